What follows belongs to an exercise in optimizing a design on an open flow for small area and a short achievable clock period; a production flow would make more cautious choices. The RTL was checked by simulation tests, not by an equivalence proof against the original design. Runs are listed by start time; runs that overlapped did not see each other's results, and the first one shown may already differ from the original design. The series may have gaps, and a smaller design here may also do less where the tests do not look. Power figures rest on the tool's default switching activity, not on a simulated workload.

<file path="flow/config.mk">
export PLATFORM = sky130hd
export DESIGN_NAME = ALU_Top
export DESIGN_NICKNAME = ALU_Top
export VERILOG_FILES = /design/flow/design.v
export SDC_FILE = /design/flow/constraint.sdc
export NUM_CORES = 4
export LEC_CHECK = 0
export CAP_MARGIN = 20
export CORE_MARGIN = 2
export CORE_UTILIZATION = 40
export SLEW_MARGIN = 20
</file>
<file path="flow/constraint.sdc">
create_clock -name core_clock -period 85.0 [get_ports {clk}]
set_input_delay 17.0000 -clock core_clock [delete_from_list [all_inputs] [get_ports {clk}]]
set_output_delay 17.0000 -clock core_clock [all_outputs]
set_load 0.01 [all_outputs]
</file>
<file path="flow/design.v">
module decod 
(
	input wire[1:0] ALU_FUN,
	output reg [3:0] Enables	
);
	always @(*)
	begin
		case (ALU_FUN)
			2'b00: Enables = 4'b1000;
			2'b01: Enables = 4'b0100;
			2'b10: Enables = 4'b0010;
			2'b11: Enables = 4'b0001;	
		endcase
	end
endmodule
module ARITH_UNIT #(parameter width = 16)
(
	input wire signed [width-1:0] A,B,
	input wire clk,reset_n,arith_en,
	output reg signed [2*width-1:0] arith_out,
	output reg arith_flag,carry_out,
	input wire [1:0] ALU_FUN
);
	always @(posedge clk, negedge reset_n)
	begin
		if (~reset_n)
		begin
			arith_out <= 0;
			arith_flag <= 0;
			carry_out <= 0;
		end
		else if (arith_en)
		begin
			case (ALU_FUN)
				2'b00: 
				begin
					{carry_out,arith_out} <= A + B;
					arith_flag <= 1'b1;
				end
				2'b01:
				begin
					{carry_out,arith_out} <= A - B;
					arith_flag <= 1'b1;
				end
				2'b10:
				begin
					{carry_out,arith_out} <= A * B;
					arith_flag <= 1'b1;
				end
				2'b11:
				begin
					{carry_out,arith_out} <= (B == 0) ? 0 : A / B;   
					arith_flag <= 1'b1;
				end
			endcase
		end
		else
		begin
			arith_out <= 0;
			arith_flag <= 0;
			carry_out <= 0;
		end
	end
endmodule
module LOGIC_UNIT #(parameter width = 16)
(
	input wire [width-1:0] A,B,
	input wire clk,reset_n,logic_en,
	output reg [width-1:0] logic_out,
	output reg logic_flag,
	input wire [1:0] ALU_FUN
);
	always @(posedge clk, negedge reset_n)
	begin
		if (~reset_n)
		begin
			logic_out <= 0;
			logic_flag <= 0;
		end
		else if (logic_en)
		begin
			case (ALU_FUN)
				2'b00: 
				begin
					logic_out <= A & B;
					logic_flag <= 1'b1;
				end
				2'b01:
				begin
					logic_out <= A | B;
					logic_flag <= 1'b1;
				end
				2'b10:
				begin
					logic_out <= ~(A & B);
					logic_flag <= 1'b1;
				end
				2'b11:
				begin
					logic_out <= ~(A | B);
					logic_flag <= 1'b1;
				end
			endcase
		end
		else
		begin
			logic_out <= 0;
			logic_flag <= 0;
		end
	end
endmodule
module CMP_UNIT #(parameter width = 16)
(
	input wire [width-1:0] A,B,
	input wire clk,reset_n,cmp_en,
	output reg [1:0] cmp_out,
	output reg cmp_flag,
	input wire [1:0] ALU_FUN
);
	always @(posedge clk, negedge reset_n)
	begin
		if (~reset_n)
		begin
			cmp_out <= 0;
			cmp_flag <= 0;
		end
		else if (cmp_en)
		begin
			case (ALU_FUN)
				2'b01: 
				begin
					cmp_out <= (A == B) ? 2'b01 : 2'b00;
					cmp_flag <= 1'b1;
				end
				2'b10:
				begin
					cmp_out <= (A > B) ? 2'b10 : 2'b00;
					cmp_flag <= 1'b1;
				end
				2'b11:
				begin
					cmp_out <= (A < B) ? 2'b11 : 2'b00;
					cmp_flag <= 1'b1;
				end
				default:
				begin
					cmp_out <= 0;
					cmp_flag <= 0;
				end
			endcase
		end
		else
		begin
			cmp_out <= 0;
			cmp_flag <= 0;
		end
	end
endmodule
module SFIT_UNIT #(parameter width = 16)
(
	input wire [width-1:0] A,B,
	input wire clk,reset_n,shift_en,
	output reg [width-1:0] shift_out,
	output reg shift_flag,
	input wire [1:0] ALU_FUN
);
	always @(posedge clk, negedge reset_n)
	begin
		if (~reset_n)
		begin
			shift_out <= 0;
			shift_flag <= 0;
		end
		else if (shift_en)
		begin
			case (ALU_FUN)
				2'b00: 
				begin
					shift_out <= A >> 1;
					shift_flag <= 1'b1;
				end
				2'b01:
				begin
					shift_out <= A << 1;
					shift_flag <= 1'b1;
				end
				2'b10:
				begin
					shift_out <= B >> 1;
					shift_flag <= 1'b1;
				end
				2'b11:
				begin
					shift_out <= B << 1;
					shift_flag <= 1'b1;
				end
			endcase
		end
		else
		begin
			shift_out <= 0;
			shift_flag <= 0;
		end
	end
endmodule
module ALU_Top #(parameter width = 16)
(
	input wire [width-1:0] A,B,
	input wire [3:0] ALU_FUN,
	input wire clk,reset_n,
	output  [2*width-1:0] Arith_OUT,
	output  [width-1:0] Logic_OUT,SHIFT_OUT,
	output [1:0] CMP_OUT,
	output Carry_OUT,Arith_Flag,CMP_Flag,Logic_Flag,SHIFT_Flag
);
	wire [3:0] Enables;
	decod B0 
	(
	.ALU_FUN(ALU_FUN[3:2]),
	.Enables(Enables)
	);
	ARITH_UNIT #(.width(width)) B1
	(
	.A(A),
	.B(B),
	.clk(clk),
	.reset_n(reset_n),
	.arith_en(Enables[3]),
	.arith_out(Arith_OUT),
	.arith_flag(Arith_Flag),
	.carry_out(Carry_OUT),
	.ALU_FUN(ALU_FUN[1:0])
	);
	LOGIC_UNIT #(.width(width)) B2
	(
	.A(A),
	.B(B),
	.clk(clk),
	.reset_n(reset_n),
	.logic_en(Enables[2]),
	.logic_out(Logic_OUT),
	.logic_flag(Logic_Flag),
	.ALU_FUN(ALU_FUN[1:0])
	);
	CMP_UNIT #(.width(width)) B3
	(
	.A(A),
	.B(B),
	.clk(clk),
	.reset_n(reset_n),
	.cmp_en(Enables[1]),
	.cmp_out(CMP_OUT),
	.cmp_flag(CMP_Flag),
	.ALU_FUN(ALU_FUN[1:0])
	);
	SFIT_UNIT #(.width(width)) B4
	(
	.A(A),
	.B(B),
	.clk(clk),
	.reset_n(reset_n),
	.shift_en(Enables[0]),
	.shift_out(SHIFT_OUT),
	.shift_flag(SHIFT_Flag),
	.ALU_FUN(ALU_FUN[1:0])
	);
endmodule
</file>
<file path="flow/run.sh">
#!/bin/bash
# synth_recipe.tcl (not shown) runs the flow's synth.tcl, then flattens the netlist and writes it again
# the make line also repeats each setting of config.mk as NAME=value (left out here)
make -C /OpenROAD-flow-scripts/flow DESIGN_CONFIG=/design/flow/config.mk WORK_HOME=/design/flow/orfs CLKGATE_MAP_FILE= SYNTH_SCRIPT=/design/flow/synth_recipe.tcl finish
</file>
==> impl_metrics.py, run 1 <==
metrics = {
    "run_status": {
        "status": "no timing/DRC/antenna violations",
    },
    "detailed_routing": {
        "routedWlPerCell_um": 21.7,
        "viasPerCell": 5.85,
        "drc_errors": 0,
        "drt-total-wl_um": 182000,
        "first_pass_iters": 6,
        "routed-via-count": 49100,
        "drtIter0Drc": 4421,
        "ant_nets": 0,
    },
    "clock_tree": {
        "cts_hold_buf": 0,
        "cts.clk_slew.worst_paths_ps": 70,
        "cts_tree": "built",
        "cts_sinks": 71,
        "clk_path_buf_depth": 2,
        "cts-buffers-inserted": 9,
        "htreeDepth": 3,
        "cts_root_buf": "clkbuf_16",
    },
    "yosys": {
        "syn_area_sq_um": 44700,
        "yosysSeqAreaShare_pct": 3.97,
        "synth_edf_count": 0,
        "ys_seq_elements": 71,
        "synth.avg_cell_area_sq_um": 7.44,
        "ys.warnings.count": 5,
        "synth_cell_types": 106,
        "synth-async-reset-ratio_pct": 100,
        "synth_ff_type": "dfrtp_1",
        "syn-instance-count": 6013,
    },
    "layout": {
        "register_area_sq_um": 1780,
        "layout_commonest_cell": "buf_4",
        "areaGrowthSynthToFinish_pct": 26.1,
        "multi_input_area_sq_um": 43300,
        "drive_gt1_share_pct": 19.7,
        "fillers": 11000,
        "nets": 7895,
        "n_antenna_cell": 0,
        "final_cell_mix": "buf_4 (767), ha_1 (674), nand2_1 (603)",
    },
    "grt": {
        "antenna_found_initial": 3,
        "grt_pass1_wl_um": 274000,
        "grt_use_total_pct": 30.4,
        "overflow": 0,
        "grt_pass1_vias": 46800,
        "grt_max_degree": 72,
    },
    "floorplanning": {
        "rows": 122,
        "die_height_um": 338,
        "coreArea_sq_um": 111000,
        "chipWidth_um": 338,
        "initial_core_util_pct": 40.4,
        "io_pins": 109,
        "dieArea_sq_um": 115000,
    },
    "worst_setup_path": {
        "path_buf_inv": 43,
        "cp-startpoint": "B[1]",
        "crit_path_start_kind": "input port",
        "crit_family": "compound AO/OA/AOI/OAI gates",
        "cp.depth": 320,
        "cp.required_ps": 85260,
        "cp.arrival_ps": 82700,
        "critPathMostFrequentCell": "ha_1",
        "crit_type": "in -> reg",
        "worst_path_max_delay_cell": "or4_4",
        "critPathMaxFanout": 21,
        "setup.worst_path.end_class": "register",
        "slowest_delay_ps": 520,
    },
    "sta": {
        "finalHoldViolations": 0,
        "period_minus_slack_ps": 82440,
        "finalMaxSlewViolations": 0,
        "slew_headroom_pct": 25.8,
        "setup_viol": 0,
        "finalCritPeriodShare_pct": 97.0,
        "worst_pin_slew_ps": 1100,
        "fin_ws_ps": 2560,
        "timing.fmax_ghz": 0.0121,
    },
    "placement": {
        "preCtsSetupSlack_ps": -2830,
        "gp_congestion": 0.994,
        "dp_hpwl_um": 146000,
        "port_buffers": 108,
    },
    "flow_run": {
        "max_cap_violations": 0,
    },
    "min_path": {
        "hp-class": "in -> async",
    },
}
-- logic make-up after synthesis --
logic type / synth area share (%)
and+or+nand+nor: 20.7
AOI/OAI and AO/OA: 25.7
adders and majority gates: 31.3
buffers and inverters: 5.83
xor gates and xnor gates: 9.01
muxes: 3.49
DFF: 3.97
other: 0.0168
-- layout make-up --
cell class,instances,area share (%)
Clock buffer,11,0.448
Clock inverter,5,0.0998
Inverter,472,3.14
Multi-Input combinational cell,5431,76.7
Sequential cell,71,3.15
Tap cell,1488,3.30
Timing Repair Buffer,913,13.2
-- cell usage after synthesis, types with 18 or more instances --
cell / n / share of area [%]
a22oi_1: 19 / 0.32
nor4_1: 31 / 0.43
mux2i_1: 33 / 0.74
nand3_1: 112 / 1.3
buf_1: 39 / 0.33
ha_1: 695 / 19
dfrtp_1: 71 / 4.0
nor3_1: 156 / 1.7
nand2_1: 612 / 5.1
o21bai_1: 55 / 0.92
nand4_1: 62 / 0.87
o22ai_1: 18 / 0.25
xor2_1: 145 / 2.8
and3_1: 42 / 0.59
o21a_1: 151 / 2.5
or2_2: 44 / 0.62
and2_1: 43 / 0.60
a21o_1: 197 / 3.3
or3_1: 77 / 1.1
a31o_2: 18 / 0.35
mux2_2: 77 / 1.9
xnor2_1: 315 / 6.2
nor2b_1: 91 / 1.3
nand2b_1: 40 / 0.56
a221oi_1: 43 / 0.84
a31oi_1: 65 / 0.91
o211ai_1: 49 / 0.82
nor2_1: 621 / 5.2
inv_1: 459 / 3.9
a211oi_1: 67 / 1.1
o21ai_0: 267 / 3.0
clkbuf_1: 148 / 1.2
a21oi_1: 441 / 4.9
fa_1: 264 / 12
o31a_1: 18 / 0.35
buf_2: 19 / 0.21
o31ai_1: 57 / 0.96
a211o_1: 20 / 0.39
a21boi_0: 24 / 0.40
-- routing by layer --
layer	vias to the layer above	part of all wire, %	global-route usage [%]
li1	23200	-	-
met1	23500	44	42.0
met2	2079	43	47.8
met3	370	8.4	5.06
met4	6	3.9	10.0
met5	-	0.020	0
-- worst paths after layout --
kind / end / slack [ps]
min in group core_clock: B2.logic_out[4] / 17330
max in group asynchronous: B4.shift_out[11] / 67740
min: B1.arith_out[24] / 16580
max: B1.carry_out / 2560
-- flip-flops by register name, summed over array words and instances (netlist names) --
signal	flops
B3.cmp_flag	1
B3.cmp_out	2
B2.logic_flag	1
B1.arith_flag	1
B4.shift_out	16
B1.carry_out	1
B2.logic_out	16
B1.arith_out	32
B4.shift_flag	1
-- repair_timing --
action,4_1_cts,5_1_grt
resized for setup,62,353
buffers inserted,4,86
cloned,1,4
setup endpoints to repair,33,33
pin swaps,4,132
-- through the flow --
step                      instances  hold WS (ps)  util, %  area (sq um)  TNS, ps
after CTS                      8301         16820     48.7         54000        0
after global routing           8391         16650     50.9         56400    -9460
after floorplan                6181         16700        -         45700        0
final                          8391         16580     50.9         56400        0
after detailed placement       8280         17250     48.1         53300   -75250
after global placement         8280         17220     48.1         53300   -46500
Power of run 1 is not shown: default switching activity piles up to over one toggle a cycle in this logic, so the estimate is an artifact.
==> run 2: changes to the inputs <==
==> flow/design.v (replaced) <==
module decod
(
	input wire [1:0] ALU_FUN,
	output wire [3:0] Enables
);
	assign Enables[3] = ~ALU_FUN[1] & ~ALU_FUN[0];
	assign Enables[2] = ~ALU_FUN[1] &  ALU_FUN[0];
	assign Enables[1] =  ALU_FUN[1] & ~ALU_FUN[0];
	assign Enables[0] =  ALU_FUN[1] &  ALU_FUN[0];
endmodule
module ARITH_UNIT (
	input wire [15:0] A, B,
	input wire clk, reset_n, arith_en,
	input wire [3:0] ALU_FUN,
	output wire a_ge_b, a_eq_b,
	output reg [31:0] arith_out,
	output reg arith_flag, carry_out
);
  wire pp1 = A[0] & B[0];
  wire pp2 = A[0] & B[1];
  wire pp3 = A[0] & B[2];
  wire pp4 = A[0] & B[3];
  wire pp5 = A[0] & B[4];
  wire pp6 = A[0] & B[5];
  wire pp7 = A[0] & B[6];
  wire pp8 = A[0] & B[7];
  wire pp9 = A[0] & B[8];
  wire pp10 = A[0] & B[9];
  wire pp11 = A[0] & B[10];
  wire pp12 = A[0] & B[11];
  wire pp13 = A[0] & B[12];
  wire pp14 = A[0] & B[13];
  wire pp15 = A[0] & B[14];
  wire pp16 = ~(A[0] & B[15]);
  wire pp17 = A[1] & B[0];
  wire pp18 = A[1] & B[1];
  wire pp19 = A[1] & B[2];
  wire pp20 = A[1] & B[3];
  wire pp21 = A[1] & B[4];
  wire pp22 = A[1] & B[5];
  wire pp23 = A[1] & B[6];
  wire pp24 = A[1] & B[7];
  wire pp25 = A[1] & B[8];
  wire pp26 = A[1] & B[9];
  wire pp27 = A[1] & B[10];
  wire pp28 = A[1] & B[11];
  wire pp29 = A[1] & B[12];
  wire pp30 = A[1] & B[13];
  wire pp31 = A[1] & B[14];
  wire pp32 = ~(A[1] & B[15]);
  wire pp33 = A[2] & B[0];
  wire pp34 = A[2] & B[1];
  wire pp35 = A[2] & B[2];
  wire pp36 = A[2] & B[3];
  wire pp37 = A[2] & B[4];
  wire pp38 = A[2] & B[5];
  wire pp39 = A[2] & B[6];
  wire pp40 = A[2] & B[7];
  wire pp41 = A[2] & B[8];
  wire pp42 = A[2] & B[9];
  wire pp43 = A[2] & B[10];
  wire pp44 = A[2] & B[11];
  wire pp45 = A[2] & B[12];
  wire pp46 = A[2] & B[13];
  wire pp47 = A[2] & B[14];
  wire pp48 = ~(A[2] & B[15]);
  wire pp49 = A[3] & B[0];
  wire pp50 = A[3] & B[1];
  wire pp51 = A[3] & B[2];
  wire pp52 = A[3] & B[3];
  wire pp53 = A[3] & B[4];
  wire pp54 = A[3] & B[5];
  wire pp55 = A[3] & B[6];
  wire pp56 = A[3] & B[7];
  wire pp57 = A[3] & B[8];
  wire pp58 = A[3] & B[9];
  wire pp59 = A[3] & B[10];
  wire pp60 = A[3] & B[11];
  wire pp61 = A[3] & B[12];
  wire pp62 = A[3] & B[13];
  wire pp63 = A[3] & B[14];
  wire pp64 = ~(A[3] & B[15]);
  wire pp65 = A[4] & B[0];
  wire pp66 = A[4] & B[1];
  wire pp67 = A[4] & B[2];
  wire pp68 = A[4] & B[3];
  wire pp69 = A[4] & B[4];
  wire pp70 = A[4] & B[5];
  wire pp71 = A[4] & B[6];
  wire pp72 = A[4] & B[7];
  wire pp73 = A[4] & B[8];
  wire pp74 = A[4] & B[9];
  wire pp75 = A[4] & B[10];
  wire pp76 = A[4] & B[11];
  wire pp77 = A[4] & B[12];
  wire pp78 = A[4] & B[13];
  wire pp79 = A[4] & B[14];
  wire pp80 = ~(A[4] & B[15]);
  wire pp81 = A[5] & B[0];
  wire pp82 = A[5] & B[1];
  wire pp83 = A[5] & B[2];
  wire pp84 = A[5] & B[3];
  wire pp85 = A[5] & B[4];
  wire pp86 = A[5] & B[5];
  wire pp87 = A[5] & B[6];
  wire pp88 = A[5] & B[7];
  wire pp89 = A[5] & B[8];
  wire pp90 = A[5] & B[9];
  wire pp91 = A[5] & B[10];
  wire pp92 = A[5] & B[11];
  wire pp93 = A[5] & B[12];
  wire pp94 = A[5] & B[13];
  wire pp95 = A[5] & B[14];
  wire pp96 = ~(A[5] & B[15]);
  wire pp97 = A[6] & B[0];
  wire pp98 = A[6] & B[1];
  wire pp99 = A[6] & B[2];
  wire pp100 = A[6] & B[3];
  wire pp101 = A[6] & B[4];
  wire pp102 = A[6] & B[5];
  wire pp103 = A[6] & B[6];
  wire pp104 = A[6] & B[7];
  wire pp105 = A[6] & B[8];
  wire pp106 = A[6] & B[9];
  wire pp107 = A[6] & B[10];
  wire pp108 = A[6] & B[11];
  wire pp109 = A[6] & B[12];
  wire pp110 = A[6] & B[13];
  wire pp111 = A[6] & B[14];
  wire pp112 = ~(A[6] & B[15]);
  wire pp113 = A[7] & B[0];
  wire pp114 = A[7] & B[1];
  wire pp115 = A[7] & B[2];
  wire pp116 = A[7] & B[3];
  wire pp117 = A[7] & B[4];
  wire pp118 = A[7] & B[5];
  wire pp119 = A[7] & B[6];
  wire pp120 = A[7] & B[7];
  wire pp121 = A[7] & B[8];
  wire pp122 = A[7] & B[9];
  wire pp123 = A[7] & B[10];
  wire pp124 = A[7] & B[11];
  wire pp125 = A[7] & B[12];
  wire pp126 = A[7] & B[13];
  wire pp127 = A[7] & B[14];
  wire pp128 = ~(A[7] & B[15]);
  wire pp129 = A[8] & B[0];
  wire pp130 = A[8] & B[1];
  wire pp131 = A[8] & B[2];
  wire pp132 = A[8] & B[3];
  wire pp133 = A[8] & B[4];
  wire pp134 = A[8] & B[5];
  wire pp135 = A[8] & B[6];
  wire pp136 = A[8] & B[7];
  wire pp137 = A[8] & B[8];
  wire pp138 = A[8] & B[9];
  wire pp139 = A[8] & B[10];
  wire pp140 = A[8] & B[11];
  wire pp141 = A[8] & B[12];
  wire pp142 = A[8] & B[13];
  wire pp143 = A[8] & B[14];
  wire pp144 = ~(A[8] & B[15]);
  wire pp145 = A[9] & B[0];
  wire pp146 = A[9] & B[1];
  wire pp147 = A[9] & B[2];
  wire pp148 = A[9] & B[3];
  wire pp149 = A[9] & B[4];
  wire pp150 = A[9] & B[5];
  wire pp151 = A[9] & B[6];
  wire pp152 = A[9] & B[7];
  wire pp153 = A[9] & B[8];
  wire pp154 = A[9] & B[9];
  wire pp155 = A[9] & B[10];
  wire pp156 = A[9] & B[11];
  wire pp157 = A[9] & B[12];
  wire pp158 = A[9] & B[13];
  wire pp159 = A[9] & B[14];
  wire pp160 = ~(A[9] & B[15]);
  wire pp161 = A[10] & B[0];
  wire pp162 = A[10] & B[1];
  wire pp163 = A[10] & B[2];
  wire pp164 = A[10] & B[3];
  wire pp165 = A[10] & B[4];
  wire pp166 = A[10] & B[5];
  wire pp167 = A[10] & B[6];
  wire pp168 = A[10] & B[7];
  wire pp169 = A[10] & B[8];
  wire pp170 = A[10] & B[9];
  wire pp171 = A[10] & B[10];
  wire pp172 = A[10] & B[11];
  wire pp173 = A[10] & B[12];
  wire pp174 = A[10] & B[13];
  wire pp175 = A[10] & B[14];
  wire pp176 = ~(A[10] & B[15]);
  wire pp177 = A[11] & B[0];
  wire pp178 = A[11] & B[1];
  wire pp179 = A[11] & B[2];
  wire pp180 = A[11] & B[3];
  wire pp181 = A[11] & B[4];
  wire pp182 = A[11] & B[5];
  wire pp183 = A[11] & B[6];
  wire pp184 = A[11] & B[7];
  wire pp185 = A[11] & B[8];
  wire pp186 = A[11] & B[9];
  wire pp187 = A[11] & B[10];
  wire pp188 = A[11] & B[11];
  wire pp189 = A[11] & B[12];
  wire pp190 = A[11] & B[13];
  wire pp191 = A[11] & B[14];
  wire pp192 = ~(A[11] & B[15]);
  wire pp193 = A[12] & B[0];
  wire pp194 = A[12] & B[1];
  wire pp195 = A[12] & B[2];
  wire pp196 = A[12] & B[3];
  wire pp197 = A[12] & B[4];
  wire pp198 = A[12] & B[5];
  wire pp199 = A[12] & B[6];
  wire pp200 = A[12] & B[7];
  wire pp201 = A[12] & B[8];
  wire pp202 = A[12] & B[9];
  wire pp203 = A[12] & B[10];
  wire pp204 = A[12] & B[11];
  wire pp205 = A[12] & B[12];
  wire pp206 = A[12] & B[13];
  wire pp207 = A[12] & B[14];
  wire pp208 = ~(A[12] & B[15]);
  wire pp209 = A[13] & B[0];
  wire pp210 = A[13] & B[1];
  wire pp211 = A[13] & B[2];
  wire pp212 = A[13] & B[3];
  wire pp213 = A[13] & B[4];
  wire pp214 = A[13] & B[5];
  wire pp215 = A[13] & B[6];
  wire pp216 = A[13] & B[7];
  wire pp217 = A[13] & B[8];
  wire pp218 = A[13] & B[9];
  wire pp219 = A[13] & B[10];
  wire pp220 = A[13] & B[11];
  wire pp221 = A[13] & B[12];
  wire pp222 = A[13] & B[13];
  wire pp223 = A[13] & B[14];
  wire pp224 = ~(A[13] & B[15]);
  wire pp225 = A[14] & B[0];
  wire pp226 = A[14] & B[1];
  wire pp227 = A[14] & B[2];
  wire pp228 = A[14] & B[3];
  wire pp229 = A[14] & B[4];
  wire pp230 = A[14] & B[5];
  wire pp231 = A[14] & B[6];
  wire pp232 = A[14] & B[7];
  wire pp233 = A[14] & B[8];
  wire pp234 = A[14] & B[9];
  wire pp235 = A[14] & B[10];
  wire pp236 = A[14] & B[11];
  wire pp237 = A[14] & B[12];
  wire pp238 = A[14] & B[13];
  wire pp239 = A[14] & B[14];
  wire pp240 = ~(A[14] & B[15]);
  wire pp241 = ~(A[15] & B[0]);
  wire pp242 = ~(A[15] & B[1]);
  wire pp243 = ~(A[15] & B[2]);
  wire pp244 = ~(A[15] & B[3]);
  wire pp245 = ~(A[15] & B[4]);
  wire pp246 = ~(A[15] & B[5]);
  wire pp247 = ~(A[15] & B[6]);
  wire pp248 = ~(A[15] & B[7]);
  wire pp249 = ~(A[15] & B[8]);
  wire pp250 = ~(A[15] & B[9]);
  wire pp251 = ~(A[15] & B[10]);
  wire pp252 = ~(A[15] & B[11]);
  wire pp253 = ~(A[15] & B[12]);
  wire pp254 = ~(A[15] & B[13]);
  wire pp255 = ~(A[15] & B[14]);
  wire pp256 = A[15] & B[15];
  wire s257 = pp14 ^ pp29;
  wire c258 = pp14 & pp29;
  wire s259 = pp15 ^ pp30 ^ pp45;
  wire c260 = (pp15 & pp30) | (pp15 & pp45) | (pp30 & pp45);
  wire s261 = pp60 ^ pp75;
  wire c262 = pp60 & pp75;
  wire s263 = pp16 ^ pp31 ^ pp46;
  wire c264 = (pp16 & pp31) | (pp16 & pp46) | (pp31 & pp46);
  wire s265 = pp61 ^ pp76 ^ pp91;
  wire c266 = (pp61 & pp76) | (pp61 & pp91) | (pp76 & pp91);
  wire s267 = pp106 ^ pp121;
  wire c268 = pp106 & pp121;
  wire s269 = pp32 ^ pp47 ^ pp62;
  wire c270 = (pp32 & pp47) | (pp32 & pp62) | (pp47 & pp62);
  wire s271 = pp77 ^ pp92 ^ pp107;
  wire c272 = (pp77 & pp92) | (pp77 & pp107) | (pp92 & pp107);
  wire s273 = pp122 ^ pp137 ^ pp152;
  wire c274 = (pp122 & pp137) | (pp122 & pp152) | (pp137 & pp152);
  wire s275 = pp48 ^ pp63 ^ pp78;
  wire c276 = (pp48 & pp63) | (pp48 & pp78) | (pp63 & pp78);
  wire s277 = pp93 ^ pp108 ^ pp123;
  wire c278 = (pp93 & pp108) | (pp93 & pp123) | (pp108 & pp123);
  wire s279 = pp64 ^ pp79 ^ pp94;
  wire c280 = (pp64 & pp79) | (pp64 & pp94) | (pp79 & pp94);
  wire s281 = pp10 ^ pp25;
  wire c282 = pp10 & pp25;
  wire s283 = pp11 ^ pp26 ^ pp41;
  wire c284 = (pp11 & pp26) | (pp11 & pp41) | (pp26 & pp41);
  wire s285 = pp56 ^ pp71;
  wire c286 = pp56 & pp71;
  wire s287 = pp12 ^ pp27 ^ pp42;
  wire c288 = (pp12 & pp27) | (pp12 & pp42) | (pp27 & pp42);
  wire s289 = pp57 ^ pp72 ^ pp87;
  wire c290 = (pp57 & pp72) | (pp57 & pp87) | (pp72 & pp87);
  wire s291 = pp102 ^ pp117;
  wire c292 = pp102 & pp117;
  wire s293 = pp13 ^ pp28 ^ pp43;
  wire c294 = (pp13 & pp28) | (pp13 & pp43) | (pp28 & pp43);
  wire s295 = pp58 ^ pp73 ^ pp88;
  wire c296 = (pp58 & pp73) | (pp58 & pp88) | (pp73 & pp88);
  wire s297 = pp103 ^ pp118 ^ pp133;
  wire c298 = (pp103 & pp118) | (pp103 & pp133) | (pp118 & pp133);
  wire s299 = pp148 ^ pp163;
  wire c300 = pp148 & pp163;
  wire s301 = s257 ^ pp44 ^ pp59;
  wire c302 = (s257 & pp44) | (s257 & pp59) | (pp44 & pp59);
  wire s303 = pp74 ^ pp89 ^ pp104;
  wire c304 = (pp74 & pp89) | (pp74 & pp104) | (pp89 & pp104);
  wire s305 = pp119 ^ pp134 ^ pp149;
  wire c306 = (pp119 & pp134) | (pp119 & pp149) | (pp134 & pp149);
  wire s307 = pp164 ^ pp179 ^ pp194;
  wire c308 = (pp164 & pp179) | (pp164 & pp194) | (pp179 & pp194);
  wire s309 = c258 ^ s259 ^ s261;
  wire c310 = (c258 & s259) | (c258 & s261) | (s259 & s261);
  wire s311 = pp90 ^ pp105 ^ pp120;
  wire c312 = (pp90 & pp105) | (pp90 & pp120) | (pp105 & pp120);
  wire s313 = pp135 ^ pp150 ^ pp165;
  wire c314 = (pp135 & pp150) | (pp135 & pp165) | (pp150 & pp165);
  wire s315 = pp180 ^ pp195 ^ pp210;
  wire c316 = (pp180 & pp195) | (pp180 & pp210) | (pp195 & pp210);
  wire s317 = c260 ^ c262 ^ s263;
  wire c318 = (c260 & c262) | (c260 & s263) | (c262 & s263);
  wire s319 = s265 ^ s267 ^ pp136;
  wire c320 = (s265 & s267) | (s265 & pp136) | (s267 & pp136);
  wire s321 = pp151 ^ pp166 ^ pp181;
  wire c322 = (pp151 & pp166) | (pp151 & pp181) | (pp166 & pp181);
  wire s323 = pp196 ^ pp211 ^ pp226;
  wire c324 = (pp196 & pp211) | (pp196 & pp226) | (pp211 & pp226);
  wire s325 = c264 ^ c266 ^ c268;
  wire c326 = (c264 & c266) | (c264 & c268) | (c266 & c268);
  wire s327 = s269 ^ s271 ^ s273;
  wire c328 = (s269 & s271) | (s269 & s273) | (s271 & s273);
  wire s329 = pp167 ^ pp182 ^ pp197;
  wire c330 = (pp167 & pp182) | (pp167 & pp197) | (pp182 & pp197);
  wire s331 = pp212 ^ pp227 ^ pp242;
  wire c332 = (pp212 & pp227) | (pp212 & pp242) | (pp227 & pp242);
  wire s333 = c270 ^ c272 ^ c274;
  wire c334 = (c270 & c272) | (c270 & c274) | (c272 & c274);
  wire s335 = s275 ^ s277 ^ pp138;
  wire c336 = (s275 & s277) | (s275 & pp138) | (s277 & pp138);
  wire s337 = pp153 ^ pp168 ^ pp183;
  wire c338 = (pp153 & pp168) | (pp153 & pp183) | (pp168 & pp183);
  wire s339 = pp198 ^ pp213 ^ pp228;
  wire c340 = (pp198 & pp213) | (pp198 & pp228) | (pp213 & pp228);
  wire s341 = c276 ^ c278 ^ s279;
  wire c342 = (c276 & c278) | (c276 & s279) | (c278 & s279);
  wire s343 = pp109 ^ pp124 ^ pp139;
  wire c344 = (pp109 & pp124) | (pp109 & pp139) | (pp124 & pp139);
  wire s345 = pp154 ^ pp169 ^ pp184;
  wire c346 = (pp154 & pp169) | (pp154 & pp184) | (pp169 & pp184);
  wire s347 = pp199 ^ pp214 ^ pp229;
  wire c348 = (pp199 & pp214) | (pp199 & pp229) | (pp214 & pp229);
  wire s349 = c280 ^ pp80 ^ pp95;
  wire c350 = (c280 & pp80) | (c280 & pp95) | (pp80 & pp95);
  wire s351 = pp110 ^ pp125 ^ pp140;
  wire c352 = (pp110 & pp125) | (pp110 & pp140) | (pp125 & pp140);
  wire s353 = pp155 ^ pp170 ^ pp185;
  wire c354 = (pp155 & pp170) | (pp155 & pp185) | (pp170 & pp185);
  wire s355 = pp200 ^ pp215 ^ pp230;
  wire c356 = (pp200 & pp215) | (pp200 & pp230) | (pp215 & pp230);
  wire s357 = pp96 ^ pp111 ^ pp126;
  wire c358 = (pp96 & pp111) | (pp96 & pp126) | (pp111 & pp126);
  wire s359 = pp141 ^ pp156 ^ pp171;
  wire c360 = (pp141 & pp156) | (pp141 & pp171) | (pp156 & pp171);
  wire s361 = pp186 ^ pp201 ^ pp216;
  wire c362 = (pp186 & pp201) | (pp186 & pp216) | (pp201 & pp216);
  wire s363 = pp112 ^ pp127 ^ pp142;
  wire c364 = (pp112 & pp127) | (pp112 & pp142) | (pp127 & pp142);
  wire s365 = pp157 ^ pp172 ^ pp187;
  wire c366 = (pp157 & pp172) | (pp157 & pp187) | (pp172 & pp187);
  wire s367 = pp128 ^ pp143 ^ pp158;
  wire c368 = (pp128 & pp143) | (pp128 & pp158) | (pp143 & pp158);
  wire s369 = pp7 ^ pp22;
  wire c370 = pp7 & pp22;
  wire s371 = pp8 ^ pp23 ^ pp38;
  wire c372 = (pp8 & pp23) | (pp8 & pp38) | (pp23 & pp38);
  wire s373 = pp53 ^ pp68;
  wire c374 = pp53 & pp68;
  wire s375 = pp9 ^ pp24 ^ pp39;
  wire c376 = (pp9 & pp24) | (pp9 & pp39) | (pp24 & pp39);
  wire s377 = pp54 ^ pp69 ^ pp84;
  wire c378 = (pp54 & pp69) | (pp54 & pp84) | (pp69 & pp84);
  wire s379 = pp99 ^ pp114;
  wire c380 = pp99 & pp114;
  wire s381 = s281 ^ pp40 ^ pp55;
  wire c382 = (s281 & pp40) | (s281 & pp55) | (pp40 & pp55);
  wire s383 = pp70 ^ pp85 ^ pp100;
  wire c384 = (pp70 & pp85) | (pp70 & pp100) | (pp85 & pp100);
  wire s385 = pp115 ^ pp130 ^ pp145;
  wire c386 = (pp115 & pp130) | (pp115 & pp145) | (pp130 & pp145);
  wire s387 = c282 ^ s283 ^ s285;
  wire c388 = (c282 & s283) | (c282 & s285) | (s283 & s285);
  wire s389 = pp86 ^ pp101 ^ pp116;
  wire c390 = (pp86 & pp101) | (pp86 & pp116) | (pp101 & pp116);
  wire s391 = pp131 ^ pp146 ^ pp161;
  wire c392 = (pp131 & pp146) | (pp131 & pp161) | (pp146 & pp161);
  wire s393 = c284 ^ c286 ^ s287;
  wire c394 = (c284 & c286) | (c284 & s287) | (c286 & s287);
  wire s395 = s289 ^ s291 ^ pp132;
  wire c396 = (s289 & s291) | (s289 & pp132) | (s291 & pp132);
  wire s397 = pp147 ^ pp162 ^ pp177;
  wire c398 = (pp147 & pp162) | (pp147 & pp177) | (pp162 & pp177);
  wire s399 = c288 ^ c290 ^ c292;
  wire c400 = (c288 & c290) | (c288 & c292) | (c290 & c292);
  wire s401 = s293 ^ s295 ^ s297;
  wire c402 = (s293 & s295) | (s293 & s297) | (s295 & s297);
  wire s403 = s299 ^ pp178 ^ pp193;
  wire c404 = (s299 & pp178) | (s299 & pp193) | (pp178 & pp193);
  wire s405 = c294 ^ c296 ^ c298;
  wire c406 = (c294 & c296) | (c294 & c298) | (c296 & c298);
  wire s407 = c300 ^ s301 ^ s303;
  wire c408 = (c300 & s301) | (c300 & s303) | (s301 & s303);
  wire s409 = s305 ^ s307 ^ pp209;
  wire c410 = (s305 & s307) | (s305 & pp209) | (s307 & pp209);
  wire s411 = c302 ^ c304 ^ c306;
  wire c412 = (c302 & c304) | (c302 & c306) | (c304 & c306);
  wire s413 = c308 ^ s309 ^ s311;
  wire c414 = (c308 & s309) | (c308 & s311) | (s309 & s311);
  wire s415 = s313 ^ s315 ^ pp225;
  wire c416 = (s313 & s315) | (s313 & pp225) | (s315 & pp225);
  wire s417 = c310 ^ c312 ^ c314;
  wire c418 = (c310 & c312) | (c310 & c314) | (c312 & c314);
  wire s419 = c316 ^ s317 ^ s319;
  wire c420 = (c316 & s317) | (c316 & s319) | (s317 & s319);
  wire s421 = s321 ^ s323 ^ pp241;
  wire c422 = (s321 & s323) | (s321 & pp241) | (s323 & pp241);
  wire s423 = c318 ^ c320 ^ c322;
  wire c424 = (c318 & c320) | (c318 & c322) | (c320 & c322);
  wire s425 = c324 ^ s325 ^ s327;
  wire c426 = (c324 & s325) | (c324 & s327) | (s325 & s327);
  wire s427 = s329 ^ s331 ^ 1'b1;
  wire c428 = (s329 & s331) | (s329 & 1'b1) | (s331 & 1'b1);
  wire s429 = c326 ^ c328 ^ c330;
  wire c430 = (c326 & c328) | (c326 & c330) | (c328 & c330);
  wire s431 = c332 ^ s333 ^ s335;
  wire c432 = (c332 & s333) | (c332 & s335) | (s333 & s335);
  wire s433 = s337 ^ s339 ^ pp243;
  wire c434 = (s337 & s339) | (s337 & pp243) | (s339 & pp243);
  wire s435 = c334 ^ c336 ^ c338;
  wire c436 = (c334 & c336) | (c334 & c338) | (c336 & c338);
  wire s437 = c340 ^ s341 ^ s343;
  wire c438 = (c340 & s341) | (c340 & s343) | (s341 & s343);
  wire s439 = s345 ^ s347 ^ pp244;
  wire c440 = (s345 & s347) | (s345 & pp244) | (s347 & pp244);
  wire s441 = c342 ^ c344 ^ c346;
  wire c442 = (c342 & c344) | (c342 & c346) | (c344 & c346);
  wire s443 = c348 ^ s349 ^ s351;
  wire c444 = (c348 & s349) | (c348 & s351) | (s349 & s351);
  wire s445 = s353 ^ s355 ^ pp245;
  wire c446 = (s353 & s355) | (s353 & pp245) | (s355 & pp245);
  wire s447 = c350 ^ c352 ^ c354;
  wire c448 = (c350 & c352) | (c350 & c354) | (c352 & c354);
  wire s449 = c356 ^ s357 ^ s359;
  wire c450 = (c356 & s357) | (c356 & s359) | (s357 & s359);
  wire s451 = s361 ^ pp231 ^ pp246;
  wire c452 = (s361 & pp231) | (s361 & pp246) | (pp231 & pp246);
  wire s453 = c358 ^ c360 ^ c362;
  wire c454 = (c358 & c360) | (c358 & c362) | (c360 & c362);
  wire s455 = s363 ^ s365 ^ pp202;
  wire c456 = (s363 & s365) | (s363 & pp202) | (s365 & pp202);
  wire s457 = pp217 ^ pp232 ^ pp247;
  wire c458 = (pp217 & pp232) | (pp217 & pp247) | (pp232 & pp247);
  wire s459 = c364 ^ c366 ^ s367;
  wire c460 = (c364 & c366) | (c364 & s367) | (c366 & s367);
  wire s461 = pp173 ^ pp188 ^ pp203;
  wire c462 = (pp173 & pp188) | (pp173 & pp203) | (pp188 & pp203);
  wire s463 = pp218 ^ pp233 ^ pp248;
  wire c464 = (pp218 & pp233) | (pp218 & pp248) | (pp233 & pp248);
  wire s465 = c368 ^ pp144 ^ pp159;
  wire c466 = (c368 & pp144) | (c368 & pp159) | (pp144 & pp159);
  wire s467 = pp174 ^ pp189 ^ pp204;
  wire c468 = (pp174 & pp189) | (pp174 & pp204) | (pp189 & pp204);
  wire s469 = pp219 ^ pp234 ^ pp249;
  wire c470 = (pp219 & pp234) | (pp219 & pp249) | (pp234 & pp249);
  wire s471 = pp160 ^ pp175 ^ pp190;
  wire c472 = (pp160 & pp175) | (pp160 & pp190) | (pp175 & pp190);
  wire s473 = pp205 ^ pp220 ^ pp235;
  wire c474 = (pp205 & pp220) | (pp205 & pp235) | (pp220 & pp235);
  wire s475 = pp176 ^ pp191 ^ pp206;
  wire c476 = (pp176 & pp191) | (pp176 & pp206) | (pp191 & pp206);
  wire s477 = pp5 ^ pp20;
  wire c478 = pp5 & pp20;
  wire s479 = pp6 ^ pp21 ^ pp36;
  wire c480 = (pp6 & pp21) | (pp6 & pp36) | (pp21 & pp36);
  wire s481 = pp51 ^ pp66;
  wire c482 = pp51 & pp66;
  wire s483 = s369 ^ pp37 ^ pp52;
  wire c484 = (s369 & pp37) | (s369 & pp52) | (pp37 & pp52);
  wire s485 = pp67 ^ pp82 ^ pp97;
  wire c486 = (pp67 & pp82) | (pp67 & pp97) | (pp82 & pp97);
  wire s487 = c370 ^ s371 ^ s373;
  wire c488 = (c370 & s371) | (c370 & s373) | (s371 & s373);
  wire s489 = pp83 ^ pp98 ^ pp113;
  wire c490 = (pp83 & pp98) | (pp83 & pp113) | (pp98 & pp113);
  wire s491 = c372 ^ c374 ^ s375;
  wire c492 = (c372 & c374) | (c372 & s375) | (c374 & s375);
  wire s493 = s377 ^ s379 ^ pp129;
  wire c494 = (s377 & s379) | (s377 & pp129) | (s379 & pp129);
  wire s495 = c376 ^ c378 ^ c380;
  wire c496 = (c376 & c378) | (c376 & c380) | (c378 & c380);
  wire s497 = s381 ^ s383 ^ s385;
  wire c498 = (s381 & s383) | (s381 & s385) | (s383 & s385);
  wire s499 = c382 ^ c384 ^ c386;
  wire c500 = (c382 & c384) | (c382 & c386) | (c384 & c386);
  wire s501 = s387 ^ s389 ^ s391;
  wire c502 = (s387 & s389) | (s387 & s391) | (s389 & s391);
  wire s503 = c388 ^ c390 ^ c392;
  wire c504 = (c388 & c390) | (c388 & c392) | (c390 & c392);
  wire s505 = s393 ^ s395 ^ s397;
  wire c506 = (s393 & s395) | (s393 & s397) | (s395 & s397);
  wire s507 = c394 ^ c396 ^ c398;
  wire c508 = (c394 & c396) | (c394 & c398) | (c396 & c398);
  wire s509 = s399 ^ s401 ^ s403;
  wire c510 = (s399 & s401) | (s399 & s403) | (s401 & s403);
  wire s511 = c400 ^ c402 ^ c404;
  wire c512 = (c400 & c402) | (c400 & c404) | (c402 & c404);
  wire s513 = s405 ^ s407 ^ s409;
  wire c514 = (s405 & s407) | (s405 & s409) | (s407 & s409);
  wire s515 = c406 ^ c408 ^ c410;
  wire c516 = (c406 & c408) | (c406 & c410) | (c408 & c410);
  wire s517 = s411 ^ s413 ^ s415;
  wire c518 = (s411 & s413) | (s411 & s415) | (s413 & s415);
  wire s519 = c412 ^ c414 ^ c416;
  wire c520 = (c412 & c414) | (c412 & c416) | (c414 & c416);
  wire s521 = s417 ^ s419 ^ s421;
  wire c522 = (s417 & s419) | (s417 & s421) | (s419 & s421);
  wire s523 = c418 ^ c420 ^ c422;
  wire c524 = (c418 & c420) | (c418 & c422) | (c420 & c422);
  wire s525 = s423 ^ s425 ^ s427;
  wire c526 = (s423 & s425) | (s423 & s427) | (s425 & s427);
  wire s527 = c424 ^ c426 ^ c428;
  wire c528 = (c424 & c426) | (c424 & c428) | (c426 & c428);
  wire s529 = s429 ^ s431 ^ s433;
  wire c530 = (s429 & s431) | (s429 & s433) | (s431 & s433);
  wire s531 = c430 ^ c432 ^ c434;
  wire c532 = (c430 & c432) | (c430 & c434) | (c432 & c434);
  wire s533 = s435 ^ s437 ^ s439;
  wire c534 = (s435 & s437) | (s435 & s439) | (s437 & s439);
  wire s535 = c436 ^ c438 ^ c440;
  wire c536 = (c436 & c438) | (c436 & c440) | (c438 & c440);
  wire s537 = s441 ^ s443 ^ s445;
  wire c538 = (s441 & s443) | (s441 & s445) | (s443 & s445);
  wire s539 = c442 ^ c444 ^ c446;
  wire c540 = (c442 & c444) | (c442 & c446) | (c444 & c446);
  wire s541 = s447 ^ s449 ^ s451;
  wire c542 = (s447 & s449) | (s447 & s451) | (s449 & s451);
  wire s543 = c448 ^ c450 ^ c452;
  wire c544 = (c448 & c450) | (c448 & c452) | (c450 & c452);
  wire s545 = s453 ^ s455 ^ s457;
  wire c546 = (s453 & s455) | (s453 & s457) | (s455 & s457);
  wire s547 = c454 ^ c456 ^ c458;
  wire c548 = (c454 & c456) | (c454 & c458) | (c456 & c458);
  wire s549 = s459 ^ s461 ^ s463;
  wire c550 = (s459 & s461) | (s459 & s463) | (s461 & s463);
  wire s551 = c460 ^ c462 ^ c464;
  wire c552 = (c460 & c462) | (c460 & c464) | (c462 & c464);
  wire s553 = s465 ^ s467 ^ s469;
  wire c554 = (s465 & s467) | (s465 & s469) | (s467 & s469);
  wire s555 = c466 ^ c468 ^ c470;
  wire c556 = (c466 & c468) | (c466 & c470) | (c468 & c470);
  wire s557 = s471 ^ s473 ^ pp250;
  wire c558 = (s471 & s473) | (s471 & pp250) | (s473 & pp250);
  wire s559 = c472 ^ c474 ^ s475;
  wire c560 = (c472 & c474) | (c472 & s475) | (c474 & s475);
  wire s561 = pp221 ^ pp236 ^ pp251;
  wire c562 = (pp221 & pp236) | (pp221 & pp251) | (pp236 & pp251);
  wire s563 = c476 ^ pp192 ^ pp207;
  wire c564 = (c476 & pp192) | (c476 & pp207) | (pp192 & pp207);
  wire s565 = pp222 ^ pp237 ^ pp252;
  wire c566 = (pp222 & pp237) | (pp222 & pp252) | (pp237 & pp252);
  wire s567 = pp208 ^ pp223 ^ pp238;
  wire c568 = (pp208 & pp223) | (pp208 & pp238) | (pp223 & pp238);
  wire s569 = pp4 ^ pp19;
  wire c570 = pp4 & pp19;
  wire s571 = s477 ^ pp35 ^ pp50;
  wire c572 = (s477 & pp35) | (s477 & pp50) | (pp35 & pp50);
  wire s573 = c478 ^ s479 ^ s481;
  wire c574 = (c478 & s479) | (c478 & s481) | (s479 & s481);
  wire s575 = c480 ^ c482 ^ s483;
  wire c576 = (c480 & c482) | (c480 & s483) | (c482 & s483);
  wire s577 = c484 ^ c486 ^ s487;
  wire c578 = (c484 & c486) | (c484 & s487) | (c486 & s487);
  wire s579 = c488 ^ c490 ^ s491;
  wire c580 = (c488 & c490) | (c488 & s491) | (c490 & s491);
  wire s581 = c492 ^ c494 ^ s495;
  wire c582 = (c492 & c494) | (c492 & s495) | (c494 & s495);
  wire s583 = c496 ^ c498 ^ s499;
  wire c584 = (c496 & c498) | (c496 & s499) | (c498 & s499);
  wire s585 = c500 ^ c502 ^ s503;
  wire c586 = (c500 & c502) | (c500 & s503) | (c502 & s503);
  wire s587 = c504 ^ c506 ^ s507;
  wire c588 = (c504 & c506) | (c504 & s507) | (c506 & s507);
  wire s589 = c508 ^ c510 ^ s511;
  wire c590 = (c508 & c510) | (c508 & s511) | (c510 & s511);
  wire s591 = c512 ^ c514 ^ s515;
  wire c592 = (c512 & c514) | (c512 & s515) | (c514 & s515);
  wire s593 = c516 ^ c518 ^ s519;
  wire c594 = (c516 & c518) | (c516 & s519) | (c518 & s519);
  wire s595 = c520 ^ c522 ^ s523;
  wire c596 = (c520 & c522) | (c520 & s523) | (c522 & s523);
  wire s597 = c524 ^ c526 ^ s527;
  wire c598 = (c524 & c526) | (c524 & s527) | (c526 & s527);
  wire s599 = c528 ^ c530 ^ s531;
  wire c600 = (c528 & c530) | (c528 & s531) | (c530 & s531);
  wire s601 = c532 ^ c534 ^ s535;
  wire c602 = (c532 & c534) | (c532 & s535) | (c534 & s535);
  wire s603 = c536 ^ c538 ^ s539;
  wire c604 = (c536 & c538) | (c536 & s539) | (c538 & s539);
  wire s605 = c540 ^ c542 ^ s543;
  wire c606 = (c540 & c542) | (c540 & s543) | (c542 & s543);
  wire s607 = c544 ^ c546 ^ s547;
  wire c608 = (c544 & c546) | (c544 & s547) | (c546 & s547);
  wire s609 = c548 ^ c550 ^ s551;
  wire c610 = (c548 & c550) | (c548 & s551) | (c550 & s551);
  wire s611 = c552 ^ c554 ^ s555;
  wire c612 = (c552 & c554) | (c552 & s555) | (c554 & s555);
  wire s613 = c556 ^ c558 ^ s559;
  wire c614 = (c556 & c558) | (c556 & s559) | (c558 & s559);
  wire s615 = c560 ^ c562 ^ s563;
  wire c616 = (c560 & c562) | (c560 & s563) | (c562 & s563);
  wire s617 = c564 ^ c566 ^ s567;
  wire c618 = (c564 & c566) | (c564 & s567) | (c566 & s567);
  wire s619 = c568 ^ pp224 ^ pp239;
  wire c620 = (c568 & pp224) | (c568 & pp239) | (pp224 & pp239);
  wire s621 = pp3 ^ pp18;
  wire c622 = pp3 & pp18;
  wire s623 = s569 ^ pp34 ^ pp49;
  wire c624 = (s569 & pp34) | (s569 & pp49) | (pp34 & pp49);
  wire s625 = c570 ^ s571 ^ pp65;
  wire c626 = (c570 & s571) | (c570 & pp65) | (s571 & pp65);
  wire s627 = c572 ^ s573 ^ pp81;
  wire c628 = (c572 & s573) | (c572 & pp81) | (s573 & pp81);
  wire s629 = c574 ^ s575 ^ s485;
  wire c630 = (c574 & s575) | (c574 & s485) | (s575 & s485);
  wire s631 = c576 ^ s577 ^ s489;
  wire c632 = (c576 & s577) | (c576 & s489) | (s577 & s489);
  wire s633 = c578 ^ s579 ^ s493;
  wire c634 = (c578 & s579) | (c578 & s493) | (s579 & s493);
  wire s635 = c580 ^ s581 ^ s497;
  wire c636 = (c580 & s581) | (c580 & s497) | (s581 & s497);
  wire s637 = c582 ^ s583 ^ s501;
  wire c638 = (c582 & s583) | (c582 & s501) | (s583 & s501);
  wire s639 = c584 ^ s585 ^ s505;
  wire c640 = (c584 & s585) | (c584 & s505) | (s585 & s505);
  wire s641 = c586 ^ s587 ^ s509;
  wire c642 = (c586 & s587) | (c586 & s509) | (s587 & s509);
  wire s643 = c588 ^ s589 ^ s513;
  wire c644 = (c588 & s589) | (c588 & s513) | (s589 & s513);
  wire s645 = c590 ^ s591 ^ s517;
  wire c646 = (c590 & s591) | (c590 & s517) | (s591 & s517);
  wire s647 = c592 ^ s593 ^ s521;
  wire c648 = (c592 & s593) | (c592 & s521) | (s593 & s521);
  wire s649 = c594 ^ s595 ^ s525;
  wire c650 = (c594 & s595) | (c594 & s525) | (s595 & s525);
  wire s651 = c596 ^ s597 ^ s529;
  wire c652 = (c596 & s597) | (c596 & s529) | (s597 & s529);
  wire s653 = c598 ^ s599 ^ s533;
  wire c654 = (c598 & s599) | (c598 & s533) | (s599 & s533);
  wire s655 = c600 ^ s601 ^ s537;
  wire c656 = (c600 & s601) | (c600 & s537) | (s601 & s537);
  wire s657 = c602 ^ s603 ^ s541;
  wire c658 = (c602 & s603) | (c602 & s541) | (s603 & s541);
  wire s659 = c604 ^ s605 ^ s545;
  wire c660 = (c604 & s605) | (c604 & s545) | (s605 & s545);
  wire s661 = c606 ^ s607 ^ s549;
  wire c662 = (c606 & s607) | (c606 & s549) | (s607 & s549);
  wire s663 = c608 ^ s609 ^ s553;
  wire c664 = (c608 & s609) | (c608 & s553) | (s609 & s553);
  wire s665 = c610 ^ s611 ^ s557;
  wire c666 = (c610 & s611) | (c610 & s557) | (s611 & s557);
  wire s667 = c612 ^ s613 ^ s561;
  wire c668 = (c612 & s613) | (c612 & s561) | (s613 & s561);
  wire s669 = c614 ^ s615 ^ s565;
  wire c670 = (c614 & s615) | (c614 & s565) | (s615 & s565);
  wire s671 = c616 ^ s617 ^ pp253;
  wire c672 = (c616 & s617) | (c616 & pp253) | (s617 & pp253);
  wire s673 = c618 ^ s619 ^ pp254;
  wire c674 = (c618 & s619) | (c618 & pp254) | (s619 & pp254);
  wire s675 = c620 ^ pp240 ^ pp255;
  wire c676 = (c620 & pp240) | (c620 & pp255) | (pp240 & pp255);
  wire s677 = pp2 ^ pp17;
  wire c678 = pp2 & pp17;
  wire s679 = s621 ^ pp33 ^ c678;
  wire c680 = (s621 & pp33) | (s621 & c678) | (pp33 & c678);
  wire s681 = c622 ^ s623 ^ c680;
  wire c682 = (c622 & s623) | (c622 & c680) | (s623 & c680);
  wire s683 = c624 ^ s625 ^ c682;
  wire c684 = (c624 & s625) | (c624 & c682) | (s625 & c682);
  wire s685 = c626 ^ s627 ^ c684;
  wire c686 = (c626 & s627) | (c626 & c684) | (s627 & c684);
  wire s687 = c628 ^ s629 ^ c686;
  wire c688 = (c628 & s629) | (c628 & c686) | (s629 & c686);
  wire s689 = c630 ^ s631 ^ c688;
  wire c690 = (c630 & s631) | (c630 & c688) | (s631 & c688);
  wire s691 = c632 ^ s633 ^ c690;
  wire c692 = (c632 & s633) | (c632 & c690) | (s633 & c690);
  wire s693 = c634 ^ s635 ^ c692;
  wire c694 = (c634 & s635) | (c634 & c692) | (s635 & c692);
  wire s695 = c636 ^ s637 ^ c694;
  wire c696 = (c636 & s637) | (c636 & c694) | (s637 & c694);
  wire s697 = c638 ^ s639 ^ c696;
  wire c698 = (c638 & s639) | (c638 & c696) | (s639 & c696);
  wire s699 = c640 ^ s641 ^ c698;
  wire c700 = (c640 & s641) | (c640 & c698) | (s641 & c698);
  wire s701 = c642 ^ s643 ^ c700;
  wire c702 = (c642 & s643) | (c642 & c700) | (s643 & c700);
  wire s703 = c644 ^ s645 ^ c702;
  wire c704 = (c644 & s645) | (c644 & c702) | (s645 & c702);
  wire s705 = c646 ^ s647 ^ c704;
  wire c706 = (c646 & s647) | (c646 & c704) | (s647 & c704);
  wire s707 = c648 ^ s649 ^ c706;
  wire c708 = (c648 & s649) | (c648 & c706) | (s649 & c706);
  wire s709 = c650 ^ s651 ^ c708;
  wire c710 = (c650 & s651) | (c650 & c708) | (s651 & c708);
  wire s711 = c652 ^ s653 ^ c710;
  wire c712 = (c652 & s653) | (c652 & c710) | (s653 & c710);
  wire s713 = c654 ^ s655 ^ c712;
  wire c714 = (c654 & s655) | (c654 & c712) | (s655 & c712);
  wire s715 = c656 ^ s657 ^ c714;
  wire c716 = (c656 & s657) | (c656 & c714) | (s657 & c714);
  wire s717 = c658 ^ s659 ^ c716;
  wire c718 = (c658 & s659) | (c658 & c716) | (s659 & c716);
  wire s719 = c660 ^ s661 ^ c718;
  wire c720 = (c660 & s661) | (c660 & c718) | (s661 & c718);
  wire s721 = c662 ^ s663 ^ c720;
  wire c722 = (c662 & s663) | (c662 & c720) | (s663 & c720);
  wire s723 = c664 ^ s665 ^ c722;
  wire c724 = (c664 & s665) | (c664 & c722) | (s665 & c722);
  wire s725 = c666 ^ s667 ^ c724;
  wire c726 = (c666 & s667) | (c666 & c724) | (s667 & c724);
  wire s727 = c668 ^ s669 ^ c726;
  wire c728 = (c668 & s669) | (c668 & c726) | (s669 & c726);
  wire s729 = c670 ^ s671 ^ c728;
  wire c730 = (c670 & s671) | (c670 & c728) | (s671 & c728);
  wire s731 = c672 ^ s673 ^ c730;
  wire c732 = (c672 & s673) | (c672 & c730) | (s673 & c730);
  wire s733 = c674 ^ s675 ^ c732;
  wire c734 = (c674 & s675) | (c674 & c732) | (s675 & c732);
  wire s735 = c676 ^ pp256 ^ c734;
  wire c736 = (c676 & pp256) | (c676 & c734) | (pp256 & c734);
  wire s737 = 1'b1 ^ c736;
  wire c738 = 1'b1 & c736;
  wire [31:0] prod = {s737, s735, s733, s731, s729, s727, s725, s723, s721, s719, s717, s715, s713, s711, s709, s707, s705, s703, s701, s699, s697, s695, s693, s691, s689, s687, s685, s683, s681, s679, s677, pp1};
  wire sA = A[15], sB = B[15];
  wire [15:0] orA, orB;
  assign orA[0] = 1'b0;  assign orB[0] = 1'b0;
  assign orA[1] = orA[0] | A[0];
  assign orB[1] = orB[0] | B[0];
  assign orA[2] = orA[1] | A[1];
  assign orB[2] = orB[1] | B[1];
  assign orA[3] = orA[2] | A[2];
  assign orB[3] = orB[2] | B[2];
  assign orA[4] = orA[3] | A[3];
  assign orB[4] = orB[3] | B[3];
  assign orA[5] = orA[4] | A[4];
  assign orB[5] = orB[4] | B[4];
  assign orA[6] = orA[5] | A[5];
  assign orB[6] = orB[5] | B[5];
  assign orA[7] = orA[6] | A[6];
  assign orB[7] = orB[6] | B[6];
  assign orA[8] = orA[7] | A[7];
  assign orB[8] = orB[7] | B[7];
  assign orA[9] = orA[8] | A[8];
  assign orB[9] = orB[8] | B[8];
  assign orA[10] = orA[9] | A[9];
  assign orB[10] = orB[9] | B[9];
  assign orA[11] = orA[10] | A[10];
  assign orB[11] = orB[10] | B[10];
  assign orA[12] = orA[11] | A[11];
  assign orB[12] = orB[11] | B[11];
  assign orA[13] = orA[12] | A[12];
  assign orB[13] = orB[12] | B[12];
  assign orA[14] = orA[13] | A[13];
  assign orB[14] = orB[13] | B[13];
  assign orA[15] = orA[14] | A[14];
  assign orB[15] = orB[14] | B[14];
  wire [15:0] aa = A ^ ({16{sA}} & orA);
  wire [15:0] ab = B ^ ({16{sB}} & orB);
  wire [15:0] nb = ~ab;
  wire [15:0] z;
  assign z[15] = 1'b1;
  assign z[14] = z[15] & ~ab[15];
  assign z[13] = z[14] & ~ab[14];
  assign z[12] = z[13] & ~ab[13];
  assign z[11] = z[12] & ~ab[12];
  assign z[10] = z[11] & ~ab[11];
  assign z[9] = z[10] & ~ab[10];
  assign z[8] = z[9] & ~ab[9];
  assign z[7] = z[8] & ~ab[8];
  assign z[6] = z[7] & ~ab[7];
  assign z[5] = z[6] & ~ab[6];
  assign z[4] = z[5] & ~ab[5];
  assign z[3] = z[4] & ~ab[4];
  assign z[2] = z[3] & ~ab[3];
  assign z[1] = z[2] & ~ab[2];
  assign z[0] = z[1] & ~ab[1];
  wire s739 = aa[15] ^ nb[0] ^ 1'b1;
  wire c740 = (aa[15] & nb[0]) | (aa[15] & 1'b1) | (nb[0] & 1'b1);
  wire [15:0] q;
  assign q[15] = c740 & z[0];
  wire r741 = q[15] ? s739 : aa[15];
  wire s742 = aa[14] ^ nb[0] ^ 1'b1;
  wire c743 = (aa[14] & nb[0]) | (aa[14] & 1'b1) | (nb[0] & 1'b1);
  wire s744 = r741 ^ nb[1] ^ c743;
  wire c745 = (r741 & nb[1]) | (r741 & c743) | (nb[1] & c743);
  assign q[14] = c745 & z[1];
  wire r746 = q[14] ? s742 : aa[14];
  wire r747 = q[14] ? s744 : r741;
  wire s748 = aa[13] ^ nb[0] ^ 1'b1;
  wire c749 = (aa[13] & nb[0]) | (aa[13] & 1'b1) | (nb[0] & 1'b1);
  wire s750 = r746 ^ nb[1] ^ c749;
  wire c751 = (r746 & nb[1]) | (r746 & c749) | (nb[1] & c749);
  wire s752 = r747 ^ nb[2] ^ c751;
  wire c753 = (r747 & nb[2]) | (r747 & c751) | (nb[2] & c751);
  assign q[13] = c753 & z[2];
  wire r754 = q[13] ? s748 : aa[13];
  wire r755 = q[13] ? s750 : r746;
  wire r756 = q[13] ? s752 : r747;
  wire s757 = aa[12] ^ nb[0] ^ 1'b1;
  wire c758 = (aa[12] & nb[0]) | (aa[12] & 1'b1) | (nb[0] & 1'b1);
  wire s759 = r754 ^ nb[1] ^ c758;
  wire c760 = (r754 & nb[1]) | (r754 & c758) | (nb[1] & c758);
  wire s761 = r755 ^ nb[2] ^ c760;
  wire c762 = (r755 & nb[2]) | (r755 & c760) | (nb[2] & c760);
  wire s763 = r756 ^ nb[3] ^ c762;
  wire c764 = (r756 & nb[3]) | (r756 & c762) | (nb[3] & c762);
  assign q[12] = c764 & z[3];
  wire r765 = q[12] ? s757 : aa[12];
  wire r766 = q[12] ? s759 : r754;
  wire r767 = q[12] ? s761 : r755;
  wire r768 = q[12] ? s763 : r756;
  wire s769 = aa[11] ^ nb[0] ^ 1'b1;
  wire c770 = (aa[11] & nb[0]) | (aa[11] & 1'b1) | (nb[0] & 1'b1);
  wire s771 = r765 ^ nb[1] ^ c770;
  wire c772 = (r765 & nb[1]) | (r765 & c770) | (nb[1] & c770);
  wire s773 = r766 ^ nb[2] ^ c772;
  wire c774 = (r766 & nb[2]) | (r766 & c772) | (nb[2] & c772);
  wire s775 = r767 ^ nb[3] ^ c774;
  wire c776 = (r767 & nb[3]) | (r767 & c774) | (nb[3] & c774);
  wire s777 = r768 ^ nb[4] ^ c776;
  wire c778 = (r768 & nb[4]) | (r768 & c776) | (nb[4] & c776);
  assign q[11] = c778 & z[4];
  wire r779 = q[11] ? s769 : aa[11];
  wire r780 = q[11] ? s771 : r765;
  wire r781 = q[11] ? s773 : r766;
  wire r782 = q[11] ? s775 : r767;
  wire r783 = q[11] ? s777 : r768;
  wire s784 = aa[10] ^ nb[0] ^ 1'b1;
  wire c785 = (aa[10] & nb[0]) | (aa[10] & 1'b1) | (nb[0] & 1'b1);
  wire s786 = r779 ^ nb[1] ^ c785;
  wire c787 = (r779 & nb[1]) | (r779 & c785) | (nb[1] & c785);
  wire s788 = r780 ^ nb[2] ^ c787;
  wire c789 = (r780 & nb[2]) | (r780 & c787) | (nb[2] & c787);
  wire s790 = r781 ^ nb[3] ^ c789;
  wire c791 = (r781 & nb[3]) | (r781 & c789) | (nb[3] & c789);
  wire s792 = r782 ^ nb[4] ^ c791;
  wire c793 = (r782 & nb[4]) | (r782 & c791) | (nb[4] & c791);
  wire s794 = r783 ^ nb[5] ^ c793;
  wire c795 = (r783 & nb[5]) | (r783 & c793) | (nb[5] & c793);
  assign q[10] = c795 & z[5];
  wire r796 = q[10] ? s784 : aa[10];
  wire r797 = q[10] ? s786 : r779;
  wire r798 = q[10] ? s788 : r780;
  wire r799 = q[10] ? s790 : r781;
  wire r800 = q[10] ? s792 : r782;
  wire r801 = q[10] ? s794 : r783;
  wire s802 = aa[9] ^ nb[0] ^ 1'b1;
  wire c803 = (aa[9] & nb[0]) | (aa[9] & 1'b1) | (nb[0] & 1'b1);
  wire s804 = r796 ^ nb[1] ^ c803;
  wire c805 = (r796 & nb[1]) | (r796 & c803) | (nb[1] & c803);
  wire s806 = r797 ^ nb[2] ^ c805;
  wire c807 = (r797 & nb[2]) | (r797 & c805) | (nb[2] & c805);
  wire s808 = r798 ^ nb[3] ^ c807;
  wire c809 = (r798 & nb[3]) | (r798 & c807) | (nb[3] & c807);
  wire s810 = r799 ^ nb[4] ^ c809;
  wire c811 = (r799 & nb[4]) | (r799 & c809) | (nb[4] & c809);
  wire s812 = r800 ^ nb[5] ^ c811;
  wire c813 = (r800 & nb[5]) | (r800 & c811) | (nb[5] & c811);
  wire s814 = r801 ^ nb[6] ^ c813;
  wire c815 = (r801 & nb[6]) | (r801 & c813) | (nb[6] & c813);
  assign q[9] = c815 & z[6];
  wire r816 = q[9] ? s802 : aa[9];
  wire r817 = q[9] ? s804 : r796;
  wire r818 = q[9] ? s806 : r797;
  wire r819 = q[9] ? s808 : r798;
  wire r820 = q[9] ? s810 : r799;
  wire r821 = q[9] ? s812 : r800;
  wire r822 = q[9] ? s814 : r801;
  wire s823 = aa[8] ^ nb[0] ^ 1'b1;
  wire c824 = (aa[8] & nb[0]) | (aa[8] & 1'b1) | (nb[0] & 1'b1);
  wire s825 = r816 ^ nb[1] ^ c824;
  wire c826 = (r816 & nb[1]) | (r816 & c824) | (nb[1] & c824);
  wire s827 = r817 ^ nb[2] ^ c826;
  wire c828 = (r817 & nb[2]) | (r817 & c826) | (nb[2] & c826);
  wire s829 = r818 ^ nb[3] ^ c828;
  wire c830 = (r818 & nb[3]) | (r818 & c828) | (nb[3] & c828);
  wire s831 = r819 ^ nb[4] ^ c830;
  wire c832 = (r819 & nb[4]) | (r819 & c830) | (nb[4] & c830);
  wire s833 = r820 ^ nb[5] ^ c832;
  wire c834 = (r820 & nb[5]) | (r820 & c832) | (nb[5] & c832);
  wire s835 = r821 ^ nb[6] ^ c834;
  wire c836 = (r821 & nb[6]) | (r821 & c834) | (nb[6] & c834);
  wire s837 = r822 ^ nb[7] ^ c836;
  wire c838 = (r822 & nb[7]) | (r822 & c836) | (nb[7] & c836);
  assign q[8] = c838 & z[7];
  wire r839 = q[8] ? s823 : aa[8];
  wire r840 = q[8] ? s825 : r816;
  wire r841 = q[8] ? s827 : r817;
  wire r842 = q[8] ? s829 : r818;
  wire r843 = q[8] ? s831 : r819;
  wire r844 = q[8] ? s833 : r820;
  wire r845 = q[8] ? s835 : r821;
  wire r846 = q[8] ? s837 : r822;
  wire s847 = aa[7] ^ nb[0] ^ 1'b1;
  wire c848 = (aa[7] & nb[0]) | (aa[7] & 1'b1) | (nb[0] & 1'b1);
  wire s849 = r839 ^ nb[1] ^ c848;
  wire c850 = (r839 & nb[1]) | (r839 & c848) | (nb[1] & c848);
  wire s851 = r840 ^ nb[2] ^ c850;
  wire c852 = (r840 & nb[2]) | (r840 & c850) | (nb[2] & c850);
  wire s853 = r841 ^ nb[3] ^ c852;
  wire c854 = (r841 & nb[3]) | (r841 & c852) | (nb[3] & c852);
  wire s855 = r842 ^ nb[4] ^ c854;
  wire c856 = (r842 & nb[4]) | (r842 & c854) | (nb[4] & c854);
  wire s857 = r843 ^ nb[5] ^ c856;
  wire c858 = (r843 & nb[5]) | (r843 & c856) | (nb[5] & c856);
  wire s859 = r844 ^ nb[6] ^ c858;
  wire c860 = (r844 & nb[6]) | (r844 & c858) | (nb[6] & c858);
  wire s861 = r845 ^ nb[7] ^ c860;
  wire c862 = (r845 & nb[7]) | (r845 & c860) | (nb[7] & c860);
  wire s863 = r846 ^ nb[8] ^ c862;
  wire c864 = (r846 & nb[8]) | (r846 & c862) | (nb[8] & c862);
  assign q[7] = c864 & z[8];
  wire r865 = q[7] ? s847 : aa[7];
  wire r866 = q[7] ? s849 : r839;
  wire r867 = q[7] ? s851 : r840;
  wire r868 = q[7] ? s853 : r841;
  wire r869 = q[7] ? s855 : r842;
  wire r870 = q[7] ? s857 : r843;
  wire r871 = q[7] ? s859 : r844;
  wire r872 = q[7] ? s861 : r845;
  wire r873 = q[7] ? s863 : r846;
  wire s874 = aa[6] ^ nb[0] ^ 1'b1;
  wire c875 = (aa[6] & nb[0]) | (aa[6] & 1'b1) | (nb[0] & 1'b1);
  wire s876 = r865 ^ nb[1] ^ c875;
  wire c877 = (r865 & nb[1]) | (r865 & c875) | (nb[1] & c875);
  wire s878 = r866 ^ nb[2] ^ c877;
  wire c879 = (r866 & nb[2]) | (r866 & c877) | (nb[2] & c877);
  wire s880 = r867 ^ nb[3] ^ c879;
  wire c881 = (r867 & nb[3]) | (r867 & c879) | (nb[3] & c879);
  wire s882 = r868 ^ nb[4] ^ c881;
  wire c883 = (r868 & nb[4]) | (r868 & c881) | (nb[4] & c881);
  wire s884 = r869 ^ nb[5] ^ c883;
  wire c885 = (r869 & nb[5]) | (r869 & c883) | (nb[5] & c883);
  wire s886 = r870 ^ nb[6] ^ c885;
  wire c887 = (r870 & nb[6]) | (r870 & c885) | (nb[6] & c885);
  wire s888 = r871 ^ nb[7] ^ c887;
  wire c889 = (r871 & nb[7]) | (r871 & c887) | (nb[7] & c887);
  wire s890 = r872 ^ nb[8] ^ c889;
  wire c891 = (r872 & nb[8]) | (r872 & c889) | (nb[8] & c889);
  wire s892 = r873 ^ nb[9] ^ c891;
  wire c893 = (r873 & nb[9]) | (r873 & c891) | (nb[9] & c891);
  assign q[6] = c893 & z[9];
  wire r894 = q[6] ? s874 : aa[6];
  wire r895 = q[6] ? s876 : r865;
  wire r896 = q[6] ? s878 : r866;
  wire r897 = q[6] ? s880 : r867;
  wire r898 = q[6] ? s882 : r868;
  wire r899 = q[6] ? s884 : r869;
  wire r900 = q[6] ? s886 : r870;
  wire r901 = q[6] ? s888 : r871;
  wire r902 = q[6] ? s890 : r872;
  wire r903 = q[6] ? s892 : r873;
  wire s904 = aa[5] ^ nb[0] ^ 1'b1;
  wire c905 = (aa[5] & nb[0]) | (aa[5] & 1'b1) | (nb[0] & 1'b1);
  wire s906 = r894 ^ nb[1] ^ c905;
  wire c907 = (r894 & nb[1]) | (r894 & c905) | (nb[1] & c905);
  wire s908 = r895 ^ nb[2] ^ c907;
  wire c909 = (r895 & nb[2]) | (r895 & c907) | (nb[2] & c907);
  wire s910 = r896 ^ nb[3] ^ c909;
  wire c911 = (r896 & nb[3]) | (r896 & c909) | (nb[3] & c909);
  wire s912 = r897 ^ nb[4] ^ c911;
  wire c913 = (r897 & nb[4]) | (r897 & c911) | (nb[4] & c911);
  wire s914 = r898 ^ nb[5] ^ c913;
  wire c915 = (r898 & nb[5]) | (r898 & c913) | (nb[5] & c913);
  wire s916 = r899 ^ nb[6] ^ c915;
  wire c917 = (r899 & nb[6]) | (r899 & c915) | (nb[6] & c915);
  wire s918 = r900 ^ nb[7] ^ c917;
  wire c919 = (r900 & nb[7]) | (r900 & c917) | (nb[7] & c917);
  wire s920 = r901 ^ nb[8] ^ c919;
  wire c921 = (r901 & nb[8]) | (r901 & c919) | (nb[8] & c919);
  wire s922 = r902 ^ nb[9] ^ c921;
  wire c923 = (r902 & nb[9]) | (r902 & c921) | (nb[9] & c921);
  wire s924 = r903 ^ nb[10] ^ c923;
  wire c925 = (r903 & nb[10]) | (r903 & c923) | (nb[10] & c923);
  assign q[5] = c925 & z[10];
  wire r926 = q[5] ? s904 : aa[5];
  wire r927 = q[5] ? s906 : r894;
  wire r928 = q[5] ? s908 : r895;
  wire r929 = q[5] ? s910 : r896;
  wire r930 = q[5] ? s912 : r897;
  wire r931 = q[5] ? s914 : r898;
  wire r932 = q[5] ? s916 : r899;
  wire r933 = q[5] ? s918 : r900;
  wire r934 = q[5] ? s920 : r901;
  wire r935 = q[5] ? s922 : r902;
  wire r936 = q[5] ? s924 : r903;
  wire s937 = aa[4] ^ nb[0] ^ 1'b1;
  wire c938 = (aa[4] & nb[0]) | (aa[4] & 1'b1) | (nb[0] & 1'b1);
  wire s939 = r926 ^ nb[1] ^ c938;
  wire c940 = (r926 & nb[1]) | (r926 & c938) | (nb[1] & c938);
  wire s941 = r927 ^ nb[2] ^ c940;
  wire c942 = (r927 & nb[2]) | (r927 & c940) | (nb[2] & c940);
  wire s943 = r928 ^ nb[3] ^ c942;
  wire c944 = (r928 & nb[3]) | (r928 & c942) | (nb[3] & c942);
  wire s945 = r929 ^ nb[4] ^ c944;
  wire c946 = (r929 & nb[4]) | (r929 & c944) | (nb[4] & c944);
  wire s947 = r930 ^ nb[5] ^ c946;
  wire c948 = (r930 & nb[5]) | (r930 & c946) | (nb[5] & c946);
  wire s949 = r931 ^ nb[6] ^ c948;
  wire c950 = (r931 & nb[6]) | (r931 & c948) | (nb[6] & c948);
  wire s951 = r932 ^ nb[7] ^ c950;
  wire c952 = (r932 & nb[7]) | (r932 & c950) | (nb[7] & c950);
  wire s953 = r933 ^ nb[8] ^ c952;
  wire c954 = (r933 & nb[8]) | (r933 & c952) | (nb[8] & c952);
  wire s955 = r934 ^ nb[9] ^ c954;
  wire c956 = (r934 & nb[9]) | (r934 & c954) | (nb[9] & c954);
  wire s957 = r935 ^ nb[10] ^ c956;
  wire c958 = (r935 & nb[10]) | (r935 & c956) | (nb[10] & c956);
  wire s959 = r936 ^ nb[11] ^ c958;
  wire c960 = (r936 & nb[11]) | (r936 & c958) | (nb[11] & c958);
  assign q[4] = c960 & z[11];
  wire r961 = q[4] ? s937 : aa[4];
  wire r962 = q[4] ? s939 : r926;
  wire r963 = q[4] ? s941 : r927;
  wire r964 = q[4] ? s943 : r928;
  wire r965 = q[4] ? s945 : r929;
  wire r966 = q[4] ? s947 : r930;
  wire r967 = q[4] ? s949 : r931;
  wire r968 = q[4] ? s951 : r932;
  wire r969 = q[4] ? s953 : r933;
  wire r970 = q[4] ? s955 : r934;
  wire r971 = q[4] ? s957 : r935;
  wire r972 = q[4] ? s959 : r936;
  wire s973 = aa[3] ^ nb[0] ^ 1'b1;
  wire c974 = (aa[3] & nb[0]) | (aa[3] & 1'b1) | (nb[0] & 1'b1);
  wire s975 = r961 ^ nb[1] ^ c974;
  wire c976 = (r961 & nb[1]) | (r961 & c974) | (nb[1] & c974);
  wire s977 = r962 ^ nb[2] ^ c976;
  wire c978 = (r962 & nb[2]) | (r962 & c976) | (nb[2] & c976);
  wire s979 = r963 ^ nb[3] ^ c978;
  wire c980 = (r963 & nb[3]) | (r963 & c978) | (nb[3] & c978);
  wire s981 = r964 ^ nb[4] ^ c980;
  wire c982 = (r964 & nb[4]) | (r964 & c980) | (nb[4] & c980);
  wire s983 = r965 ^ nb[5] ^ c982;
  wire c984 = (r965 & nb[5]) | (r965 & c982) | (nb[5] & c982);
  wire s985 = r966 ^ nb[6] ^ c984;
  wire c986 = (r966 & nb[6]) | (r966 & c984) | (nb[6] & c984);
  wire s987 = r967 ^ nb[7] ^ c986;
  wire c988 = (r967 & nb[7]) | (r967 & c986) | (nb[7] & c986);
  wire s989 = r968 ^ nb[8] ^ c988;
  wire c990 = (r968 & nb[8]) | (r968 & c988) | (nb[8] & c988);
  wire s991 = r969 ^ nb[9] ^ c990;
  wire c992 = (r969 & nb[9]) | (r969 & c990) | (nb[9] & c990);
  wire s993 = r970 ^ nb[10] ^ c992;
  wire c994 = (r970 & nb[10]) | (r970 & c992) | (nb[10] & c992);
  wire s995 = r971 ^ nb[11] ^ c994;
  wire c996 = (r971 & nb[11]) | (r971 & c994) | (nb[11] & c994);
  wire s997 = r972 ^ nb[12] ^ c996;
  wire c998 = (r972 & nb[12]) | (r972 & c996) | (nb[12] & c996);
  assign q[3] = c998 & z[12];
  wire r999 = q[3] ? s973 : aa[3];
  wire r1000 = q[3] ? s975 : r961;
  wire r1001 = q[3] ? s977 : r962;
  wire r1002 = q[3] ? s979 : r963;
  wire r1003 = q[3] ? s981 : r964;
  wire r1004 = q[3] ? s983 : r965;
  wire r1005 = q[3] ? s985 : r966;
  wire r1006 = q[3] ? s987 : r967;
  wire r1007 = q[3] ? s989 : r968;
  wire r1008 = q[3] ? s991 : r969;
  wire r1009 = q[3] ? s993 : r970;
  wire r1010 = q[3] ? s995 : r971;
  wire r1011 = q[3] ? s997 : r972;
  wire s1012 = aa[2] ^ nb[0] ^ 1'b1;
  wire c1013 = (aa[2] & nb[0]) | (aa[2] & 1'b1) | (nb[0] & 1'b1);
  wire s1014 = r999 ^ nb[1] ^ c1013;
  wire c1015 = (r999 & nb[1]) | (r999 & c1013) | (nb[1] & c1013);
  wire s1016 = r1000 ^ nb[2] ^ c1015;
  wire c1017 = (r1000 & nb[2]) | (r1000 & c1015) | (nb[2] & c1015);
  wire s1018 = r1001 ^ nb[3] ^ c1017;
  wire c1019 = (r1001 & nb[3]) | (r1001 & c1017) | (nb[3] & c1017);
  wire s1020 = r1002 ^ nb[4] ^ c1019;
  wire c1021 = (r1002 & nb[4]) | (r1002 & c1019) | (nb[4] & c1019);
  wire s1022 = r1003 ^ nb[5] ^ c1021;
  wire c1023 = (r1003 & nb[5]) | (r1003 & c1021) | (nb[5] & c1021);
  wire s1024 = r1004 ^ nb[6] ^ c1023;
  wire c1025 = (r1004 & nb[6]) | (r1004 & c1023) | (nb[6] & c1023);
  wire s1026 = r1005 ^ nb[7] ^ c1025;
  wire c1027 = (r1005 & nb[7]) | (r1005 & c1025) | (nb[7] & c1025);
  wire s1028 = r1006 ^ nb[8] ^ c1027;
  wire c1029 = (r1006 & nb[8]) | (r1006 & c1027) | (nb[8] & c1027);
  wire s1030 = r1007 ^ nb[9] ^ c1029;
  wire c1031 = (r1007 & nb[9]) | (r1007 & c1029) | (nb[9] & c1029);
  wire s1032 = r1008 ^ nb[10] ^ c1031;
  wire c1033 = (r1008 & nb[10]) | (r1008 & c1031) | (nb[10] & c1031);
  wire s1034 = r1009 ^ nb[11] ^ c1033;
  wire c1035 = (r1009 & nb[11]) | (r1009 & c1033) | (nb[11] & c1033);
  wire s1036 = r1010 ^ nb[12] ^ c1035;
  wire c1037 = (r1010 & nb[12]) | (r1010 & c1035) | (nb[12] & c1035);
  wire s1038 = r1011 ^ nb[13] ^ c1037;
  wire c1039 = (r1011 & nb[13]) | (r1011 & c1037) | (nb[13] & c1037);
  assign q[2] = c1039 & z[13];
  wire r1040 = q[2] ? s1012 : aa[2];
  wire r1041 = q[2] ? s1014 : r999;
  wire r1042 = q[2] ? s1016 : r1000;
  wire r1043 = q[2] ? s1018 : r1001;
  wire r1044 = q[2] ? s1020 : r1002;
  wire r1045 = q[2] ? s1022 : r1003;
  wire r1046 = q[2] ? s1024 : r1004;
  wire r1047 = q[2] ? s1026 : r1005;
  wire r1048 = q[2] ? s1028 : r1006;
  wire r1049 = q[2] ? s1030 : r1007;
  wire r1050 = q[2] ? s1032 : r1008;
  wire r1051 = q[2] ? s1034 : r1009;
  wire r1052 = q[2] ? s1036 : r1010;
  wire r1053 = q[2] ? s1038 : r1011;
  wire s1054 = aa[1] ^ nb[0] ^ 1'b1;
  wire c1055 = (aa[1] & nb[0]) | (aa[1] & 1'b1) | (nb[0] & 1'b1);
  wire s1056 = r1040 ^ nb[1] ^ c1055;
  wire c1057 = (r1040 & nb[1]) | (r1040 & c1055) | (nb[1] & c1055);
  wire s1058 = r1041 ^ nb[2] ^ c1057;
  wire c1059 = (r1041 & nb[2]) | (r1041 & c1057) | (nb[2] & c1057);
  wire s1060 = r1042 ^ nb[3] ^ c1059;
  wire c1061 = (r1042 & nb[3]) | (r1042 & c1059) | (nb[3] & c1059);
  wire s1062 = r1043 ^ nb[4] ^ c1061;
  wire c1063 = (r1043 & nb[4]) | (r1043 & c1061) | (nb[4] & c1061);
  wire s1064 = r1044 ^ nb[5] ^ c1063;
  wire c1065 = (r1044 & nb[5]) | (r1044 & c1063) | (nb[5] & c1063);
  wire s1066 = r1045 ^ nb[6] ^ c1065;
  wire c1067 = (r1045 & nb[6]) | (r1045 & c1065) | (nb[6] & c1065);
  wire s1068 = r1046 ^ nb[7] ^ c1067;
  wire c1069 = (r1046 & nb[7]) | (r1046 & c1067) | (nb[7] & c1067);
  wire s1070 = r1047 ^ nb[8] ^ c1069;
  wire c1071 = (r1047 & nb[8]) | (r1047 & c1069) | (nb[8] & c1069);
  wire s1072 = r1048 ^ nb[9] ^ c1071;
  wire c1073 = (r1048 & nb[9]) | (r1048 & c1071) | (nb[9] & c1071);
  wire s1074 = r1049 ^ nb[10] ^ c1073;
  wire c1075 = (r1049 & nb[10]) | (r1049 & c1073) | (nb[10] & c1073);
  wire s1076 = r1050 ^ nb[11] ^ c1075;
  wire c1077 = (r1050 & nb[11]) | (r1050 & c1075) | (nb[11] & c1075);
  wire s1078 = r1051 ^ nb[12] ^ c1077;
  wire c1079 = (r1051 & nb[12]) | (r1051 & c1077) | (nb[12] & c1077);
  wire s1080 = r1052 ^ nb[13] ^ c1079;
  wire c1081 = (r1052 & nb[13]) | (r1052 & c1079) | (nb[13] & c1079);
  wire s1082 = r1053 ^ nb[14] ^ c1081;
  wire c1083 = (r1053 & nb[14]) | (r1053 & c1081) | (nb[14] & c1081);
  assign q[1] = c1083 & z[14];
  wire r1084 = q[1] ? s1054 : aa[1];
  wire r1085 = q[1] ? s1056 : r1040;
  wire r1086 = q[1] ? s1058 : r1041;
  wire r1087 = q[1] ? s1060 : r1042;
  wire r1088 = q[1] ? s1062 : r1043;
  wire r1089 = q[1] ? s1064 : r1044;
  wire r1090 = q[1] ? s1066 : r1045;
  wire r1091 = q[1] ? s1068 : r1046;
  wire r1092 = q[1] ? s1070 : r1047;
  wire r1093 = q[1] ? s1072 : r1048;
  wire r1094 = q[1] ? s1074 : r1049;
  wire r1095 = q[1] ? s1076 : r1050;
  wire r1096 = q[1] ? s1078 : r1051;
  wire r1097 = q[1] ? s1080 : r1052;
  wire r1098 = q[1] ? s1082 : r1053;
  wire c1099 = (aa[0] & nb[0]) | (aa[0] & 1'b1) | (nb[0] & 1'b1);
  wire c1100 = (r1084 & nb[1]) | (r1084 & c1099) | (nb[1] & c1099);
  wire c1101 = (r1085 & nb[2]) | (r1085 & c1100) | (nb[2] & c1100);
  wire c1102 = (r1086 & nb[3]) | (r1086 & c1101) | (nb[3] & c1101);
  wire c1103 = (r1087 & nb[4]) | (r1087 & c1102) | (nb[4] & c1102);
  wire c1104 = (r1088 & nb[5]) | (r1088 & c1103) | (nb[5] & c1103);
  wire c1105 = (r1089 & nb[6]) | (r1089 & c1104) | (nb[6] & c1104);
  wire c1106 = (r1090 & nb[7]) | (r1090 & c1105) | (nb[7] & c1105);
  wire c1107 = (r1091 & nb[8]) | (r1091 & c1106) | (nb[8] & c1106);
  wire c1108 = (r1092 & nb[9]) | (r1092 & c1107) | (nb[9] & c1107);
  wire c1109 = (r1093 & nb[10]) | (r1093 & c1108) | (nb[10] & c1108);
  wire c1110 = (r1094 & nb[11]) | (r1094 & c1109) | (nb[11] & c1109);
  wire c1111 = (r1095 & nb[12]) | (r1095 & c1110) | (nb[12] & c1110);
  wire c1112 = (r1096 & nb[13]) | (r1096 & c1111) | (nb[13] & c1111);
  wire c1113 = (r1097 & nb[14]) | (r1097 & c1112) | (nb[14] & c1112);
  wire c1114 = (r1098 & nb[15]) | (r1098 & c1113) | (nb[15] & c1113);
  assign q[0] = c1114 & z[15];
  wire qneg = sA ^ sB;
  wire [15:0] orQ;
  assign orQ[0] = 1'b0;
  assign orQ[1] = orQ[0] | q[0];
  assign orQ[2] = orQ[1] | q[1];
  assign orQ[3] = orQ[2] | q[2];
  assign orQ[4] = orQ[3] | q[3];
  assign orQ[5] = orQ[4] | q[4];
  assign orQ[6] = orQ[5] | q[5];
  assign orQ[7] = orQ[6] | q[6];
  assign orQ[8] = orQ[7] | q[7];
  assign orQ[9] = orQ[8] | q[8];
  assign orQ[10] = orQ[9] | q[9];
  assign orQ[11] = orQ[10] | q[10];
  assign orQ[12] = orQ[11] | q[11];
  assign orQ[13] = orQ[12] | q[12];
  assign orQ[14] = orQ[13] | q[13];
  assign orQ[15] = orQ[14] | q[14];
  wire qnz = orQ[15] | q[15];
  wire [15:0] qs = q ^ ({16{qneg}} & orQ);
  wire qsign = qneg & qnz;
  wire sub = ALU_FUN[0] | ALU_FUN[3];
  wire s1115 = A[0] ^ (B[0] ^ sub) ^ sub;
  wire c1116 = (A[0] & (B[0] ^ sub)) | (A[0] & sub) | ((B[0] ^ sub) & sub);
  wire s1117 = A[1] ^ (B[1] ^ sub) ^ c1116;
  wire c1118 = (A[1] & (B[1] ^ sub)) | (A[1] & c1116) | ((B[1] ^ sub) & c1116);
  wire s1119 = A[2] ^ (B[2] ^ sub) ^ c1118;
  wire c1120 = (A[2] & (B[2] ^ sub)) | (A[2] & c1118) | ((B[2] ^ sub) & c1118);
  wire s1121 = A[3] ^ (B[3] ^ sub) ^ c1120;
  wire c1122 = (A[3] & (B[3] ^ sub)) | (A[3] & c1120) | ((B[3] ^ sub) & c1120);
  wire s1123 = A[4] ^ (B[4] ^ sub) ^ c1122;
  wire c1124 = (A[4] & (B[4] ^ sub)) | (A[4] & c1122) | ((B[4] ^ sub) & c1122);
  wire s1125 = A[5] ^ (B[5] ^ sub) ^ c1124;
  wire c1126 = (A[5] & (B[5] ^ sub)) | (A[5] & c1124) | ((B[5] ^ sub) & c1124);
  wire s1127 = A[6] ^ (B[6] ^ sub) ^ c1126;
  wire c1128 = (A[6] & (B[6] ^ sub)) | (A[6] & c1126) | ((B[6] ^ sub) & c1126);
  wire s1129 = A[7] ^ (B[7] ^ sub) ^ c1128;
  wire c1130 = (A[7] & (B[7] ^ sub)) | (A[7] & c1128) | ((B[7] ^ sub) & c1128);
  wire s1131 = A[8] ^ (B[8] ^ sub) ^ c1130;
  wire c1132 = (A[8] & (B[8] ^ sub)) | (A[8] & c1130) | ((B[8] ^ sub) & c1130);
  wire s1133 = A[9] ^ (B[9] ^ sub) ^ c1132;
  wire c1134 = (A[9] & (B[9] ^ sub)) | (A[9] & c1132) | ((B[9] ^ sub) & c1132);
  wire s1135 = A[10] ^ (B[10] ^ sub) ^ c1134;
  wire c1136 = (A[10] & (B[10] ^ sub)) | (A[10] & c1134) | ((B[10] ^ sub) & c1134);
  wire s1137 = A[11] ^ (B[11] ^ sub) ^ c1136;
  wire c1138 = (A[11] & (B[11] ^ sub)) | (A[11] & c1136) | ((B[11] ^ sub) & c1136);
  wire s1139 = A[12] ^ (B[12] ^ sub) ^ c1138;
  wire c1140 = (A[12] & (B[12] ^ sub)) | (A[12] & c1138) | ((B[12] ^ sub) & c1138);
  wire s1141 = A[13] ^ (B[13] ^ sub) ^ c1140;
  wire c1142 = (A[13] & (B[13] ^ sub)) | (A[13] & c1140) | ((B[13] ^ sub) & c1140);
  wire s1143 = A[14] ^ (B[14] ^ sub) ^ c1142;
  wire c1144 = (A[14] & (B[14] ^ sub)) | (A[14] & c1142) | ((B[14] ^ sub) & c1142);
  wire s1145 = A[15] ^ (B[15] ^ sub) ^ c1144;
  wire c1146 = (A[15] & (B[15] ^ sub)) | (A[15] & c1144) | ((B[15] ^ sub) & c1144);
  wire s1147 = A[15] ^ (B[15] ^ sub) ^ c1146;
  wire c1148 = (A[15] & (B[15] ^ sub)) | (A[15] & c1146) | ((B[15] ^ sub) & c1146);
  wire [16:0] as = {s1147, s1145, s1143, s1141, s1139, s1137, s1135, s1133, s1131, s1129, s1127, s1125, s1123, s1121, s1119, s1117, s1115};
  assign a_ge_b = c1146;
  assign a_eq_b = ~|as[15:0];
  wire bnz = |B;
  wire sel_as = arith_en & ~ALU_FUN[1];
  wire sel_m  = arith_en & ALU_FUN[1] & ~ALU_FUN[0];
  wire sel_d  = arith_en & ALU_FUN[1] & ALU_FUN[0] & bnz;
  wire [32:0] nxt = ({33{sel_as}} & {{16{as[16]}}, as})
                  | ({33{sel_m}}  & {prod[31], prod})
                  | ({33{sel_d}}  & {{17{qsign}}, qs});
  always @(posedge clk or negedge reset_n)
    if (!reset_n) begin
      arith_out <= 32'd0;
      carry_out <= 1'b0;
      arith_flag <= 1'b0;
    end else begin
      {carry_out, arith_out} <= nxt;
      arith_flag <= arith_en;
    end
endmodule
module LOGIC_UNIT
(
	input wire [15:0] A,B,
	input wire clk,reset_n,logic_en,
	output reg [15:0] logic_out,
	output reg logic_flag,
	input wire [1:0] ALU_FUN
);
	wire [15:0] r = (ALU_FUN[0] ? (A | B) : (A & B)) ^ {16{ALU_FUN[1]}};
	always @(posedge clk or negedge reset_n)
		if (!reset_n) begin
			logic_out <= 16'd0;
			logic_flag <= 1'b0;
		end else begin
			logic_out <= r & {16{logic_en}};
			logic_flag <= logic_en;
		end
endmodule
module CMP_UNIT
(
	input wire a_ge_b, a_eq_b,
	input wire clk,reset_n,cmp_en,
	output reg [1:0] cmp_out,
	output reg cmp_flag,
	input wire [1:0] ALU_FUN
);
	wire lt = ~a_ge_b;
	wire gt = a_ge_b & ~a_eq_b;
	wire c0 = ALU_FUN[0] & (ALU_FUN[1] ? lt : a_eq_b);
	wire c1 = ALU_FUN[1] & (ALU_FUN[0] ? lt : gt);
	always @(posedge clk or negedge reset_n)
		if (!reset_n) begin
			cmp_out <= 2'd0;
			cmp_flag <= 1'b0;
		end else begin
			cmp_out <= {c1, c0} & {2{cmp_en}};
			cmp_flag <= cmp_en & (ALU_FUN[1] | ALU_FUN[0]);
		end
endmodule
module SFIT_UNIT
(
	input wire [15:0] A,B,
	input wire clk,reset_n,shift_en,
	output reg [15:0] shift_out,
	output reg shift_flag,
	input wire [1:0] ALU_FUN
);
	wire [15:0] x = ALU_FUN[1] ? B : A;
	wire [15:0] r = ALU_FUN[0] ? {x[14:0], 1'b0} : {1'b0, x[15:1]};
	always @(posedge clk or negedge reset_n)
		if (!reset_n) begin
			shift_out <= 16'd0;
			shift_flag <= 1'b0;
		end else begin
			shift_out <= r & {16{shift_en}};
			shift_flag <= shift_en;
		end
endmodule
module ALU_Top #(parameter width = 16)
(
	input wire [width-1:0] A,B,
	input wire [3:0] ALU_FUN,
	input wire clk,reset_n,
	output  [2*width-1:0] Arith_OUT,
	output  [width-1:0] Logic_OUT,SHIFT_OUT,
	output [1:0] CMP_OUT,
	output Carry_OUT,Arith_Flag,CMP_Flag,Logic_Flag,SHIFT_Flag
);
	wire [3:0] Enables;
	wire a_ge_b, a_eq_b;
	decod B0 (.ALU_FUN(ALU_FUN[3:2]), .Enables(Enables));
	ARITH_UNIT B1 (
	.A(A), .B(B), .clk(clk), .reset_n(reset_n), .arith_en(Enables[3]),
	.ALU_FUN(ALU_FUN), .a_ge_b(a_ge_b), .a_eq_b(a_eq_b),
	.arith_out(Arith_OUT), .arith_flag(Arith_Flag), .carry_out(Carry_OUT));
	LOGIC_UNIT B2 (
	.A(A), .B(B), .clk(clk), .reset_n(reset_n), .logic_en(Enables[2]),
	.logic_out(Logic_OUT), .logic_flag(Logic_Flag), .ALU_FUN(ALU_FUN[1:0]));
	CMP_UNIT B3 (
	.a_ge_b(a_ge_b), .a_eq_b(a_eq_b), .clk(clk), .reset_n(reset_n), .cmp_en(Enables[1]),
	.cmp_out(CMP_OUT), .cmp_flag(CMP_Flag), .ALU_FUN(ALU_FUN[1:0]));
	SFIT_UNIT B4 (
	.A(A), .B(B), .clk(clk), .reset_n(reset_n), .shift_en(Enables[0]),
	.shift_out(SHIFT_OUT), .shift_flag(SHIFT_Flag), .ALU_FUN(ALU_FUN[1:0]));
endmodule
==> impl_metrics.py, run 2 <==
metrics = {
    "clock_tree": {
        "cts.clk_slew.worst_paths_ps": 80,
        "ctsResizeCount": 0,
        "cts_tree": "built",
        "cts_root_buf": "clkbuf_16",
        "htreeDepth": 3,
        "postCtsSetupBuffers": 0,
        "cts_sinks": 70,
        "cts_hold_buf": 0,
        "clk_path_buf_depth": 2,
        "cts-buffers-inserted": 9,
    },
    "sta": {
        "hold_ws_ps": 16740,
        "finalMaxSlewViolations": 0,
        "period_minus_slack_ps": 75770,
        "slew_headroom_pct": 26.6,
        "worst_pin_slew_ps": 1100,
        "setup_viol": 0,
        "rsz0062_at_grt": "no",
        "fin_ws_ps": 9230,
        "timing.fmax_ghz": 0.0132,
        "setup_tns_ps": 0,
        "finalHoldViolations": 0,
        "finalCritPeriodShare_pct": 89.1,
    },
    "min_path": {
        "hp-class": "in -> async",
    },
    "layout": {
        "largest_reg_flops": 32,
        "layout_commonest_cell": "fa_1",
        "final_cell_mix": "fa_1 (344), inv_1 (332), nand2_1 (204)",
        "top_regs": "B1.arith_out: 32 flops, B2.logic_out: 16 flops, B4.shift_out: 16 flops",
        "nets": 2526,
        "top_register": "B1.arith_out",
        "areaGrowthSynthToFinish_pct": 11.4,
        "fillers": 4310,
        "fin_util_pct": 45.2,
        "drive_gt1_share_pct": 6.96,
    },
    "grt": {
        "grt_pass1_vias": 16300,
        "grt_use_total_pct": 29.0,
        "antenna_found_initial": 0,
        "grt_pass1_wl_um": 101000,
        "overflow": 0,
        "grt_max_degree": 71,
    },
    "pwr": {
        "p_int_w": 0.000205,
        "p_sw_share_pct": 53.3,
        "p_leak_nw": 8.95,
        "p_seq_share_pct": 9.3,
        "p_comb_share_pct": 82.0,
        "total_power_w": 0.000439,
        "switching_power_w": 0.000234,
        "peakVddDrop_v": 0.0000286,
        "power_per_cell_area_nw_per_um2": 22.0,
        "p_clk_share_pct": 8.7,
    },
    "floorplanning": {
        "initial_core_util_pct": 40.6,
        "die_height_um": 216,
        "dieArea_sq_um": 46600,
        "io_pins": 109,
        "rows": 77,
        "chipWidth_um": 216,
        "coreArea_sq_um": 44200,
    },
    "placement": {
        "port_buffers": 108,
        "dp_hpwl_um": 48700,
        "gp_congestion": 0.937,
        "preCtsSetupSlack_ps": 9530,
    },
    "detailed_routing": {
        "first_pass_iters": 6,
        "drc_errors": 0,
        "routed-via-count": 15500,
        "route.met2.wl_um": 28500,
        "drtIter0Drc": 1421,
        "routedWlPerCell_um": 24.0,
        "viasPerCell": 5.74,
        "ant_nets": 0,
        "top_layer": "met4",
        "drt-total-wl_um": 64900,
        "wl_met1_um": 27600,
        "wl_met3_um": 6720,
    },
    "worst_setup_path": {
        "cp.required_ps": 85200,
        "worst_path_max_delay_cell": "a211oi_2",
        "critPathMaxFanout": 26,
        "slowest_delay_ps": 920,
        "crit_path_start_kind": "input port",
        "crit_type": "in -> reg",
        "critPathMostFrequentCell": "fa_1",
        "setup.worst_path.end_class": "register",
        "cp.arrival_ps": 75970,
    },
    "flow_run": {
        "max_cap_violations": 0,
    },
    "yosys": {
        "synth_edf_count": 0,
        "ys.warnings.count": 4,
        "synth-async-reset-ratio_pct": 100,
        "synth_ff_type": "dfrtp_1",
        "synth_cell_types": 99,
        "synth_top_area_share_pct": 38.4,
        "synth.avg_cell_area_sq_um": 8.75,
        "yosysSeqAreaShare_pct": 9.76,
        "synth.largest_area_cell": "fa_1",
        "ys_seq_elements": 70,
        "syn-instance-count": 2050,
        "synth_commonest_cells": "fa_1 (344), inv_1 (332), nand2_1 (204)",
        "synth_most_common_cell": "fa_1",
        "synth_area_leaders": "fa_1 (38%), dfrtp_1 (9.8%), inv_1 (6.9%)",
        "syn_area_sq_um": 17900,
    },
    "run_status": {
        "status": "no timing/DRC/antenna violations",
    },
}
## run 2: changes by cell type in the layout (fill, tap and decap cells not counted), moves of 170 or more
cell     before  now
a21oi_1     375   36
a21o_1      194    9
nor2_1      600  194
nand2_1     603  204
buf_4       767   64
xnor2_1     307   55
ha_1        674   37
conb_1      170    0
## run 2: logic make-up (layout without fill, tap and decap cells)
family                   Yosys count  in the layout  share of synthesized area, %
AND/OR/NAND/NOR                  682            682                          18.6
XOR/XNOR                          72             72                          3.51
AO/OA/AOI/OAI                    316            316                          12.7
multiplexers                      51             51                          3.80
flip-flops                        70             70                          9.76
other                              0              1                             0
buffers and inverters            469            531                          10.2
adder cells (fa/ha/maj)          390            390                          41.5
## run 2: layer usage
metal | GRT usage, % | vias to the layer above
li1 | - | 6669
met3 | 6.26 | 119
met5 | 0 | -
met4 | 8.46 | 0
met2 | 43.7 | 809
met1 | 41.8 | 7940
## run 2: worst max-delay path: cells and delay by family
kind | cells | cell delay [ps]
AOI/OAI and AO/OA | 23 | 6900
xor gates and xnor gates | 1 | 170
adders and majority gates | 107 | 41830
buffers and inverters | 12 | 1700
muxes | 12 | 2650
and+or+nand+nor | 27 | 5700
## run 2: per-stage QoR
step,cells,area (sq um)
floorplan,2050,17900
detailed placement,2688,19700
CTS,2704,20000
global route,2704,20000
global placement,2688,19700
finish,2705,20000
## run 2: power groups by stage
stage / clock, W / sequential (W) / combinational, W
2_1_floorplan: 0 / 0.0000424 / 0.000223
3_3_place_gp: 0 / 0.0000413 / 0.000358
3_5_place_dp: 0 / 0.0000410 / 0.000359
4_1_cts: 0.0000388 / 0.0000407 / 0.000364
5_1_grt: 0.0000399 / 0.0000410 / 0.000407
6_report: 0.0000381 / 0.0000407 / 0.000360
## run 2: worst max path at each step
stage	cells past startpoint	end	startpoint
CTS	182	B1.arith_out[25]	B[1]
finish	182	B1.arith_out[14]	B[1]
global placement	182	B1.arith_out[24]	B[1]
detailed placement	182	B1.arith_out[24]	B[0]
floorplan	182	B1.arith_out[15]	B[4]
global route	182	B1.arith_out[25]	B[2]
## run 2: layout make-up
| class | count | area, sq um | share of cell area [%] |
|---|---|---|---|
| Sequential cell | 70 | 1750 | 8.76 |
| Inverter | 344 | 1290 | 6.46 |
| Clock inverter | 5 | 33.8 | 0.169 |
| Tap cell | 592 | 741 | 3.71 |
| Timing Repair Buffer | 171 | 1540 | 7.71 |
| Clock buffer | 11 | 243 | 1.21 |
| Antenna cell | 1 | 2.50 | 0.0125 |
| Multi-Input combinational cell | 1511 | 14400 | 72.0 |
==> run 3: changes to the inputs <==
--- a/flow/design.v
+++ b/flow/design.v
@@ -810,395 +810,659 @@
   assign z[0] = z[1] & ~ab[1];
-  wire s739 = aa[15] ^ nb[0] ^ 1'b1;
-  wire c740 = (aa[15] & nb[0]) | (aa[15] & 1'b1) | (nb[0] & 1'b1);
   wire [15:0] q;
-  assign q[15] = c740 & z[0];
-  wire r741 = q[15] ? s739 : aa[15];
-  wire s742 = aa[14] ^ nb[0] ^ 1'b1;
-  wire c743 = (aa[14] & nb[0]) | (aa[14] & 1'b1) | (nb[0] & 1'b1);
-  wire s744 = r741 ^ nb[1] ^ c743;
-  wire c745 = (r741 & nb[1]) | (r741 & c743) | (nb[1] & c743);
-  assign q[14] = c745 & z[1];
-  wire r746 = q[14] ? s742 : aa[14];
-  wire r747 = q[14] ? s744 : r741;
-  wire s748 = aa[13] ^ nb[0] ^ 1'b1;
-  wire c749 = (aa[13] & nb[0]) | (aa[13] & 1'b1) | (nb[0] & 1'b1);
-  wire s750 = r746 ^ nb[1] ^ c749;
-  wire c751 = (r746 & nb[1]) | (r746 & c749) | (nb[1] & c749);
-  wire s752 = r747 ^ nb[2] ^ c751;
-  wire c753 = (r747 & nb[2]) | (r747 & c751) | (nb[2] & c751);
-  assign q[13] = c753 & z[2];
-  wire r754 = q[13] ? s748 : aa[13];
-  wire r755 = q[13] ? s750 : r746;
-  wire r756 = q[13] ? s752 : r747;
-  wire s757 = aa[12] ^ nb[0] ^ 1'b1;
-  wire c758 = (aa[12] & nb[0]) | (aa[12] & 1'b1) | (nb[0] & 1'b1);
-  wire s759 = r754 ^ nb[1] ^ c758;
-  wire c760 = (r754 & nb[1]) | (r754 & c758) | (nb[1] & c758);
-  wire s761 = r755 ^ nb[2] ^ c760;
-  wire c762 = (r755 & nb[2]) | (r755 & c760) | (nb[2] & c760);
-  wire s763 = r756 ^ nb[3] ^ c762;
-  wire c764 = (r756 & nb[3]) | (r756 & c762) | (nb[3] & c762);
-  assign q[12] = c764 & z[3];
-  wire r765 = q[12] ? s757 : aa[12];
-  wire r766 = q[12] ? s759 : r754;
-  wire r767 = q[12] ? s761 : r755;
-  wire r768 = q[12] ? s763 : r756;
-  wire s769 = aa[11] ^ nb[0] ^ 1'b1;
-  wire c770 = (aa[11] & nb[0]) | (aa[11] & 1'b1) | (nb[0] & 1'b1);
-  wire s771 = r765 ^ nb[1] ^ c770;
-  wire c772 = (r765 & nb[1]) | (r765 & c770) | (nb[1] & c770);
-  wire s773 = r766 ^ nb[2] ^ c772;
-  wire c774 = (r766 & nb[2]) | (r766 & c772) | (nb[2] & c772);
-  wire s775 = r767 ^ nb[3] ^ c774;
-  wire c776 = (r767 & nb[3]) | (r767 & c774) | (nb[3] & c774);
-  wire s777 = r768 ^ nb[4] ^ c776;
-  wire c778 = (r768 & nb[4]) | (r768 & c776) | (nb[4] & c776);
-  assign q[11] = c778 & z[4];
-  wire r779 = q[11] ? s769 : aa[11];
-  wire r780 = q[11] ? s771 : r765;
-  wire r781 = q[11] ? s773 : r766;
-  wire r782 = q[11] ? s775 : r767;
-  wire r783 = q[11] ? s777 : r768;
-  wire s784 = aa[10] ^ nb[0] ^ 1'b1;
-  wire c785 = (aa[10] & nb[0]) | (aa[10] & 1'b1) | (nb[0] & 1'b1);
-  wire s786 = r779 ^ nb[1] ^ c785;
-  wire c787 = (r779 & nb[1]) | (r779 & c785) | (nb[1] & c785);
-  wire s788 = r780 ^ nb[2] ^ c787;
-  wire c789 = (r780 & nb[2]) | (r780 & c787) | (nb[2] & c787);
-  wire s790 = r781 ^ nb[3] ^ c789;
-  wire c791 = (r781 & nb[3]) | (r781 & c789) | (nb[3] & c789);
-  wire s792 = r782 ^ nb[4] ^ c791;
-  wire c793 = (r782 & nb[4]) | (r782 & c791) | (nb[4] & c791);
-  wire s794 = r783 ^ nb[5] ^ c793;
-  wire c795 = (r783 & nb[5]) | (r783 & c793) | (nb[5] & c793);
-  assign q[10] = c795 & z[5];
-  wire r796 = q[10] ? s784 : aa[10];
-  wire r797 = q[10] ? s786 : r779;
-  wire r798 = q[10] ? s788 : r780;
-  wire r799 = q[10] ? s790 : r781;
-  wire r800 = q[10] ? s792 : r782;
-  wire r801 = q[10] ? s794 : r783;
-  wire s802 = aa[9] ^ nb[0] ^ 1'b1;
-  wire c803 = (aa[9] & nb[0]) | (aa[9] & 1'b1) | (nb[0] & 1'b1);
-  wire s804 = r796 ^ nb[1] ^ c803;
-  wire c805 = (r796 & nb[1]) | (r796 & c803) | (nb[1] & c803);
-  wire s806 = r797 ^ nb[2] ^ c805;
-  wire c807 = (r797 & nb[2]) | (r797 & c805) | (nb[2] & c805);
-  wire s808 = r798 ^ nb[3] ^ c807;
-  wire c809 = (r798 & nb[3]) | (r798 & c807) | (nb[3] & c807);
-  wire s810 = r799 ^ nb[4] ^ c809;
-  wire c811 = (r799 & nb[4]) | (r799 & c809) | (nb[4] & c809);
-  wire s812 = r800 ^ nb[5] ^ c811;
-  wire c813 = (r800 & nb[5]) | (r800 & c811) | (nb[5] & c811);
-  wire s814 = r801 ^ nb[6] ^ c813;
-  wire c815 = (r801 & nb[6]) | (r801 & c813) | (nb[6] & c813);
-  assign q[9] = c815 & z[6];
-  wire r816 = q[9] ? s802 : aa[9];
-  wire r817 = q[9] ? s804 : r796;
-  wire r818 = q[9] ? s806 : r797;
-  wire r819 = q[9] ? s808 : r798;
-  wire r820 = q[9] ? s810 : r799;
-  wire r821 = q[9] ? s812 : r800;
-  wire r822 = q[9] ? s814 : r801;
-  wire s823 = aa[8] ^ nb[0] ^ 1'b1;
-  wire c824 = (aa[8] & nb[0]) | (aa[8] & 1'b1) | (nb[0] & 1'b1);
-  wire s825 = r816 ^ nb[1] ^ c824;
-  wire c826 = (r816 & nb[1]) | (r816 & c824) | (nb[1] & c824);
-  wire s827 = r817 ^ nb[2] ^ c826;
-  wire c828 = (r817 & nb[2]) | (r817 & c826) | (nb[2] & c826);
-  wire s829 = r818 ^ nb[3] ^ c828;
-  wire c830 = (r818 & nb[3]) | (r818 & c828) | (nb[3] & c828);
-  wire s831 = r819 ^ nb[4] ^ c830;
-  wire c832 = (r819 & nb[4]) | (r819 & c830) | (nb[4] & c830);
-  wire s833 = r820 ^ nb[5] ^ c832;
-  wire c834 = (r820 & nb[5]) | (r820 & c832) | (nb[5] & c832);
-  wire s835 = r821 ^ nb[6] ^ c834;
-  wire c836 = (r821 & nb[6]) | (r821 & c834) | (nb[6] & c834);
-  wire s837 = r822 ^ nb[7] ^ c836;
-  wire c838 = (r822 & nb[7]) | (r822 & c836) | (nb[7] & c836);
-  assign q[8] = c838 & z[7];
-  wire r839 = q[8] ? s823 : aa[8];
-  wire r840 = q[8] ? s825 : r816;
-  wire r841 = q[8] ? s827 : r817;
-  wire r842 = q[8] ? s829 : r818;
-  wire r843 = q[8] ? s831 : r819;
-  wire r844 = q[8] ? s833 : r820;
-  wire r845 = q[8] ? s835 : r821;
-  wire r846 = q[8] ? s837 : r822;
-  wire s847 = aa[7] ^ nb[0] ^ 1'b1;
-  wire c848 = (aa[7] & nb[0]) | (aa[7] & 1'b1) | (nb[0] & 1'b1);
-  wire s849 = r839 ^ nb[1] ^ c848;
-  wire c850 = (r839 & nb[1]) | (r839 & c848) | (nb[1] & c848);
-  wire s851 = r840 ^ nb[2] ^ c850;
-  wire c852 = (r840 & nb[2]) | (r840 & c850) | (nb[2] & c850);
-  wire s853 = r841 ^ nb[3] ^ c852;
-  wire c854 = (r841 & nb[3]) | (r841 & c852) | (nb[3] & c852);
-  wire s855 = r842 ^ nb[4] ^ c854;
-  wire c856 = (r842 & nb[4]) | (r842 & c854) | (nb[4] & c854);
-  wire s857 = r843 ^ nb[5] ^ c856;
-  wire c858 = (r843 & nb[5]) | (r843 & c856) | (nb[5] & c856);
-  wire s859 = r844 ^ nb[6] ^ c858;
-  wire c860 = (r844 & nb[6]) | (r844 & c858) | (nb[6] & c858);
-  wire s861 = r845 ^ nb[7] ^ c860;
-  wire c862 = (r845 & nb[7]) | (r845 & c860) | (nb[7] & c860);
-  wire s863 = r846 ^ nb[8] ^ c862;
-  wire c864 = (r846 & nb[8]) | (r846 & c862) | (nb[8] & c862);
-  assign q[7] = c864 & z[8];
-  wire r865 = q[7] ? s847 : aa[7];
-  wire r866 = q[7] ? s849 : r839;
-  wire r867 = q[7] ? s851 : r840;
-  wire r868 = q[7] ? s853 : r841;
-  wire r869 = q[7] ? s855 : r842;
-  wire r870 = q[7] ? s857 : r843;
-  wire r871 = q[7] ? s859 : r844;
-  wire r872 = q[7] ? s861 : r845;
-  wire r873 = q[7] ? s863 : r846;
-  wire s874 = aa[6] ^ nb[0] ^ 1'b1;
-  wire c875 = (aa[6] & nb[0]) | (aa[6] & 1'b1) | (nb[0] & 1'b1);
-  wire s876 = r865 ^ nb[1] ^ c875;
-  wire c877 = (r865 & nb[1]) | (r865 & c875) | (nb[1] & c875);
-  wire s878 = r866 ^ nb[2] ^ c877;
-  wire c879 = (r866 & nb[2]) | (r866 & c877) | (nb[2] & c877);
-  wire s880 = r867 ^ nb[3] ^ c879;
-  wire c881 = (r867 & nb[3]) | (r867 & c879) | (nb[3] & c879);
-  wire s882 = r868 ^ nb[4] ^ c881;
-  wire c883 = (r868 & nb[4]) | (r868 & c881) | (nb[4] & c881);
-  wire s884 = r869 ^ nb[5] ^ c883;
-  wire c885 = (r869 & nb[5]) | (r869 & c883) | (nb[5] & c883);
-  wire s886 = r870 ^ nb[6] ^ c885;
-  wire c887 = (r870 & nb[6]) | (r870 & c885) | (nb[6] & c885);
-  wire s888 = r871 ^ nb[7] ^ c887;
-  wire c889 = (r871 & nb[7]) | (r871 & c887) | (nb[7] & c887);
-  wire s890 = r872 ^ nb[8] ^ c889;
-  wire c891 = (r872 & nb[8]) | (r872 & c889) | (nb[8] & c889);
-  wire s892 = r873 ^ nb[9] ^ c891;
-  wire c893 = (r873 & nb[9]) | (r873 & c891) | (nb[9] & c891);
-  assign q[6] = c893 & z[9];
-  wire r894 = q[6] ? s874 : aa[6];
-  wire r895 = q[6] ? s876 : r865;
-  wire r896 = q[6] ? s878 : r866;
-  wire r897 = q[6] ? s880 : r867;
-  wire r898 = q[6] ? s882 : r868;
-  wire r899 = q[6] ? s884 : r869;
-  wire r900 = q[6] ? s886 : r870;
-  wire r901 = q[6] ? s888 : r871;
-  wire r902 = q[6] ? s890 : r872;
-  wire r903 = q[6] ? s892 : r873;
-  wire s904 = aa[5] ^ nb[0] ^ 1'b1;
-  wire c905 = (aa[5] & nb[0]) | (aa[5] & 1'b1) | (nb[0] & 1'b1);
-  wire s906 = r894 ^ nb[1] ^ c905;
-  wire c907 = (r894 & nb[1]) | (r894 & c905) | (nb[1] & c905);
-  wire s908 = r895 ^ nb[2] ^ c907;
-  wire c909 = (r895 & nb[2]) | (r895 & c907) | (nb[2] & c907);
-  wire s910 = r896 ^ nb[3] ^ c909;
-  wire c911 = (r896 & nb[3]) | (r896 & c909) | (nb[3] & c909);
-  wire s912 = r897 ^ nb[4] ^ c911;
-  wire c913 = (r897 & nb[4]) | (r897 & c911) | (nb[4] & c911);
-  wire s914 = r898 ^ nb[5] ^ c913;
-  wire c915 = (r898 & nb[5]) | (r898 & c913) | (nb[5] & c913);
-  wire s916 = r899 ^ nb[6] ^ c915;
-  wire c917 = (r899 & nb[6]) | (r899 & c915) | (nb[6] & c915);
-  wire s918 = r900 ^ nb[7] ^ c917;
-  wire c919 = (r900 & nb[7]) | (r900 & c917) | (nb[7] & c917);
-  wire s920 = r901 ^ nb[8] ^ c919;
-  wire c921 = (r901 & nb[8]) | (r901 & c919) | (nb[8] & c919);
-  wire s922 = r902 ^ nb[9] ^ c921;
-  wire c923 = (r902 & nb[9]) | (r902 & c921) | (nb[9] & c921);
-  wire s924 = r903 ^ nb[10] ^ c923;
-  wire c925 = (r903 & nb[10]) | (r903 & c923) | (nb[10] & c923);
-  assign q[5] = c925 & z[10];
-  wire r926 = q[5] ? s904 : aa[5];
-  wire r927 = q[5] ? s906 : r894;
-  wire r928 = q[5] ? s908 : r895;
-  wire r929 = q[5] ? s910 : r896;
-  wire r930 = q[5] ? s912 : r897;
-  wire r931 = q[5] ? s914 : r898;
-  wire r932 = q[5] ? s916 : r899;
-  wire r933 = q[5] ? s918 : r900;
-  wire r934 = q[5] ? s920 : r901;
-  wire r935 = q[5] ? s922 : r902;
-  wire r936 = q[5] ? s924 : r903;
-  wire s937 = aa[4] ^ nb[0] ^ 1'b1;
-  wire c938 = (aa[4] & nb[0]) | (aa[4] & 1'b1) | (nb[0] & 1'b1);
-  wire s939 = r926 ^ nb[1] ^ c938;
-  wire c940 = (r926 & nb[1]) | (r926 & c938) | (nb[1] & c938);
-  wire s941 = r927 ^ nb[2] ^ c940;
-  wire c942 = (r927 & nb[2]) | (r927 & c940) | (nb[2] & c940);
-  wire s943 = r928 ^ nb[3] ^ c942;
-  wire c944 = (r928 & nb[3]) | (r928 & c942) | (nb[3] & c942);
-  wire s945 = r929 ^ nb[4] ^ c944;
-  wire c946 = (r929 & nb[4]) | (r929 & c944) | (nb[4] & c944);
-  wire s947 = r930 ^ nb[5] ^ c946;
-  wire c948 = (r930 & nb[5]) | (r930 & c946) | (nb[5] & c946);
-  wire s949 = r931 ^ nb[6] ^ c948;
-  wire c950 = (r931 & nb[6]) | (r931 & c948) | (nb[6] & c948);
-  wire s951 = r932 ^ nb[7] ^ c950;
-  wire c952 = (r932 & nb[7]) | (r932 & c950) | (nb[7] & c950);
-  wire s953 = r933 ^ nb[8] ^ c952;
-  wire c954 = (r933 & nb[8]) | (r933 & c952) | (nb[8] & c952);
-  wire s955 = r934 ^ nb[9] ^ c954;
-  wire c956 = (r934 & nb[9]) | (r934 & c954) | (nb[9] & c954);
-  wire s957 = r935 ^ nb[10] ^ c956;
-  wire c958 = (r935 & nb[10]) | (r935 & c956) | (nb[10] & c956);
-  wire s959 = r936 ^ nb[11] ^ c958;
-  wire c960 = (r936 & nb[11]) | (r936 & c958) | (nb[11] & c958);
-  assign q[4] = c960 & z[11];
-  wire r961 = q[4] ? s937 : aa[4];
-  wire r962 = q[4] ? s939 : r926;
-  wire r963 = q[4] ? s941 : r927;
-  wire r964 = q[4] ? s943 : r928;
-  wire r965 = q[4] ? s945 : r929;
-  wire r966 = q[4] ? s947 : r930;
-  wire r967 = q[4] ? s949 : r931;
-  wire r968 = q[4] ? s951 : r932;
-  wire r969 = q[4] ? s953 : r933;
-  wire r970 = q[4] ? s955 : r934;
-  wire r971 = q[4] ? s957 : r935;
-  wire r972 = q[4] ? s959 : r936;
-  wire s973 = aa[3] ^ nb[0] ^ 1'b1;
-  wire c974 = (aa[3] & nb[0]) | (aa[3] & 1'b1) | (nb[0] & 1'b1);
-  wire s975 = r961 ^ nb[1] ^ c974;
-  wire c976 = (r961 & nb[1]) | (r961 & c974) | (nb[1] & c974);
-  wire s977 = r962 ^ nb[2] ^ c976;
-  wire c978 = (r962 & nb[2]) | (r962 & c976) | (nb[2] & c976);
-  wire s979 = r963 ^ nb[3] ^ c978;
-  wire c980 = (r963 & nb[3]) | (r963 & c978) | (nb[3] & c978);
-  wire s981 = r964 ^ nb[4] ^ c980;
-  wire c982 = (r964 & nb[4]) | (r964 & c980) | (nb[4] & c980);
-  wire s983 = r965 ^ nb[5] ^ c982;
-  wire c984 = (r965 & nb[5]) | (r965 & c982) | (nb[5] & c982);
-  wire s985 = r966 ^ nb[6] ^ c984;
-  wire c986 = (r966 & nb[6]) | (r966 & c984) | (nb[6] & c984);
-  wire s987 = r967 ^ nb[7] ^ c986;
-  wire c988 = (r967 & nb[7]) | (r967 & c986) | (nb[7] & c986);
-  wire s989 = r968 ^ nb[8] ^ c988;
-  wire c990 = (r968 & nb[8]) | (r968 & c988) | (nb[8] & c988);
-  wire s991 = r969 ^ nb[9] ^ c990;
-  wire c992 = (r969 & nb[9]) | (r969 & c990) | (nb[9] & c990);
-  wire s993 = r970 ^ nb[10] ^ c992;
-  wire c994 = (r970 & nb[10]) | (r970 & c992) | (nb[10] & c992);
-  wire s995 = r971 ^ nb[11] ^ c994;
-  wire c996 = (r971 & nb[11]) | (r971 & c994) | (nb[11] & c994);
-  wire s997 = r972 ^ nb[12] ^ c996;
-  wire c998 = (r972 & nb[12]) | (r972 & c996) | (nb[12] & c996);
-  assign q[3] = c998 & z[12];
-  wire r999 = q[3] ? s973 : aa[3];
-  wire r1000 = q[3] ? s975 : r961;
-  wire r1001 = q[3] ? s977 : r962;
-  wire r1002 = q[3] ? s979 : r963;
-  wire r1003 = q[3] ? s981 : r964;
-  wire r1004 = q[3] ? s983 : r965;
-  wire r1005 = q[3] ? s985 : r966;
-  wire r1006 = q[3] ? s987 : r967;
-  wire r1007 = q[3] ? s989 : r968;
-  wire r1008 = q[3] ? s991 : r969;
-  wire r1009 = q[3] ? s993 : r970;
-  wire r1010 = q[3] ? s995 : r971;
-  wire r1011 = q[3] ? s997 : r972;
-  wire s1012 = aa[2] ^ nb[0] ^ 1'b1;
-  wire c1013 = (aa[2] & nb[0]) | (aa[2] & 1'b1) | (nb[0] & 1'b1);
-  wire s1014 = r999 ^ nb[1] ^ c1013;
-  wire c1015 = (r999 & nb[1]) | (r999 & c1013) | (nb[1] & c1013);
-  wire s1016 = r1000 ^ nb[2] ^ c1015;
-  wire c1017 = (r1000 & nb[2]) | (r1000 & c1015) | (nb[2] & c1015);
-  wire s1018 = r1001 ^ nb[3] ^ c1017;
-  wire c1019 = (r1001 & nb[3]) | (r1001 & c1017) | (nb[3] & c1017);
-  wire s1020 = r1002 ^ nb[4] ^ c1019;
-  wire c1021 = (r1002 & nb[4]) | (r1002 & c1019) | (nb[4] & c1019);
-  wire s1022 = r1003 ^ nb[5] ^ c1021;
-  wire c1023 = (r1003 & nb[5]) | (r1003 & c1021) | (nb[5] & c1021);
-  wire s1024 = r1004 ^ nb[6] ^ c1023;
-  wire c1025 = (r1004 & nb[6]) | (r1004 & c1023) | (nb[6] & c1023);
-  wire s1026 = r1005 ^ nb[7] ^ c1025;
-  wire c1027 = (r1005 & nb[7]) | (r1005 & c1025) | (nb[7] & c1025);
-  wire s1028 = r1006 ^ nb[8] ^ c1027;
-  wire c1029 = (r1006 & nb[8]) | (r1006 & c1027) | (nb[8] & c1027);
-  wire s1030 = r1007 ^ nb[9] ^ c1029;
-  wire c1031 = (r1007 & nb[9]) | (r1007 & c1029) | (nb[9] & c1029);
-  wire s1032 = r1008 ^ nb[10] ^ c1031;
-  wire c1033 = (r1008 & nb[10]) | (r1008 & c1031) | (nb[10] & c1031);
-  wire s1034 = r1009 ^ nb[11] ^ c1033;
-  wire c1035 = (r1009 & nb[11]) | (r1009 & c1033) | (nb[11] & c1033);
-  wire s1036 = r1010 ^ nb[12] ^ c1035;
-  wire c1037 = (r1010 & nb[12]) | (r1010 & c1035) | (nb[12] & c1035);
-  wire s1038 = r1011 ^ nb[13] ^ c1037;
-  wire c1039 = (r1011 & nb[13]) | (r1011 & c1037) | (nb[13] & c1037);
-  assign q[2] = c1039 & z[13];
-  wire r1040 = q[2] ? s1012 : aa[2];
-  wire r1041 = q[2] ? s1014 : r999;
-  wire r1042 = q[2] ? s1016 : r1000;
-  wire r1043 = q[2] ? s1018 : r1001;
-  wire r1044 = q[2] ? s1020 : r1002;
-  wire r1045 = q[2] ? s1022 : r1003;
-  wire r1046 = q[2] ? s1024 : r1004;
-  wire r1047 = q[2] ? s1026 : r1005;
-  wire r1048 = q[2] ? s1028 : r1006;
-  wire r1049 = q[2] ? s1030 : r1007;
-  wire r1050 = q[2] ? s1032 : r1008;
-  wire r1051 = q[2] ? s1034 : r1009;
-  wire r1052 = q[2] ? s1036 : r1010;
-  wire r1053 = q[2] ? s1038 : r1011;
-  wire s1054 = aa[1] ^ nb[0] ^ 1'b1;
-  wire c1055 = (aa[1] & nb[0]) | (aa[1] & 1'b1) | (nb[0] & 1'b1);
-  wire s1056 = r1040 ^ nb[1] ^ c1055;
-  wire c1057 = (r1040 & nb[1]) | (r1040 & c1055) | (nb[1] & c1055);
-  wire s1058 = r1041 ^ nb[2] ^ c1057;
-  wire c1059 = (r1041 & nb[2]) | (r1041 & c1057) | (nb[2] & c1057);
-  wire s1060 = r1042 ^ nb[3] ^ c1059;
-  wire c1061 = (r1042 & nb[3]) | (r1042 & c1059) | (nb[3] & c1059);
-  wire s1062 = r1043 ^ nb[4] ^ c1061;
-  wire c1063 = (r1043 & nb[4]) | (r1043 & c1061) | (nb[4] & c1061);
-  wire s1064 = r1044 ^ nb[5] ^ c1063;
-  wire c1065 = (r1044 & nb[5]) | (r1044 & c1063) | (nb[5] & c1063);
-  wire s1066 = r1045 ^ nb[6] ^ c1065;
-  wire c1067 = (r1045 & nb[6]) | (r1045 & c1065) | (nb[6] & c1065);
-  wire s1068 = r1046 ^ nb[7] ^ c1067;
-  wire c1069 = (r1046 & nb[7]) | (r1046 & c1067) | (nb[7] & c1067);
-  wire s1070 = r1047 ^ nb[8] ^ c1069;
-  wire c1071 = (r1047 & nb[8]) | (r1047 & c1069) | (nb[8] & c1069);
-  wire s1072 = r1048 ^ nb[9] ^ c1071;
-  wire c1073 = (r1048 & nb[9]) | (r1048 & c1071) | (nb[9] & c1071);
-  wire s1074 = r1049 ^ nb[10] ^ c1073;
-  wire c1075 = (r1049 & nb[10]) | (r1049 & c1073) | (nb[10] & c1073);
-  wire s1076 = r1050 ^ nb[11] ^ c1075;
-  wire c1077 = (r1050 & nb[11]) | (r1050 & c1075) | (nb[11] & c1075);
-  wire s1078 = r1051 ^ nb[12] ^ c1077;
-  wire c1079 = (r1051 & nb[12]) | (r1051 & c1077) | (nb[12] & c1077);
-  wire s1080 = r1052 ^ nb[13] ^ c1079;
-  wire c1081 = (r1052 & nb[13]) | (r1052 & c1079) | (nb[13] & c1079);
-  wire s1082 = r1053 ^ nb[14] ^ c1081;
-  wire c1083 = (r1053 & nb[14]) | (r1053 & c1081) | (nb[14] & c1081);
-  assign q[1] = c1083 & z[14];
-  wire r1084 = q[1] ? s1054 : aa[1];
-  wire r1085 = q[1] ? s1056 : r1040;
-  wire r1086 = q[1] ? s1058 : r1041;
-  wire r1087 = q[1] ? s1060 : r1042;
-  wire r1088 = q[1] ? s1062 : r1043;
-  wire r1089 = q[1] ? s1064 : r1044;
-  wire r1090 = q[1] ? s1066 : r1045;
-  wire r1091 = q[1] ? s1068 : r1046;
-  wire r1092 = q[1] ? s1070 : r1047;
-  wire r1093 = q[1] ? s1072 : r1048;
-  wire r1094 = q[1] ? s1074 : r1049;
-  wire r1095 = q[1] ? s1076 : r1050;
-  wire r1096 = q[1] ? s1078 : r1051;
-  wire r1097 = q[1] ? s1080 : r1052;
-  wire r1098 = q[1] ? s1082 : r1053;
-  wire c1099 = (aa[0] & nb[0]) | (aa[0] & 1'b1) | (nb[0] & 1'b1);
-  wire c1100 = (r1084 & nb[1]) | (r1084 & c1099) | (nb[1] & c1099);
-  wire c1101 = (r1085 & nb[2]) | (r1085 & c1100) | (nb[2] & c1100);
-  wire c1102 = (r1086 & nb[3]) | (r1086 & c1101) | (nb[3] & c1101);
-  wire c1103 = (r1087 & nb[4]) | (r1087 & c1102) | (nb[4] & c1102);
-  wire c1104 = (r1088 & nb[5]) | (r1088 & c1103) | (nb[5] & c1103);
-  wire c1105 = (r1089 & nb[6]) | (r1089 & c1104) | (nb[6] & c1104);
-  wire c1106 = (r1090 & nb[7]) | (r1090 & c1105) | (nb[7] & c1105);
-  wire c1107 = (r1091 & nb[8]) | (r1091 & c1106) | (nb[8] & c1106);
-  wire c1108 = (r1092 & nb[9]) | (r1092 & c1107) | (nb[9] & c1107);
-  wire c1109 = (r1093 & nb[10]) | (r1093 & c1108) | (nb[10] & c1108);
-  wire c1110 = (r1094 & nb[11]) | (r1094 & c1109) | (nb[11] & c1109);
-  wire c1111 = (r1095 & nb[12]) | (r1095 & c1110) | (nb[12] & c1110);
-  wire c1112 = (r1096 & nb[13]) | (r1096 & c1111) | (nb[13] & c1111);
-  wire c1113 = (r1097 & nb[14]) | (r1097 & c1112) | (nb[14] & c1112);
-  wire c1114 = (r1098 & nb[15]) | (r1098 & c1113) | (nb[15] & c1113);
-  assign q[0] = c1114 & z[15];
+  wire g739 = aa[15] & nb[0];
+  wire t740 = aa[15] | nb[0];
+  wire x741 = nb[0] ^ 1'b1;
+  assign q[15] = t740 & z[0];
+  wire r742 = aa[15] ^ (q[15] & x741);
+  wire g743 = aa[14] & nb[0];
+  wire t744 = aa[14] | nb[0];
+  wire g745 = r742 & nb[1];
+  wire t746 = r742 | nb[1];
+  wire c747 = g743 | (t744 & 1'b1);
+  wire c748 = g745 | (t746 & g743) | (t746 & t744 & 1'b1);
+  wire x749 = nb[0] ^ 1'b1;
+  wire x750 = nb[1] ^ c747;
+  assign q[14] = c748 & z[1];
+  wire r751 = aa[14] ^ (q[14] & x749);
+  wire r752 = r742 ^ (q[14] & x750);
+  wire g753 = aa[13] & nb[0];
+  wire t754 = aa[13] | nb[0];
+  wire g755 = r751 & nb[1];
+  wire t756 = r751 | nb[1];
+  wire g757 = r752 & nb[2];
+  wire t758 = r752 | nb[2];
+  wire c759 = g755 | (t756 & t754);
+  wire c760 = g757 | (t758 & g755) | (t758 & t756 & t754);
+  wire x761 = nb[0] ^ 1'b1;
+  wire x762 = nb[1] ^ t754;
+  wire x763 = nb[2] ^ c759;
+  assign q[13] = c760 & z[2];
+  wire r764 = aa[13] ^ (q[13] & x761);
+  wire r765 = r751 ^ (q[13] & x762);
+  wire r766 = r752 ^ (q[13] & x763);
+  wire g767 = aa[12] & nb[0];
+  wire t768 = aa[12] | nb[0];
+  wire g769 = r764 & nb[1];
+  wire t770 = r764 | nb[1];
+  wire g771 = r765 & nb[2];
+  wire t772 = r765 | nb[2];
+  wire g773 = r766 & nb[3];
+  wire t774 = r766 | nb[3];
+  wire c775 = g767 | (t768 & 1'b1);
+  wire c776 = g769 | (t770 & g767) | (t770 & t768 & 1'b1);
+  wire c777 = g771 | (t772 & c776);
+  wire c778 = g773 | (t774 & g771) | (t774 & t772 & c776);
+  wire x779 = nb[0] ^ 1'b1;
+  wire x780 = nb[1] ^ c775;
+  wire x781 = nb[2] ^ c776;
+  wire x782 = nb[3] ^ c777;
+  assign q[12] = c778 & z[3];
+  wire r783 = aa[12] ^ (q[12] & x779);
+  wire r784 = r764 ^ (q[12] & x780);
+  wire r785 = r765 ^ (q[12] & x781);
+  wire r786 = r766 ^ (q[12] & x782);
+  wire g787 = aa[11] & nb[0];
+  wire t788 = aa[11] | nb[0];
+  wire g789 = r783 & nb[1];
+  wire t790 = r783 | nb[1];
+  wire g791 = r784 & nb[2];
+  wire t792 = r784 | nb[2];
+  wire g793 = r785 & nb[3];
+  wire t794 = r785 | nb[3];
+  wire g795 = r786 & nb[4];
+  wire t796 = r786 | nb[4];
+  wire c797 = g789 | (t790 & t788);
+  wire c798 = g791 | (t792 & g789) | (t792 & t790 & t788);
+  wire c799 = g793 | (t794 & c798);
+  wire c800 = g795 | (t796 & g793) | (t796 & t794 & c798);
+  wire x801 = nb[0] ^ 1'b1;
+  wire x802 = nb[1] ^ t788;
+  wire x803 = nb[2] ^ c797;
+  wire x804 = nb[3] ^ c798;
+  wire x805 = nb[4] ^ c799;
+  assign q[11] = c800 & z[4];
+  wire r806 = aa[11] ^ (q[11] & x801);
+  wire r807 = r783 ^ (q[11] & x802);
+  wire r808 = r784 ^ (q[11] & x803);
+  wire r809 = r785 ^ (q[11] & x804);
+  wire r810 = r786 ^ (q[11] & x805);
+  wire g811 = aa[10] & nb[0];
+  wire t812 = aa[10] | nb[0];
+  wire g813 = r806 & nb[1];
+  wire t814 = r806 | nb[1];
+  wire g815 = r807 & nb[2];
+  wire t816 = r807 | nb[2];
+  wire g817 = r808 & nb[3];
+  wire t818 = r808 | nb[3];
+  wire g819 = r809 & nb[4];
+  wire t820 = r809 | nb[4];
+  wire g821 = r810 & nb[5];
+  wire t822 = r810 | nb[5];
+  wire c823 = g811 | (t812 & 1'b1);
+  wire c824 = g813 | (t814 & g811) | (t814 & t812 & 1'b1);
+  wire c825 = g815 | (t816 & c824);
+  wire c826 = g817 | (t818 & g815) | (t818 & t816 & c824);
+  wire c827 = g819 | (t820 & c826);
+  wire c828 = g821 | (t822 & g819) | (t822 & t820 & c826);
+  wire x829 = nb[0] ^ 1'b1;
+  wire x830 = nb[1] ^ c823;
+  wire x831 = nb[2] ^ c824;
+  wire x832 = nb[3] ^ c825;
+  wire x833 = nb[4] ^ c826;
+  wire x834 = nb[5] ^ c827;
+  assign q[10] = c828 & z[5];
+  wire r835 = aa[10] ^ (q[10] & x829);
+  wire r836 = r806 ^ (q[10] & x830);
+  wire r837 = r807 ^ (q[10] & x831);
+  wire r838 = r808 ^ (q[10] & x832);
+  wire r839 = r809 ^ (q[10] & x833);
+  wire r840 = r810 ^ (q[10] & x834);
+  wire g841 = aa[9] & nb[0];
+  wire t842 = aa[9] | nb[0];
+  wire g843 = r835 & nb[1];
+  wire t844 = r835 | nb[1];
+  wire g845 = r836 & nb[2];
+  wire t846 = r836 | nb[2];
+  wire g847 = r837 & nb[3];
+  wire t848 = r837 | nb[3];
+  wire g849 = r838 & nb[4];
+  wire t850 = r838 | nb[4];
+  wire g851 = r839 & nb[5];
+  wire t852 = r839 | nb[5];
+  wire g853 = r840 & nb[6];
+  wire t854 = r840 | nb[6];
+  wire c855 = g843 | (t844 & t842);
+  wire c856 = g845 | (t846 & g843) | (t846 & t844 & t842);
+  wire c857 = g847 | (t848 & c856);
+  wire c858 = g849 | (t850 & g847) | (t850 & t848 & c856);
+  wire c859 = g851 | (t852 & c858);
+  wire c860 = g853 | (t854 & g851) | (t854 & t852 & c858);
+  wire x861 = nb[0] ^ 1'b1;
+  wire x862 = nb[1] ^ t842;
+  wire x863 = nb[2] ^ c855;
+  wire x864 = nb[3] ^ c856;
+  wire x865 = nb[4] ^ c857;
+  wire x866 = nb[5] ^ c858;
+  wire x867 = nb[6] ^ c859;
+  assign q[9] = c860 & z[6];
+  wire r868 = aa[9] ^ (q[9] & x861);
+  wire r869 = r835 ^ (q[9] & x862);
+  wire r870 = r836 ^ (q[9] & x863);
+  wire r871 = r837 ^ (q[9] & x864);
+  wire r872 = r838 ^ (q[9] & x865);
+  wire r873 = r839 ^ (q[9] & x866);
+  wire r874 = r840 ^ (q[9] & x867);
+  wire g875 = aa[8] & nb[0];
+  wire t876 = aa[8] | nb[0];
+  wire g877 = r868 & nb[1];
+  wire t878 = r868 | nb[1];
+  wire g879 = r869 & nb[2];
+  wire t880 = r869 | nb[2];
+  wire g881 = r870 & nb[3];
+  wire t882 = r870 | nb[3];
+  wire g883 = r871 & nb[4];
+  wire t884 = r871 | nb[4];
+  wire g885 = r872 & nb[5];
+  wire t886 = r872 | nb[5];
+  wire g887 = r873 & nb[6];
+  wire t888 = r873 | nb[6];
+  wire g889 = r874 & nb[7];
+  wire t890 = r874 | nb[7];
+  wire c891 = g875 | (t876 & 1'b1);
+  wire c892 = g877 | (t878 & g875) | (t878 & t876 & 1'b1);
+  wire c893 = g879 | (t880 & c892);
+  wire c894 = g881 | (t882 & g879) | (t882 & t880 & c892);
+  wire c895 = g883 | (t884 & c894);
+  wire c896 = g885 | (t886 & g883) | (t886 & t884 & c894);
+  wire c897 = g887 | (t888 & c896);
+  wire c898 = g889 | (t890 & g887) | (t890 & t888 & c896);
+  wire x899 = nb[0] ^ 1'b1;
+  wire x900 = nb[1] ^ c891;
+  wire x901 = nb[2] ^ c892;
+  wire x902 = nb[3] ^ c893;
+  wire x903 = nb[4] ^ c894;
+  wire x904 = nb[5] ^ c895;
+  wire x905 = nb[6] ^ c896;
+  wire x906 = nb[7] ^ c897;
+  assign q[8] = c898 & z[7];
+  wire r907 = aa[8] ^ (q[8] & x899);
+  wire r908 = r868 ^ (q[8] & x900);
+  wire r909 = r869 ^ (q[8] & x901);
+  wire r910 = r870 ^ (q[8] & x902);
+  wire r911 = r871 ^ (q[8] & x903);
+  wire r912 = r872 ^ (q[8] & x904);
+  wire r913 = r873 ^ (q[8] & x905);
+  wire r914 = r874 ^ (q[8] & x906);
+  wire g915 = aa[7] & nb[0];
+  wire t916 = aa[7] | nb[0];
+  wire g917 = r907 & nb[1];
+  wire t918 = r907 | nb[1];
+  wire g919 = r908 & nb[2];
+  wire t920 = r908 | nb[2];
+  wire g921 = r909 & nb[3];
+  wire t922 = r909 | nb[3];
+  wire g923 = r910 & nb[4];
+  wire t924 = r910 | nb[4];
+  wire g925 = r911 & nb[5];
+  wire t926 = r911 | nb[5];
+  wire g927 = r912 & nb[6];
+  wire t928 = r912 | nb[6];
+  wire g929 = r913 & nb[7];
+  wire t930 = r913 | nb[7];
+  wire g931 = r914 & nb[8];
+  wire t932 = r914 | nb[8];
+  wire c933 = g917 | (t918 & t916);
+  wire c934 = g919 | (t920 & g917) | (t920 & t918 & t916);
+  wire c935 = g921 | (t922 & c934);
+  wire c936 = g923 | (t924 & g921) | (t924 & t922 & c934);
+  wire c937 = g925 | (t926 & c936);
+  wire c938 = g927 | (t928 & g925) | (t928 & t926 & c936);
+  wire c939 = g929 | (t930 & c938);
+  wire c940 = g931 | (t932 & g929) | (t932 & t930 & c938);
+  wire x941 = nb[0] ^ 1'b1;
+  wire x942 = nb[1] ^ t916;
+  wire x943 = nb[2] ^ c933;
+  wire x944 = nb[3] ^ c934;
+  wire x945 = nb[4] ^ c935;
+  wire x946 = nb[5] ^ c936;
+  wire x947 = nb[6] ^ c937;
+  wire x948 = nb[7] ^ c938;
+  wire x949 = nb[8] ^ c939;
+  assign q[7] = c940 & z[8];
+  wire r950 = aa[7] ^ (q[7] & x941);
+  wire r951 = r907 ^ (q[7] & x942);
+  wire r952 = r908 ^ (q[7] & x943);
+  wire r953 = r909 ^ (q[7] & x944);
+  wire r954 = r910 ^ (q[7] & x945);
+  wire r955 = r911 ^ (q[7] & x946);
+  wire r956 = r912 ^ (q[7] & x947);
+  wire r957 = r913 ^ (q[7] & x948);
+  wire r958 = r914 ^ (q[7] & x949);
+  wire g959 = aa[6] & nb[0];
+  wire t960 = aa[6] | nb[0];
+  wire g961 = r950 & nb[1];
+  wire t962 = r950 | nb[1];
+  wire g963 = r951 & nb[2];
+  wire t964 = r951 | nb[2];
+  wire g965 = r952 & nb[3];
+  wire t966 = r952 | nb[3];
+  wire g967 = r953 & nb[4];
+  wire t968 = r953 | nb[4];
+  wire g969 = r954 & nb[5];
+  wire t970 = r954 | nb[5];
+  wire g971 = r955 & nb[6];
+  wire t972 = r955 | nb[6];
+  wire g973 = r956 & nb[7];
+  wire t974 = r956 | nb[7];
+  wire g975 = r957 & nb[8];
+  wire t976 = r957 | nb[8];
+  wire g977 = r958 & nb[9];
+  wire t978 = r958 | nb[9];
+  wire c979 = g959 | (t960 & 1'b1);
+  wire c980 = g961 | (t962 & g959) | (t962 & t960 & 1'b1);
+  wire c981 = g963 | (t964 & c980);
+  wire c982 = g965 | (t966 & g963) | (t966 & t964 & c980);
+  wire c983 = g967 | (t968 & c982);
+  wire c984 = g969 | (t970 & g967) | (t970 & t968 & c982);
+  wire c985 = g971 | (t972 & c984);
+  wire c986 = g973 | (t974 & g971) | (t974 & t972 & c984);
+  wire c987 = g975 | (t976 & c986);
+  wire c988 = g977 | (t978 & g975) | (t978 & t976 & c986);
+  wire x989 = nb[0] ^ 1'b1;
+  wire x990 = nb[1] ^ c979;
+  wire x991 = nb[2] ^ c980;
+  wire x992 = nb[3] ^ c981;
+  wire x993 = nb[4] ^ c982;
+  wire x994 = nb[5] ^ c983;
+  wire x995 = nb[6] ^ c984;
+  wire x996 = nb[7] ^ c985;
+  wire x997 = nb[8] ^ c986;
+  wire x998 = nb[9] ^ c987;
+  assign q[6] = c988 & z[9];
+  wire r999 = aa[6] ^ (q[6] & x989);
+  wire r1000 = r950 ^ (q[6] & x990);
+  wire r1001 = r951 ^ (q[6] & x991);
+  wire r1002 = r952 ^ (q[6] & x992);
+  wire r1003 = r953 ^ (q[6] & x993);
+  wire r1004 = r954 ^ (q[6] & x994);
+  wire r1005 = r955 ^ (q[6] & x995);
+  wire r1006 = r956 ^ (q[6] & x996);
+  wire r1007 = r957 ^ (q[6] & x997);
+  wire r1008 = r958 ^ (q[6] & x998);
+  wire g1009 = aa[5] & nb[0];
+  wire t1010 = aa[5] | nb[0];
+  wire g1011 = r999 & nb[1];
+  wire t1012 = r999 | nb[1];
+  wire g1013 = r1000 & nb[2];
+  wire t1014 = r1000 | nb[2];
+  wire g1015 = r1001 & nb[3];
+  wire t1016 = r1001 | nb[3];
+  wire g1017 = r1002 & nb[4];
+  wire t1018 = r1002 | nb[4];
+  wire g1019 = r1003 & nb[5];
+  wire t1020 = r1003 | nb[5];
+  wire g1021 = r1004 & nb[6];
+  wire t1022 = r1004 | nb[6];
+  wire g1023 = r1005 & nb[7];
+  wire t1024 = r1005 | nb[7];
+  wire g1025 = r1006 & nb[8];
+  wire t1026 = r1006 | nb[8];
+  wire g1027 = r1007 & nb[9];
+  wire t1028 = r1007 | nb[9];
+  wire g1029 = r1008 & nb[10];
+  wire t1030 = r1008 | nb[10];
+  wire c1031 = g1011 | (t1012 & t1010);
+  wire c1032 = g1013 | (t1014 & g1011) | (t1014 & t1012 & t1010);
+  wire c1033 = g1015 | (t1016 & c1032);
+  wire c1034 = g1017 | (t1018 & g1015) | (t1018 & t1016 & c1032);
+  wire c1035 = g1019 | (t1020 & c1034);
+  wire c1036 = g1021 | (t1022 & g1019) | (t1022 & t1020 & c1034);
+  wire c1037 = g1023 | (t1024 & c1036);
+  wire c1038 = g1025 | (t1026 & g1023) | (t1026 & t1024 & c1036);
+  wire c1039 = g1027 | (t1028 & c1038);
+  wire c1040 = g1029 | (t1030 & g1027) | (t1030 & t1028 & c1038);
+  wire x1041 = nb[0] ^ 1'b1;
+  wire x1042 = nb[1] ^ t1010;
+  wire x1043 = nb[2] ^ c1031;
+  wire x1044 = nb[3] ^ c1032;
+  wire x1045 = nb[4] ^ c1033;
+  wire x1046 = nb[5] ^ c1034;
+  wire x1047 = nb[6] ^ c1035;
+  wire x1048 = nb[7] ^ c1036;
+  wire x1049 = nb[8] ^ c1037;
+  wire x1050 = nb[9] ^ c1038;
+  wire x1051 = nb[10] ^ c1039;
+  assign q[5] = c1040 & z[10];
+  wire r1052 = aa[5] ^ (q[5] & x1041);
+  wire r1053 = r999 ^ (q[5] & x1042);
+  wire r1054 = r1000 ^ (q[5] & x1043);
+  wire r1055 = r1001 ^ (q[5] & x1044);
+  wire r1056 = r1002 ^ (q[5] & x1045);
+  wire r1057 = r1003 ^ (q[5] & x1046);
+  wire r1058 = r1004 ^ (q[5] & x1047);
+  wire r1059 = r1005 ^ (q[5] & x1048);
+  wire r1060 = r1006 ^ (q[5] & x1049);
+  wire r1061 = r1007 ^ (q[5] & x1050);
+  wire r1062 = r1008 ^ (q[5] & x1051);
+  wire g1063 = aa[4] & nb[0];
+  wire t1064 = aa[4] | nb[0];
+  wire g1065 = r1052 & nb[1];
+  wire t1066 = r1052 | nb[1];
+  wire g1067 = r1053 & nb[2];
+  wire t1068 = r1053 | nb[2];
+  wire g1069 = r1054 & nb[3];
+  wire t1070 = r1054 | nb[3];
+  wire g1071 = r1055 & nb[4];
+  wire t1072 = r1055 | nb[4];
+  wire g1073 = r1056 & nb[5];
+  wire t1074 = r1056 | nb[5];
+  wire g1075 = r1057 & nb[6];
+  wire t1076 = r1057 | nb[6];
+  wire g1077 = r1058 & nb[7];
+  wire t1078 = r1058 | nb[7];
+  wire g1079 = r1059 & nb[8];
+  wire t1080 = r1059 | nb[8];
+  wire g1081 = r1060 & nb[9];
+  wire t1082 = r1060 | nb[9];
+  wire g1083 = r1061 & nb[10];
+  wire t1084 = r1061 | nb[10];
+  wire g1085 = r1062 & nb[11];
+  wire t1086 = r1062 | nb[11];
+  wire c1087 = g1063 | (t1064 & 1'b1);
+  wire c1088 = g1065 | (t1066 & g1063) | (t1066 & t1064 & 1'b1);
+  wire c1089 = g1067 | (t1068 & c1088);
+  wire c1090 = g1069 | (t1070 & g1067) | (t1070 & t1068 & c1088);
+  wire c1091 = g1071 | (t1072 & c1090);
+  wire c1092 = g1073 | (t1074 & g1071) | (t1074 & t1072 & c1090);
+  wire c1093 = g1075 | (t1076 & c1092);
+  wire c1094 = g1077 | (t1078 & g1075) | (t1078 & t1076 & c1092);
+  wire c1095 = g1079 | (t1080 & c1094);
+  wire c1096 = g1081 | (t1082 & g1079) | (t1082 & t1080 & c1094);
+  wire c1097 = g1083 | (t1084 & c1096);
+  wire c1098 = g1085 | (t1086 & g1083) | (t1086 & t1084 & c1096);
+  wire x1099 = nb[0] ^ 1'b1;
+  wire x1100 = nb[1] ^ c1087;
+  wire x1101 = nb[2] ^ c1088;
+  wire x1102 = nb[3] ^ c1089;
+  wire x1103 = nb[4] ^ c1090;
+  wire x1104 = nb[5] ^ c1091;
+  wire x1105 = nb[6] ^ c1092;
+  wire x1106 = nb[7] ^ c1093;
+  wire x1107 = nb[8] ^ c1094;
+  wire x1108 = nb[9] ^ c1095;
+  wire x1109 = nb[10] ^ c1096;
+  wire x1110 = nb[11] ^ c1097;
+  assign q[4] = c1098 & z[11];
+  wire r1111 = aa[4] ^ (q[4] & x1099);
+  wire r1112 = r1052 ^ (q[4] & x1100);
+  wire r1113 = r1053 ^ (q[4] & x1101);
+  wire r1114 = r1054 ^ (q[4] & x1102);
+  wire r1115 = r1055 ^ (q[4] & x1103);
+  wire r1116 = r1056 ^ (q[4] & x1104);
+  wire r1117 = r1057 ^ (q[4] & x1105);
+  wire r1118 = r1058 ^ (q[4] & x1106);
+  wire r1119 = r1059 ^ (q[4] & x1107);
+  wire r1120 = r1060 ^ (q[4] & x1108);
+  wire r1121 = r1061 ^ (q[4] & x1109);
+  wire r1122 = r1062 ^ (q[4] & x1110);
+  wire g1123 = aa[3] & nb[0];
+  wire t1124 = aa[3] | nb[0];
+  wire g1125 = r1111 & nb[1];
+  wire t1126 = r1111 | nb[1];
+  wire g1127 = r1112 & nb[2];
+  wire t1128 = r1112 | nb[2];
+  wire g1129 = r1113 & nb[3];
+  wire t1130 = r1113 | nb[3];
+  wire g1131 = r1114 & nb[4];
+  wire t1132 = r1114 | nb[4];
+  wire g1133 = r1115 & nb[5];
+  wire t1134 = r1115 | nb[5];
+  wire g1135 = r1116 & nb[6];
+  wire t1136 = r1116 | nb[6];
+  wire g1137 = r1117 & nb[7];
+  wire t1138 = r1117 | nb[7];
+  wire g1139 = r1118 & nb[8];
+  wire t1140 = r1118 | nb[8];
+  wire g1141 = r1119 & nb[9];
+  wire t1142 = r1119 | nb[9];
+  wire g1143 = r1120 & nb[10];
+  wire t1144 = r1120 | nb[10];
+  wire g1145 = r1121 & nb[11];
+  wire t1146 = r1121 | nb[11];
+  wire g1147 = r1122 & nb[12];
+  wire t1148 = r1122 | nb[12];
+  wire c1149 = g1125 | (t1126 & t1124);
+  wire c1150 = g1127 | (t1128 & g1125) | (t1128 & t1126 & t1124);
+  wire c1151 = g1129 | (t1130 & c1150);
+  wire c1152 = g1131 | (t1132 & g1129) | (t1132 & t1130 & c1150);
+  wire c1153 = g1133 | (t1134 & c1152);
+  wire c1154 = g1135 | (t1136 & g1133) | (t1136 & t1134 & c1152);
+  wire c1155 = g1137 | (t1138 & c1154);
+  wire c1156 = g1139 | (t1140 & g1137) | (t1140 & t1138 & c1154);
+  wire c1157 = g1141 | (t1142 & c1156);
+  wire c1158 = g1143 | (t1144 & g1141) | (t1144 & t1142 & c1156);
+  wire c1159 = g1145 | (t1146 & c1158);
+  wire c1160 = g1147 | (t1148 & g1145) | (t1148 & t1146 & c1158);
+  wire x1161 = nb[0] ^ 1'b1;
+  wire x1162 = nb[1] ^ t1124;
+  wire x1163 = nb[2] ^ c1149;
+  wire x1164 = nb[3] ^ c1150;
+  wire x1165 = nb[4] ^ c1151;
+  wire x1166 = nb[5] ^ c1152;
+  wire x1167 = nb[6] ^ c1153;
+  wire x1168 = nb[7] ^ c1154;
+  wire x1169 = nb[8] ^ c1155;
+  wire x1170 = nb[9] ^ c1156;
+  wire x1171 = nb[10] ^ c1157;
+  wire x1172 = nb[11] ^ c1158;
+  wire x1173 = nb[12] ^ c1159;
+  assign q[3] = c1160 & z[12];
+  wire r1174 = aa[3] ^ (q[3] & x1161);
+  wire r1175 = r1111 ^ (q[3] & x1162);
+  wire r1176 = r1112 ^ (q[3] & x1163);
+  wire r1177 = r1113 ^ (q[3] & x1164);
+  wire r1178 = r1114 ^ (q[3] & x1165);
+  wire r1179 = r1115 ^ (q[3] & x1166);
+  wire r1180 = r1116 ^ (q[3] & x1167);
+  wire r1181 = r1117 ^ (q[3] & x1168);
+  wire r1182 = r1118 ^ (q[3] & x1169);
+  wire r1183 = r1119 ^ (q[3] & x1170);
+  wire r1184 = r1120 ^ (q[3] & x1171);
+  wire r1185 = r1121 ^ (q[3] & x1172);
+  wire r1186 = r1122 ^ (q[3] & x1173);
+  wire g1187 = aa[2] & nb[0];
+  wire t1188 = aa[2] | nb[0];
+  wire g1189 = r1174 & nb[1];
+  wire t1190 = r1174 | nb[1];
+  wire g1191 = r1175 & nb[2];
+  wire t1192 = r1175 | nb[2];
+  wire g1193 = r1176 & nb[3];
+  wire t1194 = r1176 | nb[3];
+  wire g1195 = r1177 & nb[4];
+  wire t1196 = r1177 | nb[4];
+  wire g1197 = r1178 & nb[5];
+  wire t1198 = r1178 | nb[5];
+  wire g1199 = r1179 & nb[6];
+  wire t1200 = r1179 | nb[6];
+  wire g1201 = r1180 & nb[7];
+  wire t1202 = r1180 | nb[7];
+  wire g1203 = r1181 & nb[8];
+  wire t1204 = r1181 | nb[8];
+  wire g1205 = r1182 & nb[9];
+  wire t1206 = r1182 | nb[9];
+  wire g1207 = r1183 & nb[10];
+  wire t1208 = r1183 | nb[10];
+  wire g1209 = r1184 & nb[11];
+  wire t1210 = r1184 | nb[11];
+  wire g1211 = r1185 & nb[12];
+  wire t1212 = r1185 | nb[12];
+  wire g1213 = r1186 & nb[13];
+  wire t1214 = r1186 | nb[13];
+  wire c1215 = g1187 | (t1188 & 1'b1);
+  wire c1216 = g1189 | (t1190 & g1187) | (t1190 & t1188 & 1'b1);
+  wire c1217 = g1191 | (t1192 & c1216);
+  wire c1218 = g1193 | (t1194 & g1191) | (t1194 & t1192 & c1216);
+  wire c1219 = g1195 | (t1196 & c1218);
+  wire c1220 = g1197 | (t1198 & g1195) | (t1198 & t1196 & c1218);
+  wire c1221 = g1199 | (t1200 & c1220);
+  wire c1222 = g1201 | (t1202 & g1199) | (t1202 & t1200 & c1220);
+  wire c1223 = g1203 | (t1204 & c1222);
+  wire c1224 = g1205 | (t1206 & g1203) | (t1206 & t1204 & c1222);
+  wire c1225 = g1207 | (t1208 & c1224);
+  wire c1226 = g1209 | (t1210 & g1207) | (t1210 & t1208 & c1224);
+  wire c1227 = g1211 | (t1212 & c1226);
+  wire c1228 = g1213 | (t1214 & g1211) | (t1214 & t1212 & c1226);
+  wire x1229 = nb[0] ^ 1'b1;
+  wire x1230 = nb[1] ^ c1215;
+  wire x1231 = nb[2] ^ c1216;
+  wire x1232 = nb[3] ^ c1217;
+  wire x1233 = nb[4] ^ c1218;
+  wire x1234 = nb[5] ^ c1219;
+  wire x1235 = nb[6] ^ c1220;
+  wire x1236 = nb[7] ^ c1221;
+  wire x1237 = nb[8] ^ c1222;
+  wire x1238 = nb[9] ^ c1223;
+  wire x1239 = nb[10] ^ c1224;
+  wire x1240 = nb[11] ^ c1225;
+  wire x1241 = nb[12] ^ c1226;
+  wire x1242 = nb[13] ^ c1227;
+  assign q[2] = c1228 & z[13];
+  wire r1243 = aa[2] ^ (q[2] & x1229);
+  wire r1244 = r1174 ^ (q[2] & x1230);
+  wire r1245 = r1175 ^ (q[2] & x1231);
+  wire r1246 = r1176 ^ (q[2] & x1232);
+  wire r1247 = r1177 ^ (q[2] & x1233);
+  wire r1248 = r1178 ^ (q[2] & x1234);
+  wire r1249 = r1179 ^ (q[2] & x1235);
+  wire r1250 = r1180 ^ (q[2] & x1236);
+  wire r1251 = r1181 ^ (q[2] & x1237);
+  wire r1252 = r1182 ^ (q[2] & x1238);
+  wire r1253 = r1183 ^ (q[2] & x1239);
+  wire r1254 = r1184 ^ (q[2] & x1240);
+  wire r1255 = r1185 ^ (q[2] & x1241);
+  wire r1256 = r1186 ^ (q[2] & x1242);
+  wire g1257 = aa[1] & nb[0];
+  wire t1258 = aa[1] | nb[0];
+  wire g1259 = r1243 & nb[1];
+  wire t1260 = r1243 | nb[1];
+  wire g1261 = r1244 & nb[2];
+  wire t1262 = r1244 | nb[2];
+  wire g1263 = r1245 & nb[3];
+  wire t1264 = r1245 | nb[3];
+  wire g1265 = r1246 & nb[4];
+  wire t1266 = r1246 | nb[4];
+  wire g1267 = r1247 & nb[5];
+  wire t1268 = r1247 | nb[5];
+  wire g1269 = r1248 & nb[6];
+  wire t1270 = r1248 | nb[6];
+  wire g1271 = r1249 & nb[7];
+  wire t1272 = r1249 | nb[7];
+  wire g1273 = r1250 & nb[8];
+  wire t1274 = r1250 | nb[8];
+  wire g1275 = r1251 & nb[9];
+  wire t1276 = r1251 | nb[9];
+  wire g1277 = r1252 & nb[10];
+  wire t1278 = r1252 | nb[10];
+  wire g1279 = r1253 & nb[11];
+  wire t1280 = r1253 | nb[11];
+  wire g1281 = r1254 & nb[12];
+  wire t1282 = r1254 | nb[12];
+  wire g1283 = r1255 & nb[13];
+  wire t1284 = r1255 | nb[13];
+  wire g1285 = r1256 & nb[14];
+  wire t1286 = r1256 | nb[14];
+  wire c1287 = g1259 | (t1260 & t1258);
+  wire c1288 = g1261 | (t1262 & g1259) | (t1262 & t1260 & t1258);
+  wire c1289 = g1263 | (t1264 & c1288);
+  wire c1290 = g1265 | (t1266 & g1263) | (t1266 & t1264 & c1288);
+  wire c1291 = g1267 | (t1268 & c1290);
+  wire c1292 = g1269 | (t1270 & g1267) | (t1270 & t1268 & c1290);
+  wire c1293 = g1271 | (t1272 & c1292);
+  wire c1294 = g1273 | (t1274 & g1271) | (t1274 & t1272 & c1292);
+  wire c1295 = g1275 | (t1276 & c1294);
+  wire c1296 = g1277 | (t1278 & g1275) | (t1278 & t1276 & c1294);
+  wire c1297 = g1279 | (t1280 & c1296);
+  wire c1298 = g1281 | (t1282 & g1279) | (t1282 & t1280 & c1296);
+  wire c1299 = g1283 | (t1284 & c1298);
+  wire c1300 = g1285 | (t1286 & g1283) | (t1286 & t1284 & c1298);
+  wire x1301 = nb[0] ^ 1'b1;
+  wire x1302 = nb[1] ^ t1258;
+  wire x1303 = nb[2] ^ c1287;
+  wire x1304 = nb[3] ^ c1288;
+  wire x1305 = nb[4] ^ c1289;
+  wire x1306 = nb[5] ^ c1290;
+  wire x1307 = nb[6] ^ c1291;
+  wire x1308 = nb[7] ^ c1292;
+  wire x1309 = nb[8] ^ c1293;
+  wire x1310 = nb[9] ^ c1294;
+  wire x1311 = nb[10] ^ c1295;
+  wire x1312 = nb[11] ^ c1296;
+  wire x1313 = nb[12] ^ c1297;
+  wire x1314 = nb[13] ^ c1298;
+  wire x1315 = nb[14] ^ c1299;
+  assign q[1] = c1300 & z[14];
+  wire r1316 = aa[1] ^ (q[1] & x1301);
+  wire r1317 = r1243 ^ (q[1] & x1302);
+  wire r1318 = r1244 ^ (q[1] & x1303);
+  wire r1319 = r1245 ^ (q[1] & x1304);
+  wire r1320 = r1246 ^ (q[1] & x1305);
+  wire r1321 = r1247 ^ (q[1] & x1306);
+  wire r1322 = r1248 ^ (q[1] & x1307);
+  wire r1323 = r1249 ^ (q[1] & x1308);
+  wire r1324 = r1250 ^ (q[1] & x1309);
+  wire r1325 = r1251 ^ (q[1] & x1310);
+  wire r1326 = r1252 ^ (q[1] & x1311);
+  wire r1327 = r1253 ^ (q[1] & x1312);
+  wire r1328 = r1254 ^ (q[1] & x1313);
+  wire r1329 = r1255 ^ (q[1] & x1314);
+  wire r1330 = r1256 ^ (q[1] & x1315);
+  wire g1331 = aa[0] & nb[0];
+  wire t1332 = aa[0] | nb[0];
+  wire g1333 = r1316 & nb[1];
+  wire t1334 = r1316 | nb[1];
+  wire g1335 = r1317 & nb[2];
+  wire t1336 = r1317 | nb[2];
+  wire g1337 = r1318 & nb[3];
+  wire t1338 = r1318 | nb[3];
+  wire g1339 = r1319 & nb[4];
+  wire t1340 = r1319 | nb[4];
+  wire g1341 = r1320 & nb[5];
+  wire t1342 = r1320 | nb[5];
+  wire g1343 = r1321 & nb[6];
+  wire t1344 = r1321 | nb[6];
+  wire g1345 = r1322 & nb[7];
+  wire t1346 = r1322 | nb[7];
+  wire g1347 = r1323 & nb[8];
+  wire t1348 = r1323 | nb[8];
+  wire g1349 = r1324 & nb[9];
+  wire t1350 = r1324 | nb[9];
+  wire g1351 = r1325 & nb[10];
+  wire t1352 = r1325 | nb[10];
+  wire g1353 = r1326 & nb[11];
+  wire t1354 = r1326 | nb[11];
+  wire g1355 = r1327 & nb[12];
+  wire t1356 = r1327 | nb[12];
+  wire g1357 = r1328 & nb[13];
+  wire t1358 = r1328 | nb[13];
+  wire g1359 = r1329 & nb[14];
+  wire t1360 = r1329 | nb[14];
+  wire g1361 = r1330 & nb[15];
+  wire t1362 = r1330 | nb[15];
+  wire c1363 = g1331 | (t1332 & 1'b1);
+  wire c1364 = g1333 | (t1334 & g1331) | (t1334 & t1332 & 1'b1);
+  wire c1365 = g1335 | (t1336 & c1364);
+  wire c1366 = g1337 | (t1338 & g1335) | (t1338 & t1336 & c1364);
+  wire c1367 = g1339 | (t1340 & c1366);
+  wire c1368 = g1341 | (t1342 & g1339) | (t1342 & t1340 & c1366);
+  wire c1369 = g1343 | (t1344 & c1368);
+  wire c1370 = g1345 | (t1346 & g1343) | (t1346 & t1344 & c1368);
+  wire c1371 = g1347 | (t1348 & c1370);
+  wire c1372 = g1349 | (t1350 & g1347) | (t1350 & t1348 & c1370);
+  wire c1373 = g1351 | (t1352 & c1372);
+  wire c1374 = g1353 | (t1354 & g1351) | (t1354 & t1352 & c1372);
+  wire c1375 = g1355 | (t1356 & c1374);
+  wire c1376 = g1357 | (t1358 & g1355) | (t1358 & t1356 & c1374);
+  wire c1377 = g1359 | (t1360 & c1376);
+  wire c1378 = g1361 | (t1362 & g1359) | (t1362 & t1360 & c1376);
+  assign q[0] = c1378 & z[15];
   wire qneg = sA ^ sB;
@@ -1225,38 +1489,38 @@
   wire sub = ALU_FUN[0] | ALU_FUN[3];
-  wire s1115 = A[0] ^ (B[0] ^ sub) ^ sub;
-  wire c1116 = (A[0] & (B[0] ^ sub)) | (A[0] & sub) | ((B[0] ^ sub) & sub);
-  wire s1117 = A[1] ^ (B[1] ^ sub) ^ c1116;
-  wire c1118 = (A[1] & (B[1] ^ sub)) | (A[1] & c1116) | ((B[1] ^ sub) & c1116);
-  wire s1119 = A[2] ^ (B[2] ^ sub) ^ c1118;
-  wire c1120 = (A[2] & (B[2] ^ sub)) | (A[2] & c1118) | ((B[2] ^ sub) & c1118);
-  wire s1121 = A[3] ^ (B[3] ^ sub) ^ c1120;
-  wire c1122 = (A[3] & (B[3] ^ sub)) | (A[3] & c1120) | ((B[3] ^ sub) & c1120);
-  wire s1123 = A[4] ^ (B[4] ^ sub) ^ c1122;
-  wire c1124 = (A[4] & (B[4] ^ sub)) | (A[4] & c1122) | ((B[4] ^ sub) & c1122);
-  wire s1125 = A[5] ^ (B[5] ^ sub) ^ c1124;
-  wire c1126 = (A[5] & (B[5] ^ sub)) | (A[5] & c1124) | ((B[5] ^ sub) & c1124);
-  wire s1127 = A[6] ^ (B[6] ^ sub) ^ c1126;
-  wire c1128 = (A[6] & (B[6] ^ sub)) | (A[6] & c1126) | ((B[6] ^ sub) & c1126);
-  wire s1129 = A[7] ^ (B[7] ^ sub) ^ c1128;
-  wire c1130 = (A[7] & (B[7] ^ sub)) | (A[7] & c1128) | ((B[7] ^ sub) & c1128);
-  wire s1131 = A[8] ^ (B[8] ^ sub) ^ c1130;
-  wire c1132 = (A[8] & (B[8] ^ sub)) | (A[8] & c1130) | ((B[8] ^ sub) & c1130);
-  wire s1133 = A[9] ^ (B[9] ^ sub) ^ c1132;
-  wire c1134 = (A[9] & (B[9] ^ sub)) | (A[9] & c1132) | ((B[9] ^ sub) & c1132);
-  wire s1135 = A[10] ^ (B[10] ^ sub) ^ c1134;
-  wire c1136 = (A[10] & (B[10] ^ sub)) | (A[10] & c1134) | ((B[10] ^ sub) & c1134);
-  wire s1137 = A[11] ^ (B[11] ^ sub) ^ c1136;
-  wire c1138 = (A[11] & (B[11] ^ sub)) | (A[11] & c1136) | ((B[11] ^ sub) & c1136);
-  wire s1139 = A[12] ^ (B[12] ^ sub) ^ c1138;
-  wire c1140 = (A[12] & (B[12] ^ sub)) | (A[12] & c1138) | ((B[12] ^ sub) & c1138);
-  wire s1141 = A[13] ^ (B[13] ^ sub) ^ c1140;
-  wire c1142 = (A[13] & (B[13] ^ sub)) | (A[13] & c1140) | ((B[13] ^ sub) & c1140);
-  wire s1143 = A[14] ^ (B[14] ^ sub) ^ c1142;
-  wire c1144 = (A[14] & (B[14] ^ sub)) | (A[14] & c1142) | ((B[14] ^ sub) & c1142);
-  wire s1145 = A[15] ^ (B[15] ^ sub) ^ c1144;
-  wire c1146 = (A[15] & (B[15] ^ sub)) | (A[15] & c1144) | ((B[15] ^ sub) & c1144);
-  wire s1147 = A[15] ^ (B[15] ^ sub) ^ c1146;
-  wire c1148 = (A[15] & (B[15] ^ sub)) | (A[15] & c1146) | ((B[15] ^ sub) & c1146);
-  wire [16:0] as = {s1147, s1145, s1143, s1141, s1139, s1137, s1135, s1133, s1131, s1129, s1127, s1125, s1123, s1121, s1119, s1117, s1115};
-  assign a_ge_b = c1146;
+  wire s1379 = A[0] ^ (B[0] ^ sub) ^ sub;
+  wire c1380 = (A[0] & (B[0] ^ sub)) | (A[0] & sub) | ((B[0] ^ sub) & sub);
+  wire s1381 = A[1] ^ (B[1] ^ sub) ^ c1380;
+  wire c1382 = (A[1] & (B[1] ^ sub)) | (A[1] & c1380) | ((B[1] ^ sub) & c1380);
+  wire s1383 = A[2] ^ (B[2] ^ sub) ^ c1382;
+  wire c1384 = (A[2] & (B[2] ^ sub)) | (A[2] & c1382) | ((B[2] ^ sub) & c1382);
+  wire s1385 = A[3] ^ (B[3] ^ sub) ^ c1384;
+  wire c1386 = (A[3] & (B[3] ^ sub)) | (A[3] & c1384) | ((B[3] ^ sub) & c1384);
+  wire s1387 = A[4] ^ (B[4] ^ sub) ^ c1386;
+  wire c1388 = (A[4] & (B[4] ^ sub)) | (A[4] & c1386) | ((B[4] ^ sub) & c1386);
+  wire s1389 = A[5] ^ (B[5] ^ sub) ^ c1388;
+  wire c1390 = (A[5] & (B[5] ^ sub)) | (A[5] & c1388) | ((B[5] ^ sub) & c1388);
+  wire s1391 = A[6] ^ (B[6] ^ sub) ^ c1390;
+  wire c1392 = (A[6] & (B[6] ^ sub)) | (A[6] & c1390) | ((B[6] ^ sub) & c1390);
+  wire s1393 = A[7] ^ (B[7] ^ sub) ^ c1392;
+  wire c1394 = (A[7] & (B[7] ^ sub)) | (A[7] & c1392) | ((B[7] ^ sub) & c1392);
+  wire s1395 = A[8] ^ (B[8] ^ sub) ^ c1394;
+  wire c1396 = (A[8] & (B[8] ^ sub)) | (A[8] & c1394) | ((B[8] ^ sub) & c1394);
+  wire s1397 = A[9] ^ (B[9] ^ sub) ^ c1396;
+  wire c1398 = (A[9] & (B[9] ^ sub)) | (A[9] & c1396) | ((B[9] ^ sub) & c1396);
+  wire s1399 = A[10] ^ (B[10] ^ sub) ^ c1398;
+  wire c1400 = (A[10] & (B[10] ^ sub)) | (A[10] & c1398) | ((B[10] ^ sub) & c1398);
+  wire s1401 = A[11] ^ (B[11] ^ sub) ^ c1400;
+  wire c1402 = (A[11] & (B[11] ^ sub)) | (A[11] & c1400) | ((B[11] ^ sub) & c1400);
+  wire s1403 = A[12] ^ (B[12] ^ sub) ^ c1402;
+  wire c1404 = (A[12] & (B[12] ^ sub)) | (A[12] & c1402) | ((B[12] ^ sub) & c1402);
+  wire s1405 = A[13] ^ (B[13] ^ sub) ^ c1404;
+  wire c1406 = (A[13] & (B[13] ^ sub)) | (A[13] & c1404) | ((B[13] ^ sub) & c1404);
+  wire s1407 = A[14] ^ (B[14] ^ sub) ^ c1406;
+  wire c1408 = (A[14] & (B[14] ^ sub)) | (A[14] & c1406) | ((B[14] ^ sub) & c1406);
+  wire s1409 = A[15] ^ (B[15] ^ sub) ^ c1408;
+  wire c1410 = (A[15] & (B[15] ^ sub)) | (A[15] & c1408) | ((B[15] ^ sub) & c1408);
+  wire s1411 = A[15] ^ (B[15] ^ sub) ^ c1410;
+  wire c1412 = (A[15] & (B[15] ^ sub)) | (A[15] & c1410) | ((B[15] ^ sub) & c1410);
+  wire [16:0] as = {s1411, s1409, s1407, s1405, s1403, s1401, s1399, s1397, s1395, s1393, s1391, s1389, s1387, s1385, s1383, s1381, s1379};
+  assign a_ge_b = c1410;
   assign a_eq_b = ~|as[15:0];
--- a/flow/config.mk
+++ b/flow/config.mk
@@ -7,2 +7,3 @@
 export LEC_CHECK = 0
+export ABC_AREA = 1
 export CAP_MARGIN = 20
==> impl_metrics.py, run 3 <==
metrics = {
    "yosys": {
        "synth_cell_types": 63,
        "synth_top_area_share_pct": 26.0,
        "ys.warnings.count": 4,
        "synth_ff_type": "dfrtp_1",
        "synth_commonest_cells": "nand2_1 (755), inv_1 (606), fa_1 (240)",
        "ys_seq_elements": 70,
        "synth.avg_cell_area_sq_um": 6.62,
        "synth_area_leaders": "fa_1 (26%), nand2_1 (15%), inv_1 (12%)",
        "synth_most_common_cell": "nand2_1",
        "synth_edf_count": 0,
        "syn-instance-count": 2787,
        "syn_area_sq_um": 18500,
        "yosysSeqAreaShare_pct": 9.49,
        "synth.largest_area_cell": "fa_1",
        "synth-async-reset-ratio_pct": 100,
    },
    "clock_tree": {
        "cts.clk_slew.worst_paths_ps": 70,
        "cts_sinks": 70,
        "ctsResizeCount": 0,
        "htreeDepth": 3,
        "cts_root_buf": "clkbuf_16",
        "cts_hold_buf": 0,
        "cts_tree": "built",
        "clk_path_buf_depth": 2,
        "postCtsSetupBuffers": 0,
        "cts-buffers-inserted": 9,
    },
    "sta": {
        "period_minus_slack_ps": 37770,
        "slew_headroom_pct": 35.1,
        "worst_pin_slew_ps": 973,
        "setup_viol": 0,
        "setup_tns_ps": 0,
        "finalMaxSlewViolations": 0,
        "rsz0062_at_grt": "no",
        "hold_ws_ps": 16750,
        "finalCritPeriodShare_pct": 44.4,
        "timing.fmax_ghz": 0.0265,
        "finalHoldViolations": 0,
    },
    "worst_setup_path": {
        "critPathMostFrequentCell": "nand2_1",
        "crit_type": "in -> reg",
        "cp.arrival_ps": 37990,
        "critPathMaxFanout": 21,
        "setup.worst_path.end_class": "register",
        "crit_path_start_kind": "input port",
        "crit_family": "simple AND/OR/NAND/NOR gates",
        "worst_path_max_delay_cell": "o21bai_4",
        "cp.required_ps": 85220,
        "path_buf_inv": 13,
        "slowest_delay_ps": 570,
    },
    "pwr": {
        "p_leak_nw": 11.6,
        "power_per_cell_area_nw_per_um2": 19.1,
        "peakVddDrop_v": 0.0000239,
    },
    "grt": {
        "grt_use_total_pct": 25.6,
        "grt_pass1_wl_um": 95200,
        "grt_pass1_vias": 18000,
        "antenna_found_initial": 3,
        "grt_max_degree": 71,
        "overflow": 0,
    },
    "flow_run": {
        "max_cap_violations": 0,
    },
    "layout": {
        "top_regs": "B1.arith_out: 32 flops, B2.logic_out: 16 flops, B4.shift_out: 16 flops",
        "largest_reg_flops": 32,
        "final_cell_mix": "nand2_1 (755), inv_1 (606), fa_1 (240)",
        "areaGrowthSynthToFinish_pct": 10.3,
        "nets": 3126,
        "top_register": "B1.arith_out",
        "drive_gt1_share_pct": 9.71,
        "layout_commonest_cell": "nand2_1",
    },
    "placement": {
        "gp_congestion": 0.925,
        "port_buffers": 108,
        "dp_hpwl_um": 44300,
    },
    "detailed_routing": {
        "first_pass_iters": 6,
        "routedWlPerCell_um": 17.4,
        "viasPerCell": 5.12,
        "drt-total-wl_um": 59700,
        "drtIter0Drc": 1262,
        "drc_errors": 0,
        "routed-via-count": 17600,
        "ant_nets": 0,
    },
    "floorplanning": {
        "die_height_um": 219,
        "rows": 78,
        "dieArea_sq_um": 47900,
        "initial_core_util_pct": 40.6,
        "chipWidth_um": 219,
        "coreArea_sq_um": 45500,
        "io_pins": 109,
    },
    "run_status": {
        "status": "no timing/DRC/antenna violations",
    },
    "min_path": {
        "hp-class": "in -> async",
    },
}
run 3: cell count changes in the layout (fill, tap and decap cells not counted), moves of 87 or more:
cell and delta:
and2_1 -135, fa_1 -104, inv_1 +274, nand2_1 +551, nand3_1 +185, xor2_1 +87
run 3: final cells by class:
class                      count  area (sq um)
fill                        4797         25100
multi-input combinational   1927         13600
inverter                     661          2500
sequential                    70          1750
timing repair buffer         157          1440
tap                          600           751
clock buffer                   9           225
clock inverter                 7          77.6
antenna                        3          7.51
run 3: where the power goes:
part	internal (W)	leakage [nW]	total (W)	switching (W)
logic	0.000121	10.5	0.000307	0.000186
clock network	0.0000231	0.147	0.0000423	0.0000192
registers	0.0000380	0.942	0.0000398	0.00000180
total	0.000182	11.6	0.000389	0.000207
run 3: final timing paths:
kind | endpoint | from | depth (start not counted)
setup / recovery | B1.arith_out[31] | B[3] | 177
hold / removal | B1.arith_out[23] | reset_n | 1
max in group asynchronous | B1.arith_out[11] | reset_n | 1
min in group core_clock | B4.shift_out[1] | B[0] | 3
run 3: metal layers:
metal | vias up | global-route usage [%] | routed length (um)
met4 | 2 | 12.8 | 2800
met5 | - | 0 | 10
met2 | 680 | 43.9 | 29100
met3 | 149 | 3.44 | 3930
li1 | 8383 | - | -
met1 | 8359 | 31.5 | 23800
run 3: cells by family (layout without fill, tap and decap cells):
kind of cell / after synthesis / count (layout) / synth area share (%)
other: 0 / 3 / 0
adder cells (fa/ha/maj): 262 / 262 / 27.5
AND/OR/NAND/NOR: 1290 / 1290 / 31.9
XOR/XNOR: 130 / 130 / 6.29
buffers and inverters: 790 / 834 / 16.9
AO/OA/AOI/OAI: 245 / 245 / 7.89
flip-flops: 70 / 70 / 9.49
run 3: stage by stage:
| stage | cell area, sq um | util, % | setup slack (ps) | std cells | total power, W |
|---|---|---|---|---|---|
| after floorplan | 18500 | - | 52070 | 2787 | 0.000256 |
| after global placement | 20100 | 44.1 | 47740 | 3415 | 0.000343 |
| after detailed placement | 20100 | 44.1 | 47080 | 3415 | 0.000349 |
| after CTS | 20400 | 44.8 | 47460 | 3431 | 0.000395 |
| after global routing | 20400 | 44.8 | 44690 | 3432 | 0.000444 |
| final | 20400 | 44.8 | 47230 | 3434 | 0.000389 |
==> run 4: changes to the inputs <==
==> flow/design.v (replaced) <==
module decod
(
	input wire [1:0] ALU_FUN,
	output wire [3:0] Enables
);
	assign Enables[3] = ~ALU_FUN[1] & ~ALU_FUN[0];
	assign Enables[2] = ~ALU_FUN[1] &  ALU_FUN[0];
	assign Enables[1] =  ALU_FUN[1] & ~ALU_FUN[0];
	assign Enables[0] =  ALU_FUN[1] &  ALU_FUN[0];
endmodule
module ARITH_UNIT (
	input wire [15:0] A, B,
	input wire clk, reset_n, arith_en,
	input wire [3:0] ALU_FUN,
	output wire a_ge_b, a_eq_b,
	output reg [31:0] arith_out,
	output reg arith_flag, carry_out
);
  wire pp1 = ~(A[0] & B[0]);
  wire pp2 = ~(A[0] & B[1]);
  wire pp3 = ~(A[0] & B[2]);
  wire pp4 = ~(A[0] & B[3]);
  wire pp5 = ~(A[0] & B[4]);
  wire pp6 = ~(A[0] & B[5]);
  wire pp7 = ~(A[0] & B[6]);
  wire pp8 = ~(A[0] & B[7]);
  wire pp9 = ~(A[0] & B[8]);
  wire pp10 = ~(A[0] & B[9]);
  wire pp11 = ~(A[0] & B[10]);
  wire pp12 = ~(A[0] & B[11]);
  wire pp13 = ~(A[0] & B[12]);
  wire pp14 = ~(A[0] & B[13]);
  wire pp15 = ~(A[0] & B[14]);
  wire pp16 = A[0] & B[15];
  wire pp17 = ~(A[1] & B[0]);
  wire pp18 = ~(A[1] & B[1]);
  wire pp19 = ~(A[1] & B[2]);
  wire pp20 = ~(A[1] & B[3]);
  wire pp21 = ~(A[1] & B[4]);
  wire pp22 = ~(A[1] & B[5]);
  wire pp23 = ~(A[1] & B[6]);
  wire pp24 = ~(A[1] & B[7]);
  wire pp25 = ~(A[1] & B[8]);
  wire pp26 = ~(A[1] & B[9]);
  wire pp27 = ~(A[1] & B[10]);
  wire pp28 = ~(A[1] & B[11]);
  wire pp29 = ~(A[1] & B[12]);
  wire pp30 = ~(A[1] & B[13]);
  wire pp31 = ~(A[1] & B[14]);
  wire pp32 = A[1] & B[15];
  wire pp33 = ~(A[2] & B[0]);
  wire pp34 = ~(A[2] & B[1]);
  wire pp35 = ~(A[2] & B[2]);
  wire pp36 = ~(A[2] & B[3]);
  wire pp37 = ~(A[2] & B[4]);
  wire pp38 = ~(A[2] & B[5]);
  wire pp39 = ~(A[2] & B[6]);
  wire pp40 = ~(A[2] & B[7]);
  wire pp41 = ~(A[2] & B[8]);
  wire pp42 = ~(A[2] & B[9]);
  wire pp43 = ~(A[2] & B[10]);
  wire pp44 = ~(A[2] & B[11]);
  wire pp45 = ~(A[2] & B[12]);
  wire pp46 = ~(A[2] & B[13]);
  wire pp47 = ~(A[2] & B[14]);
  wire pp48 = A[2] & B[15];
  wire pp49 = ~(A[3] & B[0]);
  wire pp50 = ~(A[3] & B[1]);
  wire pp51 = ~(A[3] & B[2]);
  wire pp52 = ~(A[3] & B[3]);
  wire pp53 = ~(A[3] & B[4]);
  wire pp54 = ~(A[3] & B[5]);
  wire pp55 = ~(A[3] & B[6]);
  wire pp56 = ~(A[3] & B[7]);
  wire pp57 = ~(A[3] & B[8]);
  wire pp58 = ~(A[3] & B[9]);
  wire pp59 = ~(A[3] & B[10]);
  wire pp60 = ~(A[3] & B[11]);
  wire pp61 = ~(A[3] & B[12]);
  wire pp62 = ~(A[3] & B[13]);
  wire pp63 = ~(A[3] & B[14]);
  wire pp64 = A[3] & B[15];
  wire pp65 = ~(A[4] & B[0]);
  wire pp66 = ~(A[4] & B[1]);
  wire pp67 = ~(A[4] & B[2]);
  wire pp68 = ~(A[4] & B[3]);
  wire pp69 = ~(A[4] & B[4]);
  wire pp70 = ~(A[4] & B[5]);
  wire pp71 = ~(A[4] & B[6]);
  wire pp72 = ~(A[4] & B[7]);
  wire pp73 = ~(A[4] & B[8]);
  wire pp74 = ~(A[4] & B[9]);
  wire pp75 = ~(A[4] & B[10]);
  wire pp76 = ~(A[4] & B[11]);
  wire pp77 = ~(A[4] & B[12]);
  wire pp78 = ~(A[4] & B[13]);
  wire pp79 = ~(A[4] & B[14]);
  wire pp80 = A[4] & B[15];
  wire pp81 = ~(A[5] & B[0]);
  wire pp82 = ~(A[5] & B[1]);
  wire pp83 = ~(A[5] & B[2]);
  wire pp84 = ~(A[5] & B[3]);
  wire pp85 = ~(A[5] & B[4]);
  wire pp86 = ~(A[5] & B[5]);
  wire pp87 = ~(A[5] & B[6]);
  wire pp88 = ~(A[5] & B[7]);
  wire pp89 = ~(A[5] & B[8]);
  wire pp90 = ~(A[5] & B[9]);
  wire pp91 = ~(A[5] & B[10]);
  wire pp92 = ~(A[5] & B[11]);
  wire pp93 = ~(A[5] & B[12]);
  wire pp94 = ~(A[5] & B[13]);
  wire pp95 = ~(A[5] & B[14]);
  wire pp96 = A[5] & B[15];
  wire pp97 = ~(A[6] & B[0]);
  wire pp98 = ~(A[6] & B[1]);
  wire pp99 = ~(A[6] & B[2]);
  wire pp100 = ~(A[6] & B[3]);
  wire pp101 = ~(A[6] & B[4]);
  wire pp102 = ~(A[6] & B[5]);
  wire pp103 = ~(A[6] & B[6]);
  wire pp104 = ~(A[6] & B[7]);
  wire pp105 = ~(A[6] & B[8]);
  wire pp106 = ~(A[6] & B[9]);
  wire pp107 = ~(A[6] & B[10]);
  wire pp108 = ~(A[6] & B[11]);
  wire pp109 = ~(A[6] & B[12]);
  wire pp110 = ~(A[6] & B[13]);
  wire pp111 = ~(A[6] & B[14]);
  wire pp112 = A[6] & B[15];
  wire pp113 = ~(A[7] & B[0]);
  wire pp114 = ~(A[7] & B[1]);
  wire pp115 = ~(A[7] & B[2]);
  wire pp116 = ~(A[7] & B[3]);
  wire pp117 = ~(A[7] & B[4]);
  wire pp118 = ~(A[7] & B[5]);
  wire pp119 = ~(A[7] & B[6]);
  wire pp120 = ~(A[7] & B[7]);
  wire pp121 = ~(A[7] & B[8]);
  wire pp122 = ~(A[7] & B[9]);
  wire pp123 = ~(A[7] & B[10]);
  wire pp124 = ~(A[7] & B[11]);
  wire pp125 = ~(A[7] & B[12]);
  wire pp126 = ~(A[7] & B[13]);
  wire pp127 = ~(A[7] & B[14]);
  wire pp128 = A[7] & B[15];
  wire pp129 = ~(A[8] & B[0]);
  wire pp130 = ~(A[8] & B[1]);
  wire pp131 = ~(A[8] & B[2]);
  wire pp132 = ~(A[8] & B[3]);
  wire pp133 = ~(A[8] & B[4]);
  wire pp134 = ~(A[8] & B[5]);
  wire pp135 = ~(A[8] & B[6]);
  wire pp136 = ~(A[8] & B[7]);
  wire pp137 = ~(A[8] & B[8]);
  wire pp138 = ~(A[8] & B[9]);
  wire pp139 = ~(A[8] & B[10]);
  wire pp140 = ~(A[8] & B[11]);
  wire pp141 = ~(A[8] & B[12]);
  wire pp142 = ~(A[8] & B[13]);
  wire pp143 = ~(A[8] & B[14]);
  wire pp144 = A[8] & B[15];
  wire pp145 = ~(A[9] & B[0]);
  wire pp146 = ~(A[9] & B[1]);
  wire pp147 = ~(A[9] & B[2]);
  wire pp148 = ~(A[9] & B[3]);
  wire pp149 = ~(A[9] & B[4]);
  wire pp150 = ~(A[9] & B[5]);
  wire pp151 = ~(A[9] & B[6]);
  wire pp152 = ~(A[9] & B[7]);
  wire pp153 = ~(A[9] & B[8]);
  wire pp154 = ~(A[9] & B[9]);
  wire pp155 = ~(A[9] & B[10]);
  wire pp156 = ~(A[9] & B[11]);
  wire pp157 = ~(A[9] & B[12]);
  wire pp158 = ~(A[9] & B[13]);
  wire pp159 = ~(A[9] & B[14]);
  wire pp160 = A[9] & B[15];
  wire pp161 = ~(A[10] & B[0]);
  wire pp162 = ~(A[10] & B[1]);
  wire pp163 = ~(A[10] & B[2]);
  wire pp164 = ~(A[10] & B[3]);
  wire pp165 = ~(A[10] & B[4]);
  wire pp166 = ~(A[10] & B[5]);
  wire pp167 = ~(A[10] & B[6]);
  wire pp168 = ~(A[10] & B[7]);
  wire pp169 = ~(A[10] & B[8]);
  wire pp170 = ~(A[10] & B[9]);
  wire pp171 = ~(A[10] & B[10]);
  wire pp172 = ~(A[10] & B[11]);
  wire pp173 = ~(A[10] & B[12]);
  wire pp174 = ~(A[10] & B[13]);
  wire pp175 = ~(A[10] & B[14]);
  wire pp176 = A[10] & B[15];
  wire pp177 = ~(A[11] & B[0]);
  wire pp178 = ~(A[11] & B[1]);
  wire pp179 = ~(A[11] & B[2]);
  wire pp180 = ~(A[11] & B[3]);
  wire pp181 = ~(A[11] & B[4]);
  wire pp182 = ~(A[11] & B[5]);
  wire pp183 = ~(A[11] & B[6]);
  wire pp184 = ~(A[11] & B[7]);
  wire pp185 = ~(A[11] & B[8]);
  wire pp186 = ~(A[11] & B[9]);
  wire pp187 = ~(A[11] & B[10]);
  wire pp188 = ~(A[11] & B[11]);
  wire pp189 = ~(A[11] & B[12]);
  wire pp190 = ~(A[11] & B[13]);
  wire pp191 = ~(A[11] & B[14]);
  wire pp192 = A[11] & B[15];
  wire pp193 = ~(A[12] & B[0]);
  wire pp194 = ~(A[12] & B[1]);
  wire pp195 = ~(A[12] & B[2]);
  wire pp196 = ~(A[12] & B[3]);
  wire pp197 = ~(A[12] & B[4]);
  wire pp198 = ~(A[12] & B[5]);
  wire pp199 = ~(A[12] & B[6]);
  wire pp200 = ~(A[12] & B[7]);
  wire pp201 = ~(A[12] & B[8]);
  wire pp202 = ~(A[12] & B[9]);
  wire pp203 = ~(A[12] & B[10]);
  wire pp204 = ~(A[12] & B[11]);
  wire pp205 = ~(A[12] & B[12]);
  wire pp206 = ~(A[12] & B[13]);
  wire pp207 = ~(A[12] & B[14]);
  wire pp208 = A[12] & B[15];
  wire pp209 = ~(A[13] & B[0]);
  wire pp210 = ~(A[13] & B[1]);
  wire pp211 = ~(A[13] & B[2]);
  wire pp212 = ~(A[13] & B[3]);
  wire pp213 = ~(A[13] & B[4]);
  wire pp214 = ~(A[13] & B[5]);
  wire pp215 = ~(A[13] & B[6]);
  wire pp216 = ~(A[13] & B[7]);
  wire pp217 = ~(A[13] & B[8]);
  wire pp218 = ~(A[13] & B[9]);
  wire pp219 = ~(A[13] & B[10]);
  wire pp220 = ~(A[13] & B[11]);
  wire pp221 = ~(A[13] & B[12]);
  wire pp222 = ~(A[13] & B[13]);
  wire pp223 = ~(A[13] & B[14]);
  wire pp224 = A[13] & B[15];
  wire pp225 = ~(A[14] & B[0]);
  wire pp226 = ~(A[14] & B[1]);
  wire pp227 = ~(A[14] & B[2]);
  wire pp228 = ~(A[14] & B[3]);
  wire pp229 = ~(A[14] & B[4]);
  wire pp230 = ~(A[14] & B[5]);
  wire pp231 = ~(A[14] & B[6]);
  wire pp232 = ~(A[14] & B[7]);
  wire pp233 = ~(A[14] & B[8]);
  wire pp234 = ~(A[14] & B[9]);
  wire pp235 = ~(A[14] & B[10]);
  wire pp236 = ~(A[14] & B[11]);
  wire pp237 = ~(A[14] & B[12]);
  wire pp238 = ~(A[14] & B[13]);
  wire pp239 = ~(A[14] & B[14]);
  wire pp240 = A[14] & B[15];
  wire pp241 = A[15] & B[0];
  wire pp242 = A[15] & B[1];
  wire pp243 = A[15] & B[2];
  wire pp244 = A[15] & B[3];
  wire pp245 = A[15] & B[4];
  wire pp246 = A[15] & B[5];
  wire pp247 = A[15] & B[6];
  wire pp248 = A[15] & B[7];
  wire pp249 = A[15] & B[8];
  wire pp250 = A[15] & B[9];
  wire pp251 = A[15] & B[10];
  wire pp252 = A[15] & B[11];
  wire pp253 = A[15] & B[12];
  wire pp254 = A[15] & B[13];
  wire pp255 = A[15] & B[14];
  wire pp256 = ~(A[15] & B[15]);
  wire s257 = ~(pp14 ^ pp29);
  wire c258 = pp14 | pp29;
  wire s259, c260;
  FA u_s259 (.a(pp15), .b(pp30), .c(pp45), .s(s259), .co(c260));
  wire s261 = ~(pp60 ^ pp75);
  wire c262 = pp60 | pp75;
  wire s263, c264;
  FA u_s263 (.a(pp16), .b(pp31), .c(pp46), .s(s263), .co(c264));
  wire s265, c266;
  FA u_s265 (.a(pp61), .b(pp76), .c(pp91), .s(s265), .co(c266));
  wire s267 = ~(pp106 ^ pp121);
  wire c268 = pp106 | pp121;
  wire s269, c270;
  FA u_s269 (.a(pp32), .b(pp47), .c(pp62), .s(s269), .co(c270));
  wire s271, c272;
  FA u_s271 (.a(pp77), .b(pp92), .c(pp107), .s(s271), .co(c272));
  wire s273, c274;
  FA u_s273 (.a(pp122), .b(pp137), .c(pp152), .s(s273), .co(c274));
  wire s275, c276;
  FA u_s275 (.a(pp48), .b(pp63), .c(pp78), .s(s275), .co(c276));
  wire s277, c278;
  FA u_s277 (.a(pp93), .b(pp108), .c(pp123), .s(s277), .co(c278));
  wire s279, c280;
  FA u_s279 (.a(pp64), .b(pp79), .c(pp94), .s(s279), .co(c280));
  wire s281 = ~(pp10 ^ pp25);
  wire c282 = pp10 | pp25;
  wire s283, c284;
  FA u_s283 (.a(pp11), .b(pp26), .c(pp41), .s(s283), .co(c284));
  wire s285 = ~(pp56 ^ pp71);
  wire c286 = pp56 | pp71;
  wire s287, c288;
  FA u_s287 (.a(pp12), .b(pp27), .c(pp42), .s(s287), .co(c288));
  wire s289, c290;
  FA u_s289 (.a(pp57), .b(pp72), .c(pp87), .s(s289), .co(c290));
  wire s291 = ~(pp102 ^ pp117);
  wire c292 = pp102 | pp117;
  wire s293, c294;
  FA u_s293 (.a(pp13), .b(pp28), .c(pp43), .s(s293), .co(c294));
  wire s295, c296;
  FA u_s295 (.a(pp58), .b(pp73), .c(pp88), .s(s295), .co(c296));
  wire s297, c298;
  FA u_s297 (.a(pp103), .b(pp118), .c(pp133), .s(s297), .co(c298));
  wire s299 = ~(pp148 ^ pp163);
  wire c300 = pp148 | pp163;
  wire s301, c302;
  FA u_s301 (.a(s257), .b(pp44), .c(pp59), .s(s301), .co(c302));
  wire s303, c304;
  FA u_s303 (.a(pp74), .b(pp89), .c(pp104), .s(s303), .co(c304));
  wire s305, c306;
  FA u_s305 (.a(pp119), .b(pp134), .c(pp149), .s(s305), .co(c306));
  wire s307, c308;
  FA u_s307 (.a(pp164), .b(pp179), .c(pp194), .s(s307), .co(c308));
  wire s309, c310;
  FA u_s309 (.a(c258), .b(s259), .c(s261), .s(s309), .co(c310));
  wire s311, c312;
  FA u_s311 (.a(pp90), .b(pp105), .c(pp120), .s(s311), .co(c312));
  wire s313, c314;
  FA u_s313 (.a(pp135), .b(pp150), .c(pp165), .s(s313), .co(c314));
  wire s315, c316;
  FA u_s315 (.a(pp180), .b(pp195), .c(pp210), .s(s315), .co(c316));
  wire s317, c318;
  FA u_s317 (.a(c260), .b(c262), .c(s263), .s(s317), .co(c318));
  wire s319, c320;
  FA u_s319 (.a(s265), .b(s267), .c(pp136), .s(s319), .co(c320));
  wire s321, c322;
  FA u_s321 (.a(pp151), .b(pp166), .c(pp181), .s(s321), .co(c322));
  wire s323, c324;
  FA u_s323 (.a(pp196), .b(pp211), .c(pp226), .s(s323), .co(c324));
  wire s325, c326;
  FA u_s325 (.a(c264), .b(c266), .c(c268), .s(s325), .co(c326));
  wire s327, c328;
  FA u_s327 (.a(s269), .b(s271), .c(s273), .s(s327), .co(c328));
  wire s329, c330;
  FA u_s329 (.a(pp167), .b(pp182), .c(pp197), .s(s329), .co(c330));
  wire s331, c332;
  FA u_s331 (.a(pp212), .b(pp227), .c(pp242), .s(s331), .co(c332));
  wire s333, c334;
  FA u_s333 (.a(c270), .b(c272), .c(c274), .s(s333), .co(c334));
  wire s335, c336;
  FA u_s335 (.a(s275), .b(s277), .c(pp138), .s(s335), .co(c336));
  wire s337, c338;
  FA u_s337 (.a(pp153), .b(pp168), .c(pp183), .s(s337), .co(c338));
  wire s339, c340;
  FA u_s339 (.a(pp198), .b(pp213), .c(pp228), .s(s339), .co(c340));
  wire s341, c342;
  FA u_s341 (.a(c276), .b(c278), .c(s279), .s(s341), .co(c342));
  wire s343, c344;
  FA u_s343 (.a(pp109), .b(pp124), .c(pp139), .s(s343), .co(c344));
  wire s345, c346;
  FA u_s345 (.a(pp154), .b(pp169), .c(pp184), .s(s345), .co(c346));
  wire s347, c348;
  FA u_s347 (.a(pp199), .b(pp214), .c(pp229), .s(s347), .co(c348));
  wire s349, c350;
  FA u_s349 (.a(c280), .b(pp80), .c(pp95), .s(s349), .co(c350));
  wire s351, c352;
  FA u_s351 (.a(pp110), .b(pp125), .c(pp140), .s(s351), .co(c352));
  wire s353, c354;
  FA u_s353 (.a(pp155), .b(pp170), .c(pp185), .s(s353), .co(c354));
  wire s355, c356;
  FA u_s355 (.a(pp200), .b(pp215), .c(pp230), .s(s355), .co(c356));
  wire s357, c358;
  FA u_s357 (.a(pp96), .b(pp111), .c(pp126), .s(s357), .co(c358));
  wire s359, c360;
  FA u_s359 (.a(pp141), .b(pp156), .c(pp171), .s(s359), .co(c360));
  wire s361, c362;
  FA u_s361 (.a(pp186), .b(pp201), .c(pp216), .s(s361), .co(c362));
  wire s363, c364;
  FA u_s363 (.a(pp112), .b(pp127), .c(pp142), .s(s363), .co(c364));
  wire s365, c366;
  FA u_s365 (.a(pp157), .b(pp172), .c(pp187), .s(s365), .co(c366));
  wire s367, c368;
  FA u_s367 (.a(pp128), .b(pp143), .c(pp158), .s(s367), .co(c368));
  wire s369 = ~(pp7 ^ pp22);
  wire c370 = pp7 | pp22;
  wire s371, c372;
  FA u_s371 (.a(pp8), .b(pp23), .c(pp38), .s(s371), .co(c372));
  wire s373 = ~(pp53 ^ pp68);
  wire c374 = pp53 | pp68;
  wire s375, c376;
  FA u_s375 (.a(pp9), .b(pp24), .c(pp39), .s(s375), .co(c376));
  wire s377, c378;
  FA u_s377 (.a(pp54), .b(pp69), .c(pp84), .s(s377), .co(c378));
  wire s379 = ~(pp99 ^ pp114);
  wire c380 = pp99 | pp114;
  wire s381, c382;
  FA u_s381 (.a(s281), .b(pp40), .c(pp55), .s(s381), .co(c382));
  wire s383, c384;
  FA u_s383 (.a(pp70), .b(pp85), .c(pp100), .s(s383), .co(c384));
  wire s385, c386;
  FA u_s385 (.a(pp115), .b(pp130), .c(pp145), .s(s385), .co(c386));
  wire s387, c388;
  FA u_s387 (.a(c282), .b(s283), .c(s285), .s(s387), .co(c388));
  wire s389, c390;
  FA u_s389 (.a(pp86), .b(pp101), .c(pp116), .s(s389), .co(c390));
  wire s391, c392;
  FA u_s391 (.a(pp131), .b(pp146), .c(pp161), .s(s391), .co(c392));
  wire s393, c394;
  FA u_s393 (.a(c284), .b(c286), .c(s287), .s(s393), .co(c394));
  wire s395, c396;
  FA u_s395 (.a(s289), .b(s291), .c(pp132), .s(s395), .co(c396));
  wire s397, c398;
  FA u_s397 (.a(pp147), .b(pp162), .c(pp177), .s(s397), .co(c398));
  wire s399, c400;
  FA u_s399 (.a(c288), .b(c290), .c(c292), .s(s399), .co(c400));
  wire s401, c402;
  FA u_s401 (.a(s293), .b(s295), .c(s297), .s(s401), .co(c402));
  wire s403, c404;
  FA u_s403 (.a(s299), .b(pp178), .c(pp193), .s(s403), .co(c404));
  wire s405, c406;
  FA u_s405 (.a(c294), .b(c296), .c(c298), .s(s405), .co(c406));
  wire s407, c408;
  FA u_s407 (.a(c300), .b(s301), .c(s303), .s(s407), .co(c408));
  wire s409, c410;
  FA u_s409 (.a(s305), .b(s307), .c(pp209), .s(s409), .co(c410));
  wire s411, c412;
  FA u_s411 (.a(c302), .b(c304), .c(c306), .s(s411), .co(c412));
  wire s413, c414;
  FA u_s413 (.a(c308), .b(s309), .c(s311), .s(s413), .co(c414));
  wire s415, c416;
  FA u_s415 (.a(s313), .b(s315), .c(pp225), .s(s415), .co(c416));
  wire s417, c418;
  FA u_s417 (.a(c310), .b(c312), .c(c314), .s(s417), .co(c418));
  wire s419, c420;
  FA u_s419 (.a(c316), .b(s317), .c(s319), .s(s419), .co(c420));
  wire s421, c422;
  FA u_s421 (.a(s321), .b(s323), .c(pp241), .s(s421), .co(c422));
  wire s423, c424;
  FA u_s423 (.a(c318), .b(c320), .c(c322), .s(s423), .co(c424));
  wire s425, c426;
  FA u_s425 (.a(c324), .b(s325), .c(s327), .s(s425), .co(c426));
  wire s427 = s329 ^ s331 ^ 1'b0;
  wire c428 = (s329 & s331) | (s329 & 1'b0) | (s331 & 1'b0);
  wire s429, c430;
  FA u_s429 (.a(c326), .b(c328), .c(c330), .s(s429), .co(c430));
  wire s431, c432;
  FA u_s431 (.a(c332), .b(s333), .c(s335), .s(s431), .co(c432));
  wire s433, c434;
  FA u_s433 (.a(s337), .b(s339), .c(pp243), .s(s433), .co(c434));
  wire s435, c436;
  FA u_s435 (.a(c334), .b(c336), .c(c338), .s(s435), .co(c436));
  wire s437, c438;
  FA u_s437 (.a(c340), .b(s341), .c(s343), .s(s437), .co(c438));
  wire s439, c440;
  FA u_s439 (.a(s345), .b(s347), .c(pp244), .s(s439), .co(c440));
  wire s441, c442;
  FA u_s441 (.a(c342), .b(c344), .c(c346), .s(s441), .co(c442));
  wire s443, c444;
  FA u_s443 (.a(c348), .b(s349), .c(s351), .s(s443), .co(c444));
  wire s445, c446;
  FA u_s445 (.a(s353), .b(s355), .c(pp245), .s(s445), .co(c446));
  wire s447, c448;
  FA u_s447 (.a(c350), .b(c352), .c(c354), .s(s447), .co(c448));
  wire s449, c450;
  FA u_s449 (.a(c356), .b(s357), .c(s359), .s(s449), .co(c450));
  wire s451, c452;
  FA u_s451 (.a(s361), .b(pp231), .c(pp246), .s(s451), .co(c452));
  wire s453, c454;
  FA u_s453 (.a(c358), .b(c360), .c(c362), .s(s453), .co(c454));
  wire s455, c456;
  FA u_s455 (.a(s363), .b(s365), .c(pp202), .s(s455), .co(c456));
  wire s457, c458;
  FA u_s457 (.a(pp217), .b(pp232), .c(pp247), .s(s457), .co(c458));
  wire s459, c460;
  FA u_s459 (.a(c364), .b(c366), .c(s367), .s(s459), .co(c460));
  wire s461, c462;
  FA u_s461 (.a(pp173), .b(pp188), .c(pp203), .s(s461), .co(c462));
  wire s463, c464;
  FA u_s463 (.a(pp218), .b(pp233), .c(pp248), .s(s463), .co(c464));
  wire s465, c466;
  FA u_s465 (.a(c368), .b(pp144), .c(pp159), .s(s465), .co(c466));
  wire s467, c468;
  FA u_s467 (.a(pp174), .b(pp189), .c(pp204), .s(s467), .co(c468));
  wire s469, c470;
  FA u_s469 (.a(pp219), .b(pp234), .c(pp249), .s(s469), .co(c470));
  wire s471, c472;
  FA u_s471 (.a(pp160), .b(pp175), .c(pp190), .s(s471), .co(c472));
  wire s473, c474;
  FA u_s473 (.a(pp205), .b(pp220), .c(pp235), .s(s473), .co(c474));
  wire s475, c476;
  FA u_s475 (.a(pp176), .b(pp191), .c(pp206), .s(s475), .co(c476));
  wire s477 = ~(pp5 ^ pp20);
  wire c478 = pp5 | pp20;
  wire s479, c480;
  FA u_s479 (.a(pp6), .b(pp21), .c(pp36), .s(s479), .co(c480));
  wire s481 = ~(pp51 ^ pp66);
  wire c482 = pp51 | pp66;
  wire s483, c484;
  FA u_s483 (.a(s369), .b(pp37), .c(pp52), .s(s483), .co(c484));
  wire s485, c486;
  FA u_s485 (.a(pp67), .b(pp82), .c(pp97), .s(s485), .co(c486));
  wire s487, c488;
  FA u_s487 (.a(c370), .b(s371), .c(s373), .s(s487), .co(c488));
  wire s489, c490;
  FA u_s489 (.a(pp83), .b(pp98), .c(pp113), .s(s489), .co(c490));
  wire s491, c492;
  FA u_s491 (.a(c372), .b(c374), .c(s375), .s(s491), .co(c492));
  wire s493, c494;
  FA u_s493 (.a(s377), .b(s379), .c(pp129), .s(s493), .co(c494));
  wire s495, c496;
  FA u_s495 (.a(c376), .b(c378), .c(c380), .s(s495), .co(c496));
  wire s497, c498;
  FA u_s497 (.a(s381), .b(s383), .c(s385), .s(s497), .co(c498));
  wire s499, c500;
  FA u_s499 (.a(c382), .b(c384), .c(c386), .s(s499), .co(c500));
  wire s501, c502;
  FA u_s501 (.a(s387), .b(s389), .c(s391), .s(s501), .co(c502));
  wire s503, c504;
  FA u_s503 (.a(c388), .b(c390), .c(c392), .s(s503), .co(c504));
  wire s505, c506;
  FA u_s505 (.a(s393), .b(s395), .c(s397), .s(s505), .co(c506));
  wire s507, c508;
  FA u_s507 (.a(c394), .b(c396), .c(c398), .s(s507), .co(c508));
  wire s509, c510;
  FA u_s509 (.a(s399), .b(s401), .c(s403), .s(s509), .co(c510));
  wire s511, c512;
  FA u_s511 (.a(c400), .b(c402), .c(c404), .s(s511), .co(c512));
  wire s513, c514;
  FA u_s513 (.a(s405), .b(s407), .c(s409), .s(s513), .co(c514));
  wire s515, c516;
  FA u_s515 (.a(c406), .b(c408), .c(c410), .s(s515), .co(c516));
  wire s517, c518;
  FA u_s517 (.a(s411), .b(s413), .c(s415), .s(s517), .co(c518));
  wire s519, c520;
  FA u_s519 (.a(c412), .b(c414), .c(c416), .s(s519), .co(c520));
  wire s521, c522;
  FA u_s521 (.a(s417), .b(s419), .c(s421), .s(s521), .co(c522));
  wire s523, c524;
  FA u_s523 (.a(c418), .b(c420), .c(c422), .s(s523), .co(c524));
  wire s525, c526;
  FA u_s525 (.a(s423), .b(s425), .c(s427), .s(s525), .co(c526));
  wire s527, c528;
  FA u_s527 (.a(c424), .b(c426), .c(c428), .s(s527), .co(c528));
  wire s529, c530;
  FA u_s529 (.a(s429), .b(s431), .c(s433), .s(s529), .co(c530));
  wire s531, c532;
  FA u_s531 (.a(c430), .b(c432), .c(c434), .s(s531), .co(c532));
  wire s533, c534;
  FA u_s533 (.a(s435), .b(s437), .c(s439), .s(s533), .co(c534));
  wire s535, c536;
  FA u_s535 (.a(c436), .b(c438), .c(c440), .s(s535), .co(c536));
  wire s537, c538;
  FA u_s537 (.a(s441), .b(s443), .c(s445), .s(s537), .co(c538));
  wire s539, c540;
  FA u_s539 (.a(c442), .b(c444), .c(c446), .s(s539), .co(c540));
  wire s541, c542;
  FA u_s541 (.a(s447), .b(s449), .c(s451), .s(s541), .co(c542));
  wire s543, c544;
  FA u_s543 (.a(c448), .b(c450), .c(c452), .s(s543), .co(c544));
  wire s545, c546;
  FA u_s545 (.a(s453), .b(s455), .c(s457), .s(s545), .co(c546));
  wire s547, c548;
  FA u_s547 (.a(c454), .b(c456), .c(c458), .s(s547), .co(c548));
  wire s549, c550;
  FA u_s549 (.a(s459), .b(s461), .c(s463), .s(s549), .co(c550));
  wire s551, c552;
  FA u_s551 (.a(c460), .b(c462), .c(c464), .s(s551), .co(c552));
  wire s553, c554;
  FA u_s553 (.a(s465), .b(s467), .c(s469), .s(s553), .co(c554));
  wire s555, c556;
  FA u_s555 (.a(c466), .b(c468), .c(c470), .s(s555), .co(c556));
  wire s557, c558;
  FA u_s557 (.a(s471), .b(s473), .c(pp250), .s(s557), .co(c558));
  wire s559, c560;
  FA u_s559 (.a(c472), .b(c474), .c(s475), .s(s559), .co(c560));
  wire s561, c562;
  FA u_s561 (.a(pp221), .b(pp236), .c(pp251), .s(s561), .co(c562));
  wire s563, c564;
  FA u_s563 (.a(c476), .b(pp192), .c(pp207), .s(s563), .co(c564));
  wire s565, c566;
  FA u_s565 (.a(pp222), .b(pp237), .c(pp252), .s(s565), .co(c566));
  wire s567, c568;
  FA u_s567 (.a(pp208), .b(pp223), .c(pp238), .s(s567), .co(c568));
  wire s569 = ~(pp4 ^ pp19);
  wire c570 = pp4 | pp19;
  wire s571, c572;
  FA u_s571 (.a(s477), .b(pp35), .c(pp50), .s(s571), .co(c572));
  wire s573, c574;
  FA u_s573 (.a(c478), .b(s479), .c(s481), .s(s573), .co(c574));
  wire s575, c576;
  FA u_s575 (.a(c480), .b(c482), .c(s483), .s(s575), .co(c576));
  wire s577, c578;
  FA u_s577 (.a(c484), .b(c486), .c(s487), .s(s577), .co(c578));
  wire s579, c580;
  FA u_s579 (.a(c488), .b(c490), .c(s491), .s(s579), .co(c580));
  wire s581, c582;
  FA u_s581 (.a(c492), .b(c494), .c(s495), .s(s581), .co(c582));
  wire s583, c584;
  FA u_s583 (.a(c496), .b(c498), .c(s499), .s(s583), .co(c584));
  wire s585, c586;
  FA u_s585 (.a(c500), .b(c502), .c(s503), .s(s585), .co(c586));
  wire s587, c588;
  FA u_s587 (.a(c504), .b(c506), .c(s507), .s(s587), .co(c588));
  wire s589, c590;
  FA u_s589 (.a(c508), .b(c510), .c(s511), .s(s589), .co(c590));
  wire s591, c592;
  FA u_s591 (.a(c512), .b(c514), .c(s515), .s(s591), .co(c592));
  wire s593, c594;
  FA u_s593 (.a(c516), .b(c518), .c(s519), .s(s593), .co(c594));
  wire s595, c596;
  FA u_s595 (.a(c520), .b(c522), .c(s523), .s(s595), .co(c596));
  wire s597, c598;
  FA u_s597 (.a(c524), .b(c526), .c(s527), .s(s597), .co(c598));
  wire s599, c600;
  FA u_s599 (.a(c528), .b(c530), .c(s531), .s(s599), .co(c600));
  wire s601, c602;
  FA u_s601 (.a(c532), .b(c534), .c(s535), .s(s601), .co(c602));
  wire s603, c604;
  FA u_s603 (.a(c536), .b(c538), .c(s539), .s(s603), .co(c604));
  wire s605, c606;
  FA u_s605 (.a(c540), .b(c542), .c(s543), .s(s605), .co(c606));
  wire s607, c608;
  FA u_s607 (.a(c544), .b(c546), .c(s547), .s(s607), .co(c608));
  wire s609, c610;
  FA u_s609 (.a(c548), .b(c550), .c(s551), .s(s609), .co(c610));
  wire s611, c612;
  FA u_s611 (.a(c552), .b(c554), .c(s555), .s(s611), .co(c612));
  wire s613, c614;
  FA u_s613 (.a(c556), .b(c558), .c(s559), .s(s613), .co(c614));
  wire s615, c616;
  FA u_s615 (.a(c560), .b(c562), .c(s563), .s(s615), .co(c616));
  wire s617, c618;
  FA u_s617 (.a(c564), .b(c566), .c(s567), .s(s617), .co(c618));
  wire s619, c620;
  FA u_s619 (.a(c568), .b(pp224), .c(pp239), .s(s619), .co(c620));
  wire s621 = ~(pp3 ^ pp18);
  wire c622 = pp3 | pp18;
  wire s623, c624;
  FA u_s623 (.a(s569), .b(pp34), .c(pp49), .s(s623), .co(c624));
  wire s625, c626;
  FA u_s625 (.a(c570), .b(s571), .c(pp65), .s(s625), .co(c626));
  wire s627, c628;
  FA u_s627 (.a(c572), .b(s573), .c(pp81), .s(s627), .co(c628));
  wire s629, c630;
  FA u_s629 (.a(c574), .b(s575), .c(s485), .s(s629), .co(c630));
  wire s631, c632;
  FA u_s631 (.a(c576), .b(s577), .c(s489), .s(s631), .co(c632));
  wire s633, c634;
  FA u_s633 (.a(c578), .b(s579), .c(s493), .s(s633), .co(c634));
  wire s635, c636;
  FA u_s635 (.a(c580), .b(s581), .c(s497), .s(s635), .co(c636));
  wire s637, c638;
  FA u_s637 (.a(c582), .b(s583), .c(s501), .s(s637), .co(c638));
  wire s639, c640;
  FA u_s639 (.a(c584), .b(s585), .c(s505), .s(s639), .co(c640));
  wire s641, c642;
  FA u_s641 (.a(c586), .b(s587), .c(s509), .s(s641), .co(c642));
  wire s643, c644;
  FA u_s643 (.a(c588), .b(s589), .c(s513), .s(s643), .co(c644));
  wire s645, c646;
  FA u_s645 (.a(c590), .b(s591), .c(s517), .s(s645), .co(c646));
  wire s647, c648;
  FA u_s647 (.a(c592), .b(s593), .c(s521), .s(s647), .co(c648));
  wire s649, c650;
  FA u_s649 (.a(c594), .b(s595), .c(s525), .s(s649), .co(c650));
  wire s651, c652;
  FA u_s651 (.a(c596), .b(s597), .c(s529), .s(s651), .co(c652));
  wire s653, c654;
  FA u_s653 (.a(c598), .b(s599), .c(s533), .s(s653), .co(c654));
  wire s655, c656;
  FA u_s655 (.a(c600), .b(s601), .c(s537), .s(s655), .co(c656));
  wire s657, c658;
  FA u_s657 (.a(c602), .b(s603), .c(s541), .s(s657), .co(c658));
  wire s659, c660;
  FA u_s659 (.a(c604), .b(s605), .c(s545), .s(s659), .co(c660));
  wire s661, c662;
  FA u_s661 (.a(c606), .b(s607), .c(s549), .s(s661), .co(c662));
  wire s663, c664;
  FA u_s663 (.a(c608), .b(s609), .c(s553), .s(s663), .co(c664));
  wire s665, c666;
  FA u_s665 (.a(c610), .b(s611), .c(s557), .s(s665), .co(c666));
  wire s667, c668;
  FA u_s667 (.a(c612), .b(s613), .c(s561), .s(s667), .co(c668));
  wire s669, c670;
  FA u_s669 (.a(c614), .b(s615), .c(s565), .s(s669), .co(c670));
  wire s671, c672;
  FA u_s671 (.a(c616), .b(s617), .c(pp253), .s(s671), .co(c672));
  wire s673, c674;
  FA u_s673 (.a(c618), .b(s619), .c(pp254), .s(s673), .co(c674));
  wire s675, c676;
  FA u_s675 (.a(c620), .b(pp240), .c(pp255), .s(s675), .co(c676));
  wire s677 = ~(pp2 ^ pp17);
  wire c678 = pp2 | pp17;
  wire s679, c680;
  FA u_s679 (.a(s621), .b(pp33), .c(c678), .s(s679), .co(c680));
  wire s681, c682;
  FA u_s681 (.a(c622), .b(s623), .c(c680), .s(s681), .co(c682));
  wire s683, c684;
  FA u_s683 (.a(c624), .b(s625), .c(c682), .s(s683), .co(c684));
  wire s685, c686;
  FA u_s685 (.a(c626), .b(s627), .c(c684), .s(s685), .co(c686));
  wire s687, c688;
  FA u_s687 (.a(c628), .b(s629), .c(c686), .s(s687), .co(c688));
  wire s689, c690;
  FA u_s689 (.a(c630), .b(s631), .c(c688), .s(s689), .co(c690));
  wire s691, c692;
  FA u_s691 (.a(c632), .b(s633), .c(c690), .s(s691), .co(c692));
  wire s693, c694;
  FA u_s693 (.a(c634), .b(s635), .c(c692), .s(s693), .co(c694));
  wire s695, c696;
  FA u_s695 (.a(c636), .b(s637), .c(c694), .s(s695), .co(c696));
  wire s697, c698;
  FA u_s697 (.a(c638), .b(s639), .c(c696), .s(s697), .co(c698));
  wire s699, c700;
  FA u_s699 (.a(c640), .b(s641), .c(c698), .s(s699), .co(c700));
  wire s701, c702;
  FA u_s701 (.a(c642), .b(s643), .c(c700), .s(s701), .co(c702));
  wire s703, c704;
  FA u_s703 (.a(c644), .b(s645), .c(c702), .s(s703), .co(c704));
  wire s705, c706;
  FA u_s705 (.a(c646), .b(s647), .c(c704), .s(s705), .co(c706));
  wire s707, c708;
  FA u_s707 (.a(c648), .b(s649), .c(c706), .s(s707), .co(c708));
  wire s709, c710;
  FA u_s709 (.a(c650), .b(s651), .c(c708), .s(s709), .co(c710));
  wire s711, c712;
  FA u_s711 (.a(c652), .b(s653), .c(c710), .s(s711), .co(c712));
  wire s713, c714;
  FA u_s713 (.a(c654), .b(s655), .c(c712), .s(s713), .co(c714));
  wire s715, c716;
  FA u_s715 (.a(c656), .b(s657), .c(c714), .s(s715), .co(c716));
  wire s717, c718;
  FA u_s717 (.a(c658), .b(s659), .c(c716), .s(s717), .co(c718));
  wire s719, c720;
  FA u_s719 (.a(c660), .b(s661), .c(c718), .s(s719), .co(c720));
  wire s721, c722;
  FA u_s721 (.a(c662), .b(s663), .c(c720), .s(s721), .co(c722));
  wire s723, c724;
  FA u_s723 (.a(c664), .b(s665), .c(c722), .s(s723), .co(c724));
  wire s725, c726;
  FA u_s725 (.a(c666), .b(s667), .c(c724), .s(s725), .co(c726));
  wire s727, c728;
  FA u_s727 (.a(c668), .b(s669), .c(c726), .s(s727), .co(c728));
  wire s729, c730;
  FA u_s729 (.a(c670), .b(s671), .c(c728), .s(s729), .co(c730));
  wire s731, c732;
  FA u_s731 (.a(c672), .b(s673), .c(c730), .s(s731), .co(c732));
  wire s733, c734;
  FA u_s733 (.a(c674), .b(s675), .c(c732), .s(s733), .co(c734));
  wire s735, c736;
  FA u_s735 (.a(c676), .b(pp256), .c(c734), .s(s735), .co(c736));
  wire s737 = ~(1'b0 ^ c736);
  wire c738 = 1'b0 | c736;
  wire [31:0] prod = {~s737, ~s735, ~s733, ~s731, ~s729, ~s727, ~s725, ~s723, ~s721, ~s719, ~s717, ~s715, ~s713, ~s711, ~s709, ~s707, ~s705, ~s703, ~s701, ~s699, ~s697, ~s695, ~s693, ~s691, ~s689, ~s687, ~s685, ~s683, ~s681, ~s679, ~s677, ~pp1};
  wire sA = A[15], sB = B[15];
  wire [15:0] orA, orB;
  assign orA[0] = 1'b0;  assign orB[0] = 1'b0;
  assign orA[1] = orA[0] | A[0];
  assign orB[1] = orB[0] | B[0];
  assign orA[2] = orA[1] | A[1];
  assign orB[2] = orB[1] | B[1];
  assign orA[3] = orA[2] | A[2];
  assign orB[3] = orB[2] | B[2];
  assign orA[4] = orA[3] | A[3];
  assign orB[4] = orB[3] | B[3];
  assign orA[5] = orA[4] | A[4];
  assign orB[5] = orB[4] | B[4];
  assign orA[6] = orA[5] | A[5];
  assign orB[6] = orB[5] | B[5];
  assign orA[7] = orA[6] | A[6];
  assign orB[7] = orB[6] | B[6];
  assign orA[8] = orA[7] | A[7];
  assign orB[8] = orB[7] | B[7];
  assign orA[9] = orA[8] | A[8];
  assign orB[9] = orB[8] | B[8];
  assign orA[10] = orA[9] | A[9];
  assign orB[10] = orB[9] | B[9];
  assign orA[11] = orA[10] | A[10];
  assign orB[11] = orB[10] | B[10];
  assign orA[12] = orA[11] | A[11];
  assign orB[12] = orB[11] | B[11];
  assign orA[13] = orA[12] | A[12];
  assign orB[13] = orB[12] | B[12];
  assign orA[14] = orA[13] | A[13];
  assign orB[14] = orB[13] | B[13];
  assign orA[15] = orA[14] | A[14];
  assign orB[15] = orB[14] | B[14];
  wire [15:0] aa = A ^ ({16{sA}} & orA);
  wire [15:0] ab = B ^ ({16{sB}} & orB);
  wire [15:0] nb = ~ab;
  wire [15:0] z;
  assign z[15] = 1'b1;
  assign z[14] = z[15] & ~ab[15];
  assign z[13] = z[14] & ~ab[14];
  assign z[12] = z[13] & ~ab[13];
  assign z[11] = z[12] & ~ab[12];
  assign z[10] = z[11] & ~ab[11];
  assign z[9] = z[10] & ~ab[10];
  assign z[8] = z[9] & ~ab[9];
  assign z[7] = z[8] & ~ab[8];
  assign z[6] = z[7] & ~ab[7];
  assign z[5] = z[6] & ~ab[6];
  assign z[4] = z[5] & ~ab[5];
  assign z[3] = z[4] & ~ab[4];
  assign z[2] = z[3] & ~ab[3];
  assign z[1] = z[2] & ~ab[2];
  assign z[0] = z[1] & ~ab[1];
  wire [15:0] q;
  wire g739 = aa[15] & nb[0];
  wire t740 = aa[15] | nb[0];
  wire x741 = nb[0] ^ 1'b1;
  assign q[15] = t740 & z[0];
  wire r742 = aa[15] ^ (q[15] & x741);
  wire g743 = aa[14] & nb[0];
  wire t744 = aa[14] | nb[0];
  wire g745 = r742 & nb[1];
  wire t746 = r742 | nb[1];
  wire c747 = g743 | (t744 & 1'b1);
  wire c748 = g745 | (t746 & g743) | (t746 & t744 & 1'b1);
  wire x749 = nb[0] ^ 1'b1;
  wire x750 = nb[1] ^ c747;
  assign q[14] = c748 & z[1];
  wire r751 = aa[14] ^ (q[14] & x749);
  wire r752 = r742 ^ (q[14] & x750);
  wire g753 = aa[13] & nb[0];
  wire t754 = aa[13] | nb[0];
  wire g755 = r751 & nb[1];
  wire t756 = r751 | nb[1];
  wire g757 = r752 & nb[2];
  wire t758 = r752 | nb[2];
  wire c759 = g755 | (t756 & t754);
  wire c760 = g757 | (t758 & g755) | (t758 & t756 & t754);
  wire x761 = nb[0] ^ 1'b1;
  wire x762 = nb[1] ^ t754;
  wire x763 = nb[2] ^ c759;
  assign q[13] = c760 & z[2];
  wire r764 = aa[13] ^ (q[13] & x761);
  wire r765 = r751 ^ (q[13] & x762);
  wire r766 = r752 ^ (q[13] & x763);
  wire g767 = aa[12] & nb[0];
  wire t768 = aa[12] | nb[0];
  wire g769 = r764 & nb[1];
  wire t770 = r764 | nb[1];
  wire g771 = r765 & nb[2];
  wire t772 = r765 | nb[2];
  wire g773 = r766 & nb[3];
  wire t774 = r766 | nb[3];
  wire c775 = g767 | (t768 & 1'b1);
  wire c776 = g769 | (t770 & g767) | (t770 & t768 & 1'b1);
  wire c777 = g771 | (t772 & c776);
  wire c778 = g773 | (t774 & g771) | (t774 & t772 & c776);
  wire x779 = nb[0] ^ 1'b1;
  wire x780 = nb[1] ^ c775;
  wire x781 = nb[2] ^ c776;
  wire x782 = nb[3] ^ c777;
  assign q[12] = c778 & z[3];
  wire r783 = aa[12] ^ (q[12] & x779);
  wire r784 = r764 ^ (q[12] & x780);
  wire r785 = r765 ^ (q[12] & x781);
  wire r786 = r766 ^ (q[12] & x782);
  wire g787 = aa[11] & nb[0];
  wire t788 = aa[11] | nb[0];
  wire g789 = r783 & nb[1];
  wire t790 = r783 | nb[1];
  wire g791 = r784 & nb[2];
  wire t792 = r784 | nb[2];
  wire g793 = r785 & nb[3];
  wire t794 = r785 | nb[3];
  wire g795 = r786 & nb[4];
  wire t796 = r786 | nb[4];
  wire c797 = g789 | (t790 & t788);
  wire c798 = g791 | (t792 & g789) | (t792 & t790 & t788);
  wire c799 = g793 | (t794 & c798);
  wire c800 = g795 | (t796 & g793) | (t796 & t794 & c798);
  wire x801 = nb[0] ^ 1'b1;
  wire x802 = nb[1] ^ t788;
  wire x803 = nb[2] ^ c797;
  wire x804 = nb[3] ^ c798;
  wire x805 = nb[4] ^ c799;
  assign q[11] = c800 & z[4];
  wire r806 = aa[11] ^ (q[11] & x801);
  wire r807 = r783 ^ (q[11] & x802);
  wire r808 = r784 ^ (q[11] & x803);
  wire r809 = r785 ^ (q[11] & x804);
  wire r810 = r786 ^ (q[11] & x805);
  wire g811 = aa[10] & nb[0];
  wire t812 = aa[10] | nb[0];
  wire g813 = r806 & nb[1];
  wire t814 = r806 | nb[1];
  wire g815 = r807 & nb[2];
  wire t816 = r807 | nb[2];
  wire g817 = r808 & nb[3];
  wire t818 = r808 | nb[3];
  wire g819 = r809 & nb[4];
  wire t820 = r809 | nb[4];
  wire g821 = r810 & nb[5];
  wire t822 = r810 | nb[5];
  wire c823 = g811 | (t812 & 1'b1);
  wire c824 = g813 | (t814 & g811) | (t814 & t812 & 1'b1);
  wire c825 = g815 | (t816 & c824);
  wire c826 = g817 | (t818 & g815) | (t818 & t816 & c824);
  wire c827 = g819 | (t820 & c826);
  wire c828 = g821 | (t822 & g819) | (t822 & t820 & c826);
  wire x829 = nb[0] ^ 1'b1;
  wire x830 = nb[1] ^ c823;
  wire x831 = nb[2] ^ c824;
  wire x832 = nb[3] ^ c825;
  wire x833 = nb[4] ^ c826;
  wire x834 = nb[5] ^ c827;
  assign q[10] = c828 & z[5];
  wire r835 = aa[10] ^ (q[10] & x829);
  wire r836 = r806 ^ (q[10] & x830);
  wire r837 = r807 ^ (q[10] & x831);
  wire r838 = r808 ^ (q[10] & x832);
  wire r839 = r809 ^ (q[10] & x833);
  wire r840 = r810 ^ (q[10] & x834);
  wire g841 = aa[9] & nb[0];
  wire t842 = aa[9] | nb[0];
  wire g843 = r835 & nb[1];
  wire t844 = r835 | nb[1];
  wire g845 = r836 & nb[2];
  wire t846 = r836 | nb[2];
  wire g847 = r837 & nb[3];
  wire t848 = r837 | nb[3];
  wire g849 = r838 & nb[4];
  wire t850 = r838 | nb[4];
  wire g851 = r839 & nb[5];
  wire t852 = r839 | nb[5];
  wire g853 = r840 & nb[6];
  wire t854 = r840 | nb[6];
  wire c855 = g843 | (t844 & t842);
  wire c856 = g845 | (t846 & g843) | (t846 & t844 & t842);
  wire c857 = g847 | (t848 & c856);
  wire c858 = g849 | (t850 & g847) | (t850 & t848 & c856);
  wire c859 = g851 | (t852 & c858);
  wire c860 = g853 | (t854 & g851) | (t854 & t852 & c858);
  wire x861 = nb[0] ^ 1'b1;
  wire x862 = nb[1] ^ t842;
  wire x863 = nb[2] ^ c855;
  wire x864 = nb[3] ^ c856;
  wire x865 = nb[4] ^ c857;
  wire x866 = nb[5] ^ c858;
  wire x867 = nb[6] ^ c859;
  assign q[9] = c860 & z[6];
  wire r868 = aa[9] ^ (q[9] & x861);
  wire r869 = r835 ^ (q[9] & x862);
  wire r870 = r836 ^ (q[9] & x863);
  wire r871 = r837 ^ (q[9] & x864);
  wire r872 = r838 ^ (q[9] & x865);
  wire r873 = r839 ^ (q[9] & x866);
  wire r874 = r840 ^ (q[9] & x867);
  wire g875 = aa[8] & nb[0];
  wire t876 = aa[8] | nb[0];
  wire g877 = r868 & nb[1];
  wire t878 = r868 | nb[1];
  wire g879 = r869 & nb[2];
  wire t880 = r869 | nb[2];
  wire g881 = r870 & nb[3];
  wire t882 = r870 | nb[3];
  wire g883 = r871 & nb[4];
  wire t884 = r871 | nb[4];
  wire g885 = r872 & nb[5];
  wire t886 = r872 | nb[5];
  wire g887 = r873 & nb[6];
  wire t888 = r873 | nb[6];
  wire g889 = r874 & nb[7];
  wire t890 = r874 | nb[7];
  wire c891 = g875 | (t876 & 1'b1);
  wire c892 = g877 | (t878 & g875) | (t878 & t876 & 1'b1);
  wire c893 = g879 | (t880 & c892);
  wire c894 = g881 | (t882 & g879) | (t882 & t880 & c892);
  wire c895 = g883 | (t884 & c894);
  wire c896 = g885 | (t886 & g883) | (t886 & t884 & c894);
  wire c897 = g887 | (t888 & c896);
  wire c898 = g889 | (t890 & g887) | (t890 & t888 & c896);
  wire x899 = nb[0] ^ 1'b1;
  wire x900 = nb[1] ^ c891;
  wire x901 = nb[2] ^ c892;
  wire x902 = nb[3] ^ c893;
  wire x903 = nb[4] ^ c894;
  wire x904 = nb[5] ^ c895;
  wire x905 = nb[6] ^ c896;
  wire x906 = nb[7] ^ c897;
  assign q[8] = c898 & z[7];
  wire r907 = aa[8] ^ (q[8] & x899);
  wire r908 = r868 ^ (q[8] & x900);
  wire r909 = r869 ^ (q[8] & x901);
  wire r910 = r870 ^ (q[8] & x902);
  wire r911 = r871 ^ (q[8] & x903);
  wire r912 = r872 ^ (q[8] & x904);
  wire r913 = r873 ^ (q[8] & x905);
  wire r914 = r874 ^ (q[8] & x906);
  wire g915 = aa[7] & nb[0];
  wire t916 = aa[7] | nb[0];
  wire g917 = r907 & nb[1];
  wire t918 = r907 | nb[1];
  wire g919 = r908 & nb[2];
  wire t920 = r908 | nb[2];
  wire g921 = r909 & nb[3];
  wire t922 = r909 | nb[3];
  wire g923 = r910 & nb[4];
  wire t924 = r910 | nb[4];
  wire g925 = r911 & nb[5];
  wire t926 = r911 | nb[5];
  wire g927 = r912 & nb[6];
  wire t928 = r912 | nb[6];
  wire g929 = r913 & nb[7];
  wire t930 = r913 | nb[7];
  wire g931 = r914 & nb[8];
  wire t932 = r914 | nb[8];
  wire c933 = g917 | (t918 & t916);
  wire c934 = g919 | (t920 & g917) | (t920 & t918 & t916);
  wire c935 = g921 | (t922 & c934);
  wire c936 = g923 | (t924 & g921) | (t924 & t922 & c934);
  wire c937 = g925 | (t926 & c936);
  wire c938 = g927 | (t928 & g925) | (t928 & t926 & c936);
  wire c939 = g929 | (t930 & c938);
  wire c940 = g931 | (t932 & g929) | (t932 & t930 & c938);
  wire x941 = nb[0] ^ 1'b1;
  wire x942 = nb[1] ^ t916;
  wire x943 = nb[2] ^ c933;
  wire x944 = nb[3] ^ c934;
  wire x945 = nb[4] ^ c935;
  wire x946 = nb[5] ^ c936;
  wire x947 = nb[6] ^ c937;
  wire x948 = nb[7] ^ c938;
  wire x949 = nb[8] ^ c939;
  assign q[7] = c940 & z[8];
  wire r950 = aa[7] ^ (q[7] & x941);
  wire r951 = r907 ^ (q[7] & x942);
  wire r952 = r908 ^ (q[7] & x943);
  wire r953 = r909 ^ (q[7] & x944);
  wire r954 = r910 ^ (q[7] & x945);
  wire r955 = r911 ^ (q[7] & x946);
  wire r956 = r912 ^ (q[7] & x947);
  wire r957 = r913 ^ (q[7] & x948);
  wire r958 = r914 ^ (q[7] & x949);
  wire g959 = aa[6] & nb[0];
  wire t960 = aa[6] | nb[0];
  wire g961 = r950 & nb[1];
  wire t962 = r950 | nb[1];
  wire g963 = r951 & nb[2];
  wire t964 = r951 | nb[2];
  wire g965 = r952 & nb[3];
  wire t966 = r952 | nb[3];
  wire g967 = r953 & nb[4];
  wire t968 = r953 | nb[4];
  wire g969 = r954 & nb[5];
  wire t970 = r954 | nb[5];
  wire g971 = r955 & nb[6];
  wire t972 = r955 | nb[6];
  wire g973 = r956 & nb[7];
  wire t974 = r956 | nb[7];
  wire g975 = r957 & nb[8];
  wire t976 = r957 | nb[8];
  wire g977 = r958 & nb[9];
  wire t978 = r958 | nb[9];
  wire c979 = g959 | (t960 & 1'b1);
  wire c980 = g961 | (t962 & g959) | (t962 & t960 & 1'b1);
  wire c981 = g963 | (t964 & c980);
  wire c982 = g965 | (t966 & g963) | (t966 & t964 & c980);
  wire c983 = g967 | (t968 & c982);
  wire c984 = g969 | (t970 & g967) | (t970 & t968 & c982);
  wire c985 = g971 | (t972 & c984);
  wire c986 = g973 | (t974 & g971) | (t974 & t972 & c984);
  wire c987 = g975 | (t976 & c986);
  wire c988 = g977 | (t978 & g975) | (t978 & t976 & c986);
  wire x989 = nb[0] ^ 1'b1;
  wire x990 = nb[1] ^ c979;
  wire x991 = nb[2] ^ c980;
  wire x992 = nb[3] ^ c981;
  wire x993 = nb[4] ^ c982;
  wire x994 = nb[5] ^ c983;
  wire x995 = nb[6] ^ c984;
  wire x996 = nb[7] ^ c985;
  wire x997 = nb[8] ^ c986;
  wire x998 = nb[9] ^ c987;
  assign q[6] = c988 & z[9];
  wire r999 = aa[6] ^ (q[6] & x989);
  wire r1000 = r950 ^ (q[6] & x990);
  wire r1001 = r951 ^ (q[6] & x991);
  wire r1002 = r952 ^ (q[6] & x992);
  wire r1003 = r953 ^ (q[6] & x993);
  wire r1004 = r954 ^ (q[6] & x994);
  wire r1005 = r955 ^ (q[6] & x995);
  wire r1006 = r956 ^ (q[6] & x996);
  wire r1007 = r957 ^ (q[6] & x997);
  wire r1008 = r958 ^ (q[6] & x998);
  wire g1009 = aa[5] & nb[0];
  wire t1010 = aa[5] | nb[0];
  wire g1011 = r999 & nb[1];
  wire t1012 = r999 | nb[1];
  wire g1013 = r1000 & nb[2];
  wire t1014 = r1000 | nb[2];
  wire g1015 = r1001 & nb[3];
  wire t1016 = r1001 | nb[3];
  wire g1017 = r1002 & nb[4];
  wire t1018 = r1002 | nb[4];
  wire g1019 = r1003 & nb[5];
  wire t1020 = r1003 | nb[5];
  wire g1021 = r1004 & nb[6];
  wire t1022 = r1004 | nb[6];
  wire g1023 = r1005 & nb[7];
  wire t1024 = r1005 | nb[7];
  wire g1025 = r1006 & nb[8];
  wire t1026 = r1006 | nb[8];
  wire g1027 = r1007 & nb[9];
  wire t1028 = r1007 | nb[9];
  wire g1029 = r1008 & nb[10];
  wire t1030 = r1008 | nb[10];
  wire c1031 = g1011 | (t1012 & t1010);
  wire c1032 = g1013 | (t1014 & g1011) | (t1014 & t1012 & t1010);
  wire c1033 = g1015 | (t1016 & c1032);
  wire c1034 = g1017 | (t1018 & g1015) | (t1018 & t1016 & c1032);
  wire c1035 = g1019 | (t1020 & c1034);
  wire c1036 = g1021 | (t1022 & g1019) | (t1022 & t1020 & c1034);
  wire c1037 = g1023 | (t1024 & c1036);
  wire c1038 = g1025 | (t1026 & g1023) | (t1026 & t1024 & c1036);
  wire c1039 = g1027 | (t1028 & c1038);
  wire c1040 = g1029 | (t1030 & g1027) | (t1030 & t1028 & c1038);
  wire x1041 = nb[0] ^ 1'b1;
  wire x1042 = nb[1] ^ t1010;
  wire x1043 = nb[2] ^ c1031;
  wire x1044 = nb[3] ^ c1032;
  wire x1045 = nb[4] ^ c1033;
  wire x1046 = nb[5] ^ c1034;
  wire x1047 = nb[6] ^ c1035;
  wire x1048 = nb[7] ^ c1036;
  wire x1049 = nb[8] ^ c1037;
  wire x1050 = nb[9] ^ c1038;
  wire x1051 = nb[10] ^ c1039;
  assign q[5] = c1040 & z[10];
  wire r1052 = aa[5] ^ (q[5] & x1041);
  wire r1053 = r999 ^ (q[5] & x1042);
  wire r1054 = r1000 ^ (q[5] & x1043);
  wire r1055 = r1001 ^ (q[5] & x1044);
  wire r1056 = r1002 ^ (q[5] & x1045);
  wire r1057 = r1003 ^ (q[5] & x1046);
  wire r1058 = r1004 ^ (q[5] & x1047);
  wire r1059 = r1005 ^ (q[5] & x1048);
  wire r1060 = r1006 ^ (q[5] & x1049);
  wire r1061 = r1007 ^ (q[5] & x1050);
  wire r1062 = r1008 ^ (q[5] & x1051);
  wire g1063 = aa[4] & nb[0];
  wire t1064 = aa[4] | nb[0];
  wire g1065 = r1052 & nb[1];
  wire t1066 = r1052 | nb[1];
  wire g1067 = r1053 & nb[2];
  wire t1068 = r1053 | nb[2];
  wire g1069 = r1054 & nb[3];
  wire t1070 = r1054 | nb[3];
  wire g1071 = r1055 & nb[4];
  wire t1072 = r1055 | nb[4];
  wire g1073 = r1056 & nb[5];
  wire t1074 = r1056 | nb[5];
  wire g1075 = r1057 & nb[6];
  wire t1076 = r1057 | nb[6];
  wire g1077 = r1058 & nb[7];
  wire t1078 = r1058 | nb[7];
  wire g1079 = r1059 & nb[8];
  wire t1080 = r1059 | nb[8];
  wire g1081 = r1060 & nb[9];
  wire t1082 = r1060 | nb[9];
  wire g1083 = r1061 & nb[10];
  wire t1084 = r1061 | nb[10];
  wire g1085 = r1062 & nb[11];
  wire t1086 = r1062 | nb[11];
  wire c1087 = g1063 | (t1064 & 1'b1);
  wire c1088 = g1065 | (t1066 & g1063) | (t1066 & t1064 & 1'b1);
  wire c1089 = g1067 | (t1068 & c1088);
  wire c1090 = g1069 | (t1070 & g1067) | (t1070 & t1068 & c1088);
  wire c1091 = g1071 | (t1072 & c1090);
  wire c1092 = g1073 | (t1074 & g1071) | (t1074 & t1072 & c1090);
  wire c1093 = g1075 | (t1076 & c1092);
  wire c1094 = g1077 | (t1078 & g1075) | (t1078 & t1076 & c1092);
  wire c1095 = g1079 | (t1080 & c1094);
  wire c1096 = g1081 | (t1082 & g1079) | (t1082 & t1080 & c1094);
  wire c1097 = g1083 | (t1084 & c1096);
  wire c1098 = g1085 | (t1086 & g1083) | (t1086 & t1084 & c1096);
  wire x1099 = nb[0] ^ 1'b1;
  wire x1100 = nb[1] ^ c1087;
  wire x1101 = nb[2] ^ c1088;
  wire x1102 = nb[3] ^ c1089;
  wire x1103 = nb[4] ^ c1090;
  wire x1104 = nb[5] ^ c1091;
  wire x1105 = nb[6] ^ c1092;
  wire x1106 = nb[7] ^ c1093;
  wire x1107 = nb[8] ^ c1094;
  wire x1108 = nb[9] ^ c1095;
  wire x1109 = nb[10] ^ c1096;
  wire x1110 = nb[11] ^ c1097;
  assign q[4] = c1098 & z[11];
  wire r1111 = aa[4] ^ (q[4] & x1099);
  wire r1112 = r1052 ^ (q[4] & x1100);
  wire r1113 = r1053 ^ (q[4] & x1101);
  wire r1114 = r1054 ^ (q[4] & x1102);
  wire r1115 = r1055 ^ (q[4] & x1103);
  wire r1116 = r1056 ^ (q[4] & x1104);
  wire r1117 = r1057 ^ (q[4] & x1105);
  wire r1118 = r1058 ^ (q[4] & x1106);
  wire r1119 = r1059 ^ (q[4] & x1107);
  wire r1120 = r1060 ^ (q[4] & x1108);
  wire r1121 = r1061 ^ (q[4] & x1109);
  wire r1122 = r1062 ^ (q[4] & x1110);
  wire g1123 = aa[3] & nb[0];
  wire t1124 = aa[3] | nb[0];
  wire g1125 = r1111 & nb[1];
  wire t1126 = r1111 | nb[1];
  wire g1127 = r1112 & nb[2];
  wire t1128 = r1112 | nb[2];
  wire g1129 = r1113 & nb[3];
  wire t1130 = r1113 | nb[3];
  wire g1131 = r1114 & nb[4];
  wire t1132 = r1114 | nb[4];
  wire g1133 = r1115 & nb[5];
  wire t1134 = r1115 | nb[5];
  wire g1135 = r1116 & nb[6];
  wire t1136 = r1116 | nb[6];
  wire g1137 = r1117 & nb[7];
  wire t1138 = r1117 | nb[7];
  wire g1139 = r1118 & nb[8];
  wire t1140 = r1118 | nb[8];
  wire g1141 = r1119 & nb[9];
  wire t1142 = r1119 | nb[9];
  wire g1143 = r1120 & nb[10];
  wire t1144 = r1120 | nb[10];
  wire g1145 = r1121 & nb[11];
  wire t1146 = r1121 | nb[11];
  wire g1147 = r1122 & nb[12];
  wire t1148 = r1122 | nb[12];
  wire c1149 = g1125 | (t1126 & t1124);
  wire c1150 = g1127 | (t1128 & g1125) | (t1128 & t1126 & t1124);
  wire c1151 = g1129 | (t1130 & c1150);
  wire c1152 = g1131 | (t1132 & g1129) | (t1132 & t1130 & c1150);
  wire c1153 = g1133 | (t1134 & c1152);
  wire c1154 = g1135 | (t1136 & g1133) | (t1136 & t1134 & c1152);
  wire c1155 = g1137 | (t1138 & c1154);
  wire c1156 = g1139 | (t1140 & g1137) | (t1140 & t1138 & c1154);
  wire c1157 = g1141 | (t1142 & c1156);
  wire c1158 = g1143 | (t1144 & g1141) | (t1144 & t1142 & c1156);
  wire c1159 = g1145 | (t1146 & c1158);
  wire c1160 = g1147 | (t1148 & g1145) | (t1148 & t1146 & c1158);
  wire x1161 = nb[0] ^ 1'b1;
  wire x1162 = nb[1] ^ t1124;
  wire x1163 = nb[2] ^ c1149;
  wire x1164 = nb[3] ^ c1150;
  wire x1165 = nb[4] ^ c1151;
  wire x1166 = nb[5] ^ c1152;
  wire x1167 = nb[6] ^ c1153;
  wire x1168 = nb[7] ^ c1154;
  wire x1169 = nb[8] ^ c1155;
  wire x1170 = nb[9] ^ c1156;
  wire x1171 = nb[10] ^ c1157;
  wire x1172 = nb[11] ^ c1158;
  wire x1173 = nb[12] ^ c1159;
  assign q[3] = c1160 & z[12];
  wire r1174 = aa[3] ^ (q[3] & x1161);
  wire r1175 = r1111 ^ (q[3] & x1162);
  wire r1176 = r1112 ^ (q[3] & x1163);
  wire r1177 = r1113 ^ (q[3] & x1164);
  wire r1178 = r1114 ^ (q[3] & x1165);
  wire r1179 = r1115 ^ (q[3] & x1166);
  wire r1180 = r1116 ^ (q[3] & x1167);
  wire r1181 = r1117 ^ (q[3] & x1168);
  wire r1182 = r1118 ^ (q[3] & x1169);
  wire r1183 = r1119 ^ (q[3] & x1170);
  wire r1184 = r1120 ^ (q[3] & x1171);
  wire r1185 = r1121 ^ (q[3] & x1172);
  wire r1186 = r1122 ^ (q[3] & x1173);
  wire g1187 = aa[2] & nb[0];
  wire t1188 = aa[2] | nb[0];
  wire g1189 = r1174 & nb[1];
  wire t1190 = r1174 | nb[1];
  wire g1191 = r1175 & nb[2];
  wire t1192 = r1175 | nb[2];
  wire g1193 = r1176 & nb[3];
  wire t1194 = r1176 | nb[3];
  wire g1195 = r1177 & nb[4];
  wire t1196 = r1177 | nb[4];
  wire g1197 = r1178 & nb[5];
  wire t1198 = r1178 | nb[5];
  wire g1199 = r1179 & nb[6];
  wire t1200 = r1179 | nb[6];
  wire g1201 = r1180 & nb[7];
  wire t1202 = r1180 | nb[7];
  wire g1203 = r1181 & nb[8];
  wire t1204 = r1181 | nb[8];
  wire g1205 = r1182 & nb[9];
  wire t1206 = r1182 | nb[9];
  wire g1207 = r1183 & nb[10];
  wire t1208 = r1183 | nb[10];
  wire g1209 = r1184 & nb[11];
  wire t1210 = r1184 | nb[11];
  wire g1211 = r1185 & nb[12];
  wire t1212 = r1185 | nb[12];
  wire g1213 = r1186 & nb[13];
  wire t1214 = r1186 | nb[13];
  wire c1215 = g1187 | (t1188 & 1'b1);
  wire c1216 = g1189 | (t1190 & g1187) | (t1190 & t1188 & 1'b1);
  wire c1217 = g1191 | (t1192 & c1216);
  wire c1218 = g1193 | (t1194 & g1191) | (t1194 & t1192 & c1216);
  wire c1219 = g1195 | (t1196 & c1218);
  wire c1220 = g1197 | (t1198 & g1195) | (t1198 & t1196 & c1218);
  wire c1221 = g1199 | (t1200 & c1220);
  wire c1222 = g1201 | (t1202 & g1199) | (t1202 & t1200 & c1220);
  wire c1223 = g1203 | (t1204 & c1222);
  wire c1224 = g1205 | (t1206 & g1203) | (t1206 & t1204 & c1222);
  wire c1225 = g1207 | (t1208 & c1224);
  wire c1226 = g1209 | (t1210 & g1207) | (t1210 & t1208 & c1224);
  wire c1227 = g1211 | (t1212 & c1226);
  wire c1228 = g1213 | (t1214 & g1211) | (t1214 & t1212 & c1226);
  wire x1229 = nb[0] ^ 1'b1;
  wire x1230 = nb[1] ^ c1215;
  wire x1231 = nb[2] ^ c1216;
  wire x1232 = nb[3] ^ c1217;
  wire x1233 = nb[4] ^ c1218;
  wire x1234 = nb[5] ^ c1219;
  wire x1235 = nb[6] ^ c1220;
  wire x1236 = nb[7] ^ c1221;
  wire x1237 = nb[8] ^ c1222;
  wire x1238 = nb[9] ^ c1223;
  wire x1239 = nb[10] ^ c1224;
  wire x1240 = nb[11] ^ c1225;
  wire x1241 = nb[12] ^ c1226;
  wire x1242 = nb[13] ^ c1227;
  assign q[2] = c1228 & z[13];
  wire r1243 = aa[2] ^ (q[2] & x1229);
  wire r1244 = r1174 ^ (q[2] & x1230);
  wire r1245 = r1175 ^ (q[2] & x1231);
  wire r1246 = r1176 ^ (q[2] & x1232);
  wire r1247 = r1177 ^ (q[2] & x1233);
  wire r1248 = r1178 ^ (q[2] & x1234);
  wire r1249 = r1179 ^ (q[2] & x1235);
  wire r1250 = r1180 ^ (q[2] & x1236);
  wire r1251 = r1181 ^ (q[2] & x1237);
  wire r1252 = r1182 ^ (q[2] & x1238);
  wire r1253 = r1183 ^ (q[2] & x1239);
  wire r1254 = r1184 ^ (q[2] & x1240);
  wire r1255 = r1185 ^ (q[2] & x1241);
  wire r1256 = r1186 ^ (q[2] & x1242);
  wire g1257 = aa[1] & nb[0];
  wire t1258 = aa[1] | nb[0];
  wire g1259 = r1243 & nb[1];
  wire t1260 = r1243 | nb[1];
  wire g1261 = r1244 & nb[2];
  wire t1262 = r1244 | nb[2];
  wire g1263 = r1245 & nb[3];
  wire t1264 = r1245 | nb[3];
  wire g1265 = r1246 & nb[4];
  wire t1266 = r1246 | nb[4];
  wire g1267 = r1247 & nb[5];
  wire t1268 = r1247 | nb[5];
  wire g1269 = r1248 & nb[6];
  wire t1270 = r1248 | nb[6];
  wire g1271 = r1249 & nb[7];
  wire t1272 = r1249 | nb[7];
  wire g1273 = r1250 & nb[8];
  wire t1274 = r1250 | nb[8];
  wire g1275 = r1251 & nb[9];
  wire t1276 = r1251 | nb[9];
  wire g1277 = r1252 & nb[10];
  wire t1278 = r1252 | nb[10];
  wire g1279 = r1253 & nb[11];
  wire t1280 = r1253 | nb[11];
  wire g1281 = r1254 & nb[12];
  wire t1282 = r1254 | nb[12];
  wire g1283 = r1255 & nb[13];
  wire t1284 = r1255 | nb[13];
  wire g1285 = r1256 & nb[14];
  wire t1286 = r1256 | nb[14];
  wire c1287 = g1259 | (t1260 & t1258);
  wire c1288 = g1261 | (t1262 & g1259) | (t1262 & t1260 & t1258);
  wire c1289 = g1263 | (t1264 & c1288);
  wire c1290 = g1265 | (t1266 & g1263) | (t1266 & t1264 & c1288);
  wire c1291 = g1267 | (t1268 & c1290);
  wire c1292 = g1269 | (t1270 & g1267) | (t1270 & t1268 & c1290);
  wire c1293 = g1271 | (t1272 & c1292);
  wire c1294 = g1273 | (t1274 & g1271) | (t1274 & t1272 & c1292);
  wire c1295 = g1275 | (t1276 & c1294);
  wire c1296 = g1277 | (t1278 & g1275) | (t1278 & t1276 & c1294);
  wire c1297 = g1279 | (t1280 & c1296);
  wire c1298 = g1281 | (t1282 & g1279) | (t1282 & t1280 & c1296);
  wire c1299 = g1283 | (t1284 & c1298);
  wire c1300 = g1285 | (t1286 & g1283) | (t1286 & t1284 & c1298);
  wire x1301 = nb[0] ^ 1'b1;
  wire x1302 = nb[1] ^ t1258;
  wire x1303 = nb[2] ^ c1287;
  wire x1304 = nb[3] ^ c1288;
  wire x1305 = nb[4] ^ c1289;
  wire x1306 = nb[5] ^ c1290;
  wire x1307 = nb[6] ^ c1291;
  wire x1308 = nb[7] ^ c1292;
  wire x1309 = nb[8] ^ c1293;
  wire x1310 = nb[9] ^ c1294;
  wire x1311 = nb[10] ^ c1295;
  wire x1312 = nb[11] ^ c1296;
  wire x1313 = nb[12] ^ c1297;
  wire x1314 = nb[13] ^ c1298;
  wire x1315 = nb[14] ^ c1299;
  assign q[1] = c1300 & z[14];
  wire r1316 = aa[1] ^ (q[1] & x1301);
  wire r1317 = r1243 ^ (q[1] & x1302);
  wire r1318 = r1244 ^ (q[1] & x1303);
  wire r1319 = r1245 ^ (q[1] & x1304);
  wire r1320 = r1246 ^ (q[1] & x1305);
  wire r1321 = r1247 ^ (q[1] & x1306);
  wire r1322 = r1248 ^ (q[1] & x1307);
  wire r1323 = r1249 ^ (q[1] & x1308);
  wire r1324 = r1250 ^ (q[1] & x1309);
  wire r1325 = r1251 ^ (q[1] & x1310);
  wire r1326 = r1252 ^ (q[1] & x1311);
  wire r1327 = r1253 ^ (q[1] & x1312);
  wire r1328 = r1254 ^ (q[1] & x1313);
  wire r1329 = r1255 ^ (q[1] & x1314);
  wire r1330 = r1256 ^ (q[1] & x1315);
  wire g1331 = aa[0] & nb[0];
  wire t1332 = aa[0] | nb[0];
  wire g1333 = r1316 & nb[1];
  wire t1334 = r1316 | nb[1];
  wire g1335 = r1317 & nb[2];
  wire t1336 = r1317 | nb[2];
  wire g1337 = r1318 & nb[3];
  wire t1338 = r1318 | nb[3];
  wire g1339 = r1319 & nb[4];
  wire t1340 = r1319 | nb[4];
  wire g1341 = r1320 & nb[5];
  wire t1342 = r1320 | nb[5];
  wire g1343 = r1321 & nb[6];
  wire t1344 = r1321 | nb[6];
  wire g1345 = r1322 & nb[7];
  wire t1346 = r1322 | nb[7];
  wire g1347 = r1323 & nb[8];
  wire t1348 = r1323 | nb[8];
  wire g1349 = r1324 & nb[9];
  wire t1350 = r1324 | nb[9];
  wire g1351 = r1325 & nb[10];
  wire t1352 = r1325 | nb[10];
  wire g1353 = r1326 & nb[11];
  wire t1354 = r1326 | nb[11];
  wire g1355 = r1327 & nb[12];
  wire t1356 = r1327 | nb[12];
  wire g1357 = r1328 & nb[13];
  wire t1358 = r1328 | nb[13];
  wire g1359 = r1329 & nb[14];
  wire t1360 = r1329 | nb[14];
  wire g1361 = r1330 & nb[15];
  wire t1362 = r1330 | nb[15];
  wire c1363 = g1331 | (t1332 & 1'b1);
  wire c1364 = g1333 | (t1334 & g1331) | (t1334 & t1332 & 1'b1);
  wire c1365 = g1335 | (t1336 & c1364);
  wire c1366 = g1337 | (t1338 & g1335) | (t1338 & t1336 & c1364);
  wire c1367 = g1339 | (t1340 & c1366);
  wire c1368 = g1341 | (t1342 & g1339) | (t1342 & t1340 & c1366);
  wire c1369 = g1343 | (t1344 & c1368);
  wire c1370 = g1345 | (t1346 & g1343) | (t1346 & t1344 & c1368);
  wire c1371 = g1347 | (t1348 & c1370);
  wire c1372 = g1349 | (t1350 & g1347) | (t1350 & t1348 & c1370);
  wire c1373 = g1351 | (t1352 & c1372);
  wire c1374 = g1353 | (t1354 & g1351) | (t1354 & t1352 & c1372);
  wire c1375 = g1355 | (t1356 & c1374);
  wire c1376 = g1357 | (t1358 & g1355) | (t1358 & t1356 & c1374);
  wire c1377 = g1359 | (t1360 & c1376);
  wire c1378 = g1361 | (t1362 & g1359) | (t1362 & t1360 & c1376);
  assign q[0] = c1378 & z[15];
  wire qneg = sA ^ sB;
  wire [15:0] orQ;
  assign orQ[0] = 1'b0;
  assign orQ[1] = orQ[0] | q[0];
  assign orQ[2] = orQ[1] | q[1];
  assign orQ[3] = orQ[2] | q[2];
  assign orQ[4] = orQ[3] | q[3];
  assign orQ[5] = orQ[4] | q[4];
  assign orQ[6] = orQ[5] | q[5];
  assign orQ[7] = orQ[6] | q[6];
  assign orQ[8] = orQ[7] | q[7];
  assign orQ[9] = orQ[8] | q[8];
  assign orQ[10] = orQ[9] | q[9];
  assign orQ[11] = orQ[10] | q[10];
  assign orQ[12] = orQ[11] | q[11];
  assign orQ[13] = orQ[12] | q[12];
  assign orQ[14] = orQ[13] | q[13];
  assign orQ[15] = orQ[14] | q[14];
  wire qnz = orQ[15] | q[15];
  wire [15:0] qs = q ^ ({16{qneg}} & orQ);
  wire qsign = qneg & qnz;
  wire sub = ALU_FUN[0] | ALU_FUN[3];
  wire s1379, c1380;
  FA u_s1379 (.a(A[0]), .b((B[0] ^ sub)), .c(sub), .s(s1379), .co(c1380));
  wire s1381, c1382;
  FA u_s1381 (.a(A[1]), .b((B[1] ^ sub)), .c(c1380), .s(s1381), .co(c1382));
  wire s1383, c1384;
  FA u_s1383 (.a(A[2]), .b((B[2] ^ sub)), .c(c1382), .s(s1383), .co(c1384));
  wire s1385, c1386;
  FA u_s1385 (.a(A[3]), .b((B[3] ^ sub)), .c(c1384), .s(s1385), .co(c1386));
  wire s1387, c1388;
  FA u_s1387 (.a(A[4]), .b((B[4] ^ sub)), .c(c1386), .s(s1387), .co(c1388));
  wire s1389, c1390;
  FA u_s1389 (.a(A[5]), .b((B[5] ^ sub)), .c(c1388), .s(s1389), .co(c1390));
  wire s1391, c1392;
  FA u_s1391 (.a(A[6]), .b((B[6] ^ sub)), .c(c1390), .s(s1391), .co(c1392));
  wire s1393, c1394;
  FA u_s1393 (.a(A[7]), .b((B[7] ^ sub)), .c(c1392), .s(s1393), .co(c1394));
  wire s1395, c1396;
  FA u_s1395 (.a(A[8]), .b((B[8] ^ sub)), .c(c1394), .s(s1395), .co(c1396));
  wire s1397, c1398;
  FA u_s1397 (.a(A[9]), .b((B[9] ^ sub)), .c(c1396), .s(s1397), .co(c1398));
  wire s1399, c1400;
  FA u_s1399 (.a(A[10]), .b((B[10] ^ sub)), .c(c1398), .s(s1399), .co(c1400));
  wire s1401, c1402;
  FA u_s1401 (.a(A[11]), .b((B[11] ^ sub)), .c(c1400), .s(s1401), .co(c1402));
  wire s1403, c1404;
  FA u_s1403 (.a(A[12]), .b((B[12] ^ sub)), .c(c1402), .s(s1403), .co(c1404));
  wire s1405, c1406;
  FA u_s1405 (.a(A[13]), .b((B[13] ^ sub)), .c(c1404), .s(s1405), .co(c1406));
  wire s1407, c1408;
  FA u_s1407 (.a(A[14]), .b((B[14] ^ sub)), .c(c1406), .s(s1407), .co(c1408));
  wire s1409, c1410;
  FA u_s1409 (.a(A[15]), .b((B[15] ^ sub)), .c(c1408), .s(s1409), .co(c1410));
  wire s1411, c1412;
  FA u_s1411 (.a(A[15]), .b((B[15] ^ sub)), .c(c1410), .s(s1411), .co(c1412));
  wire [16:0] as = {s1411, s1409, s1407, s1405, s1403, s1401, s1399, s1397, s1395, s1393, s1391, s1389, s1387, s1385, s1383, s1381, s1379};
  assign a_ge_b = c1410;
  assign a_eq_b = ~|as[15:0];
  wire bnz = |B;
  wire sel_as = arith_en & ~ALU_FUN[1];
  wire sel_m  = arith_en & ALU_FUN[1] & ~ALU_FUN[0];
  wire sel_d  = arith_en & ALU_FUN[1] & ALU_FUN[0] & bnz;
  wire [32:0] nxt = ({33{sel_as}} & {{16{as[16]}}, as})
                  | ({33{sel_m}}  & {prod[31], prod})
                  | ({33{sel_d}}  & {{17{qsign}}, qs});
  always @(posedge clk or negedge reset_n)
    if (!reset_n) begin
      arith_out <= 32'd0;
      carry_out <= 1'b0;
      arith_flag <= 1'b0;
    end else begin
      {carry_out, arith_out} <= nxt;
      arith_flag <= arith_en;
    end
endmodule
module FA (input wire a, b, c, output wire s, co);
  assign s = a ^ b ^ c;
  assign co = (a & b) | (a & c) | (b & c);
endmodule
module LOGIC_UNIT
(
	input wire [15:0] A,B,
	input wire clk,reset_n,logic_en,
	output reg [15:0] logic_out,
	output reg logic_flag,
	input wire [1:0] ALU_FUN
);
	wire [15:0] m = (A & B) | ({16{ALU_FUN[0]}} & (A | B));
	wire hi = logic_en & ~ALU_FUN[1];
	wire lo = logic_en &  ALU_FUN[1];
	wire [15:0] r = (m & {16{hi}}) | (~m & {16{lo}});
	always @(posedge clk or negedge reset_n)
		if (!reset_n) begin
			logic_out <= 16'd0;
			logic_flag <= 1'b0;
		end else begin
			logic_out <= r;
			logic_flag <= logic_en;
		end
endmodule
module CMP_UNIT
(
	input wire a_ge_b, a_eq_b,
	input wire clk,reset_n,cmp_en,
	output reg [1:0] cmp_out,
	output reg cmp_flag,
	input wire [1:0] ALU_FUN
);
	wire lt = ~a_ge_b;
	wire gt = a_ge_b & ~a_eq_b;
	wire c0 = ALU_FUN[0] & (ALU_FUN[1] ? lt : a_eq_b);
	wire c1 = ALU_FUN[1] & (ALU_FUN[0] ? lt : gt);
	always @(posedge clk or negedge reset_n)
		if (!reset_n) begin
			cmp_out <= 2'd0;
			cmp_flag <= 1'b0;
		end else begin
			cmp_out <= {c1, c0} & {2{cmp_en}};
			cmp_flag <= cmp_en & (ALU_FUN[1] | ALU_FUN[0]);
		end
endmodule
module SFIT_UNIT
(
	input wire [15:0] A,B,
	input wire clk,reset_n,shift_en,
	output reg [15:0] shift_out,
	output reg shift_flag,
	input wire [1:0] ALU_FUN
);
	wire [15:0] x = ALU_FUN[1] ? B : A;
	wire rt = shift_en & ~ALU_FUN[0];
	wire lf = shift_en &  ALU_FUN[0];
	wire [15:0] r = ({16{rt}} & {1'b0, x[15:1]}) | ({16{lf}} & {x[14:0], 1'b0});
	always @(posedge clk or negedge reset_n)
		if (!reset_n) begin
			shift_out <= 16'd0;
			shift_flag <= 1'b0;
		end else begin
			shift_out <= r;
			shift_flag <= shift_en;
		end
endmodule
module ALU_Top #(parameter width = 16)
(
	input wire [width-1:0] A,B,
	input wire [3:0] ALU_FUN,
	input wire clk,reset_n,
	output  [2*width-1:0] Arith_OUT,
	output  [width-1:0] Logic_OUT,SHIFT_OUT,
	output [1:0] CMP_OUT,
	output Carry_OUT,Arith_Flag,CMP_Flag,Logic_Flag,SHIFT_Flag
);
	wire [3:0] Enables;
	wire a_ge_b, a_eq_b;
	decod B0 (.ALU_FUN(ALU_FUN[3:2]), .Enables(Enables));
	ARITH_UNIT B1 (
	.A(A), .B(B), .clk(clk), .reset_n(reset_n), .arith_en(Enables[3]),
	.ALU_FUN(ALU_FUN), .a_ge_b(a_ge_b), .a_eq_b(a_eq_b),
	.arith_out(Arith_OUT), .arith_flag(Arith_Flag), .carry_out(Carry_OUT));
	LOGIC_UNIT B2 (
	.A(A), .B(B), .clk(clk), .reset_n(reset_n), .logic_en(Enables[2]),
	.logic_out(Logic_OUT), .logic_flag(Logic_Flag), .ALU_FUN(ALU_FUN[1:0]));
	CMP_UNIT B3 (
	.a_ge_b(a_ge_b), .a_eq_b(a_eq_b), .clk(clk), .reset_n(reset_n), .cmp_en(Enables[1]),
	.cmp_out(CMP_OUT), .cmp_flag(CMP_Flag), .ALU_FUN(ALU_FUN[1:0]));
	SFIT_UNIT B4 (
	.A(A), .B(B), .clk(clk), .reset_n(reset_n), .shift_en(Enables[0]),
	.shift_out(SHIFT_OUT), .shift_flag(SHIFT_Flag), .ALU_FUN(ALU_FUN[1:0]));
endmodule
--- a/flow/config.mk
+++ b/flow/config.mk
@@ -12 +12,3 @@
 export SLEW_MARGIN = 20
+export SYNTH_HIERARCHICAL = 1
+export SYNTH_MINIMUM_KEEP_SIZE = 0
==> impl_metrics.py, run 4 <==
metrics = {
    "floorplanning": {
        "initial_core_util_pct": 40.2,
        "rows": 77,
        "dieArea_sq_um": 45900,
        "coreArea_sq_um": 43900,
        "die_height_um": 214,
        "io_pins": 109,
        "chipWidth_um": 214,
    },
    "worst_setup_path": {
        "worst_path_max_delay_cell": "clkinv_1",
        "critPathMostFrequentCell": "nand2_1",
        "critPathMaxFanout": 23,
        "crit_path_start_kind": "input port",
        "slowest_delay_ps": 530,
        "cp.arrival_ps": 37890,
        "cp.required_ps": 85230,
        "crit_type": "in -> reg",
        "setup.worst_path.end_class": "register",
    },
    "sta": {
        "rsz0062_at_grt": "no",
        "setup_viol": 0,
        "finalMaxSlewViolations": 0,
        "worst_pin_slew_ps": 1090,
        "timing.fmax_ghz": 0.0266,
        "hold_ws_ps": 16760,
        "finalCritPeriodShare_pct": 44.3,
        "slew_headroom_pct": 27.3,
        "finalHoldViolations": 0,
        "setup_tns_ps": 0,
        "period_minus_slack_ps": 37660,
    },
    "clock_tree": {
        "cts-buffers-inserted": 9,
        "cts_hold_buf": 0,
        "htreeDepth": 3,
        "cts_root_buf": "clkbuf_16",
        "postCtsSetupBuffers": 0,
        "cts.clk_slew.worst_paths_ps": 70,
        "clk_path_buf_depth": 2,
        "cts_tree": "built",
        "ctsResizeCount": 0,
        "cts_sinks": 70,
    },
    "detailed_routing": {
        "viasPerCell": 5.23,
        "drc_errors": 0,
        "drt-total-wl_um": 55700,
        "routed-via-count": 16900,
        "routedWlPerCell_um": 17.3,
        "ant_nets": 0,
        "first_pass_iters": 6,
        "drtIter0Drc": 1374,
    },
    "pwr": {
        "total_power_w": 0.000385,
        "p_leak_nw": 9.64,
        "p_comb_share_pct": 78.2,
        "p_sw_share_pct": 50.4,
        "power_per_cell_area_nw_per_um2": 19.8,
        "p_clk_share_pct": 11.3,
        "p_seq_share_pct": 10.6,
        "peakVddDrop_v": 0.0000258,
        "switching_power_w": 0.000194,
        "p_int_w": 0.000191,
    },
    "grt": {
        "overflow": 0,
        "antenna_found_initial": 0,
        "grt_max_degree": 71,
        "grt_pass1_wl_um": 90500,
        "grt_use_total_pct": 24.7,
        "grt_pass1_vias": 17100,
    },
    "yosys": {
        "synth_edf_count": 0,
        "synth.largest_area_cell": "fa_1",
        "synth-async-reset-ratio_pct": 100,
        "synth.avg_cell_area_sq_um": 6.84,
        "yosysSeqAreaShare_pct": 9.91,
        "synth_most_common_cell": "nand2_1",
        "ys_seq_elements": 70,
        "synth_top_area_share_pct": 27.3,
        "syn_area_sq_um": 17700,
        "synth_cell_types": 57,
        "synth_ff_type": "dfrtp_1",
        "synth_commonest_cells": "nand2_1 (919), inv_1 (306), fa_1 (241)",
        "ys.warnings.count": 10,
        "syn-instance-count": 2586,
        "synth_area_leaders": "fa_1 (27%), nand2_1 (20%), dfrtp_1 (9.9%)",
    },
    "placement": {
        "port_buffers": 108,
        "numPlacedInstances": 3214,
        "dp_hpwl_um": 41000,
        "gp_congestion": 0.871,
    },
    "min_path": {
        "hp-class": "in -> async",
    },
    "layout": {
        "layout_commonest_cell": "nand2_1",
        "nets": 2929,
        "final_cell_mix": "nand2_1 (919), inv_1 (306), fa_1 (241)",
        "fillers": 4493,
        "largest_reg_flops": 32,
        "top_regs": "B1.arith_out: 32 flops, B2.logic_out: 16 flops, B4.shift_out: 16 flops",
        "areaGrowthSynthToFinish_pct": 9.96,
        "top_register": "B1.arith_out",
        "n_antenna_cell": 0,
        "drive_gt1_share_pct": 9.86,
        "finalNonFillerCells": 3230,
        "fin_util_pct": 44.3,
    },
    "flow_run": {
        "max_cap_violations": 0,
    },
    "run_status": {
        "status": "no timing/DRC/antenna violations",
    },
}
run 4: cell count changes in the layout (fill, tap and decap cells not counted), sizes merged, moves of 6 or more:
cell	change
nand3	-18
nand2	+183
o21ai	-36
o22ai	-19
a21oi	-10
inv	-316
xnor2	+9
or2	-16
o211ai	+6
nor2	+40
nand4	-9
run 4: stage by stage:
step                setup WS [ps]  cell area (sq um)
floorplan                   52090              17700
global placement            47810              19100
detailed placement          47170              19100
CTS                         47520              19400
global route                44700              19400
finish                      47340              19400
run 4: cells by family (layout without fill, tap and decap cells):
logic type                 count (synthesis)  count (layout)  synth area share (%)
xor gates and xnor gates                 140             140                  7.23
adders and majority gates                258             258                  28.5
AOI/OAI and AO/OA                        177             177                  6.06
buffers and inverters                    469             521                  11.8
DFF                                       70              70                  9.91
and+or+nand+nor                         1472            1472                  36.5
run 4: critical path, delay by kind of cell:
kind                   cells  cell delay (ps)
AND/OR/NAND/NOR          146            14800
XOR/XNOR                   5             1520
AO/OA/AOI/OAI             10             2410
buffers and inverters     13             2020
run 4: how the worst max path moves through the flow:
| stage | startpoint | depth (start not counted) | endpoint | slack, ps |
|---|---|---|---|---|
| after floorplan | B[3] | 182 | B1.arith_out[20] | 52090 |
| after global placement | B[1] | 176 | B1.arith_out[23] | 47810 |
| after detailed placement | B[1] | 170 | B1.arith_out[18] | 47170 |
| after CTS | B[1] | 172 | B1.arith_out[18] | 47520 |
| after global routing | B[1] | 181 | B1.arith_out[30] | 44700 |
| final | B[1] | 174 | B1.arith_out[18] | 47340 |
run 4: per-module statistics from Yosys (local to each module, per instance), a selection:
module,area [sq um],flops+latches,copies in the design,cells inside
SFIT_UNIT,918,17,1,119
ARITH_UNIT,10700,33,1,2036
CMP_UNIT,120,3,1,14
LOGIC_UNIT,1040,17,1,169
decod,26.3,0,1,7
FA,20.0,0,241,1
run 4: layout make-up:
class                           instances  area (sq um)  area share (%)
Clock buffer                           10           239            1.23
Clock inverter                          6          92.6           0.476
Inverter                              348          1320            6.79
Multi-Input combinational cell       2047         13900            71.3
Sequential cell                        70          1750            9.01
Tap cell                              592           741            3.81
Timing Repair Buffer                  157          1440            7.41
run 4: routing by layer:
metal  vias to the layer above  track usage (%)  wire length, um
met5                         -                0                0
met4                         0             9.44             2030
met3                       132             3.01             3250
met2                       539             42.5            27100
met1                      8225             31.6            23300
li1                       7999                -                -
run 4: power groups by stage:
stage | sequential (W) | combinational [W] | clock (W)
2_1_floorplan | 0.0000423 | 0.000214 | 0
3_3_place_gp | 0.0000413 | 0.000296 | 0
3_5_place_dp | 0.0000413 | 0.000303 | 0
4_1_cts | 0.0000407 | 0.000304 | 0.0000440
5_1_grt | 0.0000408 | 0.000343 | 0.0000455
6_report | 0.0000407 | 0.000301 | 0.0000434

separate check: timing with driven ports:
The results above use ideal ports. As a check the final layouts listed here were re-extracted and re-timed, cells and wires unchanged.
Step 1: set_driving_cell puts a clkbuf_16 on clk and a buf_2 on each other input, an assumption about the parent block.
Step 2 moves the port delays by t, midway between the first and last clock arrival at a register: inputs arrive t later, outputs are due t later. That takes back most of the time a late clock gives input paths.
a / b / c = ideal ports / drivers / drivers and shift; a / b = the first two.
run	t (ns)	setup WS [ns]	worst setup path at the end	clock arrival spread, ns	cell pins on the clock port's net
run 1	0.434	2.561 / 2.568 / 2.134	input to register	0.013 / 0.013	1
run 2	0.424	9.229 / 9.256 / 8.832	input to register	0.029 / 0.028	1
run 3	0.420	47.231 / 47.209 / 46.789	input to register	0.015 / 0.015	1
run 4	0.395	47.340 / 47.365 / 46.970	input to register	0.008 / 0.007	1
After both steps every run listed still meets setup and hold. The setup slack of run 3, which loses most, moves by -0.022 ns with the drivers and by -0.442 ns with both steps.
